Background: an optimization exercise with open tools, aiming at small area. Do not read the settings as production practice.
Function was checked by simulation only, so behaviour that the tests miss may differ from the original.
Runs are listed by start time; runs that overlapped did not see each other's results, and the first one shown may already differ from the original design.
Not every run is shown, and edits may drop behaviour that the tests do not exercise.

===== config.mk =====
export PLATFORM = sky130hd
export DESIGN_NAME = dtmf
export DESIGN_NICKNAME = dtmf
export VERILOG_FILES = /design/flow/design.v
export SDC_FILE = /design/flow/constraint.sdc
export NUM_CORES = 4
export LEC_CHECK = 0
export CAP_MARGIN = 20
export CORE_MARGIN = 2
export CORE_UTILIZATION = 40
export SLEW_MARGIN = 20

===== constraint.sdc =====
create_clock -name core_clock -period 20.0 [get_ports {clk}]
set_input_delay 4.0000 -clock core_clock [delete_from_list [all_inputs] [get_ports {clk}]]
set_output_delay 4.0000 -clock core_clock [all_outputs]
set_load 0.01 [all_outputs]

===== run.sh =====
#!/bin/bash
# synth_recipe.tcl (not shown) runs the flow's synth.tcl, then flattens the netlist and writes it again
# the make line also repeats each setting of config.mk as NAME=value (left out here)
make -C /OpenROAD-flow-scripts/flow DESIGN_CONFIG=/design/flow/config.mk WORK_HOME=/design/flow/orfs CLKGATE_MAP_FILE= SYNTH_SCRIPT=/design/flow/synth_recipe.tcl finish

===== design.v =====
module dtmf
(
	input	wire			clk,
	input	wire			rst,
	input	wire			valid,
	input	wire	[11:0]	data,
	output	reg				newKey,
	output	reg		 [7:0]	theKey,
	output	reg				dtmf_valid,
	output	reg		 [3:0]	dtmf_data
);
reg [7:0] count;
reg first;
reg iir_outs_valid;
reg [19:0] r1_q1_r, r1_q2_r;
reg [19:0] r2_q1_r, r2_q2_r;
reg [19:0] r3_q1_r, r3_q2_r;
reg [19:0] r4_q1_r, r4_q2_r;
reg [19:0] c1_q1_r, c1_q2_r;
reg [19:0] c2_q1_r, c2_q2_r;
reg [19:0] c3_q1_r, c3_q2_r;
reg [19:0] c4_q1_r, c4_q2_r;
wire [19:0] r1_q1, r1_q2;
wire [19:0] r2_q1, r2_q2;
wire [19:0] r3_q1, r3_q2;
wire [19:0] r4_q1, r4_q2;
wire [19:0] c1_q1, c1_q2;
wire [19:0] c2_q1, c2_q2;
wire [19:0] c3_q1, c3_q2;
wire [19:0] c4_q1, c4_q2;
reg [3:0] mag_sq_input_number;
reg [19:0] mag_sq_q1;
reg [19:0] mag_sq_q2;
reg [12:0] mag_sq_coeff;
reg [39:0] p1, p2;
reg [51:0] p3;
reg [41:0] sum;
reg pressed;
reg r1_p, r2_p, r3_p, r4_p;
reg c1_p, c2_p, c3_p, c4_p;
reg evaluate;
reg [7:0] key, lastKey;
always @ (posedge clk)
begin
	if (rst)
	begin
		count <= 0;
		first <= 1;
		iir_outs_valid <= 0;
		r1_q1_r <= 0;
		r1_q2_r <= 0;
		r2_q1_r <= 0;
		r2_q2_r <= 0;
		r3_q1_r <= 0;
		r3_q2_r <= 0;
		r4_q1_r <= 0;
		r4_q2_r <= 0;
		c1_q1_r <= 0;
		c1_q2_r <= 0;
		c2_q1_r <= 0;
		c2_q2_r <= 0;
		c3_q1_r <= 0;
		c3_q2_r <= 0;
		c4_q1_r <= 0;
		c4_q2_r <= 0;
		mag_sq_input_number <= 0;
		mag_sq_q1 <= 0; 
		mag_sq_q2 <= 0; 
		mag_sq_coeff <= 0;
		p1 <= 0;
		p2 <= 0;
		p3 <= 0;
		sum <= 0;
		pressed <= 0;
		r1_p <= 0;
		r2_p <= 0;
		r3_p <= 0;
		r4_p <= 0;
		c1_p <= 0;
		c2_p <= 0;
		c3_p <= 0;
		c4_p <= 0;
		evaluate <= 0;
		newKey <= 0;
		key <= 0;
		theKey <= 0;
		lastKey <= 0;
		dtmf_valid <= 0;
		dtmf_data <= 0;
	end
	else
	begin
		if (valid) 
		begin
			if (count == 204)
			begin
				count <= 0;
				first <= 1;
			end
			else
			begin
				count <= count + 1;
				first <= 0;
			end
		end
		if (valid && first)
		begin
			iir_outs_valid <= 1;
			r1_q1_r <= r1_q1;
			r1_q2_r <= r1_q2;
			r2_q1_r <= r2_q1;
			r2_q2_r <= r2_q2;
			r3_q1_r <= r3_q1;
			r3_q2_r <= r3_q2;
			r4_q1_r <= r4_q1;
			r4_q2_r <= r4_q2;
			c1_q1_r <= c1_q1;
			c1_q2_r <= c1_q2;
			c2_q1_r <= c2_q1;
			c2_q2_r <= c2_q2;
			c3_q1_r <= c3_q1;
			c3_q2_r <= c3_q2;
			c4_q1_r <= c4_q1;
			c4_q2_r <= c4_q2;
		end
		else
		begin
			iir_outs_valid <= 0;
		end
		if (iir_outs_valid)
		begin
			mag_sq_input_number <= 0;
		end
		else if (mag_sq_input_number < 15)
		begin
			mag_sq_input_number <= mag_sq_input_number + 1;
		end
		case (mag_sq_input_number)
			0: begin mag_sq_q1 <= r1_q1_r; mag_sq_q2 <= r1_q2_r; mag_sq_coeff <= 3488; end
			1: begin mag_sq_q1 <= r2_q1_r; mag_sq_q2 <= r2_q2_r; mag_sq_coeff <= 3350; end
			2: begin mag_sq_q1 <= r3_q1_r; mag_sq_q2 <= r3_q2_r; mag_sq_coeff <= 3200; end
			3: begin mag_sq_q1 <= r4_q1_r; mag_sq_q2 <= r4_q2_r; mag_sq_coeff <= 3037; end
			4: begin mag_sq_q1 <= c1_q1_r; mag_sq_q2 <= c1_q2_r; mag_sq_coeff <= 2382; end
			5: begin mag_sq_q1 <= c2_q1_r; mag_sq_q2 <= c2_q2_r; mag_sq_coeff <= 2066; end
			6: begin mag_sq_q1 <= c3_q1_r; mag_sq_q2 <= c3_q2_r; mag_sq_coeff <= 1618; end
			7: begin mag_sq_q1 <= c4_q1_r; mag_sq_q2 <= c4_q2_r; mag_sq_coeff <= 1146; end
			default: begin mag_sq_q1 <= 0; mag_sq_q2 <= 0; end
		endcase
		p1 <= $signed (mag_sq_q1) * $signed (mag_sq_q1);
		p2 <= $signed (mag_sq_q2) * $signed (mag_sq_q2);
		p3 <= $signed (mag_sq_q1) * $signed (mag_sq_q2) * $signed (mag_sq_coeff);
		sum <= { {2{p1[39]}}, p1[39:0] } + 
		       { {2{p2[39]}}, p2[39:0] } - 
			   { {1{p3[51]}}, p3[51:11] };
		pressed <= $signed(sum) > 419430400;
		if (mag_sq_input_number == 4) r1_p <= pressed;
		if (mag_sq_input_number == 5) r2_p <= pressed;
		if (mag_sq_input_number == 6) r3_p <= pressed;
		if (mag_sq_input_number == 7) r4_p <= pressed;
		if (mag_sq_input_number == 8) c1_p <= pressed;
		if (mag_sq_input_number == 9) c2_p <= pressed;
		if (mag_sq_input_number == 10) c3_p <= pressed;
		if (mag_sq_input_number == 11) c4_p <= pressed;
		evaluate <= (mag_sq_input_number == 12);
		if (evaluate) 
		begin
			     if (r1_p && c1_p) begin key <= "1"; dtmf_valid <= 1; dtmf_data <=  1; end
			else if (r1_p && c2_p) begin key <= "2"; dtmf_valid <= 1; dtmf_data <=  2; end
			else if (r1_p && c3_p) begin key <= "3"; dtmf_valid <= 1; dtmf_data <=  3; end
			else if (r1_p && c4_p) begin key <= "A"; dtmf_valid <= 1; dtmf_data <= 13; end
			else if (r2_p && c1_p) begin key <= "4"; dtmf_valid <= 1; dtmf_data <=  4; end
			else if (r2_p && c2_p) begin key <= "5"; dtmf_valid <= 1; dtmf_data <=  5; end
			else if (r2_p && c3_p) begin key <= "6"; dtmf_valid <= 1; dtmf_data <=  6; end
			else if (r2_p && c4_p) begin key <= "B"; dtmf_valid <= 1; dtmf_data <= 14; end
			else if (r3_p && c1_p) begin key <= "7"; dtmf_valid <= 1; dtmf_data <=  7; end
			else if (r3_p && c2_p) begin key <= "8"; dtmf_valid <= 1; dtmf_data <=  8; end
			else if (r3_p && c3_p) begin key <= "9"; dtmf_valid <= 1; dtmf_data <=  9; end
			else if (r3_p && c4_p) begin key <= "C"; dtmf_valid <= 1; dtmf_data <= 15; end
			else if (r4_p && c1_p) begin key <= "*"; dtmf_valid <= 1; dtmf_data <= 11; end
			else if (r4_p && c2_p) begin key <= "0"; dtmf_valid <= 1; dtmf_data <= 10; end
			else if (r4_p && c3_p) begin key <= "#"; dtmf_valid <= 1; dtmf_data <= 12; end
			else if (r4_p && c4_p) begin key <= "D"; dtmf_valid <= 1; dtmf_data <=  0; end
			else begin dtmf_valid <= 0; dtmf_data <= 0; end
		end
		newKey <= (key != lastKey);
		theKey <= key;
		lastKey <= key;
	end
end
dtmf_iir #(3488) dtmf_iir_r1_697_3488
(
	.clk		(clk),
	.rst		(rst),
	.valid		(valid),
	.first		(first),
	.data		(data),
	.q1			(r1_q1),
	.q2			(r1_q2)
);
dtmf_iir #(3350) dtmf_iir_r2_770_3350
(
	.clk		(clk),
	.rst		(rst),
	.valid		(valid),
	.first		(first),
	.data		(data),
	.q1			(r2_q1),
	.q2			(r2_q2)
);
dtmf_iir #(3200) dtmf_iir_r3_852_3200
(
	.clk		(clk),
	.rst		(rst),
	.valid		(valid),
	.first		(first),
	.data		(data),
	.q1			(r3_q1),
	.q2			(r3_q2)
);
dtmf_iir #(3037) dtmf_iir_r4_941_3037
(
	.clk		(clk),
	.rst		(rst),
	.valid		(valid),
	.first		(first),
	.data		(data),
	.q1			(r4_q1),
	.q2			(r4_q2)
);
dtmf_iir #(2382) dtmf_iir_c1_1209_2382
(
	.clk		(clk),
	.rst		(rst),
	.valid		(valid),
	.first		(first),
	.data		(data),
	.q1			(c1_q1),
	.q2			(c1_q2)
);
dtmf_iir #(2066) dtmf_iir_c2_1336_2066
(
	.clk		(clk),
	.rst		(rst),
	.valid		(valid),
	.first		(first),
	.data		(data),
	.q1			(c2_q1),
	.q2			(c2_q2)
);
dtmf_iir #(1618) dtmf_iir_c3_1477_1618
(
	.clk		(clk),
	.rst		(rst),
	.valid		(valid),
	.first		(first),
	.data		(data),
	.q1			(c3_q1),
	.q2			(c3_q2)
);
dtmf_iir #(1146) dtmf_iir_c4_1633_1146
(
	.clk		(clk),
	.rst		(rst),
	.valid		(valid),
	.first		(first),
	.data		(data),
	.q1			(c4_q1),
	.q2			(c4_q2)
);
endmodule
module dtmf_iir
(
	input	wire			clk,
	input	wire			rst,
	input	wire			valid,
	input	wire			first,
	input	wire	[11:0]	data,
	output	reg		[19:0]	q1,
	output	reg		[19:0]	q2
);
parameter coeff = 12'd3200;
wire [32:0] term_pre0 = $signed ( {1'b0,coeff} ) * $signed (q1);
wire [32:0] term_pre1 = term_pre0 - 
						{ {2{q2[19]}}, q2[19:0], 11'b0 } + 
						{ {10{data[11]}}, data[11:0], 11'b0 } +
						11'b1_0000_0000_00;
wire [19:0] term_pre2 =  (term_pre1[32]) ? 
        ((&term_pre1[31:30]) ? (term_pre1[30:11]) : (20'h80000)) :
        ((|term_pre1[31:30]) ? (20'h7ffff) : (term_pre1[30:11])) ;
wire [19:0] next_q1 = first ? { {8{data[11]}}, data[11:0] } : term_pre2;
wire [19:0] next_q2 = first ? 20'b0 : q1;
always @ (posedge clk)
begin
	if (rst)
	begin
		q1 <= 0;
		q2 <= 0;
	end
	else
	begin
		if (valid) 
		begin
			q1 <= next_q1;
			q2 <= next_q2;
		end
	end
end
endmodule

==> metrics.yaml, run 1 <==
status:
  outcome: "no timing/DRC/antenna violations"
sta:
  fin_tns_setup_ns: 0
  slew_violations: 0
  tightest_slew_ns: 1.204
  fin_ws_ns: 6.126
  layout_min_cycle_time_ns: 13.87
  finalHoldViolCount: 0
  slew_headroom_pct: 19.34
  post-route-period-util_pct: 69.37
  finalSetupViolCount: 0
  rsz0062_at_grt: "false"
  max_freq_mhz: 72.08
  skew_ns: 0.07694
setup_path:
  r2r-start: "mag_sq_q1[6]$_SDFF_PP0_"
  cp.arrival_ns: 14.52
  path_buf_inv: 9
  crit_slowest_cell: "nor2_1"
  path_delay_family: "adder cells"
  crit_fanout: 24
  r2r_end: "p3[49]$_SDFF_PP0_"
  critPathMaxStageDelay_ns: 0.76
  r2r_cells: 46
  critPathCaptureType: "register"
  crit_required_ns: 20.65
  crit_type: "reg -> reg"
  reg2reg_slack_ns: 6.13
  cpMostUsedCell: "fa_1"
  start_kind: "register"
clocking:
  cts_tree: "built"
  post_cts_buffers: 0
  cts_resized: 0
  cts.path.max_buffers: 3
  ctsHoldBuffers: 0
  numCtsBuffers: 108
  h-tree-depth: 3
  clock-root-buffer: "clkbuf_16"
  clk_pin_slew_worst_paths_ns: 0.07
  clk-insertion-delay-late_ns: 0.78
  cts.sinks: 897
finish:
  finalNonFillerCells: 19380
  finalNetCount: 18590
  area_growth_pct: 6.638
  drive_gt1_share_pct: 3.437
  fillers: 33190
routing:
  ant_nets: 0
  drc_errors: 0
  wl_met3_um: 22330
  met1_length_um: 160800
  top_layer_used: "met5"
  wl_per_cell_um: 20.40
  vias: 102000
  drt-total-wl_um: 395300
  first_iter_violations: 7416
  viasPerCell: 5.264
  met2_length_um: 187600
  first_pass_iters: 9
logic_synthesis:
  synth.cell_area_um2: 134100
  ys_ff_latch: 897
  yosysSeqAreaShare_pct: 13.39
  synth-edff-count: 0
  syn_area_per_cell_um2: 8.847
  ys.flop_type: "dfxtp_1"
  synthCells: 15160
  yosys.cell_types.count: 99
  synthArstFlopShare_pct: 0
  ys_warn_count: 9
place:
  routabilityCongestion: 0.9463
  dp_cells: 19170
  hpwlAfterDp_um: 310000
  portBuffers: 27
  place_ws_ns: 6.240
hold_path:
  worst_hold_path_type: "reg -> reg"
  hold_depth: 2
  worstHoldEndpoint: "c2_q2_r[16]$_SDFFE_PP0P_"
  hp-start: "c2_q2_r[16]$_SDFFE_PP0P_"
die:
  dieArea_um2: 340000
  die_h_um: 583.1
  io_pins: 29
  core_um2: 333700
  initial_core_util_pct: 40.20
  die_x_um: 583.1
  rows: 212
global_routing:
  grt_max_degree: 171
  grt_pass1_vias: 104600
  gr-usage-all-layers_pct: 23.55
  grt_pass1_wl_um: 618000
  gr-total-overflow: 0
  antenna_found_initial: 10
flow_run:
  cap_violations: 0
## cell usage in the layout, fill, tap and decap left out, drive strengths merged, types with 26 or more instances in the layout
cell type	synthesis	final
clkbuf	528	143
nor3	119	119
ha	1361	1361
o211ai	41	41
nand4	37	37
buf	43	172
nor2	797	797
dfxtp	897	897
and3	68	68
a31oi	104	104
xnor2	405	405
a221oi	76	76
a22o	39	39
and2	531	531
inv	3166	3175
fa	2318	2318
a21boi	32	32
nor2b	101	101
a211o	33	33
o21a	84	84
or3	43	43
nand2b	102	102
a2111oi	29	29
nand3	140	140
nand2	1669	1669
or2	42	42
a22oi	205	205
a21oi	900	900
o21ai	330	330
a211oi	68	68
xor2	209	209
a311oi	26	26
o21bai	65	65
clkinv	8	36
a21o	223	223
## layer usage
| layer | vias up | GRT usage [%] |
|---|---|---|
| met5 | - | 0 |
| met4 | 6 | 12.21 |
| met3 | 740 | 2.944 |
| met2 | 2869 | 39.60 |
| met1 | 51230 | 29.65 |
| li1 | 47160 | - |
## synth_stat cells (all sizes together), types with 18 or more instances
cell type / number / area share, %
mux2i: 18 / 0.13
ha: 1361 / 13
o31ai: 25 / 0.14
or2: 42 / 0.20
a21boi: 32 / 0.18
nand4: 37 / 0.17
a22oi: 205 / 1.1
o21ai: 330 / 1.2
or3: 43 / 0.20
inv: 3166 / 8.9
xor2: 209 / 1.4
nor2b: 101 / 0.47
a22o: 39 / 0.25
a211oi: 68 / 0.39
and3: 68 / 0.32
o21a: 84 / 0.47
dfxtp: 897 / 13
a21o: 223 / 1.2
a2111oi: 29 / 0.23
nor4: 22 / 0.10
o221ai: 18 / 0.12
a221oi: 76 / 0.50
nand3: 140 / 0.52
nor2: 797 / 2.2
o21bai: 65 / 0.37
a31oi: 104 / 0.48
fa: 2318 / 35
buf: 43 / 0.15
nor3: 119 / 0.44
xnor2: 405 / 2.6
a31o: 20 / 0.13
and2: 531 / 2.5
o211ai: 41 / 0.23
nand2b: 102 / 0.48
a311oi: 26 / 0.18
clkbuf: 528 / 1.5
a21oi: 900 / 3.4
a211o: 33 / 0.22
nand2: 1669 / 4.7
## kinds of logic after synthesis
family | share of synthesized area (%)
buf+inv | 10.50
simple gates | 12.69
fa+ha+maj | 47.29
compound gates | 11.94
flops | 13.39
xor+xnor | 4.009
mux | 0.1679
other cells | 0.002795
## sequential cells by signal, indices dropped and copies added (netlist names), 39 cells and up
signal	cells
sum	42
p3	41
p1	39
p2	39
## worst max-delay path by stage
stage	cells past startpoint	slack [ns]	endpoint	from
2_1_floorplan	48	8.30	p3[49]$_SDFF_PP0_	mag_sq_q1[19]$_SDFF_PP0_
3_3_place_gp	44	6.38	p3[49]$_SDFF_PP0_	mag_sq_q1[6]$_SDFF_PP0_
3_5_place_dp	46	6.24	p3[49]$_SDFF_PP0_	mag_sq_q1[6]$_SDFF_PP0_
4_1_cts	46	6.22	p3[49]$_SDFF_PP0_	mag_sq_q1[6]$_SDFF_PP0_
5_1_grt	44	5.36	p3[49]$_SDFF_PP0_	mag_sq_q1[6]$_SDFF_PP0_
6_report	46	6.13	p3[49]$_SDFF_PP0_	mag_sq_q1[6]$_SDFF_PP0_
## tightest hold or removal path: cells and delay by family, from the launching register on
family / cells / cell delay (ns)
flops: 1 / 0.31
compound gates: 1 / 0.05
simple gates: 1 / 0.05
## stage by stage
stage               util, %  hold slack (ns)  area (um^2)
floorplan                 -           0.3987       134200
global route          42.87           0.4708       143000
global placement      41.69           0.4418       139100
finish                42.87           0.4529       143100
detailed placement    41.70           0.4460       139100
CTS                   42.86           0.4339       143000
## cell type report
cell class                 instances  area, um^2  share of cell area, %
timing repair buffer             189        1496                  1.046
clock buffer                     143        3055                  2.136
tap                             4387        5489                  3.837
inverter                        3174       11920                  8.333
sequential                       897       17970                  12.56
clock inverter                    58       818.3                 0.5720
multi-input combinational      10520      102300                  71.50
antenna                            8       20.02                0.01399
Power of run 1 is not shown: default switching activity piles up to over one toggle a cycle in this logic, so the estimate is an artifact.
==> run 2, diff against run 1 <==
==> design.v (replaced) <==
module dtmf
(
	input	wire			clk,
	input	wire			rst,
	input	wire			valid,
	input	wire	[11:0]	data,
	output	reg				newKey,
	output	wire	 [7:0]	theKey,
	output	reg				dtmf_valid,
	output	wire	 [3:0]	dtmf_data
);
function [11:0] coef (input [2:0] i);
	case (i)
		3'd0: coef = 12'd3488;
		3'd1: coef = 12'd3350;
		3'd2: coef = 12'd3200;
		3'd3: coef = 12'd3037;
		3'd4: coef = 12'd2382;
		3'd5: coef = 12'd2066;
		3'd6: coef = 12'd1618;
		default: coef = 12'd1146;
	endcase
endfunction
reg [4:0] ph;
wire [1:0] k  = ph[1:0];
wire [2:0] sf = ph[4:2];
wire slot_end = (k == 2'd3);
reg [7:0] cnt;					 
wire vn = valid && (cnt != 8'd0);	 
wire vc = valid && (cnt == 8'd0);	 
reg [11:0] xr;					 
reg [11:0] x0r;					 
reg pend;						 
reg combp;						 
reg sact;						 
reg cmode;						 
reg [2:0] scnt;					 
reg have;						 
always @ (posedge clk)
begin
	if (rst)
	begin
		ph <= 0;
		cnt <= 0;
		pend <= 0;
		combp <= 0;
		sact <= 0;
		cmode <= 0;
		scnt <= 0;
		have <= 0;
	end
	else
	begin
		ph <= ph + 5'd1;
		if (valid)
			cnt <= (cnt == 8'd204) ? 8'd0 : cnt + 8'd1;
		if (vc)
		begin
			combp <= 1'b1;
			have <= 1'b1;
		end
		if (slot_end)
		begin
			if (sact && scnt != 3'd7)
			begin
				scnt <= scnt + 3'd1;
				if (vn) pend <= 1'b1;
			end
			else if (pend || vn)
			begin
				sact <= 1'b1;
				scnt <= 3'd0;
				cmode <= combp;
				combp <= 1'b0;
				pend <= 1'b0;
			end
			else
				sact <= 1'b0;
		end
		else if (vn)
			pend <= 1'b1;
	end
end
always @ (posedge clk)
begin
	if (vn) xr <= data;
	if (vc) x0r <= data;
end
reg [139:0] q1s;				 
reg [159:0] q2s;				 
reg [19:0] res;					 
wire [4:0] q1t = q1s[4:0];
wire [4:0] q2t = q2s[4:0];
wire [19:0] sx0 = {{8{x0r[11]}}, x0r};
reg [4:0] x0d;
always @*
	case (k)
		2'd0: x0d = sx0[4:0];
		2'd1: x0d = sx0[9:5];
		2'd2: x0d = sx0[14:10];
		default: x0d = sx0[19:15];
	endcase
wire [4:0] dq = cmode ? x0d : q1t;		 
wire [4:0] eq = cmode ? 5'd0 : q2t;		 
wire [11:0] Cf = coef(sf);
wire [17:0] C16 = {2'b00, Cf, 4'd0};
wire [16:0] r0 = dq[0] ? {5'd0, Cf}       : 17'd0;
wire [16:0] r1 = dq[1] ? {4'd0, Cf, 1'b0} : 17'd0;
wire [16:0] r2 = dq[2] ? {3'd0, Cf, 2'b0} : 17'd0;
wire [16:0] r3 = dq[3] ? {2'd0, Cf, 3'b0} : 17'd0;
wire [17:0] r4 = dq[4] ? (slot_end ? (18'd0 - C16) : C16) : 18'd0;
wire signed [5:0] ee = {slot_end & eq[4], eq};
reg signed [18:0] accm;
reg [3:0] lowb;
wire signed [23:0] base = (k == 2'd0) ? {xr[11], xr, 11'd1024} : {{5{accm[18]}}, accm};
wire signed [23:0] S = base + $signed({7'd0, r0}) + $signed({7'd0, r1}) + $signed({7'd0, r2})
                     + $signed({7'd0, r3}) + $signed({{6{r4[17]}}, r4}) - $signed({{7{ee[5]}}, ee, 11'd0});
wire ovf = !((&S[19:15]) || !(|S[19:15]));
wire [19:0] q1n = ovf ? (S[23] ? 20'h80000 : 20'h7ffff) : {S[15:0], lowb};
always @ (posedge clk)
begin
	accm <= S[23:5];
	lowb <= S[4:1];
	res <= (sact && slot_end) ? q1n : {q1t, res[19:5]};
	q1s <= {res[4:0], q1s[139:5]};
	q2s <= {(sact ? dq : q2t), q2s[159:5]};
end
reg mpend;
reg mact;
reg [6:0] mt;
reg [2:0] ms;
reg eng;
reg [2:0] mf;
reg [19:0] M1, M2;
reg signed [32:0] V;
reg signed [32:0] ACC;
reg stk;
reg [7:0] pressed;
reg decide;
wire mload = mact && (mt < 7'd64) && (mt[2:0] == (mt[5] ? 3'd4 : 3'd0)) && !(mt == 7'd32);
wire [11:0] mc = coef(mf);
wire [13:0] mcx = {2'b00, mc};
reg [2:0] cw_hi, cw_lo;
always @*
	case (ms)
		3'd0: begin cw_hi = mcx[11:9]; cw_lo = mcx[9:7]; end
		3'd1: begin cw_hi = mcx[7:5];  cw_lo = mcx[5:3]; end
		default: begin cw_hi = mcx[3:1]; cw_lo = {mcx[1:0], 1'b0}; end
	endcase
wire [2:0] mm = ms - 3'd3;
wire [20:0] q1e = {M1, 1'b0};
wire [20:0] q2e = {M2, 1'b0};
reg [4:0] w1, w2;
always @*
	case (mm)
		3'd0: begin w1 = q1e[4:0];   w2 = q2e[4:0];   end
		3'd1: begin w1 = q1e[8:4];   w2 = q2e[8:4];   end
		3'd2: begin w1 = q1e[12:8];  w2 = q2e[12:8];  end
		3'd3: begin w1 = q1e[16:12]; w2 = q2e[16:12]; end
		default: begin w1 = q1e[20:16]; w2 = q2e[20:16]; end
	endcase
wire dph = (ms >= 3'd3);
wire [2:0] wq0 = dph ? w2[2:0] : ~cw_lo;	 
wire [2:0] wq1 = dph ? w2[4:2] : ~cw_hi;
wire [2:0] wv0 = w1[2:0];
wire [2:0] wv1 = w1[4:2];
wire nq0 = wq0[2] & ~(wq0[1] & wq0[0]);
wire oq0 = wq0[1] ^ wq0[0];
wire tq0 = (wq0[2] & ~wq0[1] & ~wq0[0]) | (~wq0[2] & wq0[1] & wq0[0]);
wire nq1 = wq1[2] & ~(wq1[1] & wq1[0]);
wire oq1 = wq1[1] ^ wq1[0];
wire tq1 = (wq1[2] & ~wq1[1] & ~wq1[0]) | (~wq1[2] & wq1[1] & wq1[0]);
wire nv0 = wv0[2] & ~(wv0[1] & wv0[0]);
wire ov0 = wv0[1] ^ wv0[0];
wire tv0 = (wv0[2] & ~wv0[1] & ~wv0[0]) | (~wv0[2] & wv0[1] & wv0[0]);
wire nv1 = wv1[2] & ~(wv1[1] & wv1[0]);
wire ov1 = wv1[1] ^ wv1[0];
wire tv1 = (wv1[2] & ~wv1[1] & ~wv1[0]) | (~wv1[2] & wv1[1] & wv1[0]);
wire [20:0] rq0 = (({21{oq0}} & {M2[19], M2}) | ({21{tq0}} & {M2, 1'b0})) ^ {21{nq0}};
wire [20:0] rq1 = (({21{oq1}} & {M2[19], M2}) | ({21{tq1}} & {M2, 1'b0})) ^ {21{nq1}};
wire [33:0] rv0 = (({34{ov0}} & {V[32], V}) | ({34{tv0}} & {V, 1'b0})) ^ {34{nv0}};
wire [33:0] rv1 = (({34{ov1}} & {V[32], V}) | ({34{tv1}} & {V, 1'b0})) ^ {34{nv1}};
wire signed [23:0] RQ = $signed({{3{rq0[20]}}, rq0}) + $signed({rq1[20], rq1, 2'b00})
                      + $signed({21'd0, nq1, 1'b0, nq0});
wire signed [32:0] vb = (ms == 3'd0) ? ((mc[11]) ? -$signed({{9{M2[19]}}, M2, 4'd0}) : 33'sd0)
                                     : $signed({V[28:0], 4'd0});
wire signed [32:0] vnext = vb + $signed({{9{RQ[23]}}, RQ})
                         + ((ms == 3'd2) ? $signed({{2{M1[19]}}, M1, 11'd0}) : 33'sd0);
wire signed [36:0] asum = ((ms == 3'd3) ? 37'sd0 : $signed({{4{ACC[32]}}, ACC}))
                        + $signed({{3{rv0[33]}}, rv0}) + $signed({rv1[33], rv1, 2'b00})
                        + $signed({{2{RQ[23]}}, RQ, 11'd0})
                        + $signed({34'd0, nv1, 1'b0, nv0});
wire signed [32:0] anext = asum[36:4];
wire snext = stk | (|asum[3:0]);
wire on = (anext > 33'sd819200) || (anext == 33'sd819200 && snext);
always @ (posedge clk)
begin
	if (rst)
	begin
		mpend <= 0;
		mact <= 0;
		mt <= 0;
		eng <= 0;
		decide <= 0;
	end
	else
	begin
		decide <= 0;
		if (vc && have) mpend <= 1'b1;
		if (mact) mt <= mt + 7'd1;
		if (slot_end && (mpend || (vc && have)))
		begin
			mact <= 1'b1;
			mt <= 0;
			mpend <= 1'b0;
		end
		if (mload)
		begin
			eng <= 1'b1;
		end
		else if (eng && ms == 3'd7)
		begin
			eng <= 1'b0;
		end
		if (mact && mt == 7'd68)
		begin
			mact <= 1'b0;
			decide <= 1'b1;
		end
	end
end
always @ (posedge clk)
begin
	if (mload)
	begin
		M1 <= q1s[19:0];
		M2 <= q2s[19:0];
		mf <= sf;
		ms <= 3'd0;
	end
	else if (eng)
		ms <= ms + 3'd1;
	if (eng)
	begin
		if (!dph)
			V <= vnext;
		else
		begin
			ACC <= anext;
			stk <= (ms == 3'd3) ? (|asum[3:0]) : snext;
		end
		if (ms == 3'd7)
			pressed[mf] <= on;
	end
end
wire [3:0] rows = pressed[3:0];
wire [3:0] cols = pressed[7:4];
wire found = (|rows) && (|cols);
wire [1:0] ri = rows[0] ? 2'd0 : rows[1] ? 2'd1 : rows[2] ? 2'd2 : 2'd3;
wire [1:0] ci = cols[0] ? 2'd0 : cols[1] ? 2'd1 : cols[2] ? 2'd2 : 2'd3;
reg [3:0] code;
always @*
	case ({ri, ci})
		4'h0: code = 4'd1;  4'h1: code = 4'd2;  4'h2: code = 4'd3;  4'h3: code = 4'd13;
		4'h4: code = 4'd4;  4'h5: code = 4'd5;  4'h6: code = 4'd6;  4'h7: code = 4'd14;
		4'h8: code = 4'd7;  4'h9: code = 4'd8;  4'ha: code = 4'd9;  4'hb: code = 4'd15;
		4'hc: code = 4'd11; 4'hd: code = 4'd10; 4'he: code = 4'd12; default: code = 4'd0;
	endcase
reg [3:0] kcode;
reg khave;
reg [7:0] ascii;
always @*
	case (kcode)
		4'd0: ascii = "D";
		4'd10: ascii = "0";
		4'd11: ascii = "*";
		4'd12: ascii = "#";
		4'd13: ascii = "A";
		4'd14: ascii = "B";
		4'd15: ascii = "C";
		default: ascii = {4'h3, kcode};
	endcase
assign theKey = khave ? ascii : 8'd0;
assign dtmf_data = dtmf_valid ? kcode : 4'd0;
always @ (posedge clk)
begin
	if (rst)
	begin
		newKey <= 0;
		dtmf_valid <= 0;
		khave <= 0;
	end
	else
	begin
		newKey <= 1'b0;
		if (decide)
		begin
			dtmf_valid <= found;
			if (found)
			begin
				khave <= 1'b1;
				kcode <= code;
				newKey <= !khave || (code != kcode);
			end
		end
	end
end
endmodule
==> metrics.yaml, run 2 <==
status:
  outcome: "no timing/DRC/antenna violations"
die:
  rows: 97
  io_pins: 29
  dieArea_um2: 72290
  die_h_um: 268.9
  die_x_um: 268.9
  core_um2: 69790
  initial_core_util_pct: 40.21
routing:
  drc_errors: 0
  wl_per_cell_um: 16.79
  first_iter_violations: 1156
  ant_nets: 0
  drt-total-wl_um: 60710
  first_pass_iters: 8
  vias: 18670
  viasPerCell: 5.165
logic_synthesis:
  yosys-top-cells-count: "dfxtp_1 (381), ha_1 (224), inv_1 (190)"
  yosysTopAreaCell: "dfxtp_1"
  yosys.cell_count.top_type: "dfxtp_1"
  synth-edff-count: 146
  post-synth-top-area-fraction_pct: 27.18
  syn_area_per_cell_um2: 10.60
  ys.flop_type: "dfxtp_1"
  yosys.cell_types.count: 93
  synth_area_leaders: "dfxtp_1 (27%), edfxtp_1 (16%), ha_1 (10%)"
  ys_warn_count: 1
  yosysSeqAreaShare_pct: 42.80
  synthArstFlopShare_pct: 0
  synthCells: 2648
  ys_ff_latch: 527
  synth.cell_area_um2: 28060
sta:
  finalHoldViolCount: 0
  layout_min_cycle_time_ns: 11.58
  finalSetupViolCount: 0
  rsz0062_at_grt: "false"
  max_freq_mhz: 86.39
  fin_tns_setup_ns: 0
  slew_violations: 0
  tightest_slew_ns: 0.9481
  post-route-period-util_pct: 57.88
  slew_headroom_pct: 36.79
  skew_ns: 0.04944
clocking:
  cts_resized: 0
  cts_tree: "built"
  post_cts_buffers: 0
  clk-insertion-delay-late_ns: 0.62
  ctsHoldBuffers: 0
  clock-root-buffer: "clkbuf_16"
  cts.sinks: 527
  numCtsBuffers: 52
  cts.path.max_buffers: 3
  clk_pin_slew_worst_paths_ns: 0.07
  h-tree-depth: 2
flow_run:
  cap_violations: 0
setup_path:
  crit_type: "reg -> reg"
  critPathCaptureType: "register"
  critPathMaxStageDelay_ns: 0.78
  crit_slowest_cell: "ha_1"
  cp.arrival_ns: 11.91
  path_buf_inv: 3
  crit_required_ns: 20.33
  start_kind: "register"
  path_delay_family: "compound AO/OA/AOI/OAI gates"
  crit_fanout: 21
  cpMostUsedCell: "ha_1"
finish:
  regMostFlops: "q2s"
  drive_gt1_share_pct: 6.318
  area_growth_pct: 10.80
  layout_common_cells: "dfxtp_1 (381), ha_1 (224), inv_1 (190)"
  largestRegisters: "q2s: 160 flops, q1s: 140 flops"
  finalNetCount: 3003
  layout_commonest_cell: "dfxtp_1"
  fillers: 6508
  antenna_cells: 0
  largest_register_ffs: 160
global_routing:
  gr-total-overflow: 0
  grt_pass1_wl_um: 99220
  antenna_found_initial: 1
  grt_pass1_vias: 18950
  gr-usage-all-layers_pct: 16.99
  grt_max_degree: 48
place:
  portBuffers: 27
  hpwlAfterDp_um: 45610
  routabilityCongestion: 0.8860
hold_path:
  worst_hold_path_type: "reg -> reg"
-- run 2: cell count changes after synthesis, sizes merged, moves of 516 or more --
cell	delta
a21oi	-781
dfxtp	-516
fa	-2186
ha	-1137
inv	-2974
nand2	-1480
nor2	-643
-- run 2: path summary, 6_finish.rpt --
path	end	slack, ns	startpoint	depth (start not counted)
max reg2reg	pressed[4]$_DFFE_PP_	8.42	ms[0]$_SDFFE_PP0P_	36
min reg2reg	q2s[150]$_DFF_P_	0.30	q2s[155]$_DFF_P_	0
max	pressed[4]$_DFFE_PP_	8.42	ms[0]$_SDFFE_PP0P_	36
min	q2s[150]$_DFF_P_	0.30	q2s[155]$_DFF_P_	0
-- run 2: logic make-up after synthesis --
kind of cell,synth area share (%)
simple gates,10.86
compound gates,13.72
flops,42.80
fa+ha+maj,19.40
buf+inv,4.196
xor+xnor,7.959
mux,1.039
other cells,0.01336
-- run 2: through the flow --
step | cell area [um^2] | hold slack, ns | instances | utilization [%] | setup WS (ns)
floorplan | 28060 | 0.3096 | 2648 | - | 10.25
global placement | 29230 | 0.3100 | 3518 | 41.89 | 8.799
detailed placement | 29230 | 0.3121 | 3518 | 41.89 | 8.473
CTS | 31090 | 0.2957 | 3615 | 44.56 | 8.441
global route | 31090 | 0.3071 | 3615 | 44.56 | 7.588
finish | 31090 | 0.3019 | 3615 | 44.56 | 8.424
-- run 2: layer usage --
| metal | GRT usage [%] | wire (um) |
|---|---|---|
| met5 | 0 | 0 |
| met1 | 22.92 | 28280 |
| met3 | 2.694 | 2706 |
| met4 | 5.315 | 1629 |
| met2 | 27.97 | 28100 |
-- run 2: cell type report --
class,instances,area (um^2),area share (%)
multi-input combinational,1812,14910,47.94
sequential,527,12010,38.63
clock buffer,67,1473,4.736
tap,940,1176,3.783
inverter,193,724.4,2.330
timing repair buffer,46,412.9,1.328
clock inverter,30,389.1,1.251
Power of run 2 is left out for the same reason.
==> run 3, diff against run 2 <==
--- a/design.v
+++ b/design.v
@@ -104,17 +104,28 @@
 wire [4:0] eq = cmode ? 5'd0 : q2t;		 
 wire [11:0] Cf = coef(sf);
 wire [17:0] C16 = {2'b00, Cf, 4'd0};
-wire [16:0] r0 = dq[0] ? {5'd0, Cf}       : 17'd0;
-wire [16:0] r1 = dq[1] ? {4'd0, Cf, 1'b0} : 17'd0;
-wire [16:0] r2 = dq[2] ? {3'd0, Cf, 2'b0} : 17'd0;
-wire [16:0] r3 = dq[3] ? {2'd0, Cf, 3'b0} : 17'd0;
+wire [23:0] r0 = dq[0] ? {12'd0, Cf}       : 24'd0;
+wire [23:0] r1 = dq[1] ? {11'd0, Cf, 1'b0} : 24'd0;
+wire [23:0] r2 = dq[2] ? {10'd0, Cf, 2'b0} : 24'd0;
+wire [23:0] r3 = dq[3] ? {9'd0, Cf, 3'b0}  : 24'd0;
 wire [17:0] r4 = dq[4] ? (slot_end ? (18'd0 - C16) : C16) : 18'd0;
-wire signed [5:0] ee = {slot_end & eq[4], eq};
+wire e5 = slot_end & eq[4];
+wire [23:0] r4x = {6'd0, ~r4[17], r4[16:0]};			 
+wire [23:0] rex = {7'd0, e5, ~eq, 11'd0};				 
+localparam [23:0] KM = 24'hFD0800;
 reg signed [18:0] accm;
 reg [3:0] lowb;
-wire signed [23:0] base = (k == 2'd0) ? {xr[11], xr, 11'd1024} : {{5{accm[18]}}, accm};
-wire signed [23:0] S = base + $signed({7'd0, r0}) + $signed({7'd0, r1}) + $signed({7'd0, r2})
-                     + $signed({7'd0, r3}) + $signed({{6{r4[17]}}, r4}) - $signed({{7{ee[5]}}, ee, 11'd0});
+wire [23:0] base = (k == 2'd0) ? {xr[11], xr, 11'd1024} : {{5{accm[18]}}, accm};
+wire [23:0] m1s, m1c, m2s, m2c, m3s, m3c, m4s, m4c, m5s, m5c, m6s, m6c;
+csa #(24) ma (base, r0, r1, m1s, m1c);
+csa #(24) mb (r2, r3, r4x, m2s, m2c);
+csa #(24) mc_ (rex, KM, m1s, m3s, m3c);
+csa #(24) md (m1c, m2s, m2c, m4s, m4c);
+csa #(24) me (m3s, m3c, m4s, m5s, m5c);
+csa #(24) mf_ (m5s, m5c, m4c, m6s, m6c);
+wire [23:0] S_u;
+rca #(24) mz (m6s, m6c, S_u);
+wire signed [23:0] S = S_u;
 wire ovf = !((&S[19:15]) || !(|S[19:15]));
 wire [19:0] q1n = ovf ? (S[23] ? 20'h80000 : 20'h7ffff) : {S[15:0], lowb};
 always @ (posedge clk)
@@ -139,13 +150,16 @@
 reg decide;
 wire mload = mact && (mt < 7'd64) && (mt[2:0] == (mt[5] ? 3'd4 : 3'd0)) && !(mt == 7'd32);
 wire [11:0] mc = coef(mf);
-wire [13:0] mcx = {2'b00, mc};
-reg [2:0] cw_hi, cw_lo;
+wire [11:0] kn = 12'd0 - mc;
+wire [12:0] kx = {kn, 1'b0};
+wire vph = (ms < 3'd3);
+wire dph = !vph;
+reg [2:0] kw_hi, kw_lo;
 always @*
 	case (ms)
-		3'd0: begin cw_hi = mcx[11:9]; cw_lo = mcx[9:7]; end
-		3'd1: begin cw_hi = mcx[7:5];  cw_lo = mcx[5:3]; end
-		default: begin cw_hi = mcx[3:1]; cw_lo = {mcx[1:0], 1'b0}; end
+		3'd0: begin kw_hi = kx[12:10]; kw_lo = kx[10:8]; end
+		3'd1: begin kw_hi = kx[8:6];   kw_lo = kx[6:4]; end
+		default: begin kw_hi = kx[4:2]; kw_lo = kx[2:0]; end
 	endcase
 wire [2:0] mm = ms - 3'd3;
 wire [20:0] q1e = {M1, 1'b0};
@@ -159,11 +173,10 @@
 		3'd3: begin w1 = q1e[16:12]; w2 = q2e[16:12]; end
 		default: begin w1 = q1e[20:16]; w2 = q2e[20:16]; end
 	endcase
-wire dph = (ms >= 3'd3);
-wire [2:0] wq0 = dph ? w2[2:0] : ~cw_lo;	 
-wire [2:0] wq1 = dph ? w2[4:2] : ~cw_hi;
-wire [2:0] wv0 = w1[2:0];
-wire [2:0] wv1 = w1[4:2];
+wire [2:0] wv0 = vph ? kw_lo : w1[2:0];
+wire [2:0] wv1 = vph ? kw_hi : w1[4:2];
+wire [2:0] wq0 = vph ? {(ms == 3'd2) & mc[11], 2'b00} : w2[2:0];
+wire [2:0] wq1 = vph ? 3'b000 : w2[4:2];
 wire nq0 = wq0[2] & ~(wq0[1] & wq0[0]);
 wire oq0 = wq0[1] ^ wq0[0];
 wire tq0 = (wq0[2] & ~wq0[1] & ~wq0[0]) | (~wq0[2] & wq0[1] & wq0[0]);
@@ -176,20 +189,28 @@
 wire nv1 = wv1[2] & ~(wv1[1] & wv1[0]);
 wire ov1 = wv1[1] ^ wv1[0];
 wire tv1 = (wv1[2] & ~wv1[1] & ~wv1[0]) | (~wv1[2] & wv1[1] & wv1[0]);
+wire [32:0] MV = vph ? {{13{M2[19]}}, M2} : V;
 wire [20:0] rq0 = (({21{oq0}} & {M2[19], M2}) | ({21{tq0}} & {M2, 1'b0})) ^ {21{nq0}};
 wire [20:0] rq1 = (({21{oq1}} & {M2[19], M2}) | ({21{tq1}} & {M2, 1'b0})) ^ {21{nq1}};
-wire [33:0] rv0 = (({34{ov0}} & {V[32], V}) | ({34{tv0}} & {V, 1'b0})) ^ {34{nv0}};
-wire [33:0] rv1 = (({34{ov1}} & {V[32], V}) | ({34{tv1}} & {V, 1'b0})) ^ {34{nv1}};
-wire signed [23:0] RQ = $signed({{3{rq0[20]}}, rq0}) + $signed({rq1[20], rq1, 2'b00})
-                      + $signed({21'd0, nq1, 1'b0, nq0});
-wire signed [32:0] vb = (ms == 3'd0) ? ((mc[11]) ? -$signed({{9{M2[19]}}, M2, 4'd0}) : 33'sd0)
-                                     : $signed({V[28:0], 4'd0});
-wire signed [32:0] vnext = vb + $signed({{9{RQ[23]}}, RQ})
-                         + ((ms == 3'd2) ? $signed({{2{M1[19]}}, M1, 11'd0}) : 33'sd0);
-wire signed [36:0] asum = ((ms == 3'd3) ? 37'sd0 : $signed({{4{ACC[32]}}, ACC}))
-                        + $signed({{3{rv0[33]}}, rv0}) + $signed({rv1[33], rv1, 2'b00})
-                        + $signed({{2{RQ[23]}}, RQ, 11'd0})
-                        + $signed({34'd0, nv1, 1'b0, nv0});
+wire [33:0] rv0 = (({34{ov0}} & {MV[32], MV}) | ({34{tv0}} & {MV, 1'b0})) ^ {34{nv0}};
+wire [33:0] rv1 = (({34{ov1}} & {MV[32], MV}) | ({34{tv1}} & {MV, 1'b0})) ^ {34{nv1}};
+wire [32:0] accg = (ms == 3'd0) ? {{10{M1[19]}}, M1, 3'd0} :
+                   vph ? {V[28:0], 4'd0} :
+                   (ms == 3'd3) ? 33'd0 : ACC;
+wire [36:0] da = {4'd0, ~accg[32], accg[31:0]};
+wire [36:0] dv0 = {3'd0, ~rv0[33], rv0[32:0]};
+wire [36:0] dv1 = {1'd0, ~rv1[33], rv1[32:0], 2'b00};
+wire [36:0] dq0 = {5'd0, ~rq0[20], rq0[19:0], 11'd0};
+wire [36:0] dq1 = {3'd0, ~rq1[20], rq1[19:0], 13'd0};
+localparam [36:0] KD = 37'h1000000000 | 37'h200000000 | 37'h80000000;
+wire [36:0] dx = KD | {23'd0, nq1, 1'b0, nq0, 8'd0, nv1, 1'b0, nv0};
+wire [36:0] d1s, d1c, d2s, d2c, d3s, d3c, d4s, d4c;
+csa #(37) da_ (da, dv0, dv1, d1s, d1c);
+csa #(37) db_ (dq0, dq1, dx, d2s, d2c);
+csa #(37) dc_ (d1s, d1c, d2s, d3s, d3c);
+csa #(37) dd_ (d3s, d3c, d2c, d4s, d4c);
+wire [36:0] asum;
+rca #(37) dz (d4s, d4c, asum);
 wire signed [32:0] anext = asum[36:4];
 wire snext = stk | (|asum[3:0]);
 wire on = (anext > 33'sd819200) || (anext == 33'sd819200 && snext);
@@ -242,8 +263,8 @@
 		ms <= ms + 3'd1;
 	if (eng)
 	begin
-		if (!dph)
-			V <= vnext;
+		if (vph)
+			V <= asum[32:0];
 		else
 		begin
 			ACC <= anext;
@@ -306,3 +327,29 @@
 	end
 end
 endmodule
+module csa #(parameter W = 8)
+(
+	input	wire	[W-1:0]	a,
+	input	wire	[W-1:0]	b,
+	input	wire	[W-1:0]	c,
+	output	wire	[W-1:0]	s,
+	output	wire	[W-1:0]	co
+);
+wire [W-1:0] m = (a & b) | (a & c) | (b & c);
+assign s = a ^ b ^ c;
+assign co = {m[W-2:0], 1'b0};
+endmodule
+module rca #(parameter W = 8)
+(
+	input	wire	[W-1:0]	a,
+	input	wire	[W-1:0]	b,
+	output	wire	[W-1:0]	s
+);
+wire [W:0] c;
+assign c[0] = 1'b0;
+genvar i;
+generate for (i = 0; i < W; i = i + 1) begin : bit_
+	assign s[i] = a[i] ^ b[i] ^ c[i];
+	assign c[i+1] = (a[i] & b[i]) | (a[i] & c[i]) | (b[i] & c[i]);
+end endgenerate
+endmodule
--- a/config.mk
+++ b/config.mk
@@ -5,6 +5,7 @@
 export SDC_FILE = /design/flow/constraint.sdc
 export NUM_CORES = 4
 export LEC_CHECK = 0
+export ABC_AREA = 1
 export CAP_MARGIN = 20
 export CORE_MARGIN = 2
 export CORE_UTILIZATION = 40
==> metrics.yaml, run 3 <==
status:
  outcome: "no timing/DRC/antenna violations"
setup_path:
  critPathMaxStageDelay_ns: 0.55
  start_kind: "register"
  critPathCaptureType: "register"
  crit_required_ns: 20.35
  crit_slowest_cell: "fa_1"
  crit_type: "reg -> reg"
  cpMostUsedCell: "fa_1"
  cp.arrival_ns: 19.39
  crit_fanout: 6
routing:
  first_iter_violations: 1448
  top_layer_used: "met5"
  wl_per_cell_um: 16.45
  met1_length_um: 27370
  drc_errors: 0
  ant_nets: 0
  wl_met3_um: 3209
  first_pass_iters: 5
  drt-total-wl_um: 58810
  met2_length_um: 26460
  viasPerCell: 4.893
  vias: 17490
clocking:
  ctsHoldBuffers: 0
  cts_tree: "built"
  cts.path.max_buffers: 3
  clk_pin_slew_worst_paths_ns: 0.06
  clock-root-buffer: "clkbuf_16"
  clk-insertion-delay-late_ns: 0.62
  cts.sinks: 527
  h-tree-depth: 2
  numCtsBuffers: 52
finish:
  largestRegisters: "q2s: 160 flops, q1s: 140 flops"
  regMostFlops: "q2s"
  layout_common_cells: "nand2_1 (568), inv_1 (398), dfxtp_1 (381)"
  finalNetCount: 2990
  antenna_cells: 0
  area_growth_pct: 11.69
  layout_commonest_cell: "nand2_1"
  largest_register_ffs: 160
  fillers: 6041
  drive_gt1_share_pct: 7.735
sta:
  slew_violations: 0
  fin_tns_setup_ns: 0
  finalSetupViolCount: 0
  rsz0062_at_grt: "false"
  layout_min_cycle_time_ns: 19.04
  post-route-period-util_pct: 95.19
  finalHoldViolCount: 0
  tightest_slew_ns: 1.010
  max_freq_mhz: 52.53
  skew_ns: 0.02542
  slew_headroom_pct: 31.81
logic_synthesis:
  synthArstFlopShare_pct: 0
  yosysSeqAreaShare_pct: 47.10
  post-synth-top-area-fraction_pct: 29.91
  synthCells: 2658
  synth.cell_area_um2: 25500
  yosysTopAreaCell: "dfxtp_1"
  ys_ff_latch: 527
  synth-edff-count: 146
  syn_area_per_cell_um2: 9.595
  ys.flop_type: "dfxtp_1"
  yosys.cell_count.top_type: "nand2_1"
  ys_warn_count: 1
  synth_area_leaders: "dfxtp_1 (30%), edfxtp_1 (17%), fa_1 (14%)"
  yosys.cell_types.count: 54
  yosys-top-cells-count: "nand2_1 (570), inv_1 (399), dfxtp_1 (381)"
global_routing:
  gr-total-overflow: 0
  antenna_found_initial: 2
  gr-usage-all-layers_pct: 18.12
  grt_max_degree: 66
  grt_pass1_vias: 17350
  grt_pass1_wl_um: 94880
hold_path:
  worst_hold_path_type: "reg -> reg"
die:
  die_h_um: 256.5
  dieArea_um2: 65800
  rows: 92
  die_x_um: 256.5
  initial_core_util_pct: 40.43
  core_um2: 63080
  io_pins: 29
flow_run:
  cap_violations: 0
place:
  hpwlAfterDp_um: 44830
  routabilityCongestion: 0.9110
  portBuffers: 27
==> run 3: cell types whose count changed after synthesis, moves of 43 or more <==
| cell | before | now |
|---|---|---|
| inv_1 | 190 | 399 |
| xor2_1 | 98 | 48 |
| and2_1 | 43 | 0 |
| fa_1 | 132 | 179 |
| a22oi_1 | 126 | 1 |
| a21o_1 | 50 | 0 |
| nand2_1 | 189 | 570 |
| nor2b_1 | 52 | 0 |
| ha_1 | 224 | 112 |
| nand3_1 | 24 | 203 |
| xnor2_1 | 150 | 3 |
| clkbuf_1 | 99 | 39 |
==> run 3: layer usage <==
| metal | up-vias | global-route usage [%] |
|---|---|---|
| li1 | 8464 | - |
| met1 | 8455 | 25.82 |
| met4 | 4 | 5.766 |
| met5 | - | 0 |
| met3 | 116 | 2.442 |
| met2 | 448 | 28.61 |
==> run 3: kinds of logic after synthesis <==
| family | after synthesis | synth area share (%) |
|---|---|---|
| compound gates | 252 | 5.725 |
| xor+xnor | 51 | 1.751 |
| mux | 4 | 0.1570 |
| fa+ha+maj | 291 | 19.54 |
| buf+inv | 504 | 8.041 |
| simple gates | 1028 | 17.67 |
| other cells | 1 | 0.01470 |
| flops | 527 | 47.10 |
==> run 3: per-stage QoR <==
| stage | worst slack [ns] | hold WS (ns) | util (%) | instances | area [um^2] |
|---|---|---|---|---|---|
| floorplan | 0.9756 | 0.3096 | - | 2658 | 25500 |
| global placement | 0.4800 | 0.3100 | 42.12 | 3471 | 26570 |
| detailed placement | 0.3035 | 0.3121 | 42.12 | 3471 | 26570 |
| CTS | 0.2833 | 0.3219 | 45.04 | 3569 | 28410 |
| global route | 0.003091 | 0.3236 | 45.16 | 3574 | 28480 |
| finish | 0.9620 | 0.3194 | 45.16 | 3574 | 28480 |
==> run 3: final timing paths <==
check,start,endpoint,slack [ns],cells after the start
max,mf[0]$_DFFE_PP_,pressed[3]$_DFFE_PP_,0.96,78
min,q1s[43]$_DFF_P_,q1s[38]$_DFF_P_,0.32,0
max reg2reg,mf[0]$_DFFE_PP_,pressed[3]$_DFFE_PP_,0.96,78
min reg2reg,q1s[43]$_DFF_P_,q1s[38]$_DFF_P_,0.32,0
==> run 3: critical path: cells and delay by family, from the launching register on <==
| kind | cells | cell delay, ns |
|---|---|---|
| fa+ha+maj | 41 | 14.95 |
| compound gates | 5 | 0.54 |
| buf+inv | 16 | 1.20 |
| flops | 1 | 0.45 |
| simple gates | 16 | 1.66 |
==> run 3: timing repair <==
action | 4_1_cts | 5_1_grt
buffers inserted | 0 | 5
gates resized for setup | 0 | 15
endpoints found under the hold margin | 0 | 0
setup endpoints to repair | 0 | 8
==> run 3: area by class of cell <==
cell class	instances	area, um^2	share of cell area [%]
Sequential cell	527	12010	42.17
Multi-Input combinational cell	1627	11480	40.32
Inverter	420	1592	5.587
Clock buffer	71	1474	5.174
Tap cell	846	1059	3.716
Timing Repair Buffer	56	499.2	1.753
Clock inverter	27	365.4	1.283
Power of run 3 is left out for the same reason.
==> run 4, diff against run 3 <==
--- a/design.v
+++ b/design.v
@@ -21,6 +21,18 @@
 		default: coef = 12'd1146;
 	endcase
 endfunction
+function [11:0] kneg (input [2:0] i);
+	case (i)
+		3'd0: kneg = 12'd608;
+		3'd1: kneg = 12'd746;
+		3'd2: kneg = 12'd896;
+		3'd3: kneg = 12'd1059;
+		3'd4: kneg = 12'd1714;
+		3'd5: kneg = 12'd2030;
+		3'd6: kneg = 12'd2478;
+		default: kneg = 12'd2950;
+	endcase
+endfunction
 reg [4:0] ph;
 wire [1:0] k  = ph[1:0];
 wire [2:0] sf = ph[4:2];
@@ -150,7 +162,7 @@
 reg decide;
 wire mload = mact && (mt < 7'd64) && (mt[2:0] == (mt[5] ? 3'd4 : 3'd0)) && !(mt == 7'd32);
 wire [11:0] mc = coef(mf);
-wire [11:0] kn = 12'd0 - mc;
+wire [11:0] kn = kneg(mf);
 wire [12:0] kx = {kn, 1'b0};
 wire vph = (ms < 3'd3);
 wire dph = !vph;
@@ -257,22 +269,14 @@
 		M1 <= q1s[19:0];
 		M2 <= q2s[19:0];
 		mf <= sf;
-		ms <= 3'd0;
-	end
-	else if (eng)
-		ms <= ms + 3'd1;
-	if (eng)
-	begin
-		if (vph)
-			V <= asum[32:0];
-		else
-		begin
-			ACC <= anext;
-			stk <= (ms == 3'd3) ? (|asum[3:0]) : snext;
-		end
-		if (ms == 3'd7)
-			pressed[mf] <= on;
 	end
+	ms <= mload ? 3'd0 : ms + 3'd1;
+	if (vph)
+		V <= asum[32:0];
+	ACC <= anext;
+	stk <= (ms == 3'd3) ? (|asum[3:0]) : snext;
+	if (eng && ms == 3'd7)
+		pressed[mf] <= on;
 end
 wire [3:0] rows = pressed[3:0];
 wire [3:0] cols = pressed[7:4];
==> metrics.yaml, run 4 <==
die:
  core_um2: 61710
  die_h_um: 253.8
  initial_core_util_pct: 40.44
  die_x_um: 253.8
  dieArea_um2: 64400
  io_pins: 29
  rows: 91
sta:
  post-route-period-util_pct: 94.44
  rsz0062_at_grt: "false"
  finalHoldViolCount: 0
  slew_violations: 0
  finalSetupViolCount: 0
  tightest_slew_ns: 0.8259
  max_freq_mhz: 52.94
  fin_tns_setup_ns: 0
  skew_ns: 0.01308
  layout_min_cycle_time_ns: 18.89
  slew_headroom_pct: 44.36
logic_synthesis:
  synthCells: 2712
  yosysTopAreaCell: "dfxtp_1"
  synthArstFlopShare_pct: 0
  syn_area_per_cell_um2: 9.201
  ys_warn_count: 1
  yosys.cell_types.count: 48
  yosysSeqAreaShare_pct: 46.77
  yosys-top-cells-count: "nand2_1 (653), dfxtp_1 (415), inv_1 (397)"
  synth-edff-count: 112
  yosys.cell_count.top_type: "nand2_1"
  ys_ff_latch: 527
  ys.flop_type: "dfxtp_1"
  post-synth-top-area-fraction_pct: 33.29
  synth.cell_area_um2: 24950
  synth_area_leaders: "dfxtp_1 (33%), fa_1 (14%), edfxtp_1 (13%)"
finish:
  finalNetCount: 3035
  regMostFlops: "q2s"
  largestRegisters: "q2s: 160 flops, q1s: 140 flops"
  largest_register_ffs: 160
  layout_common_cells: "nand2_1 (653), dfxtp_1 (414), inv_1 (397)"
  finalNonFillerCells: 3609
  fillers: 5870
  area_growth_pct: 12.00
  antenna_cells: 0
  layout_commonest_cell: "nand2_1"
  final_util_pct: 45.29
  drive_gt1_share_pct: 5.592
  stdcell_area_um2: 27950
clocking:
  clock-root-buffer: "clkbuf_16"
  cts.sinks: 527
  h-tree-depth: 2
  post_cts_buffers: 0
  cts.path.max_buffers: 3
  clk_pin_slew_worst_paths_ns: 0.06
  cts_tree: "built"
  numCtsBuffers: 53
  clk-insertion-delay-late_ns: 0.61
setup_path:
  r2r_cells: 69
  crit_required_ns: 20.36
  crit_fanout: 12
  crit_slowest_cell: "fa_1"
  critPathMaxStageDelay_ns: 0.56
  cpMostUsedCell: "fa_1"
  start_kind: "register"
  r2r-start: "ms[2]$_SDFF_PP0_"
  cp-startpoint: "ms[2]$_SDFF_PP0_"
  cp.arrival_ns: 19.24
  r2r_end: "pressed[7]$_DFFE_PP_"
  reg2reg_slack_ns: 1.11
  critPathCaptureType: "register"
  crit_type: "reg -> reg"
  endpoint: "pressed[7]$_DFFE_PP_"
status:
  outcome: "no timing/DRC/antenna violations"
global_routing:
  gr-total-overflow: 0
  grt_pass1_wl_um: 94520
  antenna_found_initial: 0
  gr-usage-all-layers_pct: 18.79
  grt_pass1_vias: 17430
  grt_max_degree: 66
routing:
  drt-total-wl_um: 58740
  first_iter_violations: 1280
  vias: 17670
  viasPerCell: 4.897
  ant_nets: 0
  wl_per_cell_um: 16.28
  first_pass_iters: 5
  drc_errors: 0
hold_path:
  worst_hold_path_type: "reg -> reg"
  hp-start: "q2s[112]$_DFF_P_"
place:
  placed_cell_area_um2: 26010
  hpwlAfterDp_um: 44920
  portBuffers: 27
  dp_cells: 3510
  routabilityCongestion: 0.9124
flow_run:
  cap_violations: 0
-- run 4: worst min-delay path by stage --
stage | endpoint | cells after the start
detailed placement | q1s[34]$_DFF_P_ | 0
finish | q2s[107]$_DFF_P_ | 0
global placement | q1s[103]$_DFF_P_ | 0
floorplan | q1s[100]$_DFF_P_ | 0
CTS | q2s[43]$_DFF_P_ | 0
global route | q1s[108]$_DFF_P_ | 0
-- run 4: kinds of logic (layout without fill, tap and decap cells) --
group | Yosys count | in the layout | share of synthesized area [%]
compound gates | 224 | 224 | 5.064
xor+xnor | 33 | 33 | 1.158
fa+ha+maj | 292 | 292 | 20.03
buf+inv | 497 | 557 | 7.927
flops | 527 | 527 | 46.77
mux | 4 | 4 | 0.1605
other cells | 1 | 1 | 0.01503
simple gates | 1134 | 1134 | 18.88
-- run 4: per-stage QoR --
| step | hold slack, ns | worst slack [ns] |
|---|---|---|
| after floorplan | 0.3096 | 1.795 |
| after global placement | 0.3108 | 0.9813 |
| after detailed placement | 0.3121 | 0.7337 |
| after CTS | 0.3201 | 0.7021 |
| after global routing | 0.3280 | 0.04244 |
| final | 0.3222 | 1.112 |
-- run 4: final cells by class --
| type | instances | area (um^2) | share of cell area (%) |
|---|---|---|---|
| well taps | 837 | 1047 | 3.747 |
| flip-flops and latches | 527 | 11670 | 41.76 |
| repair buffers | 49 | 435.4 | 1.558 |
| clock inverters | 31 | 430.4 | 1.540 |
| inverters | 409 | 1535 | 5.493 |
| clock buffers | 68 | 1495 | 5.350 |
| multi-input cells | 1688 | 11330 | 40.55 |
-- run 4: worst max-delay path: cells and delay by family, from the launching register on --
| family | cells | cell delay [ns] |
|---|---|---|
| fa+ha+maj | 39 | 15.03 |
| simple gates | 14 | 1.78 |
| buf+inv | 15 | 1.22 |
| flops | 1 | 0.47 |
| compound gates | 1 | 0.12 |
-- run 4: per-layer routing --
metal | part of all wire (%) | global-route usage [%] | vias to the layer above
met1 | 46 | 25.78 | 8503
met3 | 5.0 | 2.028 | 108
met2 | 46 | 30.93 | 505
met5 | 0 | 0 | -
met4 | 3.0 | 6.471 | 0
li1 | - | - | 8556
-- run 4: repair_timing --
item | CTS | global route
endpoints found under the setup margin | 0 | 8
hold buffers | 0 | 0
endpoints found under the hold margin | 0 | 0
resized for setup | 0 | 3
Power of run 4 is left out for the same reason.
==> run 5, diff against run 4 <==
--- a/config.mk
+++ b/config.mk
@@ -9,4 +9,6 @@
 export CAP_MARGIN = 20
 export CORE_MARGIN = 2
 export CORE_UTILIZATION = 40
+export CTS_BUF_LIST = sky130_fd_sc_hd__clkbuf_8
+export CTS_CLUSTER_SIZE = 30
 export SLEW_MARGIN = 20
==> metrics.yaml, run 5 <==
clocking:
  cts.sinks: 527
  cts.path.max_buffers: 3
  clk-insertion-delay-late_ns: 0.68
  clock-root-buffer: "clkbuf_8"
  ctsHoldBuffers: 0
  clk_pin_slew_worst_paths_ns: 0.06
  numCtsBuffers: 82
  cts_tree: "built"
  h-tree-depth: 3
routing:
  drt-total-wl_um: 58850
  first_iter_violations: 1301
  ant_nets: 0
  wl_per_cell_um: 16.07
  viasPerCell: 4.858
  first_pass_iters: 7
  vias: 17790
  drc_errors: 0
sta:
  post-route-period-util_pct: 94.56
  finalSetupViolCount: 0
  layout_min_cycle_time_ns: 18.91
  tightest_slew_ns: 0.8259
  slew_headroom_pct: 44.36
  slew_violations: 0
  finalHoldViolCount: 0
  rsz0062_at_grt: "false"
  max_freq_mhz: 52.88
  skew_ns: 0.03115
  fin_tns_setup_ns: 0
flow_run:
  cap_violations: 0
place:
  placed_cell_area_um2: 26010
  hpwlAfterDp_um: 44920
  portBuffers: 27
  routabilityCongestion: 0.9124
finish:
  area_growth_pct: 11.48
  largest_register_ffs: 160
  largestRegisters: "q2s: 160 flops, q1s: 140 flops"
  fillers: 5883
  antenna_cells: 0
  layout_common_cells: "nand2_1 (653), inv_1 (422), dfxtp_1 (414)"
  regMostFlops: "q2s"
  drive_gt1_share_pct: 6.584
  stdcell_area_um2: 27820
  finalNetCount: 3064
  layout_commonest_cell: "nand2_1"
setup_path:
  r2r_cells: 69
  cpMostUsedCell: "fa_1"
  critPathCaptureType: "register"
  crit_slowest_cell: "fa_1"
  crit_type: "reg -> reg"
  start_kind: "register"
  reg2reg_slack_ns: 1.09
  cp.arrival_ns: 19.34
  critPathMaxStageDelay_ns: 0.56
  r2r_end: "pressed[3]$_DFFE_PP_"
  crit_required_ns: 20.43
  r2r-start: "ms[1]$_SDFF_PP0_"
  crit_fanout: 12
status:
  outcome: "no timing/DRC/antenna violations"
global_routing:
  grt_pass1_wl_um: 94860
  antenna_found_initial: 0
  grt_pass1_vias: 17690
  gr-usage-all-layers_pct: 18.94
  grt_max_degree: 66
  gr-total-overflow: 0
die:
  die_h_um: 253.8
  die_x_um: 253.8
  dieArea_um2: 64400
  rows: 91
  initial_core_util_pct: 40.44
  io_pins: 29
  core_um2: 61710
logic_synthesis:
  synthArstFlopShare_pct: 0
  yosys.cell_types.count: 48
  yosysSeqAreaShare_pct: 46.77
  yosys.cell_count.top_type: "nand2_1"
  ys_warn_count: 1
  ys_ff_latch: 527
  synthCells: 2712
  syn_area_per_cell_um2: 9.201
  yosysTopAreaCell: "dfxtp_1"
  synth-edff-count: 112
  synth_area_leaders: "dfxtp_1 (33%), fa_1 (14%), edfxtp_1 (13%)"
  ys.flop_type: "dfxtp_1"
  synth.cell_area_um2: 24950
  yosys-top-cells-count: "nand2_1 (653), dfxtp_1 (415), inv_1 (397)"
  post-synth-top-area-fraction_pct: 33.29
hold_path:
  hold_depth: 0
  worst_hold_path_type: "reg -> reg"
  worstHoldEndpoint: "q1s[86]$_DFF_P_"
  hp-start: "q1s[91]$_DFF_P_"
-- run 5: worst max-delay path by stage --
stage / start / endpoint / slack, ns / cells after the start
after floorplan: ms[0]$_SDFF_PP0_ / pressed[1]$_DFFE_PP_ / 1.80 / 69
after global placement: ms[0]$_SDFF_PP0_ / pressed[1]$_DFFE_PP_ / 0.98 / 69
after detailed placement: ms[0]$_SDFF_PP0_ / pressed[7]$_DFFE_PP_ / 0.73 / 69
after CTS: ms[0]$_SDFF_PP0_ / pressed[7]$_DFFE_PP_ / 0.74 / 69
after global routing: ms[1]$_SDFF_PP0_ / pressed[7]$_DFFE_PP_ / 0.04 / 69
final: ms[1]$_SDFF_PP0_ / pressed[3]$_DFFE_PP_ / 1.09 / 69
-- run 5: logic make-up (layout without fill, tap and decap cells) --
group                      after synthesis  after routing  share of synthesized area (%)
and+or+nand+nor                       1134           1134                          18.88
DFF                                    527            527                          46.77
buffers and inverters                  497            610                          7.927
adders and majority gates              292            292                          20.03
AOI/OAI and AO/OA                      224            224                          5.064
xor gates and xnor gates                33             33                          1.158
muxes                                    4              4                         0.1605
other                                    1              1                        0.01503
-- run 5: timing repair --
action                     CTS  global route
setup endpoints to repair    0             8
gates resized for setup      0             3
setup buffers                0             0
-- run 5: metal layers --
layer / GRT usage, % / vias to the layer above / share of wire [%] / wire, um
li1: - / 8635 / - / -
met1: 25.71 / 8541 / 46 / 26920
met2: 30.64 / 505 / 46 / 27180
met3: 3.042 / 110 / 5.2 / 3031
met4: 6.773 / 0 / 2.9 / 1726
met5: 0 / - / 0 / 0
-- run 5: stage by stage --
| step | hold slack, ns | utilization (%) | setup WS (ns) | cells |
|---|---|---|---|---|
| 2_1_floorplan | 0.3096 | - | 1.795 | 2712 |
| 3_3_place_gp | 0.3108 | 42.14 | 0.9813 | 3509 |
| 3_5_place_dp | 0.3121 | 42.15 | 0.7337 | 3510 |
| 4_1_cts | 0.3107 | 45.05 | 0.7365 | 3662 |
| 5_1_grt | 0.3199 | 45.08 | 0.03562 | 3662 |
| 6_report | 0.3127 | 45.08 | 1.088 | 3662 |
-- run 5: worst max-delay path, delay by kind of cell (launching register included) --
family                   cells  cell delay, ns
flip-flops                   1            0.44
adder cells (fa/ha/maj)     40           15.21
AO/OA/AOI/OAI                1            0.11
AND/OR/NAND/NOR             14            1.82
buffers and inverters       14            1.11
-- run 5: layout make-up --
class / count / area [um^2] / area share (%)
inverters: 409 / 1535 / 5.519
flip-flops and latches: 527 / 11670 / 41.96
multi-input cells: 1688 / 11330 / 40.75
clock inverters: 51 / 402.9 / 1.448
well taps: 837 / 1047 / 3.765
clock buffers: 101 / 1390 / 4.997
repair buffers: 49 / 435.4 / 1.565
Power of run 5 is left out for the same reason.
==> run 6, diff against run 5 <==
--- a/config.mk
+++ b/config.mk
@@ -8,7 +8,6 @@
 export ABC_AREA = 1
 export CAP_MARGIN = 20
 export CORE_MARGIN = 2
-export CORE_UTILIZATION = 40
-export CTS_BUF_LIST = sky130_fd_sc_hd__clkbuf_8
-export CTS_CLUSTER_SIZE = 30
+export CORE_UTILIZATION = 70
+export PLACE_DENSITY = 0.8
 export SLEW_MARGIN = 20
==> metrics.yaml, run 6 <==
die:
  io_pins: 29
  die_x_um: 192.8
  initial_core_util_pct: 70.67
  core_um2: 35310
  dieArea_um2: 37180
  rows: 69
  die_h_um: 192.8
place:
  portBuffers: 27
  placed_cell_area_um2: 25530
  hpwlAfterDp_um: 43920
  routabilityCongestion: 0.9789
  dp_cells: 3132
routing:
  ant_nets: 0
  drc_errors: 0
  vias: 18550
  viasPerCell: 5.755
  wl_per_cell_um: 19.53
  first_pass_iters: 9
  first_iter_violations: 2074
  drt-total-wl_um: 62940
finish:
  largest_register_ffs: 160
  largestRegisters: "q2s: 160 flops, q1s: 140 flops"
  layout_common_cells: "nand2_1 (653), dfxtp_1 (415), inv_1 (397)"
  final_util_pct: 77.04
  finalNonFillerCells: 3223
  layout_commonest_cell: "nand2_1"
  antenna_cells: 0
  stdcell_area_um2: 27200
  area_growth_pct: 9.015
  drive_gt1_share_pct: 4.888
  finalNetCount: 3029
  regMostFlops: "q2s"
logic_synthesis:
  ys_warn_count: 1
  post-synth-top-area-fraction_pct: 33.29
  syn_area_per_cell_um2: 9.201
  yosys-top-cells-count: "nand2_1 (653), dfxtp_1 (415), inv_1 (397)"
  yosys.cell_types.count: 48
  ys_ff_latch: 527
  synth.cell_area_um2: 24950
  synthArstFlopShare_pct: 0
  synth-edff-count: 112
  yosysSeqAreaShare_pct: 46.77
  yosysTopAreaCell: "dfxtp_1"
  ys.flop_type: "dfxtp_1"
  synth_area_leaders: "dfxtp_1 (33%), fa_1 (14%), edfxtp_1 (13%)"
  synthCells: 2712
  yosys.cell_count.top_type: "nand2_1"
setup_path:
  critPathMaxStageDelay_ns: 0.58
  critPathCaptureType: "register"
  path_buf_inv: 14
  crit_required_ns: 20.35
  path_delay_family: "adder cells"
  crit_fanout: 34
  cpMostUsedCell: "fa_1"
  cp.arrival_ns: 19.40
  crit_slowest_cell: "fa_1"
  start_kind: "register"
  crit_type: "reg -> reg"
global_routing:
  grt_pass1_vias: 18710
  grt_max_degree: 51
  gr-usage-all-layers_pct: 35.23
  grt_pass1_wl_um: 98590
  gr-total-overflow: 0
  antenna_found_initial: 0
hold_path:
  worst_hold_path_type: "reg -> reg"
clocking:
  cts_tree: "built"
  clock-root-buffer: "clkbuf_16"
  cts.path.max_buffers: 3
  h-tree-depth: 2
  numCtsBuffers: 49
  clk_pin_slew_worst_paths_ns: 0.07
  cts.sinks: 527
  post_cts_buffers: 0
  clk-insertion-delay-late_ns: 0.61
sta:
  skew_ns: 0.02290
  finalSetupViolCount: 0
  finalHoldViolCount: 0
  max_freq_mhz: 52.51
  rsz0062_at_grt: "false"
  fin_tns_setup_ns: 0
  post-route-period-util_pct: 95.22
  layout_min_cycle_time_ns: 19.04
  slew_headroom_pct: 38.81
  slew_violations: 0
  tightest_slew_ns: 0.9136
flow_run:
  cap_violations: 0
status:
  outcome: "no timing/DRC/antenna violations"
## run 6: cell counts after synthesis
Identical to the previous run, type by type.
## run 6: worst register-to-register path: cells and delay by family, from the launching register on
kind,cells,cell delay (ns)
buffers and inverters,14,1.32
AO/OA/AOI/OAI,1,0.14
adder cells (fa/ha/maj),39,14.92
flip-flops,1,0.38
AND/OR/NAND/NOR,15,2.02
## run 6: area by class of cell
cell class              count  area (um^2)
flip-flops and latches    527        11670
clock inverters            19        255.2
clock buffers              72         1393
fillers                  2256         8107
multi-input cells        1688        11330
well taps                 461        576.8
repair buffers             47        435.4
inverters                 409         1538
## run 6: layer usage
metal | vias to the layer above | GRT usage, % | part of all wire (%)
li1 | 8534 | - | -
met1 | 8777 | 42.56 | 38
met2 | 959 | 58.97 | 48
met3 | 275 | 7.329 | 7.7
met4 | 2 | 19.67 | 5.9
met5 | - | 0.8242 | 0.060
## run 6: worst paths after layout
| kind | from | slack, ns | cells after the start | endpoint |
|---|---|---|---|---|
| min reg2reg | q2s[47]$_DFF_P_ | 0.32 | 0 | q2s[42]$_DFF_P_ |
| max reg2reg | ms[0]$_SDFF_PP0_ | 0.96 | 69 | pressed[7]$_DFFE_PP_ |
| max | ms[0]$_SDFF_PP0_ | 0.96 | 69 | pressed[7]$_DFFE_PP_ |
| min | q2s[47]$_DFF_P_ | 0.32 | 0 | q2s[42]$_DFF_P_ |
## run 6: cells by family after synthesis
logic type                 share of synthesized area (%)
and+or+nand+nor                                    18.88
buffers and inverters                              7.927
AOI/OAI and AO/OA                                  5.064
muxes                                             0.1605
xor gates and xnor gates                           1.158
DFF                                                46.77
other                                            0.01503
adders and majority gates                          20.03
## run 6: timing repair
item / CTS / global route
gates resized for setup: 0 / 8
hold buffers: 0 / 0
endpoints found under the setup margin: 0 / 8
## run 6: per-stage QoR
| stage | setup slack (ns) | hold WS (ns) |
|---|---|---|
| 5_1_grt | 0.04510 | 0.3259 |
| 6_report | 0.9568 | 0.3198 |
| 3_3_place_gp | 0.7776 | 0.3096 |
| 4_1_cts | 0.3714 | 0.3224 |
| 3_5_place_dp | 0.4342 | 0.3121 |
| 2_1_floorplan | 1.795 | 0.3096 |
Power of run 6 is left out for the same reason.
==> run 7, diff against run 6 <==
--- a/config.mk
+++ b/config.mk
@@ -8,6 +8,8 @@
 export ABC_AREA = 1
 export CAP_MARGIN = 20
 export CORE_MARGIN = 2
-export CORE_UTILIZATION = 70
-export PLACE_DENSITY = 0.8
+export CORE_UTILIZATION = 40
+export CTS_BUF_LIST = sky130_fd_sc_hd__clkbuf_16
+export CTS_CLUSTER_DIAMETER = 80
+export CTS_CLUSTER_SIZE = 40
 export SLEW_MARGIN = 20
==> metrics.yaml, run 7 <==
logic_synthesis:
  yosysTopAreaCell: "dfxtp_1"
  synth_top_family_by_area: "adder cells"
  yosys.cell_types.count: 48
  synth.cell_area_um2: 24950
  synthSimpleGateAreaFrac_pct: 18.88
  synth-edff-count: 112
  synthCells: 2712
  synth_fa_ha_area_share_pct: 20.03
  synthMuxAreaShare_pct: 0.1604
  syn_area_per_cell_um2: 9.201
  ys_warn_count: 1
  ys.flop_type: "dfxtp_1"
  yosys-top-cells-count: "nand2_1 (653), dfxtp_1 (415), inv_1 (397)"
  synthArstFlopShare_pct: 0
  synth_area_leaders: "dfxtp_1 (33%), fa_1 (14%), edfxtp_1 (13%)"
  synth-compound-area-share_pct: 5.064
  post-synth-top-area-fraction_pct: 33.29
  synth-xor-area-share_pct: 1.158
  yosysSeqAreaShare_pct: 46.77
  ys_ff_latch: 527
  yosys.cell_count.top_type: "nand2_1"
die:
  rows: 91
  dieArea_um2: 64400
  initial_core_util_pct: 40.44
  core_um2: 61710
  io_pins: 29
  die_h_um: 253.8
  die_x_um: 253.8
place:
  placed_cell_area_um2: 26010
  place_ws_ns: 0.7337
  portBuffers: 27
  routabilityCongestion: 0.9124
  hpwlAfterDp_um: 44920
setup_path:
  crit_slowest_cell: "fa_1"
  cp-startpoint: "ms[1]$_SDFF_PP0_"
  crit_required_ns: 20.34
  cp.arrival_ns: 19.28
  r2r_end: "pressed[7]$_DFFE_PP_"
  path_buf_inv: 14
  r2r_cells: 69
  critPathCaptureType: "register"
  r2r-start: "ms[1]$_SDFF_PP0_"
  critPathMaxStageDelay_ns: 0.56
  path_delay_family: "adder cells"
  cpMostUsedCell: "fa_1"
  crit_type: "reg -> reg"
  reg2reg_slack_ns: 1.06
  crit_fanout: 12
  start_kind: "register"
global_routing:
  antenna_found_initial: 0
  grt_max_degree: 66
  grt_pass1_wl_um: 92850
  grt_pass1_vias: 17050
  gr-total-overflow: 0
  gr-usage-all-layers_pct: 18.33
hold_path:
  hp-start: "q1s[31]$_DFF_P_"
  hold_depth: 0
  worst_hold_path_type: "reg -> reg"
  worstHoldEndpoint: "q1s[26]$_DFF_P_"
sta:
  slew_violations: 0
  fin_tns_setup_ns: 0
  post-route-period-util_pct: 94.69
  layout_min_cycle_time_ns: 18.94
  finalHoldViolCount: 0
  finalSetupViolCount: 0
  slew_headroom_pct: 47.89
  skew_ns: 0.03685
  rsz0062_at_grt: "false"
  tightest_slew_ns: 0.7735
  max_freq_mhz: 52.80
  fin_ws_ns: 1.062
finish:
  stdcell_area_um2: 26960
  finalNetCount: 3007
  final_util_pct: 43.69
  fillers: 5955
  largest_register_ffs: 160
  area_growth_pct: 8.037
  layout_common_cells: "nand2_1 (653), dfxtp_1 (414), inv_1 (398)"
  largestRegisters: "q2s: 160 flops, q1s: 140 flops"
  antenna_cells: 0
  regMostFlops: "q2s"
  layout_commonest_cell: "nand2_1"
  drive_gt1_share_pct: 3.792
clocking:
  ctsHoldBuffers: 0
  h-tree-depth: 1
  clk_pin_slew_worst_paths_ns: 0.12
  cts.path.max_buffers: 3
  numCtsBuffers: 25
  clk-insertion-delay-late_ns: 0.59
  post_cts_buffers: 0
  clock-root-buffer: "clkbuf_16"
  cts_tree: "built"
  cts.sinks: 527
  cts_resized: 0
routing:
  drc_errors: 0
  first_pass_iters: 8
  drt-total-wl_um: 57610
  viasPerCell: 4.881
  wl_per_cell_um: 16.21
  ant_nets: 0
  vias: 17340
  first_iter_violations: 1318
flow_run:
  cap_violations: 0
status:
  outcome: "no timing/DRC/antenna violations"
[run 7: per-stage QoR]
step | hold WS (ns) | instances
2_1_floorplan | 0.3096 | 2712
3_3_place_gp | 0.3108 | 3509
3_5_place_dp | 0.3121 | 3510
4_1_cts | 0.3261 | 3553
5_1_grt | 0.3225 | 3553
6_report | 0.3243 | 3553
[run 7: final cells by class]
cell class,instances,area (um^2),area share (%)
clock inverters,18,309.0,1.146
clock buffers,25,625.6,2.321
well taps,837,1047,3.885
flip-flops and latches,527,11670,43.30
repair buffers,49,435.4,1.615
multi-input cells,1688,11330,42.04
inverters,409,1535,5.695
[run 7: worst register-to-register path, delay by kind of cell, from the launching register on]
family / cells / cell delay [ns]
and+or+nand+nor: 14 / 1.84
buffers and inverters: 14 / 1.11
AOI/OAI and AO/OA: 1 / 0.11
DFF: 1 / 0.45
adders and majority gates: 40 / 15.20
[run 7: cells by family after synthesis]
logic type | Yosys count
compound gates | 224
xor+xnor | 33
fa+ha+maj | 292
buf+inv | 497
flops | 527
mux | 4
other cells | 1
simple gates | 1134
[run 7: worst max path at each step]
stage,slack [ns],to,cells past startpoint
5_1_grt,0.006,pressed[7]$_DFFE_PP_,69
3_5_place_dp,0.73,pressed[7]$_DFFE_PP_,69
4_1_cts,0.72,pressed[7]$_DFFE_PP_,69
2_1_floorplan,1.80,pressed[1]$_DFFE_PP_,69
6_report,1.06,pressed[7]$_DFFE_PP_,69
3_3_place_gp,0.98,pressed[1]$_DFFE_PP_,69
[run 7: per-layer routing]
metal / track usage (%) / share of wire [%]
met1: 25.73 / 47
met2: 30.12 / 46
met3: 1.721 / 4.7
met4: 5.361 / 2.8
met5: 0 / 0
Power of run 7 is left out for the same reason.
==> run 8, diff against run 7 <==
--- a/config.mk
+++ b/config.mk
@@ -8,8 +8,8 @@
 export ABC_AREA = 1
 export CAP_MARGIN = 20
 export CORE_MARGIN = 2
-export CORE_UTILIZATION = 40
+export CORE_UTILIZATION = 60
 export CTS_BUF_LIST = sky130_fd_sc_hd__clkbuf_16
-export CTS_CLUSTER_DIAMETER = 80
-export CTS_CLUSTER_SIZE = 40
+export CTS_CLUSTER_DIAMETER = 100
+export CTS_CLUSTER_SIZE = 30
 export SLEW_MARGIN = 20
==> metrics.yaml, run 8 <==
status:
  outcome: "no timing/DRC/antenna violations"
logic_synthesis:
  synthCells: 2712
  synth.cell_area_um2: 24950
  ys.flop_type: "dfxtp_1"
  ys_warn_count: 1
  synth-edff-count: 112
  synth_area_leaders: "dfxtp_1 (33%), fa_1 (14%), edfxtp_1 (13%)"
  yosys.cell_count.top_type: "nand2_1"
  yosysSeqAreaShare_pct: 46.77
  yosys-top-cells-count: "nand2_1 (653), dfxtp_1 (415), inv_1 (397)"
  yosys.cell_types.count: 48
  synthArstFlopShare_pct: 0
  post-synth-top-area-fraction_pct: 33.29
  syn_area_per_cell_um2: 9.201
  yosysTopAreaCell: "dfxtp_1"
  ys_ff_latch: 527
clocking:
  clock-root-buffer: "clkbuf_16"
  ctsHoldBuffers: 0
  clk-insertion-delay-late_ns: 0.59
  post_cts_buffers: 0
  numCtsBuffers: 22
  cts.path.max_buffers: 3
  h-tree-depth: 1
  clk_pin_slew_worst_paths_ns: 0.12
  cts.sinks: 527
  cts_tree: "built"
routing:
  ant_nets: 0
  viasPerCell: 5.325
  drc_errors: 0
  first_pass_iters: 5
  first_iter_violations: 1521
  vias: 17250
  wl_per_cell_um: 16.97
  drt-total-wl_um: 54960
hold_path:
  worstHoldEndpoint: "q2s[126]$_DFF_P_"
  hp-start: "q2s[131]$_DFF_P_"
  hold_depth: 0
  worst_hold_path_type: "reg -> reg"
sta:
  finalSetupViolCount: 0
  slew_violations: 0
  fin_tns_setup_ns: 0
  finalHoldViolCount: 0
  layout_min_cycle_time_ns: 18.90
  max_freq_mhz: 52.90
  skew_ns: 0.02923
  slew_headroom_pct: 46.79
  rsz0062_at_grt: "false"
  tightest_slew_ns: 0.7969
  post-route-period-util_pct: 94.52
global_routing:
  grt_pass1_vias: 17000
  grt_pass1_wl_um: 89910
  gr-total-overflow: 0
  grt_max_degree: 50
  antenna_found_initial: 3
  gr-usage-all-layers_pct: 26.08
die:
  initial_core_util_pct: 60.98
  die_x_um: 207.9
  rows: 74
  die_h_um: 207.9
  io_pins: 29
  core_um2: 40920
  dieArea_um2: 43240
finish:
  regMostFlops: "q2s"
  drive_gt1_share_pct: 3.215
  layout_common_cells: "nand2_1 (653), dfxtp_1 (413), inv_1 (406)"
  layout_commonest_cell: "nand2_1"
  largestRegisters: "q2s: 160 flops, q1s: 140 flops"
  finalNetCount: 3002
  area_growth_pct: 5.460
  largest_register_ffs: 160
  final_util_pct: 64.31
  finalNonFillerCells: 3239
  stdcell_area_um2: 26320
setup_path:
  r2r_cells: 69
  cp-startpoint: "ms[1]$_SDFF_PP0_"
  start_kind: "register"
  reg2reg_slack_ns: 1.10
  critPathMaxStageDelay_ns: 0.57
  cpMostUsedCell: "fa_1"
  crit_slowest_cell: "fa_1"
  r2r-start: "ms[1]$_SDFF_PP0_"
  cp.arrival_ns: 19.25
  crit_required_ns: 20.34
  crit_fanout: 35
  r2r_end: "pressed[7]$_DFFE_PP_"
  critPathCaptureType: "register"
  crit_type: "reg -> reg"
place:
  placed_cell_area_um2: 25620
  portBuffers: 27
  dp_cells: 3203
  routabilityCongestion: 0.9643
  hpwlAfterDp_um: 42370
flow_run:
  cap_violations: 0
run 8: layout make-up:
| class | count | area, um^2 |
|---|---|---|
| fillers | 3419 | 14610 |
| flip-flops and latches | 527 | 11670 |
| multi-input cells | 1688 | 11330 |
| inverters | 409 | 1538 |
| well taps | 532 | 665.6 |
| clock buffers | 22 | 550.5 |
| repair buffers | 47 | 442.9 |
| clock inverters | 13 | 108.9 |
| diodes | 1 | 2.502 |
run 8: what timing repair did:
item                       CTS  global route
gates resized for setup      0            12
hold endpoints to repair     0             0
setup endpoints to repair    0             8
run 8: logic make-up after synthesis:
kind of cell             after synthesis  share of synthesized area, %
other                                  1                       0.01503
flip-flops                           527                         46.77
AND/OR/NAND/NOR                     1134                         18.88
AO/OA/AOI/OAI                        224                         5.064
buffers and inverters                497                         7.927
XOR/XNOR                              33                         1.158
multiplexers                           4                        0.1605
adder cells (fa/ha/maj)              292                         20.03
run 8: per-stage QoR:
stage / hold slack (ns) / worst slack, ns
2_1_floorplan: 0.3096 / 1.795
3_3_place_gp: 0.3099 / 0.7678
3_5_place_dp: 0.3121 / 0.4884
4_1_cts: 0.3283 / 0.4373
5_1_grt: 0.3252 / 0.01580
6_report: 0.3245 / 1.095
run 8: worst max-delay path, delay by kind of cell (launching register included):
kind                     cells  cell delay, ns
adder cells (fa/ha/maj)     40           15.11
flip-flops                   1            0.47
AND/OR/NAND/NOR             14            1.67
AO/OA/AOI/OAI                1            0.12
buffers and inverters       14            1.28
run 8: worst max-delay path by stage:
stage,to
after detailed placement,pressed[7]$_DFFE_PP_
after floorplan,pressed[1]$_DFFE_PP_
after global routing,pressed[1]$_DFFE_PP_
after global placement,pressed[7]$_DFFE_PP_
after CTS,pressed[7]$_DFFE_PP_
final,pressed[7]$_DFFE_PP_
run 8: per-layer routing:
metal | wire (um) | up-vias | global-route usage, % | part of all wire, %
li1 | - | 8453 | - | -
met1 | 24420 | 8188 | 36.64 | 44
met2 | 25020 | 499 | 41.87 | 46
met3 | 3473 | 104 | 3.925 | 6.3
met4 | 2020 | 4 | 8.486 | 3.7
met5 | 23 | - | 0 | 0.042
Power of run 8 is left out for the same reason.
==> run 9, diff against run 8 <==
--- a/config.mk
+++ b/config.mk
@@ -10,6 +10,6 @@
 export CORE_MARGIN = 2
 export CORE_UTILIZATION = 60
 export CTS_BUF_LIST = sky130_fd_sc_hd__clkbuf_16
-export CTS_CLUSTER_DIAMETER = 100
-export CTS_CLUSTER_SIZE = 30
+export CTS_CLUSTER_DIAMETER = 80
+export CTS_CLUSTER_SIZE = 24
 export SLEW_MARGIN = 20
==> metrics.yaml, run 9 <==
status:
  outcome: "no timing/DRC/antenna violations"
logic_synthesis:
  yosysTopAreaCell: "dfxtp_1"
  synthSimpleGateAreaFrac_pct: 18.88
  yosys.cell_count.top_type: "nand2_1"
  syn_area_per_cell_um2: 9.201
  yosysSeqAreaShare_pct: 46.77
  ys_ff_latch: 527
  synthCells: 2712
  yosys-top-cells-count: "nand2_1 (653), dfxtp_1 (415), inv_1 (397)"
  ys.flop_type: "dfxtp_1"
  synth-compound-area-share_pct: 5.064
  ys_warn_count: 1
  synthArstFlopShare_pct: 0
  synth.cell_area_um2: 24950
  synth_top_family_by_area: "adder cells"
  synth_fa_ha_area_share_pct: 20.03
  synth-edff-count: 112
  synth_area_leaders: "dfxtp_1 (33%), fa_1 (14%), edfxtp_1 (13%)"
  post-synth-top-area-fraction_pct: 33.29
  synth-xor-area-share_pct: 1.158
  yosys.cell_types.count: 48
  synthMuxAreaShare_pct: 0.1604
setup_path:
  r2r-start: "ms[2]$_SDFF_PP0_"
  path_buf_inv: 15
  path_delay_family: "adder cells"
  start_kind: "register"
  cp.depth: 69
  crit_slowest_cell: "fa_1"
  crit_type: "reg -> reg"
  critPathMaxStageDelay_ns: 0.57
  reg2reg_slack_ns: 1.08
  cpMostUsedCell: "fa_1"
  critPathCaptureType: "register"
  crit_fanout: 35
  crit_required_ns: 20.36
  r2r_cells: 69
  r2r_end: "pressed[7]$_DFFE_PP_"
  endpoint: "pressed[7]$_DFFE_PP_"
  cp.arrival_ns: 19.28
  cp-startpoint: "ms[2]$_SDFF_PP0_"
sta:
  fin_tns_setup_ns: 0
  finalSetupViolCount: 0
  post-route-period-util_pct: 94.60
  skew_ns: 0.02409
  slew_violations: 0
  fin_hold_ws_ns: 0.3233
  max_freq_mhz: 52.86
  finalHoldViolCount: 0
  layout_min_cycle_time_ns: 18.92
  tightest_slew_ns: 0.8019
  rsz0062_at_grt: "false"
  slew_headroom_pct: 46.46
routing:
  wl_per_cell_um: 16.99
  first_iter_violations: 1506
  drc_errors: 0
  viasPerCell: 5.329
  first_pass_iters: 5
  vias: 17350
  ant_nets: 0
  drt-total-wl_um: 55320
die:
  die_h_um: 207.9
  core_um2: 40920
  io_pins: 29
  die_x_um: 207.9
  dieArea_um2: 43240
  initial_core_util_pct: 60.98
  rows: 74
clocking:
  clk_pin_slew_worst_paths_ns: 0.10
  clk-insertion-delay-late_ns: 0.62
  clock-root-buffer: "clkbuf_16"
  cts.sinks: 527
  cts.path.max_buffers: 3
  ctsHoldBuffers: 0
  numCtsBuffers: 31
  cts_tree: "built"
  h-tree-depth: 1
place:
  portBuffers: 27
  hpwlAfterDp_um: 42370
  placed_cell_area_um2: 25620
  routabilityCongestion: 0.9643
finish:
  finalNetCount: 3011
  drive_gt1_share_pct: 3.856
  regMostFlops: "q2s"
  area_growth_pct: 6.824
  layout_commonest_cell: "nand2_1"
  stdcell_area_um2: 26660
  fillers: 3380
  largestRegisters: "q2s: 160 flops, q1s: 140 flops"
  seq_area_um2: 11670
  layout_common_cells: "nand2_1 (653), dfxtp_1 (414), inv_1 (406)"
  final_util_pct: 65.14
  largest_register_ffs: 160
  multiInputGateArea_um2: 11340
global_routing:
  grt_pass1_vias: 17090
  gr-total-overflow: 0
  gr-usage-all-layers_pct: 26.21
  antenna_found_initial: 3
  grt_pass1_wl_um: 90210
  grt_max_degree: 50
hold_path:
  worst_hold_path_type: "reg -> reg"
flow_run:
  cap_violations: 0
[run 9: cell counts after synthesis]
No cell type changed its count.
[run 9: layout make-up]
class                      count  area share (%)
tap                          532           2.497
timing repair buffer          47           1.662
inverter                     409           5.769
multi-input combinational   1688           42.54
sequential                   527           43.79
clock inverter                21          0.8261
antenna                        1        0.009387
clock buffer                  31           2.910
[run 9: worst min-delay path by stage]
stage                startpoint                to  slack (ns)  depth (start not counted)
5_1_grt         q1s[25]$_DFF_P_   q1s[20]$_DFF_P_        0.34                          0
3_3_place_gp    q2s[95]$_DFF_P_   q2s[90]$_DFF_P_        0.31                          0
3_5_place_dp    q2s[28]$_DFF_P_   q2s[23]$_DFF_P_        0.31                          0
6_report       q2s[110]$_DFF_P_  q2s[105]$_DFF_P_        0.32                          0
4_1_cts         q1s[25]$_DFF_P_   q1s[20]$_DFF_P_        0.32                          0
2_1_floorplan  q1s[105]$_DFF_P_  q1s[100]$_DFF_P_        0.31                          0
[run 9: kinds of logic (layout without fill, tap and decap cells)]
kind of cell / after synthesis / after routing
adder cells (fa/ha/maj): 292 / 292
XOR/XNOR: 33 / 33
buffers and inverters: 497 / 508
multiplexers: 4 / 4
AND/OR/NAND/NOR: 1134 / 1134
other: 1 / 2
AO/OA/AOI/OAI: 224 / 224
flip-flops: 527 / 527
[run 9: per-layer routing]
| layer | part of all wire [%] | global-route usage (%) | wire length, um | vias to the layer above |
|---|---|---|---|---|
| li1 | - | - | - | 8483 |
| met1 | 45 | 36.45 | 24720 | 8269 |
| met2 | 46 | 42.17 | 25240 | 487 |
| met3 | 6.0 | 4.272 | 3337 | 108 |
| met4 | 3.6 | 8.731 | 1998 | 4 |
| met5 | 0.029 | 0 | 16 | - |
[run 9: repair_timing]
item	in CTS	in global routing
resized for setup	0	13
buffers inserted	0	0
endpoints found under the setup margin	0	8
[run 9: metrics by stage]
stage	setup slack [ns]	instances
floorplan	1.795	2712
global placement	0.7678	3203
detailed placement	0.4884	3203
CTS	0.4324	3255
global route	0.01706	3255
finish	1.081	3256
Power of run 9 is left out for the same reason.
==> run 10, diff against run 9 <==
--- a/config.mk
+++ b/config.mk
@@ -10,6 +10,6 @@
 export CORE_MARGIN = 2
 export CORE_UTILIZATION = 60
 export CTS_BUF_LIST = sky130_fd_sc_hd__clkbuf_16
-export CTS_CLUSTER_DIAMETER = 80
-export CTS_CLUSTER_SIZE = 24
+export CTS_CLUSTER_DIAMETER = 60
+export CTS_CLUSTER_SIZE = 30
 export SLEW_MARGIN = 20
==> metrics.yaml, run 10 <==
die:
  rows: 74
  core_um2: 40920
  die_h_um: 207.9
  die_x_um: 207.9
  dieArea_um2: 43240
  initial_core_util_pct: 60.98
  io_pins: 29
logic_synthesis:
  ys_warn_count: 1
  yosysSeqAreaShare_pct: 46.77
  synth_fa_ha_area_share_pct: 20.03
  yosysTopAreaCell: "dfxtp_1"
  synthMuxAreaShare_pct: 0.1604
  yosys-top-cells-count: "nand2_1 (653), dfxtp_1 (415), inv_1 (397)"
  syn_area_per_cell_um2: 9.201
  synthCells: 2712
  synth-edff-count: 112
  yosys.cell_types.count: 48
  synth_top_family_by_area: "adder cells"
  synth-xor-area-share_pct: 1.158
  post-synth-top-area-fraction_pct: 33.29
  yosys.cell_count.top_type: "nand2_1"
  synthArstFlopShare_pct: 0
  synthSimpleGateAreaFrac_pct: 18.88
  synth.cell_area_um2: 24950
  ys_ff_latch: 527
  synth-compound-area-share_pct: 5.064
  ys.flop_type: "dfxtp_1"
  synth_area_leaders: "dfxtp_1 (33%), fa_1 (14%), edfxtp_1 (13%)"
sta:
  rsz0062_at_grt: "false"
  slew_headroom_pct: 47.81
  layout_min_cycle_time_ns: 18.93
  tightest_slew_ns: 0.7817
  max_freq_mhz: 52.82
  fin_ws_ns: 1.068
  finalHoldViolCount: 0
  finalSetupViolCount: 0
  post-route-period-util_pct: 94.66
  slew_violations: 0
  fin_hold_ws_ns: 0.3228
  fin_tns_setup_ns: 0
  skew_ns: 0.04806
global_routing:
  gr-usage-all-layers_pct: 26.41
  grt_max_degree: 50
  grt_pass1_wl_um: 90840
  antenna_found_initial: 0
  gr-total-overflow: 0
  grt_pass1_vias: 17200
setup_path:
  cp.depth: 69
  crit_required_ns: 20.29
  crit_slowest_cell: "fa_1"
  crit_type: "reg -> reg"
  critPathCaptureType: "register"
  cp.arrival_ns: 19.23
  cpMostUsedCell: "fa_1"
  start_kind: "register"
  critPathMaxStageDelay_ns: 0.57
  path_buf_inv: 14
  crit_fanout: 35
  r2r_cells: 69
  path_delay_family: "adder cells"
hold_path:
  worst_hold_path_type: "reg -> reg"
  hold_depth: 0
status:
  outcome: "no timing/DRC/antenna violations"
place:
  portBuffers: 27
  routabilityCongestion: 0.9643
  placed_cell_area_um2: 25620
  hpwlAfterDp_um: 42370
  place_ws_ns: 0.4884
clocking:
  clk-insertion-delay-late_ns: 0.57
  cts_tree: "built"
  ctsHoldBuffers: 0
  numCtsBuffers: 36
  cts.sinks: 527
  cts_resized: 0
  post_cts_buffers: 0
  clock-root-buffer: "clkbuf_16"
  cts.path.max_buffers: 3
  clk_pin_slew_worst_paths_ns: 0.09
  h-tree-depth: 2
routing:
  drt-total-wl_um: 55490
  wl_per_cell_um: 17.00
  first_iter_violations: 1495
  vias: 17440
  first_pass_iters: 6
  ant_nets: 0
  viasPerCell: 5.343
  drc_errors: 0
finish:
  drive_gt1_share_pct: 4.427
  area_growth_pct: 7.967
  fillers: 3356
  regMostFlops: "q2s"
  layout_common_cells: "nand2_1 (653), dfxtp_1 (415), inv_1 (398)"
  antenna_cells: 0
  stdcell_area_um2: 26940
  largestRegisters: "q2s: 160 flops, q1s: 140 flops"
  layout_commonest_cell: "nand2_1"
  largest_register_ffs: 160
  finalNetCount: 3016
flow_run:
  cap_violations: 0
[run 10: cell counts after synthesis]
No cell type changed its count.
[run 10: cells by family (layout without fill, tap and decap cells)]
group           count (synthesis)  in the layout
fa+ha+maj                     292            292
simple gates                 1134           1134
other cells                     1              1
buf+inv                       497            518
mux                             4              4
flops                         527            527
compound gates                224            224
xor+xnor                       33             33
[run 10: metal layers]
layer / vias to the layer above / GRT usage, % / part of all wire (%)
met5: - / 0 / 0
met4: 0 / 7.899 / 3.1
met3: 85 / 3.804 / 5.6
met2: 498 / 42.94 / 46
met1: 8350 / 37.05 / 45
li1: 8511 / - / -
[run 10: stage by stage]
stage | util [%] | cells
2_1_floorplan | - | 2712
3_3_place_gp | 62.59 | 3203
3_5_place_dp | 62.60 | 3203
4_1_cts | 65.74 | 3265
5_1_grt | 65.83 | 3265
6_report | 65.83 | 3265
[run 10: final cells by class]
class                      count  area [um^2]  share of cell area [%]
tap                          532        665.6                   2.471
clock buffer                  37        925.9                   3.437
inverter                     409         1538                   5.707
timing repair buffer          47        442.9                   1.644
multi-input combinational   1688        11340                   42.09
sequential                   527        11670                   43.32
clock inverter                25        359.1                   1.333
[run 10: path summary, 6_finish.rpt]
kind                         start                   end  slack, ns
hold reg to reg    q1s[35]$_DFF_P_       q1s[30]$_DFF_P_       0.32
setup reg to reg  ms[0]$_SDFF_PP0_  pressed[7]$_DFFE_PP_       1.07
hold / removal     q1s[35]$_DFF_P_       q1s[30]$_DFF_P_       0.32
setup / recovery  ms[0]$_SDFF_PP0_  pressed[7]$_DFFE_PP_       1.07
[run 10: worst register-to-register path, delay by kind of cell, from the launching register on]
family	cells	cell delay [ns]
buffers and inverters	14	1.25
adder cells (fa/ha/maj)	40	15.13
flip-flops	1	0.48
AO/OA/AOI/OAI	1	0.12
AND/OR/NAND/NOR	14	1.67
Power of run 10 is left out for the same reason.
==> run 11, diff against run 10 <==
--- a/config.mk
+++ b/config.mk
@@ -8,8 +8,8 @@
 export ABC_AREA = 1
 export CAP_MARGIN = 20
 export CORE_MARGIN = 2
-export CORE_UTILIZATION = 60
+export CORE_UTILIZATION = 40
 export CTS_BUF_LIST = sky130_fd_sc_hd__clkbuf_16
-export CTS_CLUSTER_DIAMETER = 60
+export CTS_CLUSTER_DIAMETER = 100
 export CTS_CLUSTER_SIZE = 30
 export SLEW_MARGIN = 20
==> metrics.yaml, run 11 <==
finish:
  regMostFlops: "q2s"
  fillers: 5955
  largestRegisters: "q2s: 160 flops, q1s: 140 flops"
  seq_area_um2: 11670
  antenna_cells: 0
  multiInputGateArea_um2: 11330
  layout_commonest_cell: "nand2_1"
  finalNetCount: 3008
  layout_common_cells: "nand2_1 (653), dfxtp_1 (413), inv_1 (402)"
  largest_register_ffs: 160
  drive_gt1_share_pct: 3.682
  area_growth_pct: 7.867
clocking:
  clk_pin_slew_worst_paths_ns: 0.10
  h-tree-depth: 1
  numCtsBuffers: 26
  ctsHoldBuffers: 0
  cts_resized: 0
  cts.path.max_buffers: 3
  clk-insertion-delay-late_ns: 0.61
  clock-root-buffer: "clkbuf_16"
  cts_tree: "built"
  post_cts_buffers: 0
  cts.sinks: 527
hold_path:
  worst_hold_path_type: "reg -> reg"
  hold_depth: 0
  worstHoldEndpoint: "q1s[26]$_DFF_P_"
  hp-start: "q1s[31]$_DFF_P_"
logic_synthesis:
  synth.cell_area_um2: 24950
  yosys.cell_count.top_type: "nand2_1"
  synthArstFlopShare_pct: 0
  synth-xor-area-share_pct: 1.158
  post-synth-top-area-fraction_pct: 33.29
  yosysSeqAreaShare_pct: 46.77
  synth-edff-count: 112
  synthMuxAreaShare_pct: 0.1604
  ys_ff_latch: 527
  synth_area_leaders: "dfxtp_1 (33%), fa_1 (14%), edfxtp_1 (13%)"
  ys.flop_type: "dfxtp_1"
  yosys-top-cells-count: "nand2_1 (653), dfxtp_1 (415), inv_1 (397)"
  ys_warn_count: 1
  synth-compound-area-share_pct: 5.064
  synth_fa_ha_area_share_pct: 20.03
  yosys.cell_types.count: 48
  synthSimpleGateAreaFrac_pct: 18.88
  yosysTopAreaCell: "dfxtp_1"
  synthCells: 2712
  synth_top_family_by_area: "adder cells"
  syn_area_per_cell_um2: 9.201
global_routing:
  gr-usage-all-layers_pct: 18.45
  antenna_found_initial: 0
  grt_pass1_vias: 17120
  gr-total-overflow: 0
  grt_max_degree: 66
  grt_pass1_wl_um: 93360
setup_path:
  crit_type: "reg -> reg"
  crit_required_ns: 20.35
  cpMostUsedCell: "fa_1"
  r2r_cells: 68
  cp.arrival_ns: 19.25
  critPathMaxStageDelay_ns: 0.57
  r2r_end: "pressed[7]$_DFFE_PP_"
  crit_fanout: 10
  reg2reg_slack_ns: 1.10
  start_kind: "register"
  r2r-start: "mf[0]$_DFFE_PP_"
  critPathCaptureType: "register"
  crit_slowest_cell: "fa_1"
sta:
  slew_headroom_pct: 49.07
  rsz0062_at_grt: "false"
  fin_tns_setup_ns: 0
  tightest_slew_ns: 0.7560
  slew_violations: 0
  post-route-period-util_pct: 94.48
  skew_ns: 0.03836
  max_freq_mhz: 52.92
  finalHoldViolCount: 0
  layout_min_cycle_time_ns: 18.90
  finalSetupViolCount: 0
routing:
  drt-total-wl_um: 58020
  vias: 17380
  ant_nets: 0
  first_iter_violations: 1227
  wl_per_cell_um: 16.33
  viasPerCell: 4.890
  first_pass_iters: 7
  drc_errors: 0
flow_run:
  cap_violations: 0
die:
  io_pins: 29
  die_h_um: 253.8
  die_x_um: 253.8
  core_um2: 61710
  initial_core_util_pct: 40.44
  dieArea_um2: 64400
  rows: 91
place:
  hpwlAfterDp_um: 44920
  portBuffers: 27
  routabilityCongestion: 0.9124
status:
  outcome: "no timing/DRC/antenna violations"
## run 11: cell counts after synthesis
No cell type changed its count.
## run 11: layout make-up
type | count | share of cell area, %
Timing Repair Buffer | 49 | 1.618
Clock inverter | 16 | 0.8088
Sequential cell | 527 | 43.37
Clock buffer | 27 | 2.510
Tap cell | 837 | 3.891
Multi-Input combinational cell | 1688 | 42.10
Inverter | 409 | 5.704
## run 11: logic make-up after synthesis
logic type / Yosys count
AO/OA/AOI/OAI: 224
adder cells (fa/ha/maj): 292
other: 1
AND/OR/NAND/NOR: 1134
multiplexers: 4
XOR/XNOR: 33
buffers and inverters: 497
flip-flops: 527
## run 11: critical path, delay by kind of cell (launching register included)
kind	cells	cell delay, ns
adders and majority gates	40	15.12
buffers and inverters	13	1.02
DFF	1	0.46
and+or+nand+nor	15	2.06
## run 11: worst max path at each step
stage                      from                    to  slack [ns]  cells past startpoint
5_1_grt        ms[0]$_SDFF_PP0_  pressed[7]$_DFFE_PP_        0.04                     69
6_report        mf[0]$_DFFE_PP_  pressed[7]$_DFFE_PP_        1.10                     68
3_5_place_dp   ms[0]$_SDFF_PP0_  pressed[7]$_DFFE_PP_        0.73                     69
3_3_place_gp   ms[0]$_SDFF_PP0_  pressed[1]$_DFFE_PP_        0.98                     69
2_1_floorplan  ms[0]$_SDFF_PP0_  pressed[1]$_DFFE_PP_        1.80                     69
4_1_cts        ms[0]$_SDFF_PP0_  pressed[7]$_DFFE_PP_        0.69                     69
## run 11: routing by layer
| metal | track usage [%] | vias to the layer above | wire, um |
|---|---|---|---|
| met1 | 25.94 | 8333 | 26770 |
| met2 | 30.23 | 487 | 26570 |
| met5 | 0 | - | 0 |
| met4 | 5.664 | 0 | 1732 |
| li1 | - | 8464 | - |
| met3 | 1.629 | 91 | 2946 |
## run 11: through the flow
| step | instances | worst slack, ns | util [%] | area (um^2) | hold slack [ns] |
|---|---|---|---|---|---|
| floorplan | 2712 | 1.795 | - | 24950 | 0.3096 |
| global placement | 3509 | 0.9813 | 42.14 | 26000 | 0.3108 |
| detailed placement | 3510 | 0.7337 | 42.15 | 26010 | 0.3121 |
| CTS | 3553 | 0.6916 | 43.60 | 26900 | 0.3265 |
| global route | 3553 | 0.04120 | 43.62 | 26920 | 0.3250 |
| finish | 3553 | 1.104 | 43.62 | 26920 | 0.3222 |
Power of run 11 is left out for the same reason.
==> run 12, diff against run 11 <==
--- a/design.v
+++ b/design.v
@@ -222,7 +222,7 @@
 csa #(37) dc_ (d1s, d1c, d2s, d3s, d3c);
 csa #(37) dd_ (d3s, d3c, d2c, d4s, d4c);
 wire [36:0] asum;
-rca #(37) dz (d4s, d4c, asum);
+rcs #(37, 19) dz (d4s, d4c, asum);
 wire signed [32:0] anext = asum[36:4];
 wire snext = stk | (|asum[3:0]);
 wire on = (anext > 33'sd819200) || (anext == 33'sd819200 && snext);
@@ -357,3 +357,28 @@
 	assign c[i+1] = (a[i] & b[i]) | (a[i] & c[i]) | (b[i] & c[i]);
 end endgenerate
 endmodule
+module rcs #(parameter W = 8, parameter L = 4)
+(
+	input	wire	[W-1:0]	a,
+	input	wire	[W-1:0]	b,
+	output	wire	[W-1:0]	s
+);
+wire [L:0] c;
+assign c[0] = 1'b0;
+wire [W-1:L] s0, s1;
+wire [W:L] c0, c1;
+assign c0[L] = 1'b0;
+assign c1[L] = 1'b1;
+genvar i;
+generate for (i = 0; i < L; i = i + 1) begin : lo_
+	assign s[i] = a[i] ^ b[i] ^ c[i];
+	assign c[i+1] = (a[i] & b[i]) | (a[i] & c[i]) | (b[i] & c[i]);
+end
+for (i = L; i < W; i = i + 1) begin : hi_
+	assign s0[i] = a[i] ^ b[i] ^ c0[i];
+	assign c0[i+1] = (a[i] & b[i]) | (a[i] & c0[i]) | (b[i] & c0[i]);
+	assign s1[i] = a[i] ^ b[i] ^ c1[i];
+	assign c1[i+1] = (a[i] & b[i]) | (a[i] & c1[i]) | (b[i] & c1[i]);
+end endgenerate
+assign s[W-1:L] = c[L] ? s1 : s0;
+endmodule
==> metrics.yaml, run 12 <==
status:
  outcome: "no timing/DRC/antenna violations"
sta:
  skew_ns: 0.01732
  layout_min_cycle_time_ns: 15.19
  post-route-period-util_pct: 75.93
  slew_violations: 0
  max_freq_mhz: 65.85
  slew_headroom_pct: 24.64
  finalHoldViolCount: 0
  rsz0062_at_grt: "false"
  fin_tns_setup_ns: 0
  finalSetupViolCount: 0
  tightest_slew_ns: 1.129
die:
  core_um2: 60250
  rows: 90
  io_pins: 29
  dieArea_um2: 62910
  die_h_um: 250.8
  die_x_um: 250.8
  initial_core_util_pct: 40.45
routing:
  vias: 15890
  ant_nets: 0
  first_iter_violations: 1182
  drc_errors: 0
  first_pass_iters: 6
  viasPerCell: 4.941
  drt-total-wl_um: 54340
  wl_per_cell_um: 16.90
flow_run:
  cap_violations: 0
clocking:
  clock-root-buffer: "clkbuf_16"
  ctsHoldBuffers: 0
  cts.sinks: 527
  clk-insertion-delay-late_ns: 0.61
  post_cts_buffers: 0
  cts.path.max_buffers: 3
  cts_resized: 0
  h-tree-depth: 1
  cts_tree: "built"
  numCtsBuffers: 24
  clk_pin_slew_worst_paths_ns: 0.11
global_routing:
  grt_pass1_vias: 16190
  grt_max_degree: 89
  gr-usage-all-layers_pct: 17.59
  gr-total-overflow: 0
  grt_pass1_wl_um: 87850
  antenna_found_initial: 0
place:
  routabilityCongestion: 0.9089
  portBuffers: 27
  hpwlAfterDp_um: 40890
finish:
  largest_register_ffs: 160
  largestRegisters: "q2s: 160 flops, q1s: 140 flops"
  fillers: 5743
  layout_commonest_cell: "inv_1"
  drive_gt1_share_pct: 4.150
  area_growth_pct: 7.682
  antenna_cells: 0
  layout_common_cells: "inv_1 (422), dfxtp_1 (415), nand2_1 (294)"
  finalNetCount: 2730
  regMostFlops: "q2s"
logic_synthesis:
  ys.flop_type: "dfxtp_1"
  synthCells: 2428
  ys_ff_latch: 527
  yosysSeqAreaShare_pct: 47.90
  synth.cell_area_um2: 24370
  yosys.cell_types.count: 55
  post-synth-top-area-fraction_pct: 34.09
  ys_warn_count: 1
  yosys.cell_count.top_type: "inv_1"
  synthArstFlopShare_pct: 0
  syn_area_per_cell_um2: 10.04
  synth_area_leaders: "dfxtp_1 (34%), edfxtp_1 (14%), fa_1 (13%)"
  yosysTopAreaCell: "dfxtp_1"
  synth-edff-count: 112
  yosys-top-cells-count: "inv_1 (417), dfxtp_1 (415), nand2_1 (296)"
setup_path:
  path_delay_family: "adder cells"
  crit_fanout: 34
  cp.arrival_ns: 15.56
  crit_slowest_cell: "clkinv_1"
  crit_required_ns: 20.37
  critPathCaptureType: "register"
  cpMostUsedCell: "fa_1"
  start_kind: "register"
  critPathMaxStageDelay_ns: 0.76
  path_buf_inv: 12
  crit_type: "reg -> reg"
hold_path:
  worst_hold_path_type: "reg -> reg"
[run 12: changes by cell type in the layout (fill, tap and decap cells not counted), moves of 17 or more]
cell / before / now
o21ai_0: 101 / 123
nand2_1: 653 / 294
nand3_1: 246 / 58
xnor2_1: 4 / 26
xor2_1: 29 / 107
ha_1: 113 / 131
o22ai_1: 15 / 117
inv_1: 402 / 422
fa_1: 179 / 162
[run 12: metal layers]
metal | track usage, % | part of all wire, % | up-vias
met3 | 2.071 | 5.2 | 95
met5 | 0 | 0 | -
met2 | 29.91 | 47 | 430
met1 | 23.76 | 45 | 7629
li1 | - | - | 7735
met4 | 4.859 | 2.9 | 0
[run 12: cells by family after synthesis]
logic type,count (synthesis),share of synthesized area (%)
xor gates and xnor gates,133,4.780
other,1,0.01539
AOI/OAI and AO/OA,377,8.858
adders and majority gates,293,20.04
muxes,4,0.1643
and+or+nand+nor,589,10.26
DFF,527,47.90
buffers and inverters,504,7.990
[run 12: final timing paths]
path | end | depth (start not counted) | slack [ns] | startpoint
max | pressed[6]$_DFFE_PP_ | 60 | 4.81 | ms[0]$_SDFF_PP0_
min | q1s[39]$_DFF_P_ | 0 | 0.32 | q1s[44]$_DFF_P_
max reg2reg | pressed[6]$_DFFE_PP_ | 60 | 4.81 | ms[0]$_SDFF_PP0_
min reg2reg | q1s[39]$_DFF_P_ | 0 | 0.32 | q1s[44]$_DFF_P_
[run 12: area by class of cell]
type                    count  area (um^2)  share of cell area, %
clock buffers              24        600.6                  2.289
flip-flops and latches    527        11670                  44.48
repair buffers             43        390.4                  1.488
inverters                 429         1639                  6.247
clock inverters            14        173.9                 0.6628
well taps                 782        978.4                  3.729
multi-input cells        1397        10790                  41.10
[run 12: metrics by stage]
stage	cells	util (%)	setup slack (ns)	hold WS [ns]	instance area [um^2]
finish	3216	43.55	4.814	0.3231	26240
global route	3216	43.55	3.618	0.3319	26240
CTS	3216	43.54	4.511	0.3307	26230
detailed placement	3178	42.25	4.562	0.3121	25460
global placement	3178	42.25	4.735	0.3100	25460
floorplan	2428	-	6.893	0.3096	24370
Power of run 12 is left out for the same reason.
==> run 13, diff against run 12 <==
--- a/config.mk
+++ b/config.mk
@@ -8,7 +8,7 @@
 export ABC_AREA = 1
 export CAP_MARGIN = 20
 export CORE_MARGIN = 2
-export CORE_UTILIZATION = 40
+export CORE_UTILIZATION = 60
 export CTS_BUF_LIST = sky130_fd_sc_hd__clkbuf_16
 export CTS_CLUSTER_DIAMETER = 100
 export CTS_CLUSTER_SIZE = 30
==> metrics.yaml, run 13 <==
status:
  outcome: "no timing/DRC/antenna violations"
clocking:
  ctsHoldBuffers: 0
  clock-root-buffer: "clkbuf_16"
  cts_tree: "built"
  cts_resized: 0
  numCtsBuffers: 23
  cts.sinks: 527
  clk-insertion-delay-late_ns: 0.61
  clk_pin_slew_worst_paths_ns: 0.11
  post_cts_buffers: 0
  h-tree-depth: 1
  cts.path.max_buffers: 3
finish:
  regMostFlops: "q2s"
  antenna_cells: 0
  stdcell_area_um2: 25860
  area_growth_pct: 6.136
  multiInputGateArea_um2: 10780
  finalNetCount: 2731
  largestRegisters: "q2s: 160 flops, q1s: 140 flops"
  largest_register_ffs: 160
  layout_common_cells: "inv_1 (422), dfxtp_1 (415), nand2_1 (294)"
  drive_gt1_share_pct: 4.069
  fillers: 3219
  seq_area_um2: 11670
  layout_commonest_cell: "inv_1"
global_routing:
  grt_pass1_vias: 15850
  gr-usage-all-layers_pct: 25.39
  grt_max_degree: 95
  grt_pass1_wl_um: 83620
  antenna_found_initial: 0
  gr-total-overflow: 0
setup_path:
  crit_slowest_cell: "clkinv_1"
  r2r-start: "ms[0]$_SDFF_PP0_"
  cp.arrival_ns: 15.73
  start_kind: "register"
  crit_required_ns: 20.38
  crit_type: "reg -> reg"
  crit_fanout: 34
  cpMostUsedCell: "fa_1"
  r2r_end: "pressed[6]$_DFFE_PP_"
  critPathMaxStageDelay_ns: 0.71
  r2r_cells: 60
  critPathCaptureType: "register"
  reg2reg_slack_ns: 4.65
die:
  initial_core_util_pct: 61.05
  core_um2: 39910
  io_pins: 29
  dieArea_um2: 42240
  die_x_um: 205.5
  rows: 73
  die_h_um: 205.5
logic_synthesis:
  synth.cell_area_um2: 24370
  yosysTopAreaCell: "dfxtp_1"
  yosys-top-cells-count: "inv_1 (417), dfxtp_1 (415), nand2_1 (296)"
  yosysSeqAreaShare_pct: 47.90
  synthCells: 2428
  synth-edff-count: 112
  yosys.cell_types.count: 55
  ys_ff_latch: 527
  synthArstFlopShare_pct: 0
  synth_area_leaders: "dfxtp_1 (34%), edfxtp_1 (14%), fa_1 (13%)"
  ys_warn_count: 1
  syn_area_per_cell_um2: 10.04
  ys.flop_type: "dfxtp_1"
  yosys.cell_count.top_type: "inv_1"
  post-synth-top-area-fraction_pct: 34.09
flow_run:
  cap_violations: 0
routing:
  ant_nets: 0
  wl_per_cell_um: 17.41
  drt-total-wl_um: 51500
  drc_errors: 0
  first_iter_violations: 1190
  first_pass_iters: 5
  viasPerCell: 5.364
  vias: 15870
place:
  routabilityCongestion: 0.9428
  place_ws_ns: 4.474
  placed_cell_area_um2: 25150
  portBuffers: 27
  hpwlAfterDp_um: 38860
sta:
  tightest_slew_ns: 1.028
  skew_ns: 0.02553
  rsz0062_at_grt: "false"
  slew_violations: 0
  max_freq_mhz: 65.17
  slew_headroom_pct: 30.83
  layout_min_cycle_time_ns: 15.35
  fin_ws_ns: 4.655
  post-route-period-util_pct: 76.73
  fin_tns_setup_ns: 0
  finalSetupViolCount: 0
  finalHoldViolCount: 0
hold_path:
  hp-start: "q1s[55]$_DFF_P_"
  worst_hold_path_type: "reg -> reg"
  worstHoldEndpoint: "q1s[50]$_DFF_P_"
  hold_depth: 0
-- run 13: cell counts after synthesis --
No cell type changed its count.
-- run 13: layout make-up --
| cell class | count | share of cell area (%) |
|---|---|---|
| multi-input cells | 1397 | 41.69 |
| flip-flops and latches | 527 | 45.13 |
| clock buffers | 23 | 2.225 |
| inverters | 429 | 6.338 |
| repair buffers | 45 | 1.567 |
| clock inverters | 12 | 0.5128 |
| well taps | 525 | 2.540 |
-- run 13: worst max-delay path, delay by kind of cell, from the launching register on --
family / cells / cell delay, ns
xor gates and xnor gates: 2 / 0.51
adders and majority gates: 22 / 8.16
buffers and inverters: 12 / 2.36
DFF: 1 / 0.38
AOI/OAI and AO/OA: 8 / 1.72
and+or+nand+nor: 16 / 1.88
-- run 13: through the flow --
step | hold slack, ns | cells | utilization (%)
4_1_cts | 0.3228 | 2958 | 64.77
2_1_floorplan | 0.3096 | 2428 | -
5_1_grt | 0.3360 | 2958 | 64.79
6_report | 0.3210 | 2958 | 64.79
3_5_place_dp | 0.3121 | 2923 | 63.00
3_3_place_gp | 0.3097 | 2923 | 63.00
-- run 13: routing by layer --
layer / track usage, % / vias up / wire [um]
met5: 0 / - / 0
met4: 9.764 / 0 / 2211
met3: 2.661 / 123 / 2562
met2: 41.94 / 449 / 23780
met1: 34.67 / 7558 / 22940
li1: - / 7736 / -
-- run 13: kinds of logic (layout without fill, tap and decap cells) --
logic type | count (synthesis) | in the layout | synth area share [%]
flops | 527 | 527 | 47.90
xor+xnor | 133 | 133 | 4.780
compound gates | 377 | 377 | 8.858
buf+inv | 504 | 509 | 7.990
fa+ha+maj | 293 | 293 | 20.04
mux | 4 | 4 | 0.1643
other cells | 1 | 1 | 0.01539
simple gates | 589 | 589 | 10.26
-- run 13: worst max path at each step --
stage	start	end	slack [ns]	depth (start not counted)
4_1_cts	ms[0]$_SDFF_PP0_	pressed[6]$_DFFE_PP_	4.44	57
6_report	ms[0]$_SDFF_PP0_	pressed[6]$_DFFE_PP_	4.65	60
3_3_place_gp	ms[0]$_SDFF_PP0_	pressed[2]$_DFFE_PP_	4.77	57
3_5_place_dp	ms[0]$_SDFF_PP0_	pressed[6]$_DFFE_PP_	4.47	57
2_1_floorplan	ms[0]$_SDFF_PP0_	pressed[2]$_DFFE_PP_	6.89	62
5_1_grt	ms[0]$_SDFF_PP0_	pressed[6]$_DFFE_PP_	3.64	60
Power of run 13 is left out for the same reason.
==> run 14, diff against run 13 <==
--- a/design.v
+++ b/design.v
@@ -41,7 +41,6 @@
 wire vn = valid && (cnt != 8'd0);	 
 wire vc = valid && (cnt == 8'd0);	 
 reg [11:0] xr;					 
-reg [11:0] x0r;					 
 reg pend;						 
 reg combp;						 
 reg sact;						 
@@ -95,24 +94,28 @@
 end
 always @ (posedge clk)
 begin
-	if (vn) xr <= data;
-	if (vc) x0r <= data;
+	if (valid) xr <= data;
 end
+reg mact;						 
+reg [6:0] mt;					 
+reg fpar;						 
+wire r0w = mact && (mt < 7'd32) && !mt[2];
 reg [139:0] q1s;				 
 reg [159:0] q2s;				 
 reg [19:0] res;					 
 wire [4:0] q1t = q1s[4:0];
 wire [4:0] q2t = q2s[4:0];
-wire [19:0] sx0 = {{8{x0r[11]}}, x0r};
-reg [4:0] x0d;
+wire [19:0] sxr = {{8{xr[11]}}, xr};
+reg [4:0] xd;
 always @*
 	case (k)
-		2'd0: x0d = sx0[4:0];
-		2'd1: x0d = sx0[9:5];
-		2'd2: x0d = sx0[14:10];
-		default: x0d = sx0[19:15];
+		2'd0: xd = sxr[4:0];
+		2'd1: xd = sxr[9:5];
+		2'd2: xd = sxr[14:10];
+		default: xd = sxr[19:15];
 	endcase
-wire [4:0] dq = cmode ? x0d : q1t;		 
+wire own = (sf[0] == fpar);
+wire [4:0] dq = cmode ? (own ? q2t : q2s[144:140]) : q1t;
 wire [4:0] eq = cmode ? 5'd0 : q2t;		 
 wire [11:0] Cf = coef(sf);
 wire [17:0] C16 = {2'b00, Cf, 4'd0};
@@ -146,11 +149,10 @@
 	lowb <= S[4:1];
 	res <= (sact && slot_end) ? q1n : {q1t, res[19:5]};
 	q1s <= {res[4:0], q1s[139:5]};
-	q2s <= {(sact ? dq : q2t), q2s[159:5]};
+	q2s <= {(sact ? dq : (r0w ? xd : q2t)), q2s[159:5]};
 end
 reg mpend;
-reg mact;
-reg [6:0] mt;
+reg mdo;						 
 reg [2:0] ms;
 reg eng;
 reg [2:0] mf;
@@ -160,7 +162,8 @@
 reg stk;
 reg [7:0] pressed;
 reg decide;
-wire mload = mact && (mt < 7'd64) && (mt[2:0] == (mt[5] ? 3'd4 : 3'd0)) && !(mt == 7'd32);
+wire mslot = mact && (mt < 7'd64) && (mt[2:0] == (mt[5] ? 3'd4 : 3'd0)) && !(mt == 7'd32);
+wire mload = mslot && mdo;
 wire [11:0] mc = coef(mf);
 wire [11:0] kn = kneg(mf);
 wire [12:0] kx = {kn, 1'b0};
@@ -239,9 +242,14 @@
 	else
 	begin
 		decide <= 0;
-		if (vc && have) mpend <= 1'b1;
+		if (vc)
+		begin
+			mpend <= 1'b1;
+			mdo <= have;
+		end
 		if (mact) mt <= mt + 7'd1;
-		if (slot_end && (mpend || (vc && have)))
+		if (mact && mt == 7'd0) fpar <= sf[0];
+		if (slot_end && (mpend || vc))
 		begin
 			mact <= 1'b1;
 			mt <= 0;
@@ -258,7 +266,7 @@
 		if (mact && mt == 7'd68)
 		begin
 			mact <= 1'b0;
-			decide <= 1'b1;
+			decide <= mdo;
 		end
 	end
 end
--- a/config.mk
+++ b/config.mk
@@ -8,7 +8,7 @@
 export ABC_AREA = 1
 export CAP_MARGIN = 20
 export CORE_MARGIN = 2
-export CORE_UTILIZATION = 60
+export CORE_UTILIZATION = 40
 export CTS_BUF_LIST = sky130_fd_sc_hd__clkbuf_16
 export CTS_CLUSTER_DIAMETER = 100
 export CTS_CLUSTER_SIZE = 30
==> metrics.yaml, run 14 <==
routing:
  drt-total-wl_um: 54390
  first_iter_violations: 1202
  viasPerCell: 4.973
  drc_errors: 0
  wl_per_cell_um: 16.89
  vias: 16010
  first_pass_iters: 5
  ant_nets: 0
place:
  dp_cells: 3185
  hpwlAfterDp_um: 40990
  routabilityCongestion: 0.9300
  portBuffers: 27
  place_ws_ns: 4.420
global_routing:
  grt_max_degree: 90
  gr-total-overflow: 0
  gr-usage-all-layers_pct: 17.41
  grt_pass1_wl_um: 86800
  antenna_found_initial: 0
  grt_pass1_vias: 16050
setup_path:
  cp.arrival_ns: 15.69
  crit_type: "reg -> reg"
  crit_slowest_cell: "clkinv_1"
  cp.depth: 61
  cpMostUsedCell: "fa_1"
  r2r_cells: 61
  critPathCaptureType: "register"
  path_delay_family: "adder cells"
  crit_required_ns: 20.36
  crit_fanout: 34
  path_buf_inv: 12
  start_kind: "register"
  critPathMaxStageDelay_ns: 0.70
die:
  rows: 90
  initial_core_util_pct: 40.24
  io_pins: 29
  die_h_um: 249.7
  dieArea_um2: 62360
  die_x_um: 249.7
  core_um2: 60020
finish:
  layout_common_cells: "dfxtp_1 (415), inv_1 (402), nand2_1 (285)"
  fillers: 5774
  antenna_cells: 0
  finalNetCount: 2736
  area_growth_pct: 7.600
  largestRegisters: "q2s: 160 flops, q1s: 140 flops"
  layout_commonest_cell: "dfxtp_1"
  drive_gt1_share_pct: 4.512
  finalNonFillerCells: 3220
  largest_register_ffs: 160
  regMostFlops: "q2s"
sta:
  finalSetupViolCount: 0
  finalHoldViolCount: 0
  max_freq_mhz: 65.26
  tightest_slew_ns: 1.132
  slew_headroom_pct: 24.55
  layout_min_cycle_time_ns: 15.32
  skew_ns: 0.02476
  fin_hold_ws_ns: 0.3232
  slew_violations: 0
  fin_tns_setup_ns: 0
  rsz0062_at_grt: "false"
  fin_ws_ns: 4.676
  post-route-period-util_pct: 76.62
clocking:
  clk-insertion-delay-late_ns: 0.60
  cts.sinks: 517
  clk_pin_slew_worst_paths_ns: 0.11
  h-tree-depth: 1
  ctsHoldBuffers: 0
  cts_resized: 0
  cts.path.max_buffers: 3
  clock-root-buffer: "clkbuf_16"
  post_cts_buffers: 0
  cts_tree: "built"
  numCtsBuffers: 23
logic_synthesis:
  synth_area_leaders: "dfxtp_1 (34%), fa_1 (13%), edfxtp_1 (13%)"
  ys_ff_latch: 517
  post-synth-top-area-fraction_pct: 34.40
  synthArstFlopShare_pct: 0
  yosys.cell_count.top_type: "dfxtp_1"
  yosysTopAreaCell: "dfxtp_1"
  ys.flop_type: "dfxtp_1"
  syn_area_per_cell_um2: 9.910
  yosysSeqAreaShare_pct: 47.08
  yosys-top-cells-count: "dfxtp_1 (415), inv_1 (399), nand2_1 (286)"
  synthCells: 2437
  yosys.cell_types.count: 49
  ys_warn_count: 1
  synth-edff-count: 102
  synth.cell_area_um2: 24150
status:
  outcome: "no timing/DRC/antenna violations"
hold_path:
  hold_depth: 0
  worst_hold_path_type: "reg -> reg"
flow_run:
  cap_violations: 0
[run 14: cell count changes after synthesis, sizes merged, moves of 6 or more]
cell,previous run,this run
nor2,167,193
o21ai,137,118
nand2,304,291
edfxtp,112,102
o31ai,4,14
a31oi,12,18
nand3,64,70
[run 14: worst paths after layout]
kind,slack (ns),to,start
max reg2reg,4.68,pressed[3]$_DFFE_PP_,ms[0]$_SDFF_PP0_
max,4.68,pressed[3]$_DFFE_PP_,ms[0]$_SDFF_PP0_
min reg2reg,0.32,q2s[120]$_DFF_P_,q2s[125]$_DFF_P_
min,0.32,q2s[120]$_DFF_P_,q2s[125]$_DFF_P_
[run 14: area by class of cell]
cell class	instances	area [um^2]	area share (%)
inverters	418	1569	6.038
well taps	782	978.4	3.765
multi-input cells	1423	10940	42.09
clock buffers	23	575.6	2.215
clock inverters	12	148.9	0.5730
repair buffers	45	405.4	1.560
flip-flops and latches	517	11370	43.76
[run 14: cell families after synthesis]
kind of cell | synth area share [%]
xor+xnor | 4.860
flops | 47.08
buf+inv | 7.797
mux | 0.08290
fa+ha+maj | 20.22
simple gates | 11.06
compound gates | 8.890
other cells | 0.01553
[run 14: stage by stage]
| stage | utilization [%] | area [um^2] |
|---|---|---|
| 5_1_grt | 43.30 | 25990 |
| 4_1_cts | 43.28 | 25980 |
| 6_report | 43.30 | 25990 |
| 3_5_place_dp | 42.07 | 25250 |
| 2_1_floorplan | - | 24150 |
| 3_3_place_gp | 42.07 | 25250 |
[run 14: per-layer routing]
metal	GRT usage, %	share of wire, %	up-vias
li1	-	-	7763
met1	23.57	45	7771
met2	29.29	48	387
met3	1.877	4.3	93
met4	5.491	3.2	0
met5	0	0	-
Power of run 14 is left out for the same reason.
==> run 15, diff against run 14 <==
--- a/design.v
+++ b/design.v
@@ -119,25 +119,23 @@
 wire [4:0] eq = cmode ? 5'd0 : q2t;		 
 wire [11:0] Cf = coef(sf);
 wire [17:0] C16 = {2'b00, Cf, 4'd0};
-wire [23:0] r0 = dq[0] ? {12'd0, Cf}       : 24'd0;
-wire [23:0] r1 = dq[1] ? {11'd0, Cf, 1'b0} : 24'd0;
-wire [23:0] r2 = dq[2] ? {10'd0, Cf, 2'b0} : 24'd0;
-wire [23:0] r3 = dq[3] ? {9'd0, Cf, 3'b0}  : 24'd0;
 wire [17:0] r4 = dq[4] ? (slot_end ? (18'd0 - C16) : C16) : 18'd0;
 wire e5 = slot_end & eq[4];
-wire [23:0] r4x = {6'd0, ~r4[17], r4[16:0]};			 
-wire [23:0] rex = {7'd0, e5, ~eq, 11'd0};				 
-localparam [23:0] KM = 24'hFD0800;
 reg signed [18:0] accm;
 reg [3:0] lowb;
 wire [23:0] base = (k == 2'd0) ? {xr[11], xr, 11'd1024} : {{5{accm[18]}}, accm};
-wire [23:0] m1s, m1c, m2s, m2c, m3s, m3c, m4s, m4c, m5s, m5c, m6s, m6c;
-csa #(24) ma (base, r0, r1, m1s, m1c);
-csa #(24) mb (r2, r3, r4x, m2s, m2c);
-csa #(24) mc_ (rex, KM, m1s, m3s, m3c);
-csa #(24) md (m1c, m2s, m2c, m4s, m4c);
-csa #(24) me (m3s, m3c, m4s, m5s, m5c);
-csa #(24) mf_ (m5s, m5c, m4c, m6s, m6c);
+wire [23:0] m6s, m6c;
+red_main mred (
+	.base	(base),
+	.r0		(dq[0] ? Cf : 12'd0),
+	.r1		(dq[1] ? Cf : 12'd0),
+	.r2		(dq[2] ? Cf : 12'd0),
+	.r3		(dq[3] ? Cf : 12'd0),
+	.r4		({~r4[17], r4[16:0]}),
+	.ex		({e5, ~eq}),
+	.s		(m6s),
+	.c		(m6c)
+);
 wire [23:0] S_u;
 rca #(24) mz (m6s, m6c, S_u);
 wire signed [23:0] S = S_u;
@@ -212,18 +210,20 @@
 wire [32:0] accg = (ms == 3'd0) ? {{10{M1[19]}}, M1, 3'd0} :
                    vph ? {V[28:0], 4'd0} :
                    (ms == 3'd3) ? 33'd0 : ACC;
-wire [36:0] da = {4'd0, ~accg[32], accg[31:0]};
-wire [36:0] dv0 = {3'd0, ~rv0[33], rv0[32:0]};
-wire [36:0] dv1 = {1'd0, ~rv1[33], rv1[32:0], 2'b00};
-wire [36:0] dq0 = {5'd0, ~rq0[20], rq0[19:0], 11'd0};
-wire [36:0] dq1 = {3'd0, ~rq1[20], rq1[19:0], 13'd0};
-localparam [36:0] KD = 37'h1000000000 | 37'h200000000 | 37'h80000000;
-wire [36:0] dx = KD | {23'd0, nq1, 1'b0, nq0, 8'd0, nv1, 1'b0, nv0};
-wire [36:0] d1s, d1c, d2s, d2c, d3s, d3c, d4s, d4c;
-csa #(37) da_ (da, dv0, dv1, d1s, d1c);
-csa #(37) db_ (dq0, dq1, dx, d2s, d2c);
-csa #(37) dc_ (d1s, d1c, d2s, d3s, d3c);
-csa #(37) dd_ (d3s, d3c, d2c, d4s, d4c);
+wire [36:0] d4s, d4c;
+red_eng ered (
+	.acc	({~accg[32], accg[31:0]}),
+	.r0		({~rv0[33], rv0[32:0]}),
+	.r1		({~rv1[33], rv1[32:0]}),
+	.q0		({~rq0[20], rq0[19:0]}),
+	.q1		({~rq1[20], rq1[19:0]}),
+	.nr0	(nv0),
+	.nr1	(nv1),
+	.nq0	(nq0),
+	.nq1	(nq1),
+	.s		(d4s),
+	.c		(d4c)
+);
 wire [36:0] asum;
 rcs #(37, 19) dz (d4s, d4c, asum);
 wire signed [32:0] anext = asum[36:4];
@@ -339,18 +339,6 @@
 	end
 end
 endmodule
-module csa #(parameter W = 8)
-(
-	input	wire	[W-1:0]	a,
-	input	wire	[W-1:0]	b,
-	input	wire	[W-1:0]	c,
-	output	wire	[W-1:0]	s,
-	output	wire	[W-1:0]	co
-);
-wire [W-1:0] m = (a & b) | (a & c) | (b & c);
-assign s = a ^ b ^ c;
-assign co = {m[W-2:0], 1'b0};
-endmodule
 module rca #(parameter W = 8)
 (
 	input	wire	[W-1:0]	a,
@@ -390,3 +378,385 @@
 end endgenerate
 assign s[W-1:L] = c[L] ? s1 : s0;
 endmodule
+module red_eng
+(
+	input	wire	[32:0]	acc,
+	input	wire	[33:0]	r0,
+	input	wire	[33:0]	r1,
+	input	wire	[20:0]	q0,
+	input	wire	[20:0]	q1,
+	input	wire		nr0,
+	input	wire		nr1,
+	input	wire		nq0,
+	input	wire		nq1,
+	output	wire	[36:0]	s,
+	output	wire	[36:0]	c
+);
+wire n1 = acc[11] ^ r0[11];
+wire n2 = acc[11] & r0[11];
+wire n3 = acc[12] ^ r0[12];
+wire n4 = acc[12] & r0[12];
+wire n5 = acc[13] ^ r0[13] ^ r1[11];
+wire n6 = (acc[13] & r0[13]) | (acc[13] & r1[11]) | (r0[13] & r1[11]);
+wire n7 = q0[2] ^ q1[0];
+wire n8 = q0[2] & q1[0];
+wire n9 = acc[14] ^ r0[14] ^ r1[12];
+wire n10 = (acc[14] & r0[14]) | (acc[14] & r1[12]) | (r0[14] & r1[12]);
+wire n11 = q0[3] ^ q1[1];
+wire n12 = q0[3] & q1[1];
+wire n13 = acc[15] ^ r0[15] ^ r1[13];
+wire n14 = (acc[15] & r0[15]) | (acc[15] & r1[13]) | (r0[15] & r1[13]);
+wire n15 = q0[4] ^ q1[2];
+wire n16 = q0[4] & q1[2];
+wire n17 = acc[16] ^ r0[16] ^ r1[14];
+wire n18 = (acc[16] & r0[16]) | (acc[16] & r1[14]) | (r0[16] & r1[14]);
+wire n19 = q0[5] ^ q1[3];
+wire n20 = q0[5] & q1[3];
+wire n21 = acc[17] ^ r0[17] ^ r1[15];
+wire n22 = (acc[17] & r0[17]) | (acc[17] & r1[15]) | (r0[17] & r1[15]);
+wire n23 = q0[6] ^ q1[4];
+wire n24 = q0[6] & q1[4];
+wire n25 = acc[18] ^ r0[18] ^ r1[16];
+wire n26 = (acc[18] & r0[18]) | (acc[18] & r1[16]) | (r0[18] & r1[16]);
+wire n27 = q0[7] ^ q1[5];
+wire n28 = q0[7] & q1[5];
+wire n29 = acc[19] ^ r0[19] ^ r1[17];
+wire n30 = (acc[19] & r0[19]) | (acc[19] & r1[17]) | (r0[19] & r1[17]);
+wire n31 = q0[8] ^ q1[6];
+wire n32 = q0[8] & q1[6];
+wire n33 = acc[20] ^ r0[20] ^ r1[18];
+wire n34 = (acc[20] & r0[20]) | (acc[20] & r1[18]) | (r0[20] & r1[18]);
+wire n35 = q0[9] ^ q1[7];
+wire n36 = q0[9] & q1[7];
+wire n37 = acc[21] ^ r0[21] ^ r1[19];
+wire n38 = (acc[21] & r0[21]) | (acc[21] & r1[19]) | (r0[21] & r1[19]);
+wire n39 = q0[10] ^ q1[8];
+wire n40 = q0[10] & q1[8];
+wire n41 = acc[22] ^ r0[22] ^ r1[20];
+wire n42 = (acc[22] & r0[22]) | (acc[22] & r1[20]) | (r0[22] & r1[20]);
+wire n43 = q0[11] ^ q1[9];
+wire n44 = q0[11] & q1[9];
+wire n45 = acc[23] ^ r0[23] ^ r1[21];
+wire n46 = (acc[23] & r0[23]) | (acc[23] & r1[21]) | (r0[23] & r1[21]);
+wire n47 = q0[12] ^ q1[10];
+wire n48 = q0[12] & q1[10];
+wire n49 = acc[24] ^ r0[24] ^ r1[22];
+wire n50 = (acc[24] & r0[24]) | (acc[24] & r1[22]) | (r0[24] & r1[22]);
+wire n51 = q0[13] ^ q1[11];
+wire n52 = q0[13] & q1[11];
+wire n53 = acc[25] ^ r0[25] ^ r1[23];
+wire n54 = (acc[25] & r0[25]) | (acc[25] & r1[23]) | (r0[25] & r1[23]);
+wire n55 = q0[14] ^ q1[12];
+wire n56 = q0[14] & q1[12];
+wire n57 = acc[26] ^ r0[26] ^ r1[24];
+wire n58 = (acc[26] & r0[26]) | (acc[26] & r1[24]) | (r0[26] & r1[24]);
+wire n59 = q0[15] ^ q1[13];
+wire n60 = q0[15] & q1[13];
+wire n61 = acc[27] ^ r0[27] ^ r1[25];
+wire n62 = (acc[27] & r0[27]) | (acc[27] & r1[25]) | (r0[27] & r1[25]);
+wire n63 = q0[16] ^ q1[14];
+wire n64 = q0[16] & q1[14];
+wire n65 = acc[28] ^ r0[28] ^ r1[26];
+wire n66 = (acc[28] & r0[28]) | (acc[28] & r1[26]) | (r0[28] & r1[26]);
+wire n67 = q0[17] ^ q1[15];
+wire n68 = q0[17] & q1[15];
+wire n69 = acc[29] ^ r0[29] ^ r1[27];
+wire n70 = (acc[29] & r0[29]) | (acc[29] & r1[27]) | (r0[29] & r1[27]);
+wire n71 = q0[18] ^ q1[16];
+wire n72 = q0[18] & q1[16];
+wire n73 = acc[30] ^ r0[30] ^ r1[28];
+wire n74 = (acc[30] & r0[30]) | (acc[30] & r1[28]) | (r0[30] & r1[28]);
+wire n75 = q0[19] ^ q1[17];
+wire n76 = q0[19] & q1[17];
+wire n77 = acc[31] ^ r0[31] ^ r1[29];
+wire n78 = (acc[31] & r0[31]) | (acc[31] & r1[29]) | (r0[31] & r1[29]);
+wire n79 = q0[20] ^ q1[18] ^ 1;
+wire n80 = (q0[20] & q1[18]) | (q0[20] & 1) | (q1[18] & 1);
+wire n81 = acc[32] ^ r0[32] ^ r1[30];
+wire n82 = (acc[32] & r0[32]) | (acc[32] & r1[30]) | (r0[32] & r1[30]);
+wire n83 = r0[33] ^ r1[31];
+wire n84 = r0[33] & r1[31];
+wire n85 = acc[2] ^ r0[2];
+wire n86 = acc[2] & r0[2];
+wire n87 = acc[3] ^ r0[3];
+wire n88 = acc[3] & r0[3];
+wire n89 = acc[4] ^ r0[4];
+wire n90 = acc[4] & r0[4];
+wire n91 = acc[5] ^ r0[5];
+wire n92 = acc[5] & r0[5];
+wire n93 = acc[6] ^ r0[6];
+wire n94 = acc[6] & r0[6];
+wire n95 = acc[7] ^ r0[7];
+wire n96 = acc[7] & r0[7];
+wire n97 = acc[8] ^ r0[8];
+wire n98 = acc[8] & r0[8];
+wire n99 = acc[9] ^ r0[9];
+wire n100 = acc[9] & r0[9];
+wire n101 = acc[10] ^ r0[10];
+wire n102 = acc[10] & r0[10];
+wire n103 = n1 ^ r1[9] ^ q0[0];
+wire n104 = (n1 & r1[9]) | (n1 & q0[0]) | (r1[9] & q0[0]);
+wire n105 = n2 ^ n3 ^ r1[10];
+wire n106 = (n2 & n3) | (n2 & r1[10]) | (n3 & r1[10]);
+wire n107 = n4 ^ n5 ^ n7;
+wire n108 = (n4 & n5) | (n4 & n7) | (n5 & n7);
+wire n109 = n6 ^ n8 ^ n9;
+wire n110 = (n6 & n8) | (n6 & n9) | (n8 & n9);
+wire n111 = n10 ^ n12 ^ n13;
+wire n112 = (n10 & n12) | (n10 & n13) | (n12 & n13);
+wire n113 = n14 ^ n16 ^ n17;
+wire n114 = (n14 & n16) | (n14 & n17) | (n16 & n17);
+wire n115 = n18 ^ n20 ^ n21;
+wire n116 = (n18 & n20) | (n18 & n21) | (n20 & n21);
+wire n117 = n22 ^ n24 ^ n25;
+wire n118 = (n22 & n24) | (n22 & n25) | (n24 & n25);
+wire n119 = n26 ^ n28 ^ n29;
+wire n120 = (n26 & n28) | (n26 & n29) | (n28 & n29);
+wire n121 = n30 ^ n32 ^ n33;
+wire n122 = (n30 & n32) | (n30 & n33) | (n32 & n33);
+wire n123 = n34 ^ n36 ^ n37;
+wire n124 = (n34 & n36) | (n34 & n37) | (n36 & n37);
+wire n125 = n38 ^ n40 ^ n41;
+wire n126 = (n38 & n40) | (n38 & n41) | (n40 & n41);
+wire n127 = n42 ^ n44 ^ n45;
+wire n128 = (n42 & n44) | (n42 & n45) | (n44 & n45);
+wire n129 = n46 ^ n48 ^ n49;
+wire n130 = (n46 & n48) | (n46 & n49) | (n48 & n49);
+wire n131 = n50 ^ n52 ^ n53;
+wire n132 = (n50 & n52) | (n50 & n53) | (n52 & n53);
+wire n133 = n54 ^ n56 ^ n57;
+wire n134 = (n54 & n56) | (n54 & n57) | (n56 & n57);
+wire n135 = n58 ^ n60 ^ n61;
+wire n136 = (n58 & n60) | (n58 & n61) | (n60 & n61);
+wire n137 = n62 ^ n64 ^ n65;
+wire n138 = (n62 & n64) | (n62 & n65) | (n64 & n65);
+wire n139 = n66 ^ n68 ^ n69;
+wire n140 = (n66 & n68) | (n66 & n69) | (n68 & n69);
+wire n141 = n70 ^ n72 ^ n73;
+wire n142 = (n70 & n72) | (n70 & n73) | (n72 & n73);
+wire n143 = n74 ^ n76 ^ n77;
+wire n144 = (n74 & n76) | (n74 & n77) | (n76 & n77);
+wire n145 = n78 ^ n80 ^ n81;
+wire n146 = (n78 & n80) | (n78 & n81) | (n80 & n81);
+wire n147 = n82 ^ n83 ^ q1[20];
+wire n148 = (n82 & n83) | (n82 & q1[20]) | (n83 & q1[20]);
+wire n149 = acc[0] ^ r0[0];
+wire n150 = acc[0] & r0[0];
+wire n151 = acc[1] ^ r0[1];
+wire n152 = acc[1] & r0[1];
+wire n153 = n85 ^ r1[0] ^ nr1;
+wire n154 = (n85 & r1[0]) | (n85 & nr1) | (r1[0] & nr1);
+wire n155 = n86 ^ n87 ^ r1[1];
+wire n156 = (n86 & n87) | (n86 & r1[1]) | (n87 & r1[1]);
+wire n157 = n88 ^ n89 ^ r1[2];
+wire n158 = (n88 & n89) | (n88 & r1[2]) | (n89 & r1[2]);
+wire n159 = n90 ^ n91 ^ r1[3];
+wire n160 = (n90 & n91) | (n90 & r1[3]) | (n91 & r1[3]);
+wire n161 = n92 ^ n93 ^ r1[4];
+wire n162 = (n92 & n93) | (n92 & r1[4]) | (n93 & r1[4]);
+wire n163 = n94 ^ n95 ^ r1[5];
+wire n164 = (n94 & n95) | (n94 & r1[5]) | (n95 & r1[5]);
+wire n165 = n96 ^ n97 ^ r1[6];
+wire n166 = (n96 & n97) | (n96 & r1[6]) | (n97 & r1[6]);
+wire n167 = n98 ^ n99 ^ r1[7];
+wire n168 = (n98 & n99) | (n98 & r1[7]) | (n99 & r1[7]);
+wire n169 = n100 ^ n101 ^ r1[8];
+wire n170 = (n100 & n101) | (n100 & r1[8]) | (n101 & r1[8]);
+wire n171 = n102 ^ n103 ^ nq0;
+wire n172 = (n102 & n103) | (n102 & nq0) | (n103 & nq0);
+wire n173 = n104 ^ n105 ^ q0[1];
+wire n174 = (n104 & n105) | (n104 & q0[1]) | (n105 & q0[1]);
+wire n175 = n106 ^ n107 ^ nq1;
+wire n176 = (n106 & n107) | (n106 & nq1) | (n107 & nq1);
+wire n177 = n108 ^ n109 ^ n11;
+wire n178 = (n108 & n109) | (n108 & n11) | (n109 & n11);
+wire n179 = n110 ^ n111 ^ n15;
+wire n180 = (n110 & n111) | (n110 & n15) | (n111 & n15);
+wire n181 = n112 ^ n113 ^ n19;
+wire n182 = (n112 & n113) | (n112 & n19) | (n113 & n19);
+wire n183 = n114 ^ n115 ^ n23;
+wire n184 = (n114 & n115) | (n114 & n23) | (n115 & n23);
+wire n185 = n116 ^ n117 ^ n27;
+wire n186 = (n116 & n117) | (n116 & n27) | (n117 & n27);
+wire n187 = n118 ^ n119 ^ n31;
+wire n188 = (n118 & n119) | (n118 & n31) | (n119 & n31);
+wire n189 = n120 ^ n121 ^ n35;
+wire n190 = (n120 & n121) | (n120 & n35) | (n121 & n35);
+wire n191 = n122 ^ n123 ^ n39;
+wire n192 = (n122 & n123) | (n122 & n39) | (n123 & n39);
+wire n193 = n124 ^ n125 ^ n43;
+wire n194 = (n124 & n125) | (n124 & n43) | (n125 & n43);
+wire n195 = n126 ^ n127 ^ n47;
+wire n196 = (n126 & n127) | (n126 & n47) | (n127 & n47);
+wire n197 = n128 ^ n129 ^ n51;
+wire n198 = (n128 & n129) | (n128 & n51) | (n129 & n51);
+wire n199 = n130 ^ n131 ^ n55;
+wire n200 = (n130 & n131) | (n130 & n55) | (n131 & n55);
+wire n201 = n132 ^ n133 ^ n59;
+wire n202 = (n132 & n133) | (n132 & n59) | (n133 & n59);
+wire n203 = n134 ^ n135 ^ n63;
+wire n204 = (n134 & n135) | (n134 & n63) | (n135 & n63);
+wire n205 = n136 ^ n137 ^ n67;
+wire n206 = (n136 & n137) | (n136 & n67) | (n137 & n67);
+wire n207 = n138 ^ n139 ^ n71;
+wire n208 = (n138 & n139) | (n138 & n71) | (n139 & n71);
+wire n209 = n140 ^ n141 ^ n75;
+wire n210 = (n140 & n141) | (n140 & n75) | (n141 & n75);
+wire n211 = n142 ^ n143 ^ n79;
+wire n212 = (n142 & n143) | (n142 & n79) | (n143 & n79);
+wire n213 = n144 ^ n145 ^ q1[19];
+wire n214 = (n144 & n145) | (n144 & q1[19]) | (n145 & q1[19]);
+wire n215 = n146 ^ n147 ^ 1;
+wire n216 = (n146 & n147) | (n146 & 1) | (n147 & 1);
+wire n217 = n148 ^ n84 ^ r1[32];
+wire n218 = (n148 & n84) | (n148 & r1[32]) | (n84 & r1[32]);
+assign s = {1'b1, n218, n216, n214, n212, n210, n208, n206, n204, n202, n200, n198, n196, n194, n192, n190, n188, n186, n184, n182, n180, n178, n176, n174, n172, n170, n168, n166, n164, n162, n160, n158, n156, n154, n152, n150, n149};
+assign c = {1'b0, r1[33], n217, n215, n213, n211, n209, n207, n205, n203, n201, n199, n197, n195, n193, n191, n189, n187, n185, n183, n181, n179, n177, n175, n173, n171, n169, n167, n165, n163, n161, n159, n157, n155, n153, n151, nr0};
+endmodule
+module red_main
+(
+	input	wire	[23:0]	base,
+	input	wire	[11:0]	r0,
+	input	wire	[11:0]	r1,
+	input	wire	[11:0]	r2,
+	input	wire	[11:0]	r3,
+	input	wire	[17:0]	r4,
+	input	wire	[5:0]	ex,
+	output	wire	[23:0]	s,
+	output	wire	[23:0]	c
+);
+wire n1 = base[11] ^ r0[11] ^ r1[10];
+wire n2 = (base[11] & r0[11]) | (base[11] & r1[10]) | (r0[11] & r1[10]);
+wire n3 = base[12] ^ r1[11];
+wire n4 = base[12] & r1[11];
+wire n5 = base[2] ^ r0[2];
+wire n6 = base[2] & r0[2];
+wire n7 = base[3] ^ r0[3] ^ r1[2];
+wire n8 = (base[3] & r0[3]) | (base[3] & r1[2]) | (r0[3] & r1[2]);
+wire n9 = r2[1] ^ r3[0];
+wire n10 = r2[1] & r3[0];
+wire n11 = base[4] ^ r0[4] ^ r1[3];
+wire n12 = (base[4] & r0[4]) | (base[4] & r1[3]) | (r0[4] & r1[3]);
+wire n13 = r2[2] ^ r3[1] ^ r4[4];
+wire n14 = (r2[2] & r3[1]) | (r2[2] & r4[4]) | (r3[1] & r4[4]);
+wire n15 = base[5] ^ r0[5] ^ r1[4];
+wire n16 = (base[5] & r0[5]) | (base[5] & r1[4]) | (r0[5] & r1[4]);
+wire n17 = r2[3] ^ r3[2] ^ r4[5];
+wire n18 = (r2[3] & r3[2]) | (r2[3] & r4[5]) | (r3[2] & r4[5]);
+wire n19 = base[6] ^ r0[6] ^ r1[5];
+wire n20 = (base[6] & r0[6]) | (base[6] & r1[5]) | (r0[6] & r1[5]);
+wire n21 = r2[4] ^ r3[3] ^ r4[6];
+wire n22 = (r2[4] & r3[3]) | (r2[4] & r4[6]) | (r3[3] & r4[6]);
+wire n23 = base[7] ^ r0[7] ^ r1[6];
+wire n24 = (base[7] & r0[7]) | (base[7] & r1[6]) | (r0[7] & r1[6]);
+wire n25 = r2[5] ^ r3[4] ^ r4[7];
+wire n26 = (r2[5] & r3[4]) | (r2[5] & r4[7]) | (r3[4] & r4[7]);
+wire n27 = base[8] ^ r0[8] ^ r1[7];
+wire n28 = (base[8] & r0[8]) | (base[8] & r1[7]) | (r0[8] & r1[7]);
+wire n29 = r2[6] ^ r3[5] ^ r4[8];
+wire n30 = (r2[6] & r3[5]) | (r2[6] & r4[8]) | (r3[5] & r4[8]);
+wire n31 = base[9] ^ r0[9] ^ r1[8];
+wire n32 = (base[9] & r0[9]) | (base[9] & r1[8]) | (r0[9] & r1[8]);
+wire n33 = r2[7] ^ r3[6] ^ r4[9];
+wire n34 = (r2[7] & r3[6]) | (r2[7] & r4[9]) | (r3[6] & r4[9]);
+wire n35 = base[10] ^ r0[10] ^ r1[9];
+wire n36 = (base[10] & r0[10]) | (base[10] & r1[9]) | (r0[10] & r1[9]);
+wire n37 = r2[8] ^ r3[7] ^ r4[10];
+wire n38 = (r2[8] & r3[7]) | (r2[8] & r4[10]) | (r3[7] & r4[10]);
+wire n39 = n1 ^ r2[9] ^ r3[8];
+wire n40 = (n1 & r2[9]) | (n1 & r3[8]) | (r2[9] & r3[8]);
+wire n41 = r4[11] ^ ex[0] ^ 1;
+wire n42 = (r4[11] & ex[0]) | (r4[11] & 1) | (ex[0] & 1);
+wire n43 = n2 ^ n3 ^ r2[10];
+wire n44 = (n2 & n3) | (n2 & r2[10]) | (n3 & r2[10]);
+wire n45 = r3[9] ^ r4[12] ^ ex[1];
+wire n46 = (r3[9] & r4[12]) | (r3[9] & ex[1]) | (r4[12] & ex[1]);
+wire n47 = n4 ^ base[13] ^ r2[11];
+wire n48 = (n4 & base[13]) | (n4 & r2[11]) | (base[13] & r2[11]);
+wire n49 = r3[10] ^ r4[13] ^ ex[2];
+wire n50 = (r3[10] & r4[13]) | (r3[10] & ex[2]) | (r4[13] & ex[2]);
+wire n51 = base[14] ^ r3[11] ^ r4[14];
+wire n52 = (base[14] & r3[11]) | (base[14] & r4[14]) | (r3[11] & r4[14]);
+wire n53 = base[1] ^ r0[1];
+wire n54 = base[1] & r0[1];
+wire n55 = n5 ^ r1[1] ^ r2[0];
+wire n56 = (n5 & r1[1]) | (n5 & r2[0]) | (r1[1] & r2[0]);
+wire n57 = n6 ^ n7 ^ n9;
+wire n58 = (n6 & n7) | (n6 & n9) | (n7 & n9);
+wire n59 = n8 ^ n10 ^ n11;
+wire n60 = (n8 & n10) | (n8 & n11) | (n10 & n11);
+wire n61 = n12 ^ n14 ^ n15;
+wire n62 = (n12 & n14) | (n12 & n15) | (n14 & n15);
+wire n63 = n16 ^ n18 ^ n19;
+wire n64 = (n16 & n18) | (n16 & n19) | (n18 & n19);
+wire n65 = n20 ^ n22 ^ n23;
+wire n66 = (n20 & n22) | (n20 & n23) | (n22 & n23);
+wire n67 = n24 ^ n26 ^ n27;
+wire n68 = (n24 & n26) | (n24 & n27) | (n26 & n27);
+wire n69 = n28 ^ n30 ^ n31;
+wire n70 = (n28 & n30) | (n28 & n31) | (n30 & n31);
+wire n71 = n32 ^ n34 ^ n35;
+wire n72 = (n32 & n34) | (n32 & n35) | (n34 & n35);
+wire n73 = n36 ^ n38 ^ n39;
+wire n74 = (n36 & n38) | (n36 & n39) | (n38 & n39);
+wire n75 = n40 ^ n42 ^ n43;
+wire n76 = (n40 & n42) | (n40 & n43) | (n42 & n43);
+wire n77 = n44 ^ n46 ^ n47;
+wire n78 = (n44 & n46) | (n44 & n47) | (n46 & n47);
+wire n79 = n48 ^ n50 ^ n51;
+wire n80 = (n48 & n50) | (n48 & n51) | (n50 & n51);
+wire n81 = n52 ^ base[15] ^ r4[15];
+wire n82 = (n52 & base[15]) | (n52 & r4[15]) | (base[15] & r4[15]);
+wire n83 = base[16] ^ r4[16] ^ ex[5];
+wire n84 = (base[16] & r4[16]) | (base[16] & ex[5]) | (r4[16] & ex[5]);
+wire n85 = base[0] ^ r0[0];
+wire n86 = base[0] & r0[0];
+wire n87 = n53 ^ r1[0] ^ r4[1];
+wire n88 = (n53 & r1[0]) | (n53 & r4[1]) | (r1[0] & r4[1]);
+wire n89 = n54 ^ n55 ^ r4[2];
+wire n90 = (n54 & n55) | (n54 & r4[2]) | (n55 & r4[2]);
+wire n91 = n56 ^ n57 ^ r4[3];
+wire n92 = (n56 & n57) | (n56 & r4[3]) | (n57 & r4[3]);
+wire n93 = n58 ^ n59 ^ n13;
+wire n94 = (n58 & n59) | (n58 & n13) | (n59 & n13);
+wire n95 = n60 ^ n61 ^ n17;
+wire n96 = (n60 & n61) | (n60 & n17) | (n61 & n17);
+wire n97 = n62 ^ n63 ^ n21;
+wire n98 = (n62 & n63) | (n62 & n21) | (n63 & n21);
+wire n99 = n64 ^ n65 ^ n25;
+wire n100 = (n64 & n65) | (n64 & n25) | (n65 & n25);
+wire n101 = n66 ^ n67 ^ n29;
+wire n102 = (n66 & n67) | (n66 & n29) | (n67 & n29);
+wire n103 = n68 ^ n69 ^ n33;
+wire n104 = (n68 & n69) | (n68 & n33) | (n69 & n33);
+wire n105 = n70 ^ n71 ^ n37;
+wire n106 = (n70 & n71) | (n70 & n37) | (n71 & n37);
+wire n107 = n72 ^ n73 ^ n41;
+wire n108 = (n72 & n73) | (n72 & n41) | (n73 & n41);
+wire n109 = n74 ^ n75 ^ n45;
+wire n110 = (n74 & n75) | (n74 & n45) | (n75 & n45);
+wire n111 = n76 ^ n77 ^ n49;
+wire n112 = (n76 & n77) | (n76 & n49) | (n77 & n49);
+wire n113 = n78 ^ n79 ^ ex[3];
+wire n114 = (n78 & n79) | (n78 & ex[3]) | (n79 & ex[3]);
+wire n115 = n80 ^ n81 ^ ex[4];
+wire n116 = (n80 & n81) | (n80 & ex[4]) | (n81 & ex[4]);
+wire n117 = n82 ^ n83 ^ 1;
+wire n118 = (n82 & n83) | (n82 & 1) | (n83 & 1);
+wire n119 = n84 ^ base[17] ^ r4[17];
+wire n120 = (n84 & base[17]) | (n84 & r4[17]) | (base[17] & r4[17]);
+wire n121 = base[18] ^ 1;
+wire n122 = base[18] & 1;
+wire n123 = base[19] ^ 1;
+wire n124 = base[19] & 1;
+wire n125 = base[20] ^ 1;
+wire n126 = base[20] & 1;
+wire n127 = base[21] ^ 1;
+wire n128 = base[21] & 1;
+wire n129 = base[22] ^ 1;
+wire n130 = base[22] & 1;
+wire n131 = base[23] ^ 1;
+wire n132 = base[23] & 1;
+assign s = {n130, n128, n126, n124, n122, n120, n118, n116, n114, n112, n110, n108, n106, n104, n102, n100, n98, n96, n94, n92, n90, n88, n86, n85};
+assign c = {n131, n129, n127, n125, n123, n121, n119, n117, n115, n113, n111, n109, n107, n105, n103, n101, n99, n97, n95, n93, n91, n89, n87, r4[0]};
+endmodule
==> metrics.yaml, run 15 <==
status:
  outcome: "no timing/DRC/antenna violations"
setup_path:
  cpMostUsedCell: "fa_1"
  path_delay_family: "adder cells"
  start_kind: "register"
  crit_type: "reg -> reg"
  critPathMaxStageDelay_ns: 0.62
  crit_slowest_cell: "nor4_4"
  path_buf_inv: 11
  crit_required_ns: 20.36
  crit_fanout: 34
  critPathCaptureType: "register"
  cp.arrival_ns: 14.20
finish:
  largestRegisters: "q2s: 160 flops, q1s: 140 flops"
  area_growth_pct: 7.889
  final_util_pct: 43.36
  layout_commonest_cell: "dfxtp_1"
  seq_area_um2: 11370
  fillers: 5527
  drive_gt1_share_pct: 5.023
  finalNetCount: 2629
  regMostFlops: "q2s"
  layout_common_cells: "dfxtp_1 (415), inv_1 (371), nand2_1 (318)"
  stdcell_area_um2: 25450
  multiInputGateArea_um2: 10470
  antenna_cells: 0
  largest_register_ffs: 160
clocking:
  h-tree-depth: 1
  numCtsBuffers: 23
  post_cts_buffers: 0
  cts.path.max_buffers: 3
  cts_tree: "built"
  cts.sinks: 517
  ctsHoldBuffers: 0
  cts_resized: 0
  clk-insertion-delay-late_ns: 0.59
  clock-root-buffer: "clkbuf_16"
  clk_pin_slew_worst_paths_ns: 0.11
sta:
  slew_violations: 0
  max_freq_mhz: 72.29
  finalHoldViolCount: 0
  post-route-period-util_pct: 69.17
  layout_min_cycle_time_ns: 13.83
  finalSetupViolCount: 0
  rsz0062_at_grt: "false"
  skew_ns: 0.02522
  slew_headroom_pct: 35.33
  fin_tns_setup_ns: 0
  tightest_slew_ns: 0.9700
logic_synthesis:
  synth_area_leaders: "dfxtp_1 (35%), fa_1 (14%), edfxtp_1 (13%)"
  post-synth-top-area-fraction_pct: 35.23
  syn_area_per_cell_um2: 9.981
  yosys.cell_types.count: 54
  ys.flop_type: "dfxtp_1"
  synthArstFlopShare_pct: 0
  ys_ff_latch: 517
  yosysTopAreaCell: "dfxtp_1"
  synth.cell_area_um2: 23590
  yosys-top-cells-count: "dfxtp_1 (415), inv_1 (366), nand2_1 (319)"
  synth-edff-count: 102
  yosysSeqAreaShare_pct: 48.21
  ys_warn_count: 1
  synthCells: 2363
  yosys.cell_count.top_type: "dfxtp_1"
routing:
  drc_errors: 0
  first_iter_violations: 1303
  first_pass_iters: 6
  ant_nets: 0
  wl_per_cell_um: 17.07
  drt-total-wl_um: 53620
  viasPerCell: 4.995
  vias: 15690
die:
  initial_core_util_pct: 40.19
  die_x_um: 246.8
  io_pins: 29
  rows: 89
  dieArea_um2: 60920
  die_h_um: 246.8
  core_um2: 58690
global_routing:
  grt_max_degree: 84
  antenna_found_initial: 2
  gr-usage-all-layers_pct: 17.88
  grt_pass1_wl_um: 85460
  grt_pass1_vias: 15730
  gr-total-overflow: 0
place:
  routabilityCongestion: 0.9114
  hpwlAfterDp_um: 39750
  placed_cell_area_um2: 24670
  portBuffers: 27
hold_path:
  worst_hold_path_type: "reg -> reg"
flow_run:
  cap_violations: 0
## run 15: cell count changes after synthesis, sizes merged, moves of 6 or more
cell / before / now
nand2: 291 / 330
xor2: 109 / 101
o31ai: 14 / 1
ha: 131 / 96
nor3: 20 / 13
xnor2: 25 / 31
a21oi: 79 / 73
a31oi: 18 / 11
nor2: 193 / 148
inv: 414 / 376
o21ai: 118 / 135
## run 15: cell families (layout without fill, tap and decap cells)
logic type,count (synthesis),in the layout,share of synthesized area (%)
xor+xnor,132,132,4.902
flops,517,517,48.21
fa+ha+maj,259,259,18.93
compound gates,379,379,9.369
buf+inv,464,470,7.544
mux,3,3,0.1273
other cells,1,1,0.01590
simple gates,608,608,10.90
## run 15: path summary, 6_finish.rpt
check,from,end,slack [ns],cells past startpoint
hold reg to reg,q1s[60]$_DFF_P_,q1s[55]$_DFF_P_,0.33,0
hold / removal,q1s[60]$_DFF_P_,q1s[55]$_DFF_P_,0.33,0
setup reg to reg,ms[0]$_SDFF_PP0_,pressed[7]$_DFFE_PP_,6.17,58
setup / recovery,ms[0]$_SDFF_PP0_,pressed[7]$_DFFE_PP_,6.17,58
## run 15: layout make-up
type	count	area share, %
sequential	517	44.69
clock inverter	14	0.5753
inverter	382	5.635
timing repair buffer	49	1.711
multi-input combinational	1382	41.13
tap	773	3.801
clock buffer	25	2.459
## run 15: through the flow
stage          hold WS [ns]  cells  setup slack, ns
3_3_place_gp         0.3099   3103            6.422
6_report             0.3272   3142            6.167
4_1_cts              0.3299   3142            6.201
3_5_place_dp         0.3121   3103            6.240
2_1_floorplan        0.3096   2363            8.005
5_1_grt              0.3335   3142            5.287
## run 15: worst reg2reg max path: cells and delay by family (launching register included)
| family | cells | cell delay (ns) |
|---|---|---|
| xor gates and xnor gates | 2 | 0.49 |
| DFF | 1 | 0.38 |
| buffers and inverters | 11 | 1.25 |
| and+or+nand+nor | 19 | 2.71 |
| AOI/OAI and AO/OA | 3 | 0.57 |
| adders and majority gates | 23 | 8.23 |
## run 15: routing by layer
| layer | wire [um] | part of all wire (%) | vias to the layer above | global-route usage (%) |
|---|---|---|---|---|
| li1 | - | - | 7543 | - |
| met1 | 24460 | 46 | 7636 | 24.09 |
| met2 | 25130 | 47 | 415 | 30.20 |
| met3 | 2343 | 4.4 | 95 | 2.095 |
| met4 | 1667 | 3.1 | 4 | 5.333 |
| met5 | 22 | 0.041 | - | 0 |
Power of run 15 is left out for the same reason.
==> run 16, diff against run 15 <==
--- a/design.v
+++ b/design.v
@@ -159,6 +159,8 @@
 reg signed [32:0] ACC;
 reg stk;
 reg [7:0] pressed;
+reg fin;						 
+reg [2:0] mfd;					 
 reg decide;
 wire mslot = mact && (mt < 7'd64) && (mt[2:0] == (mt[5] ? 3'd4 : 3'd0)) && !(mt == 7'd32);
 wire mload = mslot && mdo;
@@ -174,16 +176,15 @@
 		3'd1: begin kw_hi = kx[8:6];   kw_lo = kx[6:4]; end
 		default: begin kw_hi = kx[4:2]; kw_lo = kx[2:0]; end
 	endcase
-wire [2:0] mm = ms - 3'd3;
 wire [20:0] q1e = {M1, 1'b0};
 wire [20:0] q2e = {M2, 1'b0};
 reg [4:0] w1, w2;
 always @*
-	case (mm)
-		3'd0: begin w1 = q1e[4:0];   w2 = q2e[4:0];   end
-		3'd1: begin w1 = q1e[8:4];   w2 = q2e[8:4];   end
-		3'd2: begin w1 = q1e[12:8];  w2 = q2e[12:8];  end
-		3'd3: begin w1 = q1e[16:12]; w2 = q2e[16:12]; end
+	case (ms)
+		3'd3: begin w1 = q1e[4:0];   w2 = q2e[4:0];   end
+		3'd4: begin w1 = q1e[8:4];   w2 = q2e[8:4];   end
+		3'd5: begin w1 = q1e[12:8];  w2 = q2e[12:8];  end
+		3'd6: begin w1 = q1e[16:12]; w2 = q2e[16:12]; end
 		default: begin w1 = q1e[20:16]; w2 = q2e[20:16]; end
 	endcase
 wire [2:0] wv0 = vph ? kw_lo : w1[2:0];
@@ -228,7 +229,7 @@
 rcs #(37, 19) dz (d4s, d4c, asum);
 wire signed [32:0] anext = asum[36:4];
 wire snext = stk | (|asum[3:0]);
-wire on = (anext > 33'sd819200) || (anext == 33'sd819200 && snext);
+wire on = (ACC > 33'sd819200) || (ACC == 33'sd819200 && stk);
 always @ (posedge clk)
 begin
 	if (rst)
@@ -263,7 +264,7 @@
 		begin
 			eng <= 1'b0;
 		end
-		if (mact && mt == 7'd68)
+		if (mact && mt == 7'd69)
 		begin
 			mact <= 1'b0;
 			decide <= mdo;
@@ -283,8 +284,10 @@
 		V <= asum[32:0];
 	ACC <= anext;
 	stk <= (ms == 3'd3) ? (|asum[3:0]) : snext;
-	if (eng && ms == 3'd7)
-		pressed[mf] <= on;
+	fin <= eng && (ms == 3'd7);
+	mfd <= mf;
+	if (fin)
+		pressed[mfd] <= on;
 end
 wire [3:0] rows = pressed[3:0];
 wire [3:0] cols = pressed[7:4];
--- a/config.mk
+++ b/config.mk
@@ -10,6 +10,6 @@
 export CORE_MARGIN = 2
 export CORE_UTILIZATION = 40
 export CTS_BUF_LIST = sky130_fd_sc_hd__clkbuf_16
-export CTS_CLUSTER_DIAMETER = 100
-export CTS_CLUSTER_SIZE = 30
+export CTS_CLUSTER_DIAMETER = 90
+export CTS_CLUSTER_SIZE = 26
 export SLEW_MARGIN = 20
==> metrics.yaml, run 16 <==
setup_path:
  cp.arrival_ns: 13.52
  crit_type: "reg -> reg"
  critPathMaxStageDelay_ns: 0.78
  start_kind: "register"
  crit_fanout: 34
  cpMostUsedCell: "fa_1"
  critPathCaptureType: "register"
  crit_slowest_cell: "clkinv_1"
  crit_required_ns: 20.43
clocking:
  numCtsBuffers: 25
  clock-root-buffer: "clkbuf_16"
  post_cts_buffers: 0
  cts.sinks: 521
  h-tree-depth: 1
  clk_pin_slew_worst_paths_ns: 0.11
  cts_tree: "built"
  cts.path.max_buffers: 3
  clk-insertion-delay-late_ns: 0.61
  cts_resized: 0
  ctsHoldBuffers: 0
routing:
  first_iter_violations: 1148
  drc_errors: 0
  viasPerCell: 4.945
  first_pass_iters: 6
  drt-total-wl_um: 51530
  ant_nets: 0
  vias: 15290
  wl_per_cell_um: 16.67
logic_synthesis:
  synth-xor-area-share_pct: 5.112
  synth-edff-count: 102
  synth-compound-area-share_pct: 9.668
  yosys.cell_types.count: 56
  synthArstFlopShare_pct: 0
  yosys-top-cells-count: "dfxtp_1 (419), inv_1 (344), nand2_1 (321)"
  yosysTopAreaCell: "dfxtp_1"
  ys_warn_count: 1
  yosys.cell_count.top_type: "dfxtp_1"
  synth_top_family_by_area: "adder cells"
  ys.flop_type: "dfxtp_1"
  post-synth-top-area-fraction_pct: 35.77
  synth_fa_ha_area_share_pct: 18.82
  yosysSeqAreaShare_pct: 48.83
  synthCells: 2324
  syn_area_per_cell_um2: 10.09
  ys_ff_latch: 521
  synthMuxAreaShare_pct: 0.04268
  synth.cell_area_um2: 23450
  synthSimpleGateAreaFrac_pct: 10.22
  synth_area_leaders: "dfxtp_1 (36%), fa_1 (14%), edfxtp_1 (13%)"
sta:
  finalHoldViolCount: 0
  fin_tns_setup_ns: 0
  finalSetupViolCount: 0
  post-route-period-util_pct: 65.43
  tightest_slew_ns: 1.057
  slew_violations: 0
  skew_ns: 0.02937
  max_freq_mhz: 76.41
  layout_min_cycle_time_ns: 13.09
  slew_headroom_pct: 29.56
  rsz0062_at_grt: "false"
global_routing:
  gr-total-overflow: 0
  grt_pass1_wl_um: 83990
  gr-usage-all-layers_pct: 17.38
  grt_pass1_vias: 15440
  grt_max_degree: 76
  antenna_found_initial: 0
die:
  rows: 88
  io_pins: 29
  die_h_um: 246.1
  dieArea_um2: 60580
  die_x_um: 246.1
  core_um2: 57810
  initial_core_util_pct: 40.57
place:
  placed_cell_area_um2: 24490
  dp_cells: 3052
  hpwlAfterDp_um: 38760
  routabilityCongestion: 0.9105
  portBuffers: 27
finish:
  drive_gt1_share_pct: 4.299
  layout_commonest_cell: "dfxtp_1"
  regMostFlops: "q2s"
  largest_register_ffs: 160
  area_growth_pct: 7.582
  largestRegisters: "q2s: 160 flops, q1s: 140 flops"
  layout_common_cells: "dfxtp_1 (419), inv_1 (351), nand2_1 (320)"
  antenna_cells: 0
  finalNonFillerCells: 3091
  stdcell_area_um2: 25230
  finalNetCount: 2584
status:
  outcome: "no timing/DRC/antenna violations"
flow_run:
  cap_violations: 0
hold_path:
  worst_hold_path_type: "reg -> reg"
[run 16: cells by family after synthesis]
| family | Yosys count |
|---|---|
| AOI/OAI and AO/OA | 394 |
| other | 1 |
| xor gates and xnor gates | 136 |
| buffers and inverters | 444 |
| and+or+nand+nor | 572 |
| adders and majority gates | 255 |
| DFF | 521 |
| muxes | 1 |
[run 16: layout make-up]
cell class / count / area, um^2
fillers: 5566 / 32580
flip-flops and latches: 521 / 11450
multi-input cells: 1359 / 10320
inverters: 362 / 1360
well taps: 765 / 957.2
clock buffers: 25 / 625.6
repair buffers: 45 / 405.4
clock inverters: 14 / 111.4
[run 16: final timing paths]
check | startpoint | endpoint | slack, ns | cells after the start
worst min-delay path | q2s[33]$_DFF_P_ | q2s[28]$_DFF_P_ | 0.30 | 0
worst max register to register | ms[0]$_SDFF_PP0_ | V[21]$_DFFE_PP_ | 6.91 | 37
worst max-delay path | ms[0]$_SDFF_PP0_ | V[21]$_DFFE_PP_ | 6.91 | 37
worst min register to register | q2s[33]$_DFF_P_ | q2s[28]$_DFF_P_ | 0.30 | 0
[run 16: layer usage]
metal | track usage [%] | routed length, um | vias to the layer above
met4 | 5.187 | 1600 | 0
met5 | 0 | 0 | -
met2 | 28.46 | 24010 | 429
met1 | 23.95 | 23160 | 7345
met3 | 2.298 | 2763 | 78
li1 | - | - | 7434
[run 16: critical path, delay by kind of cell (launching register included)]
kind	cells	cell delay, ns
AOI/OAI and AO/OA	3	0.63
DFF	1	0.36
adders and majority gates	23	9.08
buffers and inverters	6	1.94
and+or+nand+nor	3	0.53
xor gates and xnor gates	2	0.33
[run 16: through the flow]
step	hold WS (ns)	setup WS (ns)	util, %
final	0.3026	6.913	43.64
after floorplan	0.3096	8.710	-
after detailed placement	0.3121	6.641	42.36
after global placement	0.3095	6.850	42.36
after global routing	0.3209	6.122	43.64
after CTS	0.3084	6.618	43.64
Power of run 16 is left out for the same reason.
==> run 17, diff against run 16 <==
==> flow/run.sh (new file) <==
#!/bin/bash
# The standard layout, with one netlist pass between synthesis and floorplan: full adders are
# flipped (a full adder with all inputs inverted has both outputs inverted) where that removes
# inverters around them.  Registers and the logic function are unchanged.
set -euo pipefail
R=orfs/results/sky130hd/dtmf/base
bash standard.sh synth > standard_synth.log 2>&1
cp "$R/1_2_yosys.v" 1_2_yosys_standard.v
if python3 flow/polfix.py 1_2_yosys_standard.v polfix_out.v > polfix.log 2>&1; then
  cp polfix_out.v "$R/1_2_yosys.v"
  rm -f "$R/1_synth.odb" "$R/1_synth.sdc"
fi
bash standard.sh > standard_layout.log 2>&1
==> flow/polfix.py (new file) <==
#!/usr/bin/env python3
"""Remove inverters around full adders in a flat yosys netlist by flipping adders.

A full adder is self-dual: inverting its three inputs inverts both outputs.  Each fa cell gets
a polarity bit (greedy search); every input pin of every cell is then wired to its source signal
or to one shared inverter of it, whichever the polarities need.  Flip-flops and all other cells
keep their polarity, so the logic function of every flip-flop input and output port is unchanged.

usage: polfix.py in.v out.v
"""
import re, sys, collections

src = open(sys.argv[1]).read()
inst_re = re.compile(r'(?:\(\*[^)]*\*\)\s*)*(sky130_fd_sc_hd__\w+)\s+(\S+)\s*\(((?:\s*\.\w+\([^()]*\)\s*,?)*)\s*\);', re.S)
pin_re = re.compile(r'\.(\w+)\(([^()]*)\)')
OUT = {'X', 'Y', 'Q', 'Q_N', 'SUM', 'COUT', 'HI', 'LO'}

mod_start = src.index('module ')
end_idx = src.rindex('endmodule')
cells = []
for m in inst_re.finditer(src, mod_start, end_idx):
    pins = [(p, n.strip()) for p, n in pin_re.findall(m.group(3))]
    cells.append(dict(typ=m.group(1), name=m.group(2), pins=pins, span=m.span()))

if len(cells) != src.count('sky130_fd_sc_hd__'):
    raise SystemExit('polfix: parse mismatch %d vs %d' % (len(cells), src.count('sky130_fd_sc_hd__')))
ports = set()
for m in re.finditer(r'^\s*(input|output|inout)\s+(\[[^\]]*\]\s*)?([\w\\$.\[\]]+)\s*;', src, re.M):
    ports.add(m.group(3))
def isport(n):
    return re.sub(r'\s*\[\d+\]$', '', n) in ports

drv = {}
for i, c in enumerate(cells):
    for p, n in c['pins']:
        if p in OUT:
            drv[n] = i
def isinv(i):
    t = cells[i]['typ']
    return re.match(r'sky130_fd_sc_hd__(clk)?inv_\d+$', t) is not None
assign_nets = set()
for m in re.finditer(r'^\s*assign\s+(.*?)\s*=\s*(.*?)\s*;', src, re.M):
    for part in (m.group(1), m.group(2)):
        for n in re.findall(r'\\\S+|[A-Za-z_][\w$]*(?:\s*\[\d+\])?', part):
            assign_nets.add(n.strip())
def fixed_net(n):
    return isport(n) or n.strip() in assign_nets
removable = set()
for i, c in enumerate(cells):
    if isinv(i):
        d = dict(c['pins'])
        if not fixed_net(d['Y']):
            removable.add(i)

def esc(n):
    return n + ' ' if n.startswith('\\') else n

def root_of(n):
    par = 0
    seen = 0
    while n in drv and drv[n] in removable:
        n = dict(cells[drv[n]]['pins'])['A']
        par ^= 1
        seen += 1
        if seen > 100: raise SystemExit('inverter loop')
    return n, par

# load requirements: (cell index, pin position, root, parity)
reqs = []
for i, c in enumerate(cells):
    if i in removable: continue
    for k, (p, n) in enumerate(c['pins']):
        if p in OUT: continue
        r, par = root_of(n)
        reqs.append((i, k, r, par))
byroot = collections.defaultdict(list)
for q in reqs:
    byroot[q[2]].append(q)

fas = []
for i, c in enumerate(cells):
    if c['typ'] == 'sky130_fd_sc_hd__fa_1':
        nets = [n for p, n in c['pins']]
        if not any(fixed_net(n) for n in nets):
            fas.append(i)
pol = collections.defaultdict(int)

def ninv(r):
    dp = pol[drv[r]] if r in drv else 0
    need = set((par ^ dp ^ pol[i]) for i, k, rr, par in byroot[r])
    return 1 if 1 in need else 0

def roots_of_fa(i):
    rs = set()
    for p, n in cells[i]['pins']:
        if p in OUT: rs.add(n)
        else: rs.add(root_of(n)[0])
    return rs

before = sum(ninv(r) for r in byroot)
for it in range(20):
    changed = False
    for i in fas:
        rs = roots_of_fa(i)
        b = sum(ninv(r) for r in rs)
        pol[i] ^= 1
        a = sum(ninv(r) for r in rs)
        if a < b:
            changed = True
        else:
            pol[i] ^= 1
    if not changed: break
after = sum(ninv(r) for r in byroot)

# rebuild connections
invnet = {}
newcells = []
def inv_of(r):
    if r not in invnet:
        k = len(invnet)
        invnet[r] = 'polfix_n%d' % k
        newcells.append('  sky130_fd_sc_hd__inv_1 polfix_i%d (\n    .A(%s),\n    .Y(%s)\n  );\n' % (k, esc(r), invnet[r]))
    return invnet[r]
newpins = {i: list(c['pins']) for i, c in enumerate(cells)}
for i, k, r, par in reqs:
    dp = pol[drv[r]] if r in drv else 0
    need = par ^ dp ^ pol[i]
    p, _ = newpins[i][k]
    newpins[i][k] = (p, inv_of(r) if need else r)

out = []
pos = 0
for i, c in enumerate(cells):
    s, e = c['span']
    out.append(src[pos:s])
    if i not in removable:
        body = ',\n'.join('    .%s(%s)' % (p, esc(n)) for p, n in newpins[i])
        out.append('%s %s (\n%s\n  );' % (c['typ'], c['name'], body))
    pos = e
rest = src[pos:]
j = rest.rindex('endmodule')
decl = ''.join('  wire %s;\n' % n for n in invnet.values())
out.append(rest[:j] + decl + ''.join(newcells) + rest[j:])
open(sys.argv[2], 'w').write(''.join(out))
print('polfix: %d full adders, %d flipped; inverters %d -> %d (needed before flipping: %d)' %
      (len(fas), sum(pol[i] for i in fas), len(removable) + sum(1 for i in range(len(cells)) if isinv(i) and i not in removable) - 0,
       len(invnet) + sum(1 for i in range(len(cells)) if isinv(i) and i not in removable), before))
==> standard.sh (new file) <==
#!/bin/bash
# synth_recipe.tcl (not shown) runs the flow's synth.tcl, then flattens the netlist and writes it again
# the make line also repeats each setting of config.mk as NAME=value (left out here)
make -C /OpenROAD-flow-scripts/flow DESIGN_CONFIG=/design/flow/config.mk WORK_HOME=/design/flow/orfs CLKGATE_MAP_FILE= SYNTH_SCRIPT=/design/flow/synth_recipe.tcl "${@:-finish}"
removed: run.sh
==> metrics.yaml, run 17 <==
place:
  hpwlAfterDp_um: 38670
  routabilityCongestion: 0.9148
  portBuffers: 27
  place_ws_ns: 5.786
logic_synthesis:
  synth.cell_area_um2: 23050
  synthCells: 2217
  syn_area_per_cell_um2: 10.40
  ys_warn_count: 1
routing:
  first_iter_violations: 1110
  drc_errors: 0
  wl_per_cell_um: 17.33
  ant_nets: 0
  vias: 15120
  viasPerCell: 5.073
  drt-total-wl_um: 51650
  first_pass_iters: 5
finish:
  drive_gt1_share_pct: 4.002
  layout_common_cells: "dfxtp_1 (419), nand2_1 (320), inv_1 (259)"
  largestRegisters: "q2s: 160 flops, q1s: 140 flops"
  antenna_cells: 0
  finalNetCount: 2479
  largest_register_ffs: 160
  layout_commonest_cell: "dfxtp_1"
  fillers: 5376
  regMostFlops: "q2s"
  area_growth_pct: 8.046
clocking:
  cts.sinks: 521
  cts.path.max_buffers: 3
  h-tree-depth: 1
  cts_tree: "built"
  clk_pin_slew_worst_paths_ns: 0.10
  post_cts_buffers: 0
  clk-insertion-delay-late_ns: 0.61
  clock-root-buffer: "clkbuf_16"
  ctsHoldBuffers: 0
  cts_resized: 0
  numCtsBuffers: 26
die:
  initial_core_util_pct: 40.64
  io_pins: 29
  die_x_um: 244.0
  die_h_um: 244.0
  rows: 87
  dieArea_um2: 59550
  core_um2: 56710
global_routing:
  grt_pass1_vias: 15260
  gr-usage-all-layers_pct: 17.56
  gr-total-overflow: 0
  grt_pass1_wl_um: 83540
  grt_max_degree: 76
  antenna_found_initial: 0
setup_path:
  cp.arrival_ns: 14.45
  crit_type: "reg -> reg"
  critPathMaxStageDelay_ns: 0.80
  critPathCaptureType: "register"
  crit_required_ns: 20.45
  start_kind: "register"
  crit_fanout: 34
  path_delay_family: "adder cells"
  crit_slowest_cell: "clkinv_1"
  path_buf_inv: 3
  cpMostUsedCell: "fa_1"
sta:
  finalSetupViolCount: 0
  finalHoldViolCount: 0
  rsz0062_at_grt: "false"
  layout_min_cycle_time_ns: 14.00
  slew_violations: 0
  slew_headroom_pct: 29.38
  post-route-period-util_pct: 70.00
  max_freq_mhz: 71.43
  tightest_slew_ns: 1.053
  fin_ws_ns: 6.000
  fin_tns_setup_ns: 0
  skew_ns: 0.03402
flow_run:
  cap_violations: 0
hold_path:
  worst_hold_path_type: "reg -> reg"
status:
  outcome: "no timing/DRC/antenna violations"
[run 17: path summary, 6_finish.rpt]
check        cells past startpoint  slack [ns]              from               to
max reg2reg                     34        6.00  ms[0]$_SDFF_PP0_  V[21]$_DFFE_PP_
min                              0        0.31   q1s[38]$_DFF_P_  q1s[33]$_DFF_P_
max                             34        6.00  ms[0]$_SDFF_PP0_  V[21]$_DFFE_PP_
min reg2reg                      0        0.31   q1s[38]$_DFF_P_  q1s[33]$_DFF_P_
[run 17: cell type report]
type	instances	area (um^2)	area share [%]
Sequential cell	521	11450	45.99
Inverter	255	957.2	3.844
Multi-Input combinational cell	1359	10310	41.42
Timing Repair Buffer	46	432.9	1.739
Clock inverter	17	150.1	0.6030
Tap cell	756	945.9	3.799
Clock buffer	26	650.6	2.613
[run 17: stage by stage]
| stage | instance area (um^2) | std cells | hold slack (ns) | utilization (%) |
|---|---|---|---|---|
| floorplan | 23050 | 2217 | 0.3096 | - |
| global placement | 24070 | 2936 | 0.3104 | 42.44 |
| detailed placement | 24070 | 2936 | 0.3121 | 42.44 |
| CTS | 24870 | 2979 | 0.3203 | 43.85 |
| global route | 24900 | 2980 | 0.3349 | 43.91 |
| finish | 24900 | 2980 | 0.3129 | 43.91 |
[run 17: per-layer routing]
| metal | global-route usage [%] | part of all wire [%] |
|---|---|---|
| met3 | 2.206 | 5.0 |
| met2 | 29.04 | 47 |
| met5 | 0 | 0 |
| met4 | 4.466 | 2.8 |
| met1 | 24.43 | 46 |
Power of run 17 is left out for the same reason.
==> run 18, diff against run 17 <==
--- a/config.mk
+++ b/config.mk
@@ -8,7 +8,7 @@
 export ABC_AREA = 1
 export CAP_MARGIN = 20
 export CORE_MARGIN = 2
-export CORE_UTILIZATION = 40
+export CORE_UTILIZATION = 55
 export CTS_BUF_LIST = sky130_fd_sc_hd__clkbuf_16
 export CTS_CLUSTER_DIAMETER = 90
 export CTS_CLUSTER_SIZE = 26
==> metrics.yaml, run 18 <==
setup_path:
  r2r_cells: 34
  crit_type: "reg -> reg"
  r2r-start: "ms[0]$_SDFF_PP0_"
  cpMostUsedCell: "fa_1"
  path_delay_family: "adder cells"
  crit_slowest_cell: "clkinv_1"
  endpoint: "V[21]$_DFFE_PP_"
  r2r_end: "V[21]$_DFFE_PP_"
  critPathMaxStageDelay_ns: 0.80
  crit_fanout: 34
  crit_required_ns: 20.45
  critPathCaptureType: "register"
  start_kind: "register"
  cp.arrival_ns: 14.31
  cp.depth: 34
  cp-startpoint: "ms[0]$_SDFF_PP0_"
  path_buf_inv: 3
  reg2reg_slack_ns: 6.13
clocking:
  cts.sinks: 521
  cts.path.max_buffers: 3
  cts_tree: "built"
  clk-insertion-delay-late_ns: 0.62
  post_cts_buffers: 0
  numCtsBuffers: 27
  ctsHoldBuffers: 0
  clk_pin_slew_worst_paths_ns: 0.10
  cts_resized: 0
  h-tree-depth: 1
  clock-root-buffer: "clkbuf_16"
finish:
  drive_gt1_share_pct: 4.049
  layout_common_cells: "dfxtp_1 (419), nand2_1 (320), inv_1 (260)"
  largest_register_ffs: 160
  fillers: 3568
  layout_commonest_cell: "dfxtp_1"
  largestRegisters: "q2s: 160 flops, q1s: 140 flops"
  multiInputGateArea_um2: 10320
  seq_area_um2: 11450
  regMostFlops: "q2s"
  antenna_cells: 0
  finalNetCount: 2478
  area_growth_pct: 7.030
status:
  outcome: "no timing/DRC/antenna violations"
global_routing:
  gr-usage-all-layers_pct: 24.43
  grt_pass1_vias: 15080
  grt_max_degree: 76
  gr-total-overflow: 0
  antenna_found_initial: 1
  grt_pass1_wl_um: 83230
logic_synthesis:
  synthCells: 2217
  ys_warn_count: 1
  syn_area_per_cell_um2: 10.40
  synth.cell_area_um2: 23050
hold_path:
  worst_hold_path_type: "reg -> reg"
routing:
  wl_per_cell_um: 18.87
  drc_errors: 0
  viasPerCell: 5.432
  drt-total-wl_um: 51990
  first_iter_violations: 1226
  first_pass_iters: 5
  ant_nets: 0
  vias: 14970
die:
  core_um2: 41110
  io_pins: 29
  die_h_um: 208.7
  rows: 74
  initial_core_util_pct: 56.06
  dieArea_um2: 43560
  die_x_um: 208.7
sta:
  slew_violations: 0
  slew_headroom_pct: 24.74
  rsz0062_at_grt: "false"
  finalHoldViolCount: 0
  layout_min_cycle_time_ns: 13.87
  tightest_slew_ns: 1.129
  skew_ns: 0.02968
  fin_ws_ns: 6.132
  post-route-period-util_pct: 69.34
  fin_tns_setup_ns: 0
  max_freq_mhz: 72.11
  finalSetupViolCount: 0
place:
  hpwlAfterDp_um: 39210
  routabilityCongestion: 0.9051
  portBuffers: 27
  place_ws_ns: 5.807
flow_run:
  cap_violations: 0
-- run 18: worst register-to-register path, delay by kind of cell, from the launching register on --
| kind | cells | cell delay, ns |
|---|---|---|
| XOR/XNOR | 2 | 0.38 |
| flip-flops | 1 | 0.41 |
| AND/OR/NAND/NOR | 3 | 0.55 |
| buffers and inverters | 3 | 1.66 |
| AO/OA/AOI/OAI | 3 | 0.62 |
| adder cells (fa/ha/maj) | 23 | 10.15 |
-- run 18: worst min-delay path by stage --
stage | cells after the start | endpoint | from
2_1_floorplan | 0 | q1s[100]$_DFF_P_ | q1s[105]$_DFF_P_
3_3_place_gp | 0 | q2s[40]$_DFF_P_ | q2s[45]$_DFF_P_
3_5_place_dp | 0 | q1s[79]$_DFF_P_ | q1s[84]$_DFF_P_
4_1_cts | 0 | q1s[139]$_DFF_P_ | res[4]$_DFF_P_
5_1_grt | 0 | q1s[139]$_DFF_P_ | res[4]$_DFF_P_
6_report | 0 | q1s[15]$_DFF_P_ | q1s[20]$_DFF_P_
-- run 18: routing by layer --
layer	vias to the layer above	track usage, %	part of all wire, %
met1	7214	33.94	45
li1	7228	-	-
met3	96	3.937	6.3
met2	428	39.21	45
met5	-	0	0
met4	0	8.300	3.6
-- run 18: area by class of cell --
type	count	area share, %
Timing Repair Buffer	44	1.694
Multi-Input combinational cell	1359	41.85
Clock inverter	17	0.7203
Sequential cell	521	46.42
Clock buffer	27	2.739
Tap cell	532	2.698
Inverter	255	3.880
-- run 18: stage by stage --
| step | std cells | hold WS, ns | utilization [%] | area, um^2 |
|---|---|---|---|---|
| after global placement | 2710 | 0.3096 | 57.86 | 23780 |
| after floorplan | 2217 | 0.3096 | - | 23050 |
| final | 2755 | 0.3157 | 60.00 | 24670 |
| after CTS | 2754 | 0.3167 | 59.93 | 24640 |
| after detailed placement | 2710 | 0.3121 | 57.86 | 23780 |
| after global routing | 2755 | 0.3132 | 60.00 | 24670 |
Power of run 18 is left out for the same reason.
==> run 19, diff against run 18 <==
==> flow/run.sh (replaced) <==
#!/bin/bash
# The standard layout with a netlist pass between synthesis and floorplan:
#  1. the combinational cells of the standard synthesis (all but flip-flops and adder cells) are
#     mapped again with two ABC scripts, and the smaller result is kept (flip-flops, their
#     names and cell types are checked unchanged);
#  2. full adders are flipped (all inputs and both outputs inverted) where that removes inverters.
set -euo pipefail
R=orfs/results/sky130hd/dtmf/base
LIB="$FLOW_HOME/platforms/$FLOW_PLATFORM/lib/sky130_fd_sc_hd__tt_025C_1v80.lib"
bash standard.sh synth > standard_synth.log 2>&1
cp "$R/1_2_yosys.v" 1_2_yosys_standard.v
cands=()
for S in mix2 deep; do
  sed "s#@LIB@#$LIB#g; s#@TOP@#$FLOW_TOP#; s#@SCRIPT@#flow/abc_$S.script#; s#@OUT@#remap_$S.v#; s#@STAT@#remap_$S.stat#" flow/remap.ys.in > remap_$S.ys
  if timeout 900 yosys -l remap_$S.log remap_$S.ys > /dev/null 2>&1; then
    cands+=(remap_$S.v remap_$S.stat)
  fi
done
CHOSEN=$(python3 flow/pick.py 1_2_yosys_standard.v "${cands[@]}" 2> pick.log)
echo "chosen: $CHOSEN" >> pick.log
if python3 flow/polfix.py "$CHOSEN" polfix_out.v > polfix.log 2>&1; then
  FINAL=polfix_out.v
else
  FINAL="$CHOSEN"
fi
echo "final: $FINAL" >> pick.log
if [[ "$FINAL" != 1_2_yosys_standard.v ]]; then
  cp "$FINAL" "$R/1_2_yosys.v"
  rm -f "$R/1_synth.odb" "$R/1_synth.sdc"
fi
bash standard.sh > standard_layout.log 2>&1
==> flow/abc_deep.script (new file) <==
&get -n
&st
&deepsyn -T 20
&dch -f
&nf -a
&put
topo
dnsize -c
==> flow/abc_mix2.script (new file) <==
&get -n
&st
&syn2
&syn2
&dch -f
&nf -a -R 1000
&put
topo
dnsize -c
==> flow/pick.py (new file) <==
#!/usr/bin/env python3
"""pick.py standard.v cand1.v cand1.stat [cand2.v cand2.stat ...] -> prints the chosen netlist.
A candidate is used only if it has exactly the standard netlist's flip-flops (type and name)."""
import re, sys
def ffs(f):
    s = open(f).read()
    return sorted(re.findall(r'(sky130_fd_sc_hd__\w*df\w*)\s+(\S+)\s*\(', s))
std = sys.argv[1]
ref = ffs(std)
best, besta = std, None
args = sys.argv[2:]
for v, st in zip(args[0::2], args[1::2]):
    try:
        a = float(re.search(r'Chip area for module \S+: ([\d.]+)', open(st).read()).group(1))
        if ffs(v) != ref:
            print('skip %s: flip-flops differ' % v, file=sys.stderr); continue
        if re.search(r'\\\S*[:/]', open(v).read()):
            print('skip %s: bad names' % v, file=sys.stderr); continue
        print('%s: %.1f' % (v, a), file=sys.stderr)
        if besta is None or a < besta: best, besta = v, a
    except Exception as e:
        print('skip %s: %s' % (v, e), file=sys.stderr)
print(best)
==> flow/remap.ys.in (new file) <==
read_liberty -lib @LIB@
read_verilog 1_2_yosys_standard.v
hierarchy -top @TOP@
techmap -map flow/unmap.v
techmap
opt -fast
abc -liberty @LIB@ -script @SCRIPT@ -dont_use sky130_fd_sc_hd__lpflow_bleeder_1 -dont_use sky130_fd_sc_hd__lpflow_clkbufkapwr_1 -dont_use sky130_fd_sc_hd__lpflow_clkbufkapwr_16 -dont_use sky130_fd_sc_hd__lpflow_clkbufkapwr_2 -dont_use sky130_fd_sc_hd__lpflow_clkbufkapwr_4 -dont_use sky130_fd_sc_hd__lpflow_clkbufkapwr_8 -dont_use sky130_fd_sc_hd__lpflow_clkinvkapwr_1 -dont_use sky130_fd_sc_hd__lpflow_clkinvkapwr_16 -dont_use sky130_fd_sc_hd__lpflow_clkinvkapwr_2 -dont_use sky130_fd_sc_hd__lpflow_clkinvkapwr_4 -dont_use sky130_fd_sc_hd__lpflow_clkinvkapwr_8 -dont_use sky130_fd_sc_hd__lpflow_decapkapwr_12 -dont_use sky130_fd_sc_hd__lpflow_decapkapwr_3 -dont_use sky130_fd_sc_hd__lpflow_decapkapwr_4 -dont_use sky130_fd_sc_hd__lpflow_decapkapwr_6 -dont_use sky130_fd_sc_hd__lpflow_decapkapwr_8 -dont_use sky130_fd_sc_hd__lpflow_inputiso0n_1 -dont_use sky130_fd_sc_hd__lpflow_inputiso0p_1 -dont_use sky130_fd_sc_hd__lpflow_inputiso1n_1 -dont_use sky130_fd_sc_hd__lpflow_inputiso1p_1 -dont_use sky130_fd_sc_hd__lpflow_inputisolatch_1 -dont_use sky130_fd_sc_hd__lpflow_isobufsrc_1 -dont_use sky130_fd_sc_hd__lpflow_isobufsrc_16 -dont_use sky130_fd_sc_hd__lpflow_isobufsrc_2 -dont_use sky130_fd_sc_hd__lpflow_isobufsrc_4 -dont_use sky130_fd_sc_hd__lpflow_isobufsrc_8 -dont_use sky130_fd_sc_hd__lpflow_isobufsrckapwr_16 -dont_use sky130_fd_sc_hd__lpflow_lsbuf_lh_hl_isowell_tap_1 -dont_use sky130_fd_sc_hd__lpflow_lsbuf_lh_hl_isowell_tap_2 -dont_use sky130_fd_sc_hd__lpflow_lsbuf_lh_hl_isowell_tap_4 -dont_use sky130_fd_sc_hd__lpflow_lsbuf_lh_isowell_4 -dont_use sky130_fd_sc_hd__lpflow_lsbuf_lh_isowell_tap_1 -dont_use sky130_fd_sc_hd__lpflow_lsbuf_lh_isowell_tap_2 -dont_use sky130_fd_sc_hd__lpflow_lsbuf_lh_isowell_tap_4 -dont_use sky130_fd_sc_hd__probe_p_8 -dont_use sky130_fd_sc_hd__probec_p_8 
opt_clean -purge
tee -o @STAT@ stat -liberty @LIB@
write_verilog -noattr -nohex -nodec @OUT@
==> flow/unmap.v (new file) <==
(* techmap_celltype = "sky130_fd_sc_hd__a211oi_1" *)
module _tm_sky130_fd_sc_hd__a211oi_1 (A1, A2, B1, C1, Y);
input A1;
input A2;
input B1;
input C1;
output Y;
assign Y = (~A1&~B1&~C1) | (~A2&~B1&~C1);
endmodule

(* techmap_celltype = "sky130_fd_sc_hd__a21boi_0" *)
module _tm_sky130_fd_sc_hd__a21boi_0 (A1, A2, B1_N, Y);
input A1;
input A2;
input B1_N;
output Y;
assign Y = (~A1&B1_N) | (~A2&B1_N);
endmodule

(* techmap_celltype = "sky130_fd_sc_hd__a21oi_1" *)
module _tm_sky130_fd_sc_hd__a21oi_1 (A1, A2, B1, Y);
input A1;
input A2;
input B1;
output Y;
assign Y = (~A1&~B1) | (~A2&~B1);
endmodule

(* techmap_celltype = "sky130_fd_sc_hd__a21oi_2" *)
module _tm_sky130_fd_sc_hd__a21oi_2 (A1, A2, B1, Y);
input A1;
input A2;
input B1;
output Y;
assign Y = (~A1&~B1) | (~A2&~B1);
endmodule

(* techmap_celltype = "sky130_fd_sc_hd__a221oi_1" *)
module _tm_sky130_fd_sc_hd__a221oi_1 (A1, A2, B1, B2, C1, Y);
input A1;
input A2;
input B1;
input B2;
input C1;
output Y;
assign Y = (~A1&~B1&~C1) | (~A1&~B2&~C1) | (~A2&~B1&~C1) | (~A2&~B2&~C1);
endmodule

(* techmap_celltype = "sky130_fd_sc_hd__a221oi_2" *)
module _tm_sky130_fd_sc_hd__a221oi_2 (A1, A2, B1, B2, C1, Y);
input A1;
input A2;
input B1;
input B2;
input C1;
output Y;
assign Y = (~A1&~B1&~C1) | (~A1&~B2&~C1) | (~A2&~B1&~C1) | (~A2&~B2&~C1);
endmodule

(* techmap_celltype = "sky130_fd_sc_hd__a22o_1" *)
module _tm_sky130_fd_sc_hd__a22o_1 (A1, A2, B1, B2, X);
input A1;
input A2;
input B1;
input B2;
output X;
assign X = (B1&B2) | (A1&A2);
endmodule

(* techmap_celltype = "sky130_fd_sc_hd__a22oi_1" *)
module _tm_sky130_fd_sc_hd__a22oi_1 (A1, A2, B1, B2, Y);
input A1;
input A2;
input B1;
input B2;
output Y;
assign Y = (~A1&~B1) | (~A1&~B2) | (~A2&~B1) | (~A2&~B2);
endmodule

(* techmap_celltype = "sky130_fd_sc_hd__a311oi_1" *)
module _tm_sky130_fd_sc_hd__a311oi_1 (A1, A2, A3, B1, C1, Y);
input A1;
input A2;
input A3;
input B1;
input C1;
output Y;
assign Y = (~A1&~B1&~C1) | (~A2&~B1&~C1) | (~A3&~B1&~C1);
endmodule

(* techmap_celltype = "sky130_fd_sc_hd__a31oi_1" *)
module _tm_sky130_fd_sc_hd__a31oi_1 (A1, A2, A3, B1, Y);
input A1;
input A2;
input A3;
input B1;
output Y;
assign Y = (~A1&~B1) | (~A2&~B1) | (~A3&~B1);
endmodule

(* techmap_celltype = "sky130_fd_sc_hd__a41oi_1" *)
module _tm_sky130_fd_sc_hd__a41oi_1 (A1, A2, A3, A4, B1, Y);
input A1;
input A2;
input A3;
input A4;
input B1;
output Y;
assign Y = (~A1&~B1) | (~A2&~B1) | (~A3&~B1) | (~A4&~B1);
endmodule

(* techmap_celltype = "sky130_fd_sc_hd__and2_1" *)
module _tm_sky130_fd_sc_hd__and2_1 (A, B, X);
input A;
input B;
output X;
assign X = (A&B);
endmodule

(* techmap_celltype = "sky130_fd_sc_hd__and3_1" *)
module _tm_sky130_fd_sc_hd__and3_1 (A, B, C, X);
input A;
input B;
input C;
output X;
assign X = (A&B&C);
endmodule

(* techmap_celltype = "sky130_fd_sc_hd__buf_1" *)
module _tm_sky130_fd_sc_hd__buf_1 (A, X);
input A;
output X;
assign X = (A);
endmodule

(* techmap_celltype = "sky130_fd_sc_hd__buf_2" *)
module _tm_sky130_fd_sc_hd__buf_2 (A, X);
input A;
output X;
assign X = (A);
endmodule

(* techmap_celltype = "sky130_fd_sc_hd__buf_4" *)
module _tm_sky130_fd_sc_hd__buf_4 (A, X);
input A;
output X;
assign X = (A);
endmodule

(* techmap_celltype = "sky130_fd_sc_hd__clkbuf_1" *)
module _tm_sky130_fd_sc_hd__clkbuf_1 (A, X);
input A;
output X;
assign X = (A);
endmodule

(* techmap_celltype = "sky130_fd_sc_hd__clkinv_1" *)
module _tm_sky130_fd_sc_hd__clkinv_1 (A, Y);
input A;
output Y;
assign Y = (~A);
endmodule

(* techmap_celltype = "sky130_fd_sc_hd__clkinv_2" *)
module _tm_sky130_fd_sc_hd__clkinv_2 (A, Y);
input A;
output Y;
assign Y = (~A);
endmodule

(* techmap_celltype = "sky130_fd_sc_hd__inv_1" *)
module _tm_sky130_fd_sc_hd__inv_1 (A, Y);
input A;
output Y;
assign Y = (~A);
endmodule

(* techmap_celltype = "sky130_fd_sc_hd__inv_2" *)
module _tm_sky130_fd_sc_hd__inv_2 (A, Y);
input A;
output Y;
assign Y = (~A);
endmodule

(* techmap_celltype = "sky130_fd_sc_hd__mux2i_1" *)
module _tm_sky130_fd_sc_hd__mux2i_1 (A0, A1, S, Y);
input A0;
input A1;
input S;
output Y;
assign Y = (~A0&~S) | (~A1&S);
endmodule

(* techmap_celltype = "sky130_fd_sc_hd__nand2_1" *)
module _tm_sky130_fd_sc_hd__nand2_1 (A, B, Y);
input A;
input B;
output Y;
assign Y = (~A) | (~B);
endmodule

(* techmap_celltype = "sky130_fd_sc_hd__nand2_2" *)
module _tm_sky130_fd_sc_hd__nand2_2 (A, B, Y);
input A;
input B;
output Y;
assign Y = (~A) | (~B);
endmodule

(* techmap_celltype = "sky130_fd_sc_hd__nand3_1" *)
module _tm_sky130_fd_sc_hd__nand3_1 (A, B, C, Y);
input A;
input B;
input C;
output Y;
assign Y = (~A) | (~B) | (~C);
endmodule

(* techmap_celltype = "sky130_fd_sc_hd__nand3_2" *)
module _tm_sky130_fd_sc_hd__nand3_2 (A, B, C, Y);
input A;
input B;
input C;
output Y;
assign Y = (~A) | (~B) | (~C);
endmodule

(* techmap_celltype = "sky130_fd_sc_hd__nand3b_1" *)
module _tm_sky130_fd_sc_hd__nand3b_1 (A_N, B, C, Y);
input A_N;
input B;
input C;
output Y;
assign Y = (A_N) | (~B) | (~C);
endmodule

(* techmap_celltype = "sky130_fd_sc_hd__nand4_1" *)
module _tm_sky130_fd_sc_hd__nand4_1 (A, B, C, D, Y);
input A;
input B;
input C;
input D;
output Y;
assign Y = (~A) | (~B) | (~C) | (~D);
endmodule

(* techmap_celltype = "sky130_fd_sc_hd__nor2_1" *)
module _tm_sky130_fd_sc_hd__nor2_1 (A, B, Y);
input A;
input B;
output Y;
assign Y = (~A&~B);
endmodule

(* techmap_celltype = "sky130_fd_sc_hd__nor2_2" *)
module _tm_sky130_fd_sc_hd__nor2_2 (A, B, Y);
input A;
input B;
output Y;
assign Y = (~A&~B);
endmodule

(* techmap_celltype = "sky130_fd_sc_hd__nor2_4" *)
module _tm_sky130_fd_sc_hd__nor2_4 (A, B, Y);
input A;
input B;
output Y;
assign Y = (~A&~B);
endmodule

(* techmap_celltype = "sky130_fd_sc_hd__nor3_1" *)
module _tm_sky130_fd_sc_hd__nor3_1 (A, B, C, Y);
input A;
input B;
input C;
output Y;
assign Y = (~A&~B&~C);
endmodule

(* techmap_celltype = "sky130_fd_sc_hd__nor3b_1" *)
module _tm_sky130_fd_sc_hd__nor3b_1 (A, B, C_N, Y);
input A;
input B;
input C_N;
output Y;
assign Y = (~A&~B&C_N);
endmodule

(* techmap_celltype = "sky130_fd_sc_hd__nor4_1" *)
module _tm_sky130_fd_sc_hd__nor4_1 (A, B, C, D, Y);
input A;
input B;
input C;
input D;
output Y;
assign Y = (~A&~B&~C&~D);
endmodule

(* techmap_celltype = "sky130_fd_sc_hd__nor4_4" *)
module _tm_sky130_fd_sc_hd__nor4_4 (A, B, C, D, Y);
input A;
input B;
input C;
input D;
output Y;
assign Y = (~A&~B&~C&~D);
endmodule

(* techmap_celltype = "sky130_fd_sc_hd__o2111ai_1" *)
module _tm_sky130_fd_sc_hd__o2111ai_1 (A1, A2, B1, C1, D1, Y);
input A1;
input A2;
input B1;
input C1;
input D1;
output Y;
assign Y = (~A1&~A2) | (~B1) | (~C1) | (~D1);
endmodule

(* techmap_celltype = "sky130_fd_sc_hd__o211ai_1" *)
module _tm_sky130_fd_sc_hd__o211ai_1 (A1, A2, B1, C1, Y);
input A1;
input A2;
input B1;
input C1;
output Y;
assign Y = (~A1&~A2) | (~B1) | (~C1);
endmodule

(* techmap_celltype = "sky130_fd_sc_hd__o21ai_0" *)
module _tm_sky130_fd_sc_hd__o21ai_0 (A1, A2, B1, Y);
input A1;
input A2;
input B1;
output Y;
assign Y = (~A1&~A2) | (~B1);
endmodule

(* techmap_celltype = "sky130_fd_sc_hd__o21ai_1" *)
module _tm_sky130_fd_sc_hd__o21ai_1 (A1, A2, B1, Y);
input A1;
input A2;
input B1;
output Y;
assign Y = (~A1&~A2) | (~B1);
endmodule

(* techmap_celltype = "sky130_fd_sc_hd__o221ai_1" *)
module _tm_sky130_fd_sc_hd__o221ai_1 (A1, A2, B1, B2, C1, Y);
input A1;
input A2;
input B1;
input B2;
input C1;
output Y;
assign Y = (~B1&~B2) | (~A1&~A2) | (~C1);
endmodule

(* techmap_celltype = "sky130_fd_sc_hd__o22ai_1" *)
module _tm_sky130_fd_sc_hd__o22ai_1 (A1, A2, B1, B2, Y);
input A1;
input A2;
input B1;
input B2;
output Y;
assign Y = (~B1&~B2) | (~A1&~A2);
endmodule

(* techmap_celltype = "sky130_fd_sc_hd__o31ai_1" *)
module _tm_sky130_fd_sc_hd__o31ai_1 (A1, A2, A3, B1, Y);
input A1;
input A2;
input A3;
input B1;
output Y;
assign Y = (~A1&~A2&~A3) | (~B1);
endmodule

(* techmap_celltype = "sky130_fd_sc_hd__o32ai_1" *)
module _tm_sky130_fd_sc_hd__o32ai_1 (A1, A2, A3, B1, B2, Y);
input A1;
input A2;
input A3;
input B1;
input B2;
output Y;
assign Y = (~A1&~A2&~A3) | (~B1&~B2);
endmodule

(* techmap_celltype = "sky130_fd_sc_hd__o41ai_1" *)
module _tm_sky130_fd_sc_hd__o41ai_1 (A1, A2, A3, A4, B1, Y);
input A1;
input A2;
input A3;
input A4;
input B1;
output Y;
assign Y = (~A1&~A2&~A3&~A4) | (~B1);
endmodule

(* techmap_celltype = "sky130_fd_sc_hd__or2_1" *)
module _tm_sky130_fd_sc_hd__or2_1 (A, B, X);
input A;
input B;
output X;
assign X = (A) | (B);
endmodule

(* techmap_celltype = "sky130_fd_sc_hd__or2_2" *)
module _tm_sky130_fd_sc_hd__or2_2 (A, B, X);
input A;
input B;
output X;
assign X = (A) | (B);
endmodule

(* techmap_celltype = "sky130_fd_sc_hd__or2_4" *)
module _tm_sky130_fd_sc_hd__or2_4 (A, B, X);
input A;
input B;
output X;
assign X = (A) | (B);
endmodule

(* techmap_celltype = "sky130_fd_sc_hd__or4_1" *)
module _tm_sky130_fd_sc_hd__or4_1 (A, B, C, D, X);
input A;
input B;
input C;
input D;
output X;
assign X = (A) | (B) | (C) | (D);
endmodule

(* techmap_celltype = "sky130_fd_sc_hd__xnor2_1" *)
module _tm_sky130_fd_sc_hd__xnor2_1 (A, B, Y);
input A;
input B;
output Y;
assign Y = (~A&~B) | (A&B);
endmodule

(* techmap_celltype = "sky130_fd_sc_hd__xor2_1" *)
module _tm_sky130_fd_sc_hd__xor2_1 (A, B, X);
input A;
input B;
output X;
assign X = (A&~B) | (~A&B);
endmodule

(* techmap_celltype = "sky130_fd_sc_hd__xor2_2" *)
module _tm_sky130_fd_sc_hd__xor2_2 (A, B, X);
input A;
input B;
output X;
assign X = (A&~B) | (~A&B);
endmodule
--- a/config.mk
+++ b/config.mk
@@ -8,7 +8,7 @@
 export ABC_AREA = 1
 export CAP_MARGIN = 20
 export CORE_MARGIN = 2
-export CORE_UTILIZATION = 55
+export CORE_UTILIZATION = 40
 export CTS_BUF_LIST = sky130_fd_sc_hd__clkbuf_16
 export CTS_CLUSTER_DIAMETER = 90
 export CTS_CLUSTER_SIZE = 26
==> metrics.yaml, run 19 <==
die:
  io_pins: 29
  core_um2: 54030
  die_h_um: 238.0
  dieArea_um2: 56660
  initial_core_util_pct: 40.55
  die_x_um: 238.0
  rows: 85
sta:
  slew_violations: 0
  rsz0062_at_grt: "false"
  finalHoldViolCount: 0
  finalSetupViolCount: 0
  max_freq_mhz: 63.37
  fin_tns_setup_ns: 0
  skew_ns: 0.03983
  post-route-period-util_pct: 78.90
  tightest_slew_ns: 1.050
  slew_headroom_pct: 29.93
  layout_min_cycle_time_ns: 15.78
flow_run:
  cap_violations: 0
clocking:
  cts_resized: 0
  h-tree-depth: 1
  cts_tree: "built"
  post_cts_buffers: 0
  clock-root-buffer: "clkbuf_16"
  cts.sinks: 521
  clk_pin_slew_worst_paths_ns: 0.10
  cts.path.max_buffers: 3
  numCtsBuffers: 28
  clk-insertion-delay-late_ns: 0.61
  ctsHoldBuffers: 0
setup_path:
  r2r-start: "ms[1]$_SDFF_PP0_"
  crit_required_ns: 20.46
  crit_fanout: 32
  r2r_end: "ACC[31]$_DFF_P_"
  cp.arrival_ns: 16.24
  path_delay_family: "adder cells"
  reg2reg_slack_ns: 4.22
  crit_slowest_cell: "inv_1"
  critPathCaptureType: "register"
  cpMostUsedCell: "fa_1"
  crit_type: "reg -> reg"
  start_kind: "register"
  critPathMaxStageDelay_ns: 0.79
  r2r_cells: 50
  path_buf_inv: 6
finish:
  layout_commonest_cell: "dfxtp_1"
  drive_gt1_share_pct: 4.336
  fillers: 4966
  antenna_cells: 0
  finalNetCount: 2168
  area_growth_pct: 10.79
  largestRegisters: "q2s: 160 flops, q1s: 140 flops"
  largest_register_ffs: 160
  layout_common_cells: "dfxtp_1 (419), nand2_1 (169), fa_1 (163)"
  regMostFlops: "q2s"
routing:
  vias: 13710
  drt-total-wl_um: 48530
  wl_per_cell_um: 18.60
  first_pass_iters: 6
  first_iter_violations: 1076
  ant_nets: 0
  viasPerCell: 5.251
  drc_errors: 0
place:
  hpwlAfterDp_um: 35000
  routabilityCongestion: 0.8706
  portBuffers: 27
logic_synthesis:
  synthCells: 1810
  synth.cell_area_um2: 21910
  ys_warn_count: 1
  syn_area_per_cell_um2: 12.10
hold_path:
  hold_depth: 0
  hp-start: "q1s[22]$_DFF_P_"
  worstHoldEndpoint: "q1s[17]$_DFF_P_"
  worst_hold_path_type: "reg -> reg"
global_routing:
  antenna_found_initial: 0
  met2_usage_pct: 28.39
  grt_pass1_wl_um: 77770
  gr-usage-met3_pct: 2.476
  grt_pass1_vias: 13780
  gr-total-overflow: 0
  gr-usage-all-layers_pct: 17.39
  groute.layer.met1.usage_pct: 24.20
  busiest_layer: "met2"
  grt_max_degree: 61
status:
  outcome: "no timing/DRC/antenna violations"
run 19: how the worst max path moves through the flow:
stage	depth (start not counted)	slack, ns	to	start
final	50	4.22	ACC[31]$_DFF_P_	ms[1]$_SDFF_PP0_
after global routing	50	3.11	ACC[31]$_DFF_P_	ms[0]$_SDFF_PP0_
after CTS	50	4.24	ACC[31]$_DFF_P_	ms[0]$_SDFF_PP0_
after detailed placement	50	4.37	ACC[31]$_DFF_P_	ms[0]$_SDFF_PP0_
after global placement	50	4.53	ACC[31]$_DFF_P_	ms[0]$_SDFF_PP0_
after floorplan	47	1.78	ACC[31]$_DFF_P_	ms[0]$_SDFF_PP0_
run 19: metal layers:
layer  up-vias  wire (um)
met2       464      22240
met4         0       1541
li1       6417          -
met3        91       2983
met5         -          0
met1      6734      21770
run 19: layout make-up:
class / instances / area, um^2 / share of cell area (%)
inverter: 101 / 379.1 / 1.562
clock buffer: 29 / 725.7 / 2.990
clock inverter: 17 / 216.5 / 0.8918
timing repair buffer: 58 / 503.0 / 2.072
sequential: 521 / 11450 / 47.18
multi-input combinational: 1188 / 10130 / 41.72
tap: 696 / 870.8 / 3.588
run 19: through the flow:
stage / std cells / setup slack [ns] / util (%) / instance area, um^2 / hold slack [ns]
final: 2610 / 4.220 / 44.93 / 24270 / 0.3235
after global routing: 2610 / 3.106 / 44.93 / 24270 / 0.3276
after CTS: 2610 / 4.244 / 44.93 / 24270 / 0.3260
after detailed placement: 2564 / 4.372 / 43.18 / 23330 / 0.3121
after global placement: 2564 / 4.527 / 43.18 / 23330 / 0.3106
after floorplan: 1810 / 1.783 / - / 21910 / 0.3096
Power of run 19 is left out for the same reason.
==> run 20, diff against run 19 <==
==> flow/run.sh (replaced) <==
#!/bin/bash
# The standard layout with a netlist pass between synthesis and floorplan:
#  1. the combinational cells of the standard synthesis (all but flip-flops and full adders; half
#     adders in some runs) are mapped again with a few ABC scripts, and the smallest result is
#     kept (flip-flops, their names and cell types are checked unchanged);
#  2. full adders are flipped (all inputs and both outputs inverted) where that removes inverters.
set -euo pipefail
R=orfs/results/sky130hd/dtmf/base
LIB="$FLOW_HOME/platforms/$FLOW_PLATFORM/lib/sky130_fd_sc_hd__tt_025C_1v80.lib"
bash standard.sh synth > standard_synth.log 2>&1
cp "$R/1_2_yosys.v" 1_2_yosys_standard.v
cands=()
for V in deep:unmap_ha mix2:unmap_ha deep:unmap; do
  S=${V%%:*}; U=${V##*:}; N=${S}_${U}
  sed "s#@LIB@#$LIB#g; s#@TOP@#$FLOW_TOP#; s#@UNMAP@#flow/$U.v#; s#@SCRIPT@#flow/abc_$S.script#; s#@OUT@#remap_$N.v#; s#@STAT@#remap_$N.stat#" flow/remap.ys.in > remap_$N.ys
  if timeout 900 yosys -l remap_$N.log remap_$N.ys > /dev/null 2>&1; then
    cands+=(remap_$N.v remap_$N.stat)
  fi
done
CHOSEN=$(python3 flow/pick.py 1_2_yosys_standard.v "${cands[@]}" 2> pick.log)
echo "chosen: $CHOSEN" >> pick.log
if python3 flow/polfix.py "$CHOSEN" polfix_out.v > polfix.log 2>&1; then
  FINAL=polfix_out.v
else
  FINAL="$CHOSEN"
fi
echo "final: $FINAL" >> pick.log
if [[ "$FINAL" != 1_2_yosys_standard.v ]]; then
  cp "$FINAL" "$R/1_2_yosys.v"
  rm -f "$R/1_synth.odb" "$R/1_synth.sdc"
fi
bash standard.sh > standard_layout.log 2>&1
==> flow/remap.ys.in (replaced) <==
read_liberty -lib @LIB@
read_verilog 1_2_yosys_standard.v
hierarchy -top @TOP@
techmap -map @UNMAP@
techmap
opt -fast
abc -liberty @LIB@ -script @SCRIPT@ -dont_use sky130_fd_sc_hd__lpflow_bleeder_1 -dont_use sky130_fd_sc_hd__lpflow_clkbufkapwr_1 -dont_use sky130_fd_sc_hd__lpflow_clkbufkapwr_16 -dont_use sky130_fd_sc_hd__lpflow_clkbufkapwr_2 -dont_use sky130_fd_sc_hd__lpflow_clkbufkapwr_4 -dont_use sky130_fd_sc_hd__lpflow_clkbufkapwr_8 -dont_use sky130_fd_sc_hd__lpflow_clkinvkapwr_1 -dont_use sky130_fd_sc_hd__lpflow_clkinvkapwr_16 -dont_use sky130_fd_sc_hd__lpflow_clkinvkapwr_2 -dont_use sky130_fd_sc_hd__lpflow_clkinvkapwr_4 -dont_use sky130_fd_sc_hd__lpflow_clkinvkapwr_8 -dont_use sky130_fd_sc_hd__lpflow_decapkapwr_12 -dont_use sky130_fd_sc_hd__lpflow_decapkapwr_3 -dont_use sky130_fd_sc_hd__lpflow_decapkapwr_4 -dont_use sky130_fd_sc_hd__lpflow_decapkapwr_6 -dont_use sky130_fd_sc_hd__lpflow_decapkapwr_8 -dont_use sky130_fd_sc_hd__lpflow_inputiso0n_1 -dont_use sky130_fd_sc_hd__lpflow_inputiso0p_1 -dont_use sky130_fd_sc_hd__lpflow_inputiso1n_1 -dont_use sky130_fd_sc_hd__lpflow_inputiso1p_1 -dont_use sky130_fd_sc_hd__lpflow_inputisolatch_1 -dont_use sky130_fd_sc_hd__lpflow_isobufsrc_1 -dont_use sky130_fd_sc_hd__lpflow_isobufsrc_16 -dont_use sky130_fd_sc_hd__lpflow_isobufsrc_2 -dont_use sky130_fd_sc_hd__lpflow_isobufsrc_4 -dont_use sky130_fd_sc_hd__lpflow_isobufsrc_8 -dont_use sky130_fd_sc_hd__lpflow_isobufsrckapwr_16 -dont_use sky130_fd_sc_hd__lpflow_lsbuf_lh_hl_isowell_tap_1 -dont_use sky130_fd_sc_hd__lpflow_lsbuf_lh_hl_isowell_tap_2 -dont_use sky130_fd_sc_hd__lpflow_lsbuf_lh_hl_isowell_tap_4 -dont_use sky130_fd_sc_hd__lpflow_lsbuf_lh_isowell_4 -dont_use sky130_fd_sc_hd__lpflow_lsbuf_lh_isowell_tap_1 -dont_use sky130_fd_sc_hd__lpflow_lsbuf_lh_isowell_tap_2 -dont_use sky130_fd_sc_hd__lpflow_lsbuf_lh_isowell_tap_4 -dont_use sky130_fd_sc_hd__probe_p_8 -dont_use sky130_fd_sc_hd__probec_p_8 
setundef -zero
splitnets
opt_clean -purge
hilomap -singleton -hicell sky130_fd_sc_hd__conb_1 HI -locell sky130_fd_sc_hd__conb_1 LO
opt_clean -purge
tee -o @STAT@ stat -liberty @LIB@
write_verilog -noattr -nohex -nodec @OUT@
==> flow/unmap_ha.v (new file) <==
(* techmap_celltype = "sky130_fd_sc_hd__a211oi_1" *)
module _tm_sky130_fd_sc_hd__a211oi_1 (A1, A2, B1, C1, Y);
input A1;
input A2;
input B1;
input C1;
output Y;
assign Y = (~A1&~B1&~C1) | (~A2&~B1&~C1);
endmodule

(* techmap_celltype = "sky130_fd_sc_hd__a21boi_0" *)
module _tm_sky130_fd_sc_hd__a21boi_0 (A1, A2, B1_N, Y);
input A1;
input A2;
input B1_N;
output Y;
assign Y = (~A1&B1_N) | (~A2&B1_N);
endmodule

(* techmap_celltype = "sky130_fd_sc_hd__a21oi_1" *)
module _tm_sky130_fd_sc_hd__a21oi_1 (A1, A2, B1, Y);
input A1;
input A2;
input B1;
output Y;
assign Y = (~A1&~B1) | (~A2&~B1);
endmodule

(* techmap_celltype = "sky130_fd_sc_hd__a21oi_2" *)
module _tm_sky130_fd_sc_hd__a21oi_2 (A1, A2, B1, Y);
input A1;
input A2;
input B1;
output Y;
assign Y = (~A1&~B1) | (~A2&~B1);
endmodule

(* techmap_celltype = "sky130_fd_sc_hd__a221oi_1" *)
module _tm_sky130_fd_sc_hd__a221oi_1 (A1, A2, B1, B2, C1, Y);
input A1;
input A2;
input B1;
input B2;
input C1;
output Y;
assign Y = (~A1&~B1&~C1) | (~A1&~B2&~C1) | (~A2&~B1&~C1) | (~A2&~B2&~C1);
endmodule

(* techmap_celltype = "sky130_fd_sc_hd__a221oi_2" *)
module _tm_sky130_fd_sc_hd__a221oi_2 (A1, A2, B1, B2, C1, Y);
input A1;
input A2;
input B1;
input B2;
input C1;
output Y;
assign Y = (~A1&~B1&~C1) | (~A1&~B2&~C1) | (~A2&~B1&~C1) | (~A2&~B2&~C1);
endmodule

(* techmap_celltype = "sky130_fd_sc_hd__a22o_1" *)
module _tm_sky130_fd_sc_hd__a22o_1 (A1, A2, B1, B2, X);
input A1;
input A2;
input B1;
input B2;
output X;
assign X = (B1&B2) | (A1&A2);
endmodule

(* techmap_celltype = "sky130_fd_sc_hd__a22oi_1" *)
module _tm_sky130_fd_sc_hd__a22oi_1 (A1, A2, B1, B2, Y);
input A1;
input A2;
input B1;
input B2;
output Y;
assign Y = (~A1&~B1) | (~A1&~B2) | (~A2&~B1) | (~A2&~B2);
endmodule

(* techmap_celltype = "sky130_fd_sc_hd__a311oi_1" *)
module _tm_sky130_fd_sc_hd__a311oi_1 (A1, A2, A3, B1, C1, Y);
input A1;
input A2;
input A3;
input B1;
input C1;
output Y;
assign Y = (~A1&~B1&~C1) | (~A2&~B1&~C1) | (~A3&~B1&~C1);
endmodule

(* techmap_celltype = "sky130_fd_sc_hd__a31oi_1" *)
module _tm_sky130_fd_sc_hd__a31oi_1 (A1, A2, A3, B1, Y);
input A1;
input A2;
input A3;
input B1;
output Y;
assign Y = (~A1&~B1) | (~A2&~B1) | (~A3&~B1);
endmodule

(* techmap_celltype = "sky130_fd_sc_hd__a41oi_1" *)
module _tm_sky130_fd_sc_hd__a41oi_1 (A1, A2, A3, A4, B1, Y);
input A1;
input A2;
input A3;
input A4;
input B1;
output Y;
assign Y = (~A1&~B1) | (~A2&~B1) | (~A3&~B1) | (~A4&~B1);
endmodule

(* techmap_celltype = "sky130_fd_sc_hd__and2_1" *)
module _tm_sky130_fd_sc_hd__and2_1 (A, B, X);
input A;
input B;
output X;
assign X = (A&B);
endmodule

(* techmap_celltype = "sky130_fd_sc_hd__and3_1" *)
module _tm_sky130_fd_sc_hd__and3_1 (A, B, C, X);
input A;
input B;
input C;
output X;
assign X = (A&B&C);
endmodule

(* techmap_celltype = "sky130_fd_sc_hd__buf_1" *)
module _tm_sky130_fd_sc_hd__buf_1 (A, X);
input A;
output X;
assign X = (A);
endmodule

(* techmap_celltype = "sky130_fd_sc_hd__buf_2" *)
module _tm_sky130_fd_sc_hd__buf_2 (A, X);
input A;
output X;
assign X = (A);
endmodule

(* techmap_celltype = "sky130_fd_sc_hd__buf_4" *)
module _tm_sky130_fd_sc_hd__buf_4 (A, X);
input A;
output X;
assign X = (A);
endmodule

(* techmap_celltype = "sky130_fd_sc_hd__clkbuf_1" *)
module _tm_sky130_fd_sc_hd__clkbuf_1 (A, X);
input A;
output X;
assign X = (A);
endmodule

(* techmap_celltype = "sky130_fd_sc_hd__clkinv_1" *)
module _tm_sky130_fd_sc_hd__clkinv_1 (A, Y);
input A;
output Y;
assign Y = (~A);
endmodule

(* techmap_celltype = "sky130_fd_sc_hd__clkinv_2" *)
module _tm_sky130_fd_sc_hd__clkinv_2 (A, Y);
input A;
output Y;
assign Y = (~A);
endmodule

(* techmap_celltype = "sky130_fd_sc_hd__inv_1" *)
module _tm_sky130_fd_sc_hd__inv_1 (A, Y);
input A;
output Y;
assign Y = (~A);
endmodule

(* techmap_celltype = "sky130_fd_sc_hd__inv_2" *)
module _tm_sky130_fd_sc_hd__inv_2 (A, Y);
input A;
output Y;
assign Y = (~A);
endmodule

(* techmap_celltype = "sky130_fd_sc_hd__mux2i_1" *)
module _tm_sky130_fd_sc_hd__mux2i_1 (A0, A1, S, Y);
input A0;
input A1;
input S;
output Y;
assign Y = (~A0&~S) | (~A1&S);
endmodule

(* techmap_celltype = "sky130_fd_sc_hd__nand2_1" *)
module _tm_sky130_fd_sc_hd__nand2_1 (A, B, Y);
input A;
input B;
output Y;
assign Y = (~A) | (~B);
endmodule

(* techmap_celltype = "sky130_fd_sc_hd__nand2_2" *)
module _tm_sky130_fd_sc_hd__nand2_2 (A, B, Y);
input A;
input B;
output Y;
assign Y = (~A) | (~B);
endmodule

(* techmap_celltype = "sky130_fd_sc_hd__nand3_1" *)
module _tm_sky130_fd_sc_hd__nand3_1 (A, B, C, Y);
input A;
input B;
input C;
output Y;
assign Y = (~A) | (~B) | (~C);
endmodule

(* techmap_celltype = "sky130_fd_sc_hd__nand3_2" *)
module _tm_sky130_fd_sc_hd__nand3_2 (A, B, C, Y);
input A;
input B;
input C;
output Y;
assign Y = (~A) | (~B) | (~C);
endmodule

(* techmap_celltype = "sky130_fd_sc_hd__nand3b_1" *)
module _tm_sky130_fd_sc_hd__nand3b_1 (A_N, B, C, Y);
input A_N;
input B;
input C;
output Y;
assign Y = (A_N) | (~B) | (~C);
endmodule

(* techmap_celltype = "sky130_fd_sc_hd__nand4_1" *)
module _tm_sky130_fd_sc_hd__nand4_1 (A, B, C, D, Y);
input A;
input B;
input C;
input D;
output Y;
assign Y = (~A) | (~B) | (~C) | (~D);
endmodule

(* techmap_celltype = "sky130_fd_sc_hd__nor2_1" *)
module _tm_sky130_fd_sc_hd__nor2_1 (A, B, Y);
input A;
input B;
output Y;
assign Y = (~A&~B);
endmodule

(* techmap_celltype = "sky130_fd_sc_hd__nor2_2" *)
module _tm_sky130_fd_sc_hd__nor2_2 (A, B, Y);
input A;
input B;
output Y;
assign Y = (~A&~B);
endmodule

(* techmap_celltype = "sky130_fd_sc_hd__nor2_4" *)
module _tm_sky130_fd_sc_hd__nor2_4 (A, B, Y);
input A;
input B;
output Y;
assign Y = (~A&~B);
endmodule

(* techmap_celltype = "sky130_fd_sc_hd__nor3_1" *)
module _tm_sky130_fd_sc_hd__nor3_1 (A, B, C, Y);
input A;
input B;
input C;
output Y;
assign Y = (~A&~B&~C);
endmodule

(* techmap_celltype = "sky130_fd_sc_hd__nor3b_1" *)
module _tm_sky130_fd_sc_hd__nor3b_1 (A, B, C_N, Y);
input A;
input B;
input C_N;
output Y;
assign Y = (~A&~B&C_N);
endmodule

(* techmap_celltype = "sky130_fd_sc_hd__nor4_1" *)
module _tm_sky130_fd_sc_hd__nor4_1 (A, B, C, D, Y);
input A;
input B;
input C;
input D;
output Y;
assign Y = (~A&~B&~C&~D);
endmodule

(* techmap_celltype = "sky130_fd_sc_hd__nor4_4" *)
module _tm_sky130_fd_sc_hd__nor4_4 (A, B, C, D, Y);
input A;
input B;
input C;
input D;
output Y;
assign Y = (~A&~B&~C&~D);
endmodule

(* techmap_celltype = "sky130_fd_sc_hd__o2111ai_1" *)
module _tm_sky130_fd_sc_hd__o2111ai_1 (A1, A2, B1, C1, D1, Y);
input A1;
input A2;
input B1;
input C1;
input D1;
output Y;
assign Y = (~A1&~A2) | (~B1) | (~C1) | (~D1);
endmodule

(* techmap_celltype = "sky130_fd_sc_hd__o211ai_1" *)
module _tm_sky130_fd_sc_hd__o211ai_1 (A1, A2, B1, C1, Y);
input A1;
input A2;
input B1;
input C1;
output Y;
assign Y = (~A1&~A2) | (~B1) | (~C1);
endmodule

(* techmap_celltype = "sky130_fd_sc_hd__o21ai_0" *)
module _tm_sky130_fd_sc_hd__o21ai_0 (A1, A2, B1, Y);
input A1;
input A2;
input B1;
output Y;
assign Y = (~A1&~A2) | (~B1);
endmodule

(* techmap_celltype = "sky130_fd_sc_hd__o21ai_1" *)
module _tm_sky130_fd_sc_hd__o21ai_1 (A1, A2, B1, Y);
input A1;
input A2;
input B1;
output Y;
assign Y = (~A1&~A2) | (~B1);
endmodule

(* techmap_celltype = "sky130_fd_sc_hd__o221ai_1" *)
module _tm_sky130_fd_sc_hd__o221ai_1 (A1, A2, B1, B2, C1, Y);
input A1;
input A2;
input B1;
input B2;
input C1;
output Y;
assign Y = (~B1&~B2) | (~A1&~A2) | (~C1);
endmodule

(* techmap_celltype = "sky130_fd_sc_hd__o22ai_1" *)
module _tm_sky130_fd_sc_hd__o22ai_1 (A1, A2, B1, B2, Y);
input A1;
input A2;
input B1;
input B2;
output Y;
assign Y = (~B1&~B2) | (~A1&~A2);
endmodule

(* techmap_celltype = "sky130_fd_sc_hd__o31ai_1" *)
module _tm_sky130_fd_sc_hd__o31ai_1 (A1, A2, A3, B1, Y);
input A1;
input A2;
input A3;
input B1;
output Y;
assign Y = (~A1&~A2&~A3) | (~B1);
endmodule

(* techmap_celltype = "sky130_fd_sc_hd__o32ai_1" *)
module _tm_sky130_fd_sc_hd__o32ai_1 (A1, A2, A3, B1, B2, Y);
input A1;
input A2;
input A3;
input B1;
input B2;
output Y;
assign Y = (~A1&~A2&~A3) | (~B1&~B2);
endmodule

(* techmap_celltype = "sky130_fd_sc_hd__o41ai_1" *)
module _tm_sky130_fd_sc_hd__o41ai_1 (A1, A2, A3, A4, B1, Y);
input A1;
input A2;
input A3;
input A4;
input B1;
output Y;
assign Y = (~A1&~A2&~A3&~A4) | (~B1);
endmodule

(* techmap_celltype = "sky130_fd_sc_hd__or2_1" *)
module _tm_sky130_fd_sc_hd__or2_1 (A, B, X);
input A;
input B;
output X;
assign X = (A) | (B);
endmodule

(* techmap_celltype = "sky130_fd_sc_hd__or2_2" *)
module _tm_sky130_fd_sc_hd__or2_2 (A, B, X);
input A;
input B;
output X;
assign X = (A) | (B);
endmodule

(* techmap_celltype = "sky130_fd_sc_hd__or2_4" *)
module _tm_sky130_fd_sc_hd__or2_4 (A, B, X);
input A;
input B;
output X;
assign X = (A) | (B);
endmodule

(* techmap_celltype = "sky130_fd_sc_hd__or4_1" *)
module _tm_sky130_fd_sc_hd__or4_1 (A, B, C, D, X);
input A;
input B;
input C;
input D;
output X;
assign X = (A) | (B) | (C) | (D);
endmodule

(* techmap_celltype = "sky130_fd_sc_hd__xnor2_1" *)
module _tm_sky130_fd_sc_hd__xnor2_1 (A, B, Y);
input A;
input B;
output Y;
assign Y = (~A&~B) | (A&B);
endmodule

(* techmap_celltype = "sky130_fd_sc_hd__xor2_1" *)
module _tm_sky130_fd_sc_hd__xor2_1 (A, B, X);
input A;
input B;
output X;
assign X = (A&~B) | (~A&B);
endmodule

(* techmap_celltype = "sky130_fd_sc_hd__xor2_2" *)
module _tm_sky130_fd_sc_hd__xor2_2 (A, B, X);
input A;
input B;
output X;
assign X = (A&~B) | (~A&B);
endmodule
(* techmap_celltype = "sky130_fd_sc_hd__ha_1" *)
module _tm_sky130_fd_sc_hd__ha_1 (A, B, COUT, SUM);
input A;
input B;
output COUT;
output SUM;
assign COUT = A & B;
assign SUM = A ^ B;
endmodule
==> metrics.yaml, run 20 <==
routing:
  first_iter_violations: 1068
  drt-total-wl_um: 49620
  viasPerCell: 5.242
  ant_nets: 0
  vias: 13480
  drc_errors: 0
  first_pass_iters: 5
  wl_per_cell_um: 19.30
global_routing:
  grt_pass1_vias: 13440
  antenna_found_initial: 0
  gr-total-overflow: 0
  grt_pass1_wl_um: 78090
  grt_max_degree: 51
  gr-usage-all-layers_pct: 17.99
finish:
  regMostFlops: "q2s"
  stdcell_area_um2: 23600
  finalNetCount: 2046
  layout_commonest_cell: "dfxtp_1"
  final_util_pct: 44.74
  area_growth_pct: 10.35
  largest_register_ffs: 160
  layout_common_cells: "dfxtp_1 (419), fa_1 (163), nand2_1 (161)"
  drive_gt1_share_pct: 3.826
  largestRegisters: "q2s: 160 flops, q1s: 140 flops"
setup_path:
  path_delay_family: "adder cells"
  cp.arrival_ns: 15.85
  crit_slowest_cell: "nor2_1"
  crit_required_ns: 20.54
  path_buf_inv: 6
  reg2reg_slack_ns: 4.69
  r2r_end: "ACC[32]$_DFF_P_"
  critPathMaxStageDelay_ns: 0.58
  crit_fanout: 50
  start_kind: "register"
  r2r_cells: 45
  r2r-start: "ms[2]$_SDFF_PP0_"
  cp-startpoint: "ms[2]$_SDFF_PP0_"
  cpMostUsedCell: "fa_1"
  critPathCaptureType: "register"
  crit_type: "reg -> reg"
die:
  core_um2: 52760
  io_pins: 29
  die_x_um: 235.2
  die_h_um: 235.2
  dieArea_um2: 55340
  rows: 84
  initial_core_util_pct: 40.54
sta:
  slew_violations: 0
  rsz0062_at_grt: "false"
  finalSetupViolCount: 0
  skew_ns: 0.01764
  post-route-period-util_pct: 76.55
  layout_min_cycle_time_ns: 15.31
  tightest_slew_ns: 1.015
  finalHoldViolCount: 0
  max_freq_mhz: 65.32
  slew_headroom_pct: 32.24
  fin_hold_ws_ns: 0.3259
  fin_tns_setup_ns: 0
clocking:
  h-tree-depth: 1
  ctsHoldBuffers: 0
  post_cts_buffers: 0
  numCtsBuffers: 26
  clock-root-buffer: "clkbuf_16"
  cts_tree: "built"
  clk-insertion-delay-late_ns: 0.60
  cts_resized: 0
  cts.sinks: 521
  clk_pin_slew_worst_paths_ns: 0.10
  cts.path.max_buffers: 3
logic_synthesis:
  synth.cell_area_um2: 21390
  synthCells: 1786
  syn_area_per_cell_um2: 11.98
  ys_warn_count: 1
flow_run:
  cap_violations: 0
hold_path:
  hold_depth: 0
  hp-start: "q1s[23]$_DFF_P_"
  worst_hold_path_type: "reg -> reg"
  worstHoldEndpoint: "q1s[18]$_DFF_P_"
place:
  placed_cell_area_um2: 22760
  hpwlAfterDp_um: 36160
  routabilityCongestion: 0.9014
  portBuffers: 27
status:
  outcome: "no timing/DRC/antenna violations"
==> run 20: worst max path at each step <==
stage	end	slack, ns	cells after the start
after floorplan	ACC[32]$_DFF_P_	0.12	43
after global placement	ACC[32]$_DFF_P_	4.92	46
after detailed placement	ACC[32]$_DFF_P_	4.67	46
after CTS	ACC[32]$_DFF_P_	4.66	45
after global routing	ACC[32]$_DFF_P_	3.69	45
final	ACC[32]$_DFF_P_	4.69	45
==> run 20: through the flow <==
step	setup WS (ns)	cells
detailed placement	4.674	2527
floorplan	0.1206	1786
global route	3.692	2570
global placement	4.923	2527
CTS	4.662	2569
finish	4.690	2571
==> run 20: area by class of cell <==
type | instances | area, um^2
antenna | 1 | 2.502
clock buffer | 26 | 650.6
clock inverter | 16 | 151.4
fill | 4954 | 29160
inverter | 110 | 412.9
multi-input combinational | 1155 | 9588
sequential | 521 | 11450
tap | 688 | 860.8
timing repair buffer | 54 | 485.5
==> run 20: worst reg2reg max path, delay by kind of cell, from the launching register on <==
kind / cells / cell delay [ns]
AOI/OAI and AO/OA: 14 / 3.36
xor gates and xnor gates: 1 / 0.17
adders and majority gates: 20 / 8.73
buffers and inverters: 6 / 1.63
DFF: 1 / 0.33
and+or+nand+nor: 4 / 1.03
==> run 20: layer usage <==
layer  vias to the layer above  track usage, %  routed length, um
li1                       6296               -                  -
met4                         0           5.539               1675
met1                      6659           25.03              22190
met2                       440           29.09              22900
met5                         -               0                  0
met3                        81           2.674               2858
Power of run 20 is left out for the same reason.

## what the ideal ports hide
No port has a modelled driver above. Below, the same layouts with a new extraction and two added sets of constraints. Step 1 sets driving cells, clkbuf_16 on the clock port and buf_2 on the other inputs (assumed; they add their load-dependent delay and slew). Step 2 also shifts input and output timing later by t, the mid clock arrival at the registers, as if the neighbouring blocks saw the same clock. Three values: no drivers, after step 1, after step 2; two values: the first two.
run	shift t [ns]	setup WS [ns]	hold slack, ns	latest minus earliest clock arrival (ns)	pins driven straight from the clock port
run 1	0.844	6.126 / 6.126 / 6.126	0.453 / 0.453 / 0.453	0.084 / 0.083	1
run 2	0.656	8.424 / 8.424 / 8.424	0.302 / 0.302 / 0.302	0.050 / 0.050	1
run 3	0.663	0.962 / 0.962 / 0.962	0.319 / 0.319 / 0.319	0.025 / 0.025	1
run 4	0.656	1.112 / 1.112 / 1.112	0.322 / 0.322 / 0.322	0.014 / 0.014	1
run 5	0.713	1.088 / 1.088 / 1.088	0.313 / 0.313 / 0.313	0.034 / 0.034	1
run 6	0.658	0.957 / 0.957 / 0.957	0.320 / 0.320 / 0.320	0.025 / 0.026	1
run 7	0.628	1.062 / 1.062 / 1.062	0.324 / 0.324 / 0.324	0.038 / 0.038	1
run 8	0.623	1.095 / 1.095 / 1.095	0.325 / 0.325 / 0.325	0.038 / 0.039	1
run 9	0.659	1.081 / 1.081 / 1.081	0.323 / 0.323 / 0.323	0.025 / 0.025	1
run 10	0.605	1.068 / 1.068 / 1.068	0.323 / 0.323 / 0.323	0.048 / 0.048	1
run 11	0.639	1.104 / 1.104 / 1.104	0.322 / 0.322 / 0.322	0.039 / 0.039	1
run 12	0.656	4.814 / 4.814 / 4.814	0.323 / 0.323 / 0.323	0.018 / 0.018	1
run 13	0.653	4.655 / 4.655 / 4.655	0.321 / 0.321 / 0.321	0.029 / 0.029	1
run 14	0.644	4.676 / 4.676 / 4.676	0.323 / 0.323 / 0.323	0.034 / 0.034	1
run 15	0.641	6.167 / 6.167 / 6.167	0.327 / 0.327 / 0.327	0.026 / 0.025	1
run 16	0.647	6.913 / 6.913 / 6.913	0.303 / 0.303 / 0.303	0.033 / 0.033	1
run 17	0.649	6.000 / 6.000 / 6.000	0.313 / 0.313 / 0.313	0.035 / 0.035	1
run 18	0.656	6.132 / 6.132 / 6.132	0.316 / 0.316 / 0.316	0.029 / 0.030	1
run 19	0.651	4.220 / 4.220 / 4.220	0.323 / 0.323 / 0.323	0.044 / 0.044	1
run 20	0.641	4.690 / 4.690 / 4.690	0.326 / 0.326 / 0.326	0.019 / 0.018	1
After both steps every run listed still meets setup and hold.
